Source: an optimization exercise on an open RTL-to-GDS flow (aim: small area). Production flows keep margins and buffers that such runs may drop. Function was checked by simulation only, so behaviour that the tests miss may differ from the original. Runs are listed by start time; runs that overlapped did not see each other's results, and the first one shown may already differ from the original design. Some runs may be left out. An edit can pass the tests and still lose a function that they never use. The clock port is modelled as an ideal driver; clocking choices that lean on that would not hold on a real chip. No activity file was given, so power comes from the tool's default toggle rates.

==> flow/design.v <==
module DMA(
	clk_in_COM,
	write_in_COM,
	addr_in_COM,
	reset_in_COM,
	error_in_COM,
	data_in_RAM,
	data_in_FIFO,
	full_FIFO,
	block_size_REG,
	continue_block_gap_REG,
	stop_block_gap_REG,
	enable_transfer_mode_REG,
	transfer_complete_DAT,
	addr_out_RAM,
	data_out_RAM,
	data_out_FIFO,
	busy,
	newDAT_DAT
);
	input clk_in_COM;
	input write_in_COM;
	input [95:0] addr_in_COM;
	input reset_in_COM;
	input error_in_COM;
	input [7:0] data_in_RAM;
	input [7:0] data_in_FIFO;
	input full_FIFO;
	input [11:0] block_size_REG;
	input continue_block_gap_REG;
	input stop_block_gap_REG;
	input enable_transfer_mode_REG;
	input transfer_complete_DAT;
	output reg [63:0] addr_out_RAM;
	output reg [7:0] data_out_RAM;
	output reg [7:0] data_out_FIFO;
	output reg busy;
	output reg newDAT_DAT;
	reg        valid_r, end_r, act2_r;
	reg [63:0] addr_r;
	localparam [1:0] ST_STOP = 2'd0, ST_FDS = 2'd1, ST_CADR = 2'd2, ST_TFR = 2'd3;
	reg [1:0]  state;
	reg [11:0] cnt;    
	wire kill = reset_in_COM | error_in_COM;
	wire c2r  = ~write_in_COM & enable_transfer_mode_REG;
	wire run  = ~kill & ~c2r;
	wire lt   = cnt < block_size_REG;
	wire ld   = run & (state == ST_TFR) & lt;
	wire clr  = kill | c2r | (state == ST_STOP);
	always @(posedge clk_in_COM) begin
		valid_r    <= addr_in_COM[0];
		end_r      <= addr_in_COM[1];
		act2_r     <= addr_in_COM[5];
		addr_r     <= addr_in_COM[95:32];
		newDAT_DAT <= |data_in_RAM;
		if (clr)
			addr_out_RAM <= 64'd0;
		else if (ld)
			addr_out_RAM <= addr_r + {52'd0, cnt};
		if (clr)
			data_out_FIFO <= 8'd0;
		else if (ld)
			data_out_FIFO <= data_in_RAM;
		if (kill)
			data_out_RAM <= 8'd0;
		else if (c2r)
			data_out_RAM <= data_in_FIFO;
		else if (state == ST_STOP)
			data_out_RAM <= 8'd0;
		if (kill) begin
			busy  <= 1'b0;
			state <= ST_STOP;
		end else if (!c2r) begin
			case (state)
				ST_STOP: begin
					busy <= 1'b0;
					if ((write_in_COM | continue_block_gap_REG) & ~full_FIFO)
						state <= ST_FDS;
				end
				ST_FDS: begin
					busy <= valid_r;
					if (valid_r)
						state <= ST_CADR;
				end
				ST_CADR: begin
					if (act2_r)
						state <= ST_TFR;
					else if (end_r)
						state <= ST_STOP;
					else
						state <= ST_FDS;
				end
				default: begin
					if (!lt)
						state <= (end_r | stop_block_gap_REG) ? ST_STOP : ST_FDS;
				end
			endcase
		end
		if (run & (state == ST_CADR) & act2_r)
			cnt <= 12'd0;
		else if (ld)
			cnt <= cnt + 12'd1;
	end
endmodule
==> flow/run.sh <==
#!/bin/bash
# synth_recipe.tcl (not shown) runs the flow's synth.tcl, then flattens the netlist and writes it again
# the make line also repeats each setting of config.mk as NAME=value (left out here)
make -C /OpenROAD-flow-scripts/flow DESIGN_CONFIG=/design/flow/config.mk WORK_HOME=/design/flow/orfs CLKGATE_MAP_FILE= SYNTH_SCRIPT=/design/flow/synth_recipe.tcl finish
==> flow/config.mk <==
export PLATFORM = sky130hd
export DESIGN_NAME = DMA
export DESIGN_NICKNAME = DMA
export VERILOG_FILES = /design/flow/design.v
export SDC_FILE = /design/flow/constraint.sdc
export NUM_CORES = 4
export LEC_CHECK = 0
export CAP_MARGIN = 20
export CORE_MARGIN = 2
export CORE_UTILIZATION = 40
export SLEW_MARGIN = 20
==> flow/constraint.sdc <==
create_clock -name core_clock -period 4.0 [get_ports {clk_in_COM}]
set_input_delay 0.8000 -clock core_clock [delete_from_list [all_inputs] [get_ports {clk_in_COM}]]
set_output_delay 0.8000 -clock core_clock [all_outputs]
set_load 0.01 [all_outputs]
==> flow_summary_export.csv, run 1 <==
group,metric,value,unit
outcome,outcome,"finished clean",
sta,hold_viol,0,
global_routing,grtUsageTotal,0.203,
power,clockPowerShare,0.469,
power,cell_internal_pwr,2.81,mW
sta,final_period_minus_worst_setup_slack,3080,ps
synth,synth_xor_xnor_area_share,0.0893,
synth,yosys-top-cells-count,"163 x dfxtp_1, 78 x nand2_1, 72 x a21oi_1, 51 x xnor2_1, 46 x o21ai_0",
synth,synth_fp_nets,911,
place,placement.io_buffers,184,
synth,synth-async-reset-ratio,0,
min_path,hold_path_depth,2,
final_layout,layout-area-overhead-vs-synth,37.8,%
clock_tree,clockBufferDepth,2,
die,dieHeight,136,µm
worst_setup_path,setup.worst_path.class,"in2reg",
global_routing,antenna_found_initial,0,
clock_tree,postCtsResizedCells,0,
power,power.ir.vdd_worst,0.000293,V
synth,synth.mux.area_fraction,0.00144,
synth,synth-compound-area-share,0.154,
power,seq_power_share,0.475,
job,max_cap_violations,0,
power,p_total,3.58,mW
sta,final_min_period_over_clock_period,0.771,
route,initialDrtViolationCount,307,
worst_setup_path,reg2regPathDepth,9,
final_layout,drive_gt1_frac,0.0749,
synth,synth_area,6970,µm²
global_routing,first_pass_grt_wire_length,29.4,mm
clock_tree,cts-buffers-inserted,17,
worst_setup_path,timing.critical_path.from_type,"input port",
route,postRouteAntennaNets,0,
power,power.switching_fraction,0.215,
clock_tree,hold_buffers,0,
die,design.core.area,17200,µm²
sta,fmax,324,MHz
synth,synth_top_area_cell,"dfxtp_1",
die,ioPinCount,215,
synth,synth-edff-count,0,
clock_tree,cts.htree.levels,4,
global_routing,overflow,0,
global_routing,number_of_global_route_vias_before_repair,5895,
sta,setup_total_negative_slack,0,ps
synth,synth_top_cells_by_area,"dfxtp_1 47%, xnor2_1 6.4%, ha_1 5.2%, a21oi_1 5.2%, nand2_1 4.2%",
die,floorplan.die_area,18500,µm²
synth,syn-instance-count,748,
route,finalWirelength,18.5,mm
route,viasPerCell,5.09,
sta,rsz_0062_raised_after_global_routing,"no",
power,leakagePower,3.54,nW
clock_tree,clkLatencyLatePin,430,ps
clock_tree,ctsRootBufferMaster,"clkbuf_16",
route,drtPass1Iterations,4,
clock_tree,tritoncts,"yes",
synth,synth_ff_type,"dfxtp_1",
die,die_w,136,µm
synth,flops_latches_synth,163,
synth,synth_most_common_cell,"dfxtp_1",
synth,syn_area_per_cell,9.31,µm²
clock_tree,clk_pin_slew,60,ps
sta,slew_violations,0,
place,gp_congestion,0.911,
die,placement_rows,48,
synth,synth_top_family_by_area,"simple AND/OR/NAND/NOR gates",
sta,timing.clock.skew,11.0,ps
min_path,worst_hold_path_type,"reg2reg",
worst_setup_path,worstPathMaxFanout,44,
route,post_drt_wl_per_cell,15.9,µm
synth,synthAdderAreaFrac,0.0550,
clock_tree,post_cts_buffers,0,
synth,yosysWarnings,1,
power,switching_power,771,µW
worst_setup_path,worst_ep_arrival_time,3430,ps
final_layout,antennaDiodeCount,0,
die,floorplan.initialDensity,0.406,
route,post-route-drc-count,0,
global_routing,largest_net_degree_at_the_start_of_global_routing,46,
route,num_vias,5901,
synth,count_of_cell_types_in_the_netlist,62,
clock_tree,clock_sinks,163,
synth,synth_seq_area_share,0.468,
worst_setup_path,critPathRequiredTime,4350,ps
synth,synth_simple_gate_area_frac,0.196,
final_layout,nets,1086,
place,hpwl,13.9,mm
power,combPwrFrac,0.056,
worst_setup_path,worstSetupEndpointType,"flop",
sta,slew_headroom,0.396,
synth,post-synth-top-area-fraction,0.468,
sta,setup_viol,0,
power,power_per_cell_area,373,nW/µm²
sta,least_margin_pin_slew,899,ps
state kept, by name, summed over array words and instances, names as in the netlist:
name / count
busy: 1
state: 2
end_r: 1
act2_r: 1
valid_r: 1
addr_out_RAM: 64
newDAT_DAT: 1
data_out_FIFO: 8
data_out_RAM: 8
cnt: 12
addr_r: 64
power by group through the flow:
stage	clock network, mW	logic (mW)	registers (mW)
after floorplan	0	0.0807	1.73
after global placement	0	0.199	1.73
after detailed placement	0	0.202	1.74
after CTS	1.71	0.204	1.70
after global routing	1.78	0.219	1.70
final	1.68	0.202	1.70
critical path, cell delays in order:
cell and delay, ps:
clkdlybuf4s50_1 460, inv_1 40, ha_1 290, a211oi_1 190
o21ai_0 120, a21oi_1 170, o21ai_0 100, buf_4 200
nor2_4 130, buf_4 390, nand2_1 310, o2bb2ai_1 220
layout make-up:
cell class	count	area, µm²
Clock buffer	20	457
Sequential cell	163	3260
Multi-Input combinational cell	526	3460
Timing Repair Buffer	189	1880
Inverter	26	97.6
Fill cell	1522	7580
Tap cell	225	282
Clock inverter	11	153
cell families after synthesis:
kind of cell,Yosys count
AO/OA/AOI/OAI,173
XOR/XNOR,71
adder cells (fa/ha/maj),30
buffers and inverters,59
flip-flops,163
multiplexers,1
AND/OR/NAND/NOR,251
layout by cell type (no fill, tap or decap), types with 6 or more instances in the layout:
| cell | synthesis | routed |
|---|---|---|
| o21ai_0 | 46 | 46 |
| dfxtp_1 | 163 | 163 |
| nand2_1 | 78 | 78 |
| clkbuf_16 | 0 | 17 |
| and3_1 | 11 | 11 |
| xnor2_1 | 51 | 51 |
| nor4_1 | 6 | 6 |
| nand4_1 | 13 | 13 |
| nor2_1 | 45 | 43 |
| xor2_1 | 20 | 20 |
| clkdlybuf4s50_1 | 0 | 184 |
| a211oi_1 | 12 | 12 |
| a22o_1 | 8 | 8 |
| a21oi_1 | 72 | 72 |
| inv_1 | 26 | 26 |
| o2bb2ai_1 | 7 | 7 |
| nor3_1 | 19 | 19 |
| nand3_1 | 31 | 31 |
| ha_1 | 29 | 29 |
metal layers:
layer  global-route usage  vias up  wire, µm  part of all wire
met2                0.348      162      8880              0.48
met4               0.0735        0       344             0.019
met5                    0        -         0                 0
met3               0.0488       26       970             0.052
li1                     -     2980         -                 -
met1                0.248     2733      8310              0.45
stage by stage:
step / utilization / setup slack [ps] / area (µm²) / std cells / hold WS, ps
after floorplan: - / 1370 / 6970 / 748 / 476
after global placement: 0.523 / 482 / 8990 / 1129 / 443
after detailed placement: 0.523 / 422 / 8990 / 1129 / 447
after CTS: 0.559 / 862 / 9600 / 1160 / 455
after global routing: 0.559 / 674 / 9600 / 1160 / 477
final: 0.559 / 916 / 9600 / 1160 / 454
worst paths after layout:
check                                         to         startpoint  slack (ps)
worst max register to register  addr_out_RAM[40]             cnt[0]        1040
worst min register to register   addr_out_RAM[1]    addr_out_RAM[1]         450
worst max-delay path            addr_out_RAM[48]  block_size_REG[2]         920
worst min-delay path             addr_out_RAM[1]    addr_out_RAM[1]         450
==> run 2, diff against run 1 <==
--- a/flow/design.v
+++ b/flow/design.v
@@ -45,28 +45,25 @@
 	wire c2r  = ~write_in_COM & enable_transfer_mode_REG;
 	wire run  = ~kill & ~c2r;
 	wire lt   = cnt < block_size_REG;
-	wire ld   = run & (state == ST_TFR) & lt;
-	wire clr  = kill | c2r | (state == ST_STOP);
+	wire ld   = run & (state == ST_TFR) & lt;           
+	wire hold = run & (state != ST_STOP) & ~ld;          
+	wire zc   = run & (state == ST_CADR) & act2_r;       
+	wire ldr  = ~kill & c2r;                             
+	wire hldr = run & (state != ST_STOP);                
+	wire [12:0] lo = {1'b0, addr_r[11:0]} + {1'b0, cnt};
+	wire [51:0] hi = addr_r[63:12] + {51'd0, lo[12]};
+	wire [63:0] sum = {hi, lo[11:0]};
+	wire [11:0] inc = cnt + 12'd1;
 	always @(posedge clk_in_COM) begin
 		valid_r    <= addr_in_COM[0];
 		end_r      <= addr_in_COM[1];
 		act2_r     <= addr_in_COM[5];
 		addr_r     <= addr_in_COM[95:32];
 		newDAT_DAT <= |data_in_RAM;
-		if (clr)
-			addr_out_RAM <= 64'd0;
-		else if (ld)
-			addr_out_RAM <= addr_r + {52'd0, cnt};
-		if (clr)
-			data_out_FIFO <= 8'd0;
-		else if (ld)
-			data_out_FIFO <= data_in_RAM;
-		if (kill)
-			data_out_RAM <= 8'd0;
-		else if (c2r)
-			data_out_RAM <= data_in_FIFO;
-		else if (state == ST_STOP)
-			data_out_RAM <= 8'd0;
+		addr_out_RAM  <= ({64{ld}} & sum) | ({64{hold}} & addr_out_RAM);
+		data_out_FIFO <= ({8{ld}} & data_in_RAM) | ({8{hold}} & data_out_FIFO);
+		data_out_RAM  <= ({8{ldr}} & data_in_FIFO) | ({8{hldr}} & data_out_RAM);
+		cnt           <= ({12{ld}} & inc) | ({12{~zc & ~ld}} & cnt);
 		if (kill) begin
 			busy  <= 1'b0;
 			state <= ST_STOP;
@@ -96,9 +93,5 @@
 				end
 			endcase
 		end
-		if (run & (state == ST_CADR) & act2_r)
-			cnt <= 12'd0;
-		else if (ld)
-			cnt <= cnt + 12'd1;
 	end
 endmodule
==> flow/flow/run.sh (new file) <==
#!/bin/bash
# The standard layout, with two changes:
#  - after the standard synthesis, the combinational logic between the registers is mapped
#    again by ABC with an area-oriented script (registers, their names and cells are kept);
#  - the port buffers are made from the smallest buffer cell.
set -euo pipefail
WORK=$(pwd)
export BUFFER_PORTS_ARGS="-buffer_cell sky130_fd_sc_hd__buf_1"
RES=$WORK/orfs/results/$FLOW_PLATFORM/DMA/base
LOGS=$WORK/orfs/logs/$FLOW_PLATFORM/DMA/base
LIB=$FLOW_HOME/platforms/$FLOW_PLATFORM/lib/sky130_fd_sc_hd__tt_025C_1v80.lib
YOSYS=$FLOW_HOME/../tools/install/yosys/bin/yosys
[[ -x $YOSYS ]] || YOSYS=yosys

bash standard.sh synth > flow_synth.log 2>&1

# re-map the combinational logic
cp $RES/1_2_yosys.v $WORK/1_2_yosys_standard.v
ABCARGS=$(grep -o -- "-liberty [^ ]*tt_025C_1v80.lib.* -constr" $LOGS/1_2_yosys.log | head -1 | sed 's/ -constr$//')
cat > $WORK/remap.ys <<EOT
read_liberty -ignore_miss_func -overwrite $LIB
read_verilog $WORK/1_2_yosys_standard.v
hierarchy -top $FLOW_TOP
setattr -mod -set keep_hierarchy 1 sky130_fd_sc_hd__df*
flatten
opt_clean -purge
abc -script $WORK/flow/remap.abc $ABCARGS -constr $WORK/orfs/objects/$FLOW_PLATFORM/DMA/base/abc.constr
opt_clean -purge
rename -hide w:*.*
select -module $FLOW_TOP
stat -liberty $LIB
write_verilog -noattr -nohex -nodec -selected $WORK/1_2_yosys_remap.v
EOT
$YOSYS -l remap.log -q remap.ys > /dev/null 2>&1
cp $WORK/1_2_yosys_remap.v $RES/1_2_yosys.v
rm -f $RES/1_synth.odb $RES/1_synth.sdc

bash standard.sh > flow_layout.log 2>&1
==> flow/flow/remap.abc (new file) <==
strash
dc2
dch -f
map -a
topo
strash
dch -f
map -a
topo
==> flow/standard.sh (new file) <==
#!/bin/bash
# synth_recipe.tcl (not shown) runs the flow's synth.tcl, then flattens the netlist and writes it again
# the make line also repeats each setting of config.mk as NAME=value (left out here)
make -C /OpenROAD-flow-scripts/flow DESIGN_CONFIG=/design/flow/config.mk WORK_HOME=/design/flow/orfs CLKGATE_MAP_FILE= SYNTH_SCRIPT=/design/flow/synth_recipe.tcl "${@:-finish}"
--- a/flow/config.mk
+++ b/flow/config.mk
@@ -8,4 +8,5 @@
 export CAP_MARGIN = 20
 export CORE_MARGIN = 2
 export CORE_UTILIZATION = 40
+export CTS_BUF_LIST = sky130_fd_sc_hd__clkbuf_8
 export SLEW_MARGIN = 20
removed: flow/run.sh
==> run 2 against run 1 <==
Against the previous run:
- now fails the layout checks on setup timing
- clock power down 29%
- utilization up 12 points
- first-iteration DRC count decreased by 14%
- worst hold slack worse by 21 ps
- sequential power about the same
- total power down 11%
- final area is 2.9% lower
- critical path depth grew 76
- clock skew up 2.3 ps
- non-clock buffer count increased by 216
- final cell count is 11% higher
- largest power group unchanged
==> flow_summary_export.csv, run 2 <==
group,metric,value,unit
route,num_vias,6183,
global_routing,largest_net_degree_at_the_start_of_global_routing,49,
die,floorplan.die_area,15100,µm²
sta,hold_viol,0,
final_layout,area_of_all_placed_cells_without_fillers,9320,µm²
worst_setup_path,setup.worst_path.class,"reg2reg",
route,post-route-drc-count,0,
global_routing,antenna_found_initial,0,
die,floorplan.initialDensity,0.409,
clock_tree,cts.htree.levels,4,
worst_setup_path,worstPathMaxFanout,3,
clock_tree,clock_sinks,163,
final_layout,antennaDiodeCount,0,
final_layout,layoutNonFillerInstCount,1284,
place,hpwl,10.4,mm
place,gp_congestion,0.823,
route,post_drt_wl_per_cell,14.1,µm
route,viasPerCell,4.82,
sta,setup_slack,-3070,ps
worst_setup_path,critPathRequiredTime,4350,ps
outcome,so_faults,"setup timing",
clock_tree,tritoncts,"yes",
global_routing,number_of_global_route_vias_before_repair,6360,
sta,setup_total_negative_slack,-79060,ps
sta,rsz_0062_raised_after_global_routing,"yes",
final_layout,multi_input_area,2430,µm²
outcome,outcome,"failed layout checks",
die,die_w,123,µm
place,place_inst,1111,
final_layout,nets,1224,
sta,slew_headroom,0.518,
final_layout,num-fill-cells,1095,
die,design.core.area,13800,µm²
synth,synth_area,5650,µm²
sta,least_margin_pin_slew,724,ps
sta,setup_viol,41,
route,finalWirelength,18.1,mm
power,power.ir.vdd_worst,0.000287,V
worst_setup_path,timing.critical_path.from_type,"flop",
place,placed_area,7370,µm²
synth,syn_area_per_cell,8.47,µm²
final_layout,sequential_cell_area,3270,µm²
die,ioPinCount,215,
die,dieHeight,123,µm
sta,fmax,141,MHz
worst_setup_path,worst_ep_arrival_time,7420,ps
clock_tree,clockBufferDepth,2,
route,initialDrtViolationCount,264,
worst_setup_path,critical_path.most_common_cell,"nand2_4",
global_routing,grtUsageTotal,0.245,
route,drtPass1Iterations,5,
power,leakagePower,4.01,nW
sta,final_min_period_over_clock_period,1.77,
power,power_per_cell_area,341,nW/µm²
global_routing,overflow,0,
final_layout,mostFrequentLayoutCell,"buf_1",
route,postRouteAntennaNets,0,
final_layout,top_regs,"addr_out_RAM x64, addr_r x64, cnt x12",
synth,yosysWarnings,1,
synth,synth_fp_nets,800,
die,placement_rows,43,
sta,slew_violations,0,
place,placement.io_buffers,184,
worst_setup_path,worstSetupEndpointType,"flop",
clock_tree,hold_buffers,0,
clock_tree,cts-buffers-inserted,17,
job,max_cap_violations,0,
worst_setup_path,slowest_stage,"dfxtp_2",
clock_tree,clk_pin_slew,90,ps
final_layout,layout.cells.most_common_list,"184 x buf_1, 170 x buf_4, 157 x dfxtp_1",
synth,syn-instance-count,667,
worst_setup_path,crit_path_max_incr_delay,370,ps
final_layout,layout-area-overhead-vs-synth,64.9,%
min_path,worst_hold_path_type,"in2reg",
global_routing,first_pass_grt_wire_length,28.8,mm
sta,final_period_minus_worst_setup_slack,7070,ps
clock_tree,ctsRootBufferMaster,"clkbuf_8",
clock_tree,clkLatencyLatePin,450,ps
final_layout,drive_gt1_frac,0.341,
sta,timing.clock.skew,13.4,ps
## run 2: routing by layer
metal	part of all wire	wire length (µm)	global-route usage
met1	0.39	7120	0.268
met2	0.51	9300	0.436
met3	0.058	1060	0.0683
met4	0.034	613	0.114
met5	0	0	0
## run 2: layout make-up
| cell class | instances | share of cell area |
|---|---|---|
| Clock buffer | 17 | 0.0251 |
| Multi-Input combinational cell | 410 | 0.261 |
| Sequential cell | 163 | 0.351 |
| Inverter | 94 | 0.0469 |
| Tap cell | 180 | 0.0242 |
| Timing Repair Buffer | 405 | 0.275 |
| Clock inverter | 15 | 0.0167 |
## run 2: timing repair
item	in CTS	in global routing
buffers inserted	198	28
gates resized for setup	65	79
endpoints found under the setup margin	38	50
pin swaps	26	29
## run 2: power breakdown
part / leakage [nW] / internal [mW] / switching, mW
clock: 0.193 / 0.559 / 0.628
sequential: 1.34 / 1.67 / 0.0386
combinational: 2.47 / 0.150 / 0.130
## run 2: path summary, 6_finish.rpt
kind | from | slack, ps | end | cells after the start
setup reg to reg | cnt[1] | -3070 | addr_out_RAM[63] | 88
setup / recovery | cnt[1] | -3070 | addr_out_RAM[63] | 88
hold / removal | addr_in_COM[90] | 430 | addr_r[58] | 1
hold reg to reg | addr_out_RAM[5] | 460 | addr_out_RAM[5] | 2
## run 2: through the flow
stage          total power, mW  hold slack [ps]  utilization  setup WS [ps]
3_5_place_dp              1.93              444        0.533          -2840
5_1_grt                   3.31              396        0.674          -3680
3_3_place_gp              1.92              436        0.533          -2680
6_report                  3.17              433        0.674          -3070
2_1_floorplan             1.83              476            -          -2650
4_1_cts                   3.17              407        0.671          -2690
## run 2: critical path: cells and delay by family (launching register included)
family | cells | cell delay (ps)
buf+inv | 26 | 1570
simple gates | 55 | 4120
flops | 1 | 370
compound gates | 7 | 920
==> run 3, diff against run 2 <==
==> flow/flow/run.sh (replaced) <==
#!/bin/bash
set -euo pipefail
export BUFFER_PORTS_ARGS="-buffer_cell sky130_fd_sc_hd__buf_1"
bash standard.sh > standard_flow.log 2>&1
removed: flow/flow/remap.abc
==> run 3 against run 2 <==
Against the previous run:
- now clean on timing, DRC and antenna
- worst setup slack better by 3300 ps
- clock-buffer cell count up 2
- utilization down 17 points
- synthesized cell count down 8.7%
- clock skew down 2.3 ps
- sequential share of layout area up 6.0 points
- total power down 2.7%
- first-iteration DRC count down 33%
- via count down 16%
- critical path type unchanged
- critical endpoint is now addr_out_RAM[58]
==> flow_summary_export.csv, run 3 <==
group,metric,value,unit
outcome,outcome,"finished clean",
power,clockPowerShare,0.405,
global_routing,number_of_global_route_vias_before_repair,4929,
final_layout,layoutNonFillerInstCount,1031,
final_layout,nets,963,
min_path,worst_hold_path_type,"in2reg",
worst_setup_path,critical_path.top_delay_family,"simple AND/OR/NAND/NOR gates",
final_layout,multi_input_area,3080,µm²
sta,hold_viol,0,
die,ioPinCount,215,
clock_tree,clk_pin_slew,90,ps
route,highest-signal-layer,"met5",
sta,slew_headroom,0.415,
global_routing,largest_net_degree_at_the_start_of_global_routing,39,
worst_setup_path,slowest_stage,"fa_1",
synth,post-synth-top-area-fraction,0.505,
final_layout,final_core_util,0.502,
place,place_inst,997,
sta,setup_total_negative_slack,0,ps
sta,finalHoldWorstSlack,432,ps
place,placed_area,7430,µm²
synth,flops_latches_synth,163,
synth,synth-async-reset-ratio,0,
synth,synth_top_area_cell,"dfxtp_1",
route,drtPass1Iterations,4,
place,placement.io_buffers,184,
route,route.met3.wl,1.09,mm
worst_setup_path,crit_path_max_incr_delay,370,ps
synth,synth_seq_area_share,0.505,
synth,synth_most_common_cell,"dfxtp_1",
power,power.ir.vdd_worst,0.000244,V
final_layout,num-fill-cells,1488,
clock_tree,clkLatencyLatePin,450,ps
clock_tree,tritoncts,"yes",
clock_tree,cts.htree.levels,4,
route,post_drt_wl_per_cell,14.9,µm
global_routing,antenna_found_initial,1,
sta,final_period_minus_worst_setup_slack,3740,ps
die,dieHeight,131,µm
power,power_per_cell_area,389,nW/µm²
worst_setup_path,critPathRequiredTime,4340,ps
die,placement_rows,46,
synth,synth_area,6460,µm²
final_layout,layout-area-overhead-vs-synth,22.9,%
power,switching_power,709,µW
synth,syn_area_per_cell,10.6,µm²
global_routing,first_pass_grt_wire_length,23.7,mm
synth,synth-edff-count,0,
final_layout,area_of_all_placed_cells_without_fillers,7940,µm²
global_routing,overflow,0,
job,max_cap_violations,0,
die,floorplan.die_area,17200,µm²
clock_tree,ctsRootBufferMaster,"clkbuf_8",
power,cell_internal_pwr,2.38,mW
sta,fmax,267,MHz
worst_setup_path,critical_path_cell_by_cell,"ha_1, inv_1, fa_1, nand2b_1, a21oi_2, o21ai_1, o21ai_1, a21o_1, a21o_1, ha_1, nand4_4, nor4_4, buf_4, nand4_4, nor4_2, xor2_1, a22o_1",
die,design.core.area,15800,µm²
worst_setup_path,worstPathMaxFanout,8,
sta,final_min_period_over_clock_period,0.935,
clock_tree,clock_sinks,163,
route,num_vias,5178,
die,die_w,131,µm
worst_setup_path,timing.critical_path.from_type,"flop",
global_routing,grtUsageTotal,0.176,
synth,count_of_cell_types_in_the_netlist,55,
sta,least_margin_pin_slew,877,ps
final_layout,layout.cells.most_common_list,"184 x buf_1, 163 x dfxtp_1, 71 x a22o_1",
sta,setup_viol,0,
clock_tree,clockBufferDepth,2,
sta,timing.clock.skew,11.0,ps
worst_setup_path,worst-path-buf-inv,2,
clock_tree,cts-buffers-inserted,17,
synth,syn-instance-count,609,
final_layout,top_regs,"addr_out_RAM x64, addr_r x64, cnt x12",
synth,synth_top_cells_by_area,"dfxtp_1 51%, a22o_1 9.6%, ha_1 5.0%, xor2_1 4.2%, xnor2_1 4.1%",
final_layout,drive_gt1_frac,0.0847,
route,route.layer.met1.wl,6.70,mm
power,combPwrFrac,0.045,
route,viasPerCell,5.02,
synth,yosysWarnings,1,
sta,slew_violations,0,
route,post-route-drc-count,0,
place,gp_congestion,0.809,
worst_setup_path,worst_ep_arrival_time,4080,ps
die,floorplan.initialDensity,0.408,
power,seq_power_share,0.550,
power,leakagePower,3.13,nW
power,power.switching_fraction,0.230,
synth,synth_fp_nets,769,
route,postRouteAntennaNets,0,
route,finalWirelength,15.3,mm
worst_setup_path,worstSetupEndpointType,"flop",
final_layout,sequential_cell_area,3260,µm²
place,hpwl,11.3,mm
worst_setup_path,setup.worst_path.class,"reg2reg",
final_layout,mostFrequentLayoutCell,"buf_1",
synth,yosys-top-cells-count,"163 x dfxtp_1, 71 x a22o_1, 31 x xor2_1, 30 x nand2_1, 30 x xnor2_1",
route,dr_wl_met2,7.31,mm
synth,synth_ff_type,"dfxtp_1",
route,initialDrtViolationCount,178,
final_layout,antennaDiodeCount,0,
==> run 3: worst paths after layout <==
kind | slack, ps | depth (start not counted) | to | startpoint
setup / recovery | 260 | 17 | addr_out_RAM[58] | cnt[0]
hold / removal | 430 | 1 | addr_r[61] | addr_in_COM[93]
setup reg to reg | 260 | 17 | addr_out_RAM[58] | cnt[0]
hold reg to reg | 470 | 1 | addr_out_RAM[47] | addr_out_RAM[47]
==> run 3: per-stage QoR <==
stage          total power [mW]  worst slack [ps]
4_1_cts                    3.13              11.2
6_report                   3.09               259
2_1_floorplan              1.81               395
3_3_place_gp               1.87              72.2
5_1_grt                    3.22             -19.9
3_5_place_dp               1.87              -102
==> run 3: cell families after synthesis <==
logic type / count (synthesis) / synth area share
and+or+nand+nor: 163 / 0.151
DFF: 163 / 0.505
xor gates and xnor gates: 61 / 0.0827
buffers and inverters: 49 / 0.0304
muxes: 1 / 0.00155
adders and majority gates: 27 / 0.0535
AOI/OAI and AO/OA: 145 / 0.176
==> run 3: power by group through the flow <==
stage / clock network (mW) / registers [mW] / logic [mW]
3_5_place_dp: 0 / 1.73 / 0.136
2_1_floorplan: 0 / 1.73 / 0.0821
6_report: 1.25 / 1.70 / 0.139
5_1_grt: 1.36 / 1.70 / 0.157
3_3_place_gp: 0 / 1.73 / 0.132
4_1_cts: 1.29 / 1.70 / 0.138
==> run 3: area by class of cell <==
cell class                      count  share of cell area
Sequential cell                   163               0.411
Clock buffer                       19              0.0329
Tap cell                          216              0.0340
Inverter                           28              0.0132
Multi-Input combinational cell    397               0.388
Clock inverter                     12              0.0195
Timing Repair Buffer              196               0.101
==> run 3: timing repair <==
action | 4_1_cts | 5_1_grt
hold buffers | 0 | 0
buffers inserted | 2 | 1
pin swaps | 1 | 2
resized for setup | 4 | 10
endpoints found under the setup margin | 8 | 27
==> run 3: per-layer routing <==
metal  vias up  track usage
li1       2608            -
met5         -            0
met2       144        0.284
met4         2       0.0613
met3        19       0.0641
met1      2405        0.217
==> run 4, diff against run 3 <==
==> flow/flow/run.sh (replaced) <==
#!/bin/bash
# The standard layout, with two changes:
#  - after the standard synthesis, the combinational logic between the registers is mapped
#    again by ABC with the speed script, on the flattened netlist (half and full adder cells included) (registers, their names and cells are kept);
#  - the port buffers are made from the smallest buffer cell.
set -euo pipefail
WORK=$(pwd)
export BUFFER_PORTS_ARGS="-buffer_cell sky130_fd_sc_hd__buf_1"
RES=$WORK/orfs/results/$FLOW_PLATFORM/DMA/base
LOGS=$WORK/orfs/logs/$FLOW_PLATFORM/DMA/base
LIB=$FLOW_HOME/platforms/$FLOW_PLATFORM/lib/sky130_fd_sc_hd__tt_025C_1v80.lib
YOSYS=$FLOW_HOME/../tools/install/yosys/bin/yosys
[[ -x $YOSYS ]] || YOSYS=yosys

bash standard.sh synth > flow_synth.log 2>&1

# re-map the combinational logic
cp $RES/1_2_yosys.v $WORK/1_2_yosys_standard.v
ABCARGS=$(grep -o -- "-liberty [^ ]*tt_025C_1v80.lib.* -constr" $LOGS/1_2_yosys.log | head -1 | sed 's/ -constr$//')
cat > $WORK/remap.ys <<EOT
read_liberty -ignore_miss_func -overwrite $LIB
read_verilog $WORK/1_2_yosys_standard.v
hierarchy -top $FLOW_TOP
setattr -mod -set keep_hierarchy 1 sky130_fd_sc_hd__df*
flatten
opt_clean -purge
abc -script $WORK/flow/remap.abc $ABCARGS -constr $WORK/orfs/objects/$FLOW_PLATFORM/DMA/base/abc.constr
opt_clean -purge
rename -hide w:*.*
select -module $FLOW_TOP
stat -liberty $LIB
write_verilog -noattr -nohex -nodec -selected $WORK/1_2_yosys_remap.v
EOT
$YOSYS -l remap.log -q remap.ys > /dev/null 2>&1
cp $WORK/1_2_yosys_remap.v $RES/1_2_yosys.v
rm -f $RES/1_synth.odb $RES/1_synth.sdc

bash standard.sh > flow_layout.log 2>&1
==> flow/flow/remap.abc (new file) <==
&get -n
&st
&dch
&nf
&st
&syn2
&if -g -K 6
&synch2
&nf
&st
&syn2
&if -g -K 6
&synch2
&nf
&st
&syn2
&if -g -K 6
&synch2
&nf
&st
&syn2
&if -g -K 6
&synch2
&nf
&st
&syn2
&if -g -K 6
&synch2
&nf
&put
buffer -c
topo
stime -c
upsize -c
dnsize -c
--- a/flow/config.mk
+++ b/flow/config.mk
@@ -7,6 +7,6 @@
 export LEC_CHECK = 0
 export CAP_MARGIN = 20
 export CORE_MARGIN = 2
-export CORE_UTILIZATION = 40
+export CORE_UTILIZATION = 65
 export CTS_BUF_LIST = sky130_fd_sc_hd__clkbuf_8
 export SLEW_MARGIN = 20
==> run 4 against run 3 <==
Against the previous run:
- sequential cell count unchanged
- non-clock buffer count is the same
- global-route usage is 11 points higher
- final area increased by 0.39%
- largest power group unchanged
- critical path type unchanged
- die area is 34% lower
- utilization rose by 27 points
- maximum frequency is 14% higher
- clock power is 14% lower
- routed wire length grew 5.1%
==> flow_summary_export.csv, run 4 <==
group,metric,value,unit
outcome,outcome,"finished clean",
synth,synth_area,6830,µm²
clock_tree,tritoncts,"yes",
route,post-route-drc-count,0,
die,die_w,107,µm
die,floorplan.die_area,11300,µm²
clock_tree,clk_pin_slew,80,ps
clock_tree,postCtsResizedCells,0,
global_routing,grtUsageTotal,0.289,
worst_setup_path,timing.critical_path.from_type,"flop",
min_path,holdCritStartpoint,"addr_in_COM[81]",
global_routing,overflow,0,
power,power.ir.vdd_worst,0.000279,V
clock_tree,cts.htree.levels,4,
power,clockPowerShare,0.367,
final_layout,top_regs,"addr_out_RAM x64, addr_r x64, cnt x12",
route,post_drt_wl_per_cell,15.1,µm
clock_tree,clockBufferDepth,2,
die,floorplan.initialDensity,0.665,
sta,fmax,305,MHz
place,hpwl,11.3,mm
worst_setup_path,reg2regPathDepth,8,
power,power_per_cell_area,369,nW/µm²
route,postRouteAntennaNets,0,
worst_setup_path,timing.critical_path.to,"addr_out_RAM[59]",
worst_setup_path,timing.rr.end,"addr_out_RAM[59]",
power,switching_power,701,µW
sta,slew_headroom,0.409,
worst_setup_path,worstPathMaxFanout,10,
die,dieHeight,107,µm
route,num_vias,6248,
route,initialDrtViolationCount,347,
final_layout,mostFrequentLayoutCell,"buf_1",
synth,syn-instance-count,750,
route,finalWirelength,16.1,mm
sta,hold_viol,0,
sta,timing.clock.skew,8.80,ps
place,placement.io_buffers,184,
worst_setup_path,worst_ep_arrival_time,3600,ps
final_layout,drive_gt1_frac,0.0721,
final_layout,num-fill-cells,771,
sta,rsz_0062_raised_after_global_routing,"no",
route,viasPerCell,5.87,
die,design.core.area,10300,µm²
die,placement_rows,37,
clock_tree,ctsRootBufferMaster,"clkbuf_8",
worst_setup_path,regToRegSetupSlack,720,ps
clock_tree,cts-buffers-inserted,17,
clock_tree,clkLatencyLatePin,450,ps
power,power.switching_fraction,0.238,
clock_tree,post_cts_buffers,0,
clock_tree,clock_sinks,163,
die,ioPinCount,215,
sta,final_min_period_over_clock_period,0.820,
final_layout,antennaDiodeCount,0,
power,cell_internal_pwr,2.24,mW
power,leakagePower,2.91,nW
sta,setup_total_negative_slack,0,ps
power,seq_power_share,0.581,
route,drtPass1Iterations,5,
power,p_total,2.94,mW
sta,slew_violations,0,
worst_setup_path,startpoint_of_the_most_critical_setup_path,"addr_r[27]",
sta,least_margin_pin_slew,880,ps
job,max_cap_violations,0,
worst_setup_path,rr_startpoint,"addr_r[27]",
final_layout,layout.cells.most_common_list,"184 x buf_1, 163 x dfxtp_1, 100 x nand2_1",
global_routing,largest_net_degree_at_the_start_of_global_routing,73,
global_routing,antenna_found_initial,0,
sta,final_period_minus_worst_setup_slack,3280,ps
power,combPwrFrac,0.052,
worst_setup_path,worstSetupEndpointType,"flop",
global_routing,first_pass_grt_wire_length,26.4,mm
min_path,worst_hold_path_type,"in2reg",
final_layout,nets,1051,
synth,synth_fp_nets,883,
final_layout,layout-area-overhead-vs-synth,16.7,%
synth,syn_area_per_cell,9.11,µm²
clock_tree,hold_buffers,0,
synth,yosysWarnings,1,
global_routing,number_of_global_route_vias_before_repair,5956,
worst_setup_path,setup.worst_path.class,"reg2reg",
worst_setup_path,critPathRequiredTime,4330,ps
sta,setup_viol,0,
place,gp_congestion,0.843,
-- run 4: stage by stage --
step	instances	area (µm²)	hold slack [ps]	setup slack [ps]	utilization
2_1_floorplan	750	6830	480	853	-
3_3_place_gp	1035	7620	433	562	0.741
3_5_place_dp	1035	7620	440	513	0.741
4_1_cts	1065	7970	420	708	0.776
5_1_grt	1065	7970	411	489	0.776
6_report	1065	7970	437	721	0.776
-- run 4: metal layers --
layer / GRT usage / wire length (µm) / vias up
met4: 0.105 / 257 / 0
li1: - / - / 3102
met5: 0 / 0 / -
met3: 0.0822 / 988 / 28
met2: 0.507 / 8130 / 189
met1: 0.337 / 6750 / 2929
-- run 4: critical path: stages (launching register included) --
cell and delay [ps]:
dfxtp_1 450, nand4_4 160, nor4_2 530, nand3_4 180, nor4_4 300, a31oi_1 230
a2111oi_4 850, mux2i_1 340, nand2_1 100
-- run 4: worst min path at each step --
stage	end	slack, ps	cells past startpoint
after floorplan	addr_out_RAM[14]	480	2
after global placement	addr_out_RAM[41]	430	2
after detailed placement	addr_out_RAM[39]	440	2
after CTS	addr_r[26]	420	1
after global routing	addr_r[49]	410	1
final	addr_r[49]	440	1
-- run 4: area by class of cell --
class / instances / area [µm²] / share of cell area
inverter: 30 / 113 / 0.0141
sequential: 163 / 3260 / 0.409
multi-input combinational: 510 / 3260 / 0.408
tap: 136 / 170 / 0.0213
timing repair buffer: 196 / 818 / 0.103
clock inverter: 11 / 90.1 / 0.0113
clock buffer: 19 / 262 / 0.0328
-- run 4: power groups by stage --
stage                     registers, mW  clock network [mW]  logic (mW)
final                              1.71                1.08       0.154
after global placement             1.74                   0       0.144
after detailed placement           1.75                   0       0.152
after CTS                          1.71                1.09       0.154
after global routing               1.72                1.16       0.173
after floorplan                    1.73                   0      0.0962
==> run 5, diff against run 4 <==
==> flow/flow/run.sh (replaced) <==
#!/bin/bash
set -euo pipefail
export BUFFER_PORTS_ARGS="-buffer_cell sky130_fd_sc_hd__buf_1"
bash standard.sh > standard_flow.log 2>&1
--- a/flow/config.mk
+++ b/flow/config.mk
@@ -8,5 +8,5 @@
 export CAP_MARGIN = 20
 export CORE_MARGIN = 2
 export CORE_UTILIZATION = 65
-export CTS_BUF_LIST = sky130_fd_sc_hd__clkbuf_8
+export CTS_BUF_LIST = sky130_fd_sc_hd__clkbuf_4 sky130_fd_sc_hd__clkbuf_8
 export SLEW_MARGIN = 20
removed: flow/flow/remap.abc
==> run 5 against run 4 <==
Against the previous run:
- die area fell by 5.2%
- utilization rose by 2.8 points
- total power rose by 3.5%
- first-iteration DRC count fell by 36%
==> flow_summary_export.csv, run 5 <==
group,metric,value,unit
outcome,outcome,"finished clean",
final_layout,top_regs,"addr_out_RAM x64, addr_r x64, cnt x12",
clock_tree,ctsRootBufferMaster,"clkbuf_8",
global_routing,first_pass_grt_wire_length,23.8,mm
worst_setup_path,crit_path_max_incr_delay,380,ps
sta,slew_headroom,0.481,
worst_setup_path,critical_path_cell_by_cell,"ha_1, inv_1, fa_1, nand2b_4, a21oi_2, o21ai_1, o21ai_2, a21o_1, a21o_1, ha_2, nand4_1, buf_4, nor4_4, buf_4, nand4_4, nor4_4, xor2_1, a22o_1",
min_path,worst_hold_path_type,"in2reg",
route,postRouteAntennaNets,0,
worst_setup_path,worstPathMaxFanout,7,
worst_setup_path,worstSetupEndpointType,"flop",
job,max_cap_violations,0,
synth,yosys-top-cells-count,"163 x dfxtp_1, 71 x a22o_1, 31 x xor2_1, 30 x nand2_1, 30 x xnor2_1",
final_layout,mostFrequentLayoutCell,"buf_1",
clock_tree,tritoncts,"yes",
clock_tree,hold_buffers,0,
place,gp_congestion,0.839,
worst_setup_path,worst-path-buf-inv,3,
clock_tree,clk_pin_slew,90,ps
final_layout,layout.cells.most_common_list,"184 x buf_1, 163 x dfxtp_1, 71 x a22o_1",
worst_setup_path,worst_ep_arrival_time,4120,ps
synth,count_of_cell_types_in_the_netlist,55,
sta,timing.clock.skew,11.0,ps
final_layout,layout-area-overhead-vs-synth,21.0,%
worst_setup_path,setup.worst_path.class,"reg2reg",
sta,final_min_period_over_clock_period,0.941,
route,post-route-drc-count,0,
sta,fmax,266,MHz
route,post_drt_wl_per_cell,15.5,µm
sta,final_period_minus_worst_setup_slack,3760,ps
synth,syn-instance-count,609,
place,hpwl,10.4,mm
synth,synth_most_common_cell,"dfxtp_1",
final_layout,antennaDiodeCount,0,
die,floorplan.die_area,10700,µm²
synth,synth_top_area_cell,"dfxtp_1",
synth,yosysWarnings,1,
final_layout,final_core_util,0.803,
synth,synth_fp_nets,769,
synth,synth_ff_type,"dfxtp_1",
global_routing,grtUsageTotal,0.276,
clock_tree,cts-buffers-inserted,17,
worst_setup_path,timing.critical_path.from_type,"flop",
power,power.ir.vdd_worst,0.000355,V
synth,syn_area_per_cell,10.6,µm²
global_routing,largest_net_degree_at_the_start_of_global_routing,41,
worst_setup_path,critical_path.top_delay_family,"simple AND/OR/NAND/NOR gates",
synth,synth-async-reset-ratio,0,
die,dieHeight,104,µm
die,die_w,104,µm
route,drtPass1Iterations,4,
clock_tree,clock_sinks,163,
global_routing,number_of_global_route_vias_before_repair,5215,
synth,post-synth-top-area-fraction,0.505,
synth,synth_area,6460,µm²
synth,synth-edff-count,0,
route,finalWirelength,14.8,mm
die,placement_rows,36,
die,ioPinCount,215,
clock_tree,clockBufferDepth,2,
synth,synth_top_cells_by_area,"dfxtp_1 51%, a22o_1 9.6%, ha_1 5.0%, xor2_1 4.2%, xnor2_1 4.1%",
sta,setup_total_negative_slack,0,ps
power,power_per_cell_area,390,nW/µm²
worst_setup_path,critPathRequiredTime,4360,ps
die,design.core.area,9730,µm²
global_routing,antenna_found_initial,0,
final_layout,sequential_cell_area,3260,µm²
route,num_vias,5313,
clock_tree,clkLatencyLatePin,470,ps
synth,flops_latches_synth,163,
route,initialDrtViolationCount,222,
final_layout,drive_gt1_frac,0.0857,
final_layout,num-fill-cells,644,
sta,setup_viol,0,
synth,synth_seq_area_share,0.505,
final_layout,nets,964,
sta,slew_violations,0,
place,placement.io_buffers,184,
die,floorplan.initialDensity,0.664,
sta,hold_viol,0,
final_layout,multi_input_area,3070,µm²
worst_setup_path,slowest_stage,"fa_1",
route,viasPerCell,5.59,
global_routing,overflow,0,
sta,least_margin_pin_slew,779,ps
clock_tree,cts.htree.levels,4,
power,leakagePower,3.16,nW
run 5: where the power goes:
group	switching [mW]	internal [mW]	total, mW	leakage, nW
combinational	0.0732	0.0677	0.141	1.61
sequential	0.0356	1.66	1.70	1.34
clock	0.596	0.615	1.21	0.212
run 5: layout make-up:
| cell class | instances | share of cell area |
|---|---|---|
| multi-input combinational | 397 | 0.392 |
| clock buffer | 21 | 0.0362 |
| inverter | 28 | 0.0134 |
| clock inverter | 11 | 0.0160 |
| timing repair buffer | 197 | 0.103 |
| sequential | 163 | 0.417 |
| tap | 133 | 0.0213 |
run 5: repair_timing:
action,CTS,global route
setup buffers,2,1
gates resized for setup,3,10
pin swaps,1,3
endpoints found under the setup margin,8,16
run 5: metal layers:
metal | up-vias | global-route usage | wire length [µm]
met5 | - | 0 | 0
met2 | 160 | 0.468 | 7390
met3 | 34 | 0.0963 | 907
li1 | 2610 | - | -
met1 | 2509 | 0.314 | 6090
met4 | 0 | 0.125 | 377
run 5: path summary, 6_finish.rpt:
kind	startpoint	endpoint	slack [ps]	depth (start not counted)
min reg2reg	addr_out_RAM[22]	addr_out_RAM[22]	470	1
max	cnt[0]	addr_out_RAM[59]	240	18
min	addr_in_COM[45]	addr_r[13]	410	1
max reg2reg	cnt[0]	addr_out_RAM[59]	240	18
run 5: worst reg2reg max path, delay by kind of cell (launching register included):
| family | cells | cell delay, ps |
|---|---|---|
| AOI/OAI and AO/OA | 6 | 980 |
| xor gates and xnor gates | 1 | 100 |
| adders and majority gates | 3 | 760 |
| buffers and inverters | 3 | 430 |
| DFF | 1 | 340 |
| and+or+nand+nor | 5 | 1060 |
run 5: stage by stage:
| stage | hold WS, ps | setup WS [ps] | total power, mW | std cells | instance area, µm² |
|---|---|---|---|---|---|
| 5_1_grt | 392 | -16.2 | 3.16 | 950 | 7820 |
| 2_1_floorplan | 483 | 395 | 1.81 | 609 | 6460 |
| 6_report | 414 | 237 | 3.05 | 950 | 7820 |
| 3_3_place_gp | 443 | 89.5 | 1.86 | 914 | 7300 |
| 3_5_place_dp | 449 | -88.3 | 1.87 | 914 | 7300 |
| 4_1_cts | 393 | 43.2 | 3.06 | 948 | 7740 |
run 5: cells by family (layout without fill, tap and decap cells):
family,count (synthesis),count (layout),synth area share
and+or+nand+nor,163,163,0.151
buffers and inverters,49,257,0.0304
xor gates and xnor gates,61,61,0.0827
AOI/OAI and AO/OA,145,145,0.176
DFF,163,163,0.505
muxes,1,1,0.00155
adders and majority gates,27,27,0.0535
==> run 6, diff against run 5 <==
--- a/flow/design.v
+++ b/flow/design.v
@@ -40,18 +40,19 @@
 	reg [63:0] addr_r;
 	localparam [1:0] ST_STOP = 2'd0, ST_FDS = 2'd1, ST_CADR = 2'd2, ST_TFR = 2'd3;
 	reg [1:0]  state;
-	reg [11:0] cnt;    
+	reg [11:0] cnt;
 	wire kill = reset_in_COM | error_in_COM;
 	wire c2r  = ~write_in_COM & enable_transfer_mode_REG;
 	wire run  = ~kill & ~c2r;
+	wire tfr  = (state == ST_TFR);
 	wire lt   = cnt < block_size_REG;
-	wire ld   = run & (state == ST_TFR) & lt;           
+	wire ld   = run & tfr & lt;                          
 	wire hold = run & (state != ST_STOP) & ~ld;          
-	wire zc   = run & (state == ST_CADR) & act2_r;       
 	wire ldr  = ~kill & c2r;                             
 	wire hldr = run & (state != ST_STOP);                
-	wire [12:0] lo = {1'b0, addr_r[11:0]} + {1'b0, cnt};
-	wire [51:0] hi = addr_r[63:12] + {51'd0, lo[12]};
+	wire hcnt = tfr & ~ld;                               
+	wire [12:0] lo  = {1'b0, addr_r[11:0]} + {1'b0, cnt};
+	wire [51:0] hi  = addr_r[63:12] + {51'd0, lo[12]};
 	wire [63:0] sum = {hi, lo[11:0]};
 	wire [11:0] inc = cnt + 12'd1;
 	always @(posedge clk_in_COM) begin
@@ -63,7 +64,7 @@
 		addr_out_RAM  <= ({64{ld}} & sum) | ({64{hold}} & addr_out_RAM);
 		data_out_FIFO <= ({8{ld}} & data_in_RAM) | ({8{hold}} & data_out_FIFO);
 		data_out_RAM  <= ({8{ldr}} & data_in_FIFO) | ({8{hldr}} & data_out_RAM);
-		cnt           <= ({12{ld}} & inc) | ({12{~zc & ~ld}} & cnt);
+		cnt           <= ({12{ld}} & inc) | ({12{hcnt}} & cnt);
 		if (kill) begin
 			busy  <= 1'b0;
 			state <= ST_STOP;
==> flow/flow/run.sh (replaced) <==
#!/bin/bash
# The standard layout, with two changes:
#  - after the standard synthesis, its flip-flops are kept (same instances and cells) and the logic
#    between them is replaced by the one flow/handmap.py writes: the wide datapath as explicit
#    cells, the control as expressions that Yosys/ABC map with ORFS's own speed script;
#  - the port buffers are made from the smallest buffer cell.
set -euo pipefail
WORK=$(pwd)
export BUFFER_PORTS_ARGS="-buffer_cell sky130_fd_sc_hd__buf_1"
RES=$WORK/orfs/results/$FLOW_PLATFORM/DMA/base
LOGS=$WORK/orfs/logs/$FLOW_PLATFORM/DMA/base
LIB=$FLOW_HOME/platforms/$FLOW_PLATFORM/lib/sky130_fd_sc_hd__tt_025C_1v80.lib
YOSYS=$FLOW_HOME/../tools/install/yosys/bin/yosys
[[ -x $YOSYS ]] || YOSYS=yosys

bash standard.sh synth > flow_synth.log 2>&1

cp $RES/1_2_yosys.v $WORK/1_2_yosys_standard.v
python3 $WORK/flow/handmap.py $WORK/1_2_yosys_standard.v $WORK/handmap.v 6 > handmap.log 2>&1
ABCARGS=$(grep -o -- "-liberty [^ ]*tt_025C_1v80.lib.* -constr" $LOGS/1_2_yosys.log | head -1 | sed 's/ -constr$//')
cat > $WORK/map.ys <<EOT
read_liberty -lib $LIB
read_verilog $WORK/handmap.v
hierarchy -top $FLOW_TOP
proc
opt_expr
opt_clean
techmap
opt -fast
abc -script $FLOW_HOME/scripts/abc_speed.script $ABCARGS -constr $WORK/orfs/objects/$FLOW_PLATFORM/DMA/base/abc.constr
opt_clean -purge
stat -liberty $LIB
write_verilog -noattr -nohex -nodec $WORK/1_2_yosys_handmap.v
EOT
$YOSYS -l map.log -q map.ys > /dev/null 2>&1
cp $WORK/1_2_yosys_handmap.v $RES/1_2_yosys.v
rm -f $RES/1_synth.odb $RES/1_synth.sdc

bash standard.sh > flow_layout.log 2>&1
==> flow/flow/handmap.py (new file) <==
#!/usr/bin/env python3
"""Write the DMA netlist with a hand-built datapath.

usage: handmap.py STANDARD_NETLIST OUT.v [GROUP]

STANDARD_NETLIST is the standard synthesis of rtl/ (1_2_yosys.v); its flip-flops are kept as they
are (same instance names and cell type). The datapath between them is written here as cells:
 - addr_out_RAM[63:12]: A[63:12] + carry, as ripple chains of half adders in groups of GROUP bits,
   each group's carry-in being the low carry ANDed with all the address bits below the group;
 - every register with a hold: one a22o (load & new | hold & old);
 - the byte counter's +1: a half-adder chain.
The control (state machine, compare, the low 12-bit add, group carries) is left as expressions
for ABC to map; the result still has to go through Yosys (see run.sh).
"""
import re
import sys

std, out = sys.argv[1], sys.argv[2]
G = int(sys.argv[3]) if len(sys.argv) > 3 else 6

txt = open(std).read()
flops = {}
for typ, name in re.findall(r'^\s*(sky130_fd_sc_hd__\w+)\s+(\\\S+|\S+)\s*\(', txt, re.M):
    if not typ.startswith('sky130_fd_sc_hd__df'):
        continue
    assert typ == 'sky130_fd_sc_hd__dfxtp_1', typ
    reg = name.lstrip('\\').split('$')[0]
    flops[reg] = name
assert len(flops) == 163, len(flops)

L = []
w = L.append


def q(reg):
    return 'q_' + re.sub(r'\W', '_', reg).strip('_')


def d(reg):
    return 'd_' + re.sub(r'\W', '_', reg).strip('_')


def bits(base, n):
    return [f'{base}[{i}]' for i in range(n)]


regs = (['valid_r', 'end_r', 'act2_r', 'newDAT_DAT', 'busy'] + bits('state', 2) + bits('cnt', 12)
        + bits('addr_r', 64) + bits('addr_out_RAM', 64) + bits('data_out_FIFO', 8)
        + bits('data_out_RAM', 8))
assert sorted(regs) == sorted(flops), set(regs) ^ set(flops)

ncell = [0]


def cell(typ, **pins):
    ncell[0] += 1
    conn = ', '.join(f'.{p}({n})' for p, n in pins.items())
    w(f'  sky130_fd_sc_hd__{typ} hm_{ncell[0]} ({conn});')


w('module DMA(clk_in_COM, write_in_COM, addr_in_COM, reset_in_COM, error_in_COM, data_in_RAM,')
w('  data_in_FIFO, full_FIFO, block_size_REG, continue_block_gap_REG, stop_block_gap_REG,')
w('  enable_transfer_mode_REG, transfer_complete_DAT, addr_out_RAM, data_out_RAM, data_out_FIFO,')
w('  busy, newDAT_DAT);')
w('  input clk_in_COM; input write_in_COM; input [95:0] addr_in_COM; input reset_in_COM;')
w('  input error_in_COM; input [7:0] data_in_RAM; input [7:0] data_in_FIFO; input full_FIFO;')
w('  input [11:0] block_size_REG; input continue_block_gap_REG; input stop_block_gap_REG;')
w('  input enable_transfer_mode_REG; input transfer_complete_DAT;')
w('  output [63:0] addr_out_RAM; output [7:0] data_out_RAM; output [7:0] data_out_FIFO;')
w('  output busy; output newDAT_DAT;')
for r in regs:
    w(f'  wire {q(r)}, {d(r)};')
for r in regs:
    w(f'  sky130_fd_sc_hd__dfxtp_1 {flops[r]} (.CLK(clk_in_COM), .D({d(r)}), .Q({q(r)}));')

# register inputs that are plain wires
w(f'  assign {d("valid_r")} = addr_in_COM[0];')
w(f'  assign {d("end_r")} = addr_in_COM[1];')
w(f'  assign {d("act2_r")} = addr_in_COM[5];')
for i in range(64):
    w(f'  assign {d(f"addr_r[{i}]")} = addr_in_COM[{32 + i}];')
# outputs
for i in range(64):
    w(f'  assign addr_out_RAM[{i}] = {q(f"addr_out_RAM[{i}]")};')
for i in range(8):
    w(f'  assign data_out_FIFO[{i}] = {q(f"data_out_FIFO[{i}]")};')
    w(f'  assign data_out_RAM[{i}] = {q(f"data_out_RAM[{i}]")};')
w(f'  assign busy = {q("busy")};')
w(f'  assign newDAT_DAT = {q("newDAT_DAT")};')

A = [q(f'addr_r[{i}]') for i in range(64)]
N = [q(f'cnt[{i}]') for i in range(12)]
s1, s0 = q('state[1]'), q('state[0]')

# ---- control, left to ABC
w('  wire kill = reset_in_COM | error_in_COM;')
w('  wire c2r = ~write_in_COM & enable_transfer_mode_REG;')
w('  wire run = ~kill & ~c2r;')
w(f'  wire tfr = {s1} & {s0};')
w(f'  wire stop = ~{s1} & ~{s0};')
w(f'  wire [11:0] cntv = {{{", ".join(reversed(N))}}};')
w('  wire lt = cntv < block_size_REG;')
w('  wire ld = run & tfr & lt;')
w('  wire hold = run & ~stop & ~ld;')
w('  wire ldr = ~kill & c2r;')
w('  wire hldr = run & ~stop;')
w('  wire hcnt = tfr & ~ld;')
w(f'  assign {d("newDAT_DAT")} = |data_in_RAM;')
# state machine: STOP 00, FDS 01, CADR 10, TFR 11
w('  wire go = (write_in_COM | continue_block_gap_REG) & ~full_FIFO;')
w(f'  wire n1 = {s1} ? ({s0} ? lt : {q("act2_r")}) : ({s0} ? {q("valid_r")} : 1\'b0);')
w(f'  wire n0 = {s1} ? ({s0} ? (lt | ~({q("end_r")} | stop_block_gap_REG)) : '
  f'({q("act2_r")} | ~{q("end_r")})) : ({s0} ? ~{q("valid_r")} : go);')
w(f'  assign {d("state[1]")} = ~kill & (c2r ? {s1} : n1);')
w(f'  assign {d("state[0]")} = ~kill & (c2r ? {s0} : n0);')
w(f'  wire nb = {s1} ? {q("busy")} : ({s0} ? {q("valid_r")} : 1\'b0);')
w(f'  assign {d("busy")} = ~kill & (c2r ? {q("busy")} : nb);')
# low 12-bit add and the carries into the upper groups
w(f'  wire [11:0] alo = {{{", ".join(reversed(A[:12]))}}};')
w('  wire [12:0] lo = {1\'b0, alo} + {1\'b0, cntv};')
starts = list(range(12, 64, G))
for s in starts:
    if s == 12:
        w(f'  wire cg_{s} = lo[12];')
    else:
        w(f'  wire cg_{s} = lo[12] & {" & ".join(A[12:s])};')


def a22o(out, a1, a2, b1, b2):
    cell('a22o_1', A1=a1, A2=a2, B1=b1, B2=b2, X=out)


# ---- upper 52 bits: half-adder ripple inside each group
for s in starts:
    e = min(s + G, 64)
    c = f'cg_{s}'
    for i in range(s, e):
        sm = f'su_{i}'
        w(f'  wire {sm};')
        if i == e - 1:
            cell('xor2_1', A=A[i], B=c, X=sm)
        else:
            nc = f'cu_{i + 1}'
            w(f'  wire {nc};')
            cell('ha_1', A=A[i], B=c, SUM=sm, COUT=nc)
            c = nc
        a22o(d(f'addr_out_RAM[{i}]'), 'ld', sm, 'hold', q(f'addr_out_RAM[{i}]'))
for i in range(12):
    a22o(d(f'addr_out_RAM[{i}]'), 'ld', f'lo[{i}]', 'hold', q(f'addr_out_RAM[{i}]'))
for i in range(8):
    a22o(d(f'data_out_FIFO[{i}]'), 'ld', f'data_in_RAM[{i}]', 'hold', q(f'data_out_FIFO[{i}]'))
    a22o(d(f'data_out_RAM[{i}]'), 'ldr', f'data_in_FIFO[{i}]', 'hldr', q(f'data_out_RAM[{i}]'))

# ---- byte counter +1: half-adder chain
w('  wire inc_0, pc_1;')
cell('inv_1', A=N[0], Y='inc_0')
w(f'  assign pc_1 = {N[0]};')
for i in range(1, 12):
    w(f'  wire inc_{i};')
    if i == 11:
        cell('xor2_1', A=N[i], B=f'pc_{i}', X=f'inc_{i}')
    else:
        w(f'  wire pc_{i + 1};')
        cell('ha_1', A=N[i], B=f'pc_{i}', SUM=f'inc_{i}', COUT=f'pc_{i + 1}')
for i in range(12):
    a22o(d(f'cnt[{i}]'), 'ld', f'inc_{i}', 'hcnt', N[i])

w('endmodule')
open(out, 'w').write('\n'.join(L) + '\n')
==> run 6 against run 5 <==
Against the previous run:
- largest power group unchanged
- still clean on timing, DRC and antenna
- largest cell class unchanged
- routed wire length down 12%
- final area down 6.7%
- clock skew up 1.3 ps
- critical path type unchanged
- combinational power down 27%
==> flow_summary_export.csv, run 6 <==
group,metric,value,unit
outcome,outcome,"finished clean",
place,gp_congestion,0.823,
sta,slew_headroom,0.588,
power,power.ir.vdd_worst,0.000331,V
synth,yosysWarnings,1,
clock_tree,cts.htree.levels,4,
route,dr_wl_met2,6.07,mm
clock_tree,tritoncts,"yes",
worst_setup_path,critical_path.top_delay_family,"adder cells",
global_routing,largest_net_degree_at_the_start_of_global_routing,85,
clock_tree,hold_buffers,0,
sta,final_min_period_over_clock_period,0.820,
clock_tree,clk_pin_slew,90,ps
clock_tree,clkLatencyLatePin,440,ps
min_path,worst_hold_path_type,"in2reg",
route,finalWirelength,13.0,mm
power,leakagePower,3.01,nW
route,route.layer.met1.wl,5.79,mm
clock_tree,clockBufferDepth,2,
global_routing,first_pass_grt_wire_length,20.8,mm
route,viasPerCell,5.68,
sta,fmax,305,MHz
route,route.met3.wl,924,µm
sta,rsz_0062_raised_after_global_routing,"no",
worst_setup_path,reg2regPathDepth,13,
worst_setup_path,critical_path_cell_by_cell,"a31oi_1, nor2_1, maj3_1, maj3_1, a41oi_1, nor4b_1, ha_1, ha_1, ha_1, ha_1, ha_1, xor2_1, a22o_1",
sta,timing.clock.skew,12.3,ps
worst_setup_path,critPathRequiredTime,4320,ps
route,initialDrtViolationCount,126,
clock_tree,cts-buffers-inserted,17,
worst_setup_path,timing.rr.end,"addr_out_RAM[41]",
min_path,hold_path_depth,1,
route,drtPass1Iterations,4,
route,num_vias,4684,
final_layout,final_core_util,0.801,
worst_setup_path,critical_path.most_common_cell,"ha_1",
route,highest-signal-layer,"met4",
clock_tree,clock_sinks,163,
clock_tree,post_cts_buffers,0,
route,post-route-drc-count,0,
clock_tree,postCtsResizedCells,0,
global_routing,antenna_found_initial,0,
sta,setup_viol,0,
final_layout,drive_gt1_frac,0.0602,
job,max_cap_violations,0,
die,floorplan.initialDensity,0.662,
worst_setup_path,rr_startpoint,"cnt[8]",
synth,synth_area,6030,µm²
sta,final_period_minus_worst_setup_slack,3280,ps
route,postRouteAntennaNets,0,
final_layout,top_regs,"addr_out_RAM x64, addr_r x64, cnt x12",
sta,hold_viol,0,
power,clockPowerShare,0.405,
die,design.core.area,9110,µm²
power,power.switching_fraction,0.237,
synth,syn_area_per_cell,12.0,µm²
worst_setup_path,worstSetupEndpointType,"flop",
worst_setup_path,crit_path_max_incr_delay,400,ps
min_path,min_to,"addr_r[26]",
sta,least_margin_pin_slew,618,ps
worst_setup_path,timing.critical_path.from_type,"flop",
sta,setup_total_negative_slack,0,ps
final_layout,num-fill-cells,581,
final_layout,mostFrequentLayoutCell,"buf_1",
global_routing,overflow,0,
die,ioPinCount,215,
worst_setup_path,worstPathMaxFanout,8,
worst_setup_path,worst-path-buf-inv,0,
worst_setup_path,startpoint_of_the_most_critical_setup_path,"cnt[8]",
synth,syn-instance-count,501,
global_routing,grtUsageTotal,0.262,
route,post_drt_wl_per_cell,15.8,µm
min_path,holdCritStartpoint,"addr_in_COM[58]",
power,switching_power,713,µW
synth,synth_fp_nets,687,
place,placement.io_buffers,184,
worst_setup_path,slowest_stage,"dfxtp_1",
power,seq_power_share,0.561,
final_layout,nets,887,
place,hpwl,8.93,mm
sta,slew_violations,0,
final_layout,antennaDiodeCount,0,
final_layout,layout-area-overhead-vs-synth,21.1,%
power,power_per_cell_area,412,nW/µm²
die,placement_rows,35,
final_layout,layout.cells.most_common_list,"184 x buf_1, 163 x dfxtp_1, 92 x a22o_1",
die,floorplan.die_area,10100,µm²
power,cell_internal_pwr,2.29,mW
worst_setup_path,regToRegSetupSlack,720,ps
worst_setup_path,setup.worst_path.class,"reg2reg",
worst_setup_path,worst_ep_arrival_time,3600,ps
global_routing,number_of_global_route_vias_before_repair,4522,
die,die_w,100,µm
power,combPwrFrac,0.034,
clock_tree,ctsRootBufferMaster,"clkbuf_8",
die,dieHeight,100,µm
==> run 6: worst register-to-register path: cells and delay by family (launching register included) <==
| family | cells | cell delay [ps] |
|---|---|---|
| fa+ha+maj | 7 | 1710 |
| flops | 1 | 400 |
| simple gates | 2 | 220 |
| xor+xnor | 1 | 140 |
| compound gates | 3 | 710 |
==> run 6: power by group through the flow <==
| stage | Sequential [mW] | Clock (mW) | Combinational, mW |
|---|---|---|---|
| after floorplan | 1.72 | 0 | 0.0517 |
| after global placement | 1.72 | 0 | 0.0971 |
| after detailed placement | 1.72 | 0 | 0.102 |
| after CTS | 1.69 | 1.24 | 0.103 |
| after global routing | 1.69 | 1.31 | 0.116 |
| final | 1.69 | 1.22 | 0.103 |
==> run 6: stage by stage <==
step                      hold slack, ps  total power, mW  instances  instance area [µm²]  worst slack, ps
after floorplan                      465             1.77        501                 6030              127
after global placement               453             1.82        793                 6890              684
after detailed placement             454             1.83        793                 6890              644
after CTS                            425             3.03        825                 7300              712
after global routing                 419             3.12        825                 7300              490
final                                447             3.01        825                 7300              721
==> run 6: worst max-delay path by stage <==
stage,slack (ps),cells after the start,endpoint
6_report,720,13,addr_out_RAM[41]
5_1_grt,490,14,addr_out_RAM[59]
4_1_cts,710,13,addr_out_RAM[41]
3_5_place_dp,640,9,addr_out_RAM[60]
3_3_place_gp,680,9,addr_out_RAM[28]
2_1_floorplan,130,7,addr_out_RAM[0]
==> run 6: metal layers <==
layer,track usage,vias to the layer above
li1,-,2319
met1,0.324,2175
met2,0.424,169
met3,0.0836,21
met4,0.106,0
met5,0,-
==> run 6: area by class of cell <==
class / instances / area, µm² / area share
Clock buffer: 18 / 241 / 0.0331
Sequential cell: 163 / 3260 / 0.447
Inverter: 12 / 45.0 / 0.00617
Tap cell: 111 / 139 / 0.0190
Timing Repair Buffer: 187 / 738 / 0.101
Multi-Input combinational cell: 320 / 2710 / 0.371
Clock inverter: 14 / 164 / 0.0225
==> run 7, diff against run 6 <==
--- a/flow/flow/run.sh
+++ b/flow/flow/run.sh
@@ -2,7 +2,7 @@
 # The standard layout, with two changes:
 #  - after the standard synthesis, its flip-flops are kept (same instances and cells) and the logic
 #    between them is replaced by the one flow/handmap.py writes: the wide datapath as explicit
-#    cells, the control as expressions that Yosys/ABC map with ORFS's own speed script;
+#    cells, the control as expressions that Yosys/ABC map with ORFS's speed script less its final buffering and sizing (flow/ctrl.abc);
 #  - the port buffers are made from the smallest buffer cell.
 set -euo pipefail
 WORK=$(pwd)
@@ -27,7 +27,7 @@
 opt_clean
 techmap
 opt -fast
-abc -script $FLOW_HOME/scripts/abc_speed.script $ABCARGS -constr $WORK/orfs/objects/$FLOW_PLATFORM/DMA/base/abc.constr
+abc -script $WORK/flow/ctrl.abc $ABCARGS -constr $WORK/orfs/objects/$FLOW_PLATFORM/DMA/base/abc.constr
 opt_clean -purge
 stat -liberty $LIB
 write_verilog -noattr -nohex -nodec $WORK/1_2_yosys_handmap.v
==> flow/flow/ctrl.abc (new file) <==
&get -n
&st
&dch
&nf
&st
&syn2
&if -g -K 6
&synch2
&nf
&st
&syn2
&if -g -K 6
&synch2
&nf
&st
&syn2
&if -g -K 6
&synch2
&nf
&st
&syn2
&if -g -K 6
&synch2
&nf
&st
&syn2
&if -g -K 6
&synch2
&nf
&put
topo
==> run 7 against run 6 <==
Against the previous run:
- still clean
- combinational power barely moved
- critical path depth fell by 1
- die area fell by 0.87%
- via count rose by 1.4%
- sequential share of layout area rose by 0.23 points
- utilization rose by 2.3 points
- register-to-register slack got worse by 120 ps
- sequential cell count did not move
- area after synthesis fell by 0.89%
- sequential power barely moved
- clock-buffer cell count did not move
- final area fell by 0.51%
- critical path type unchanged
==> flow_summary_export.csv, run 7 <==
group,metric,value,unit
outcome,outcome,"finished clean",
final_layout,layout-area-overhead-vs-synth,21.6,%
worst_setup_path,timing.critical_path.from_type,"flop",
clock_tree,cts.htree.levels,4,
place,dpl_worst_slack,442,ps
worst_setup_path,worstSetupEndpointType,"flop",
final_layout,multi_input_area,2680,µm²
global_routing,largest_net_degree_at_the_start_of_global_routing,73,
clock_tree,post_cts_buffers,0,
sta,final_period_minus_worst_setup_slack,3400,ps
die,dieHeight,99.9,µm
die,floorplan.die_area,9970,µm²
route,initialDrtViolationCount,118,
global_routing,routing_usage_on_met2,0.454,
worst_setup_path,worst-path-buf-inv,0,
route,viasPerCell,5.78,
final_layout,sequential_cell_area,3260,µm²
clock_tree,hold_buffers,0,
worst_setup_path,worst_ep_arrival_time,3730,ps
place,hpwl,9.33,mm
clock_tree,clk_pin_slew,100,ps
worst_setup_path,critical_path.top_delay_family,"adder cells",
die,ioPinCount,215,
route,postRouteAntennaNets,0,
sta,setup_slack,602,ps
worst_setup_path,critical_path.most_common_cell,"ha_1",
worst_setup_path,regToRegSetupSlack,600,ps
place,placement.io_buffers,184,
synth,yosysWarnings,1,
sta,slew_headroom,0.461,
route,num_vias,4751,
worst_setup_path,slowest_stage,"dfxtp_1",
sta,slew_violations,0,
worst_setup_path,crit_path_max_incr_delay,510,ps
die,design.core.area,8810,µm²
worst_setup_path,rr_startpoint,"cnt[0]",
clock_tree,clockBufferDepth,2,
synth,synth_area,5970,µm²
power,power_per_cell_area,413,nW/µm²
sta,final_min_period_over_clock_period,0.849,
final_layout,antennaDiodeCount,0,
clock_tree,postCtsResizedCells,0,
global_routing,number_of_global_route_vias_before_repair,4699,
min_path,hold_path_depth,1,
worst_setup_path,timing.rr.end,"addr_out_RAM[40]",
clock_tree,tritoncts,"yes",
min_path,holdCritStartpoint,"addr_in_COM[52]",
final_layout,num-fill-cells,537,
final_layout,nets,887,
clock_tree,clkLatencyLatePin,450,ps
route,post-route-drc-count,0,
global_routing,first_pass_grt_wire_length,21.7,mm
synth,syn-instance-count,495,
clock_tree,cts-buffers-inserted,17,
clock_tree,ctsRootBufferMaster,"clkbuf_8",
global_routing,overflow,0,
sta,hold_viol,0,
die,placement_rows,34,
route,finalWirelength,13.5,mm
global_routing,use_met3,0.0850,
synth,syn_area_per_cell,12.1,µm²
final_layout,final_core_util,0.824,
sta,timing.clock.skew,15.9,ps
global_routing,grt-busiest-layer,"met2",
sta,finalHoldWorstSlack,433,ps
sta,setup_viol,0,
place,gp_congestion,0.832,
sta,rsz_0062_raised_after_global_routing,"no",
die,die_w,99.9,µm
worst_setup_path,reg2regPathDepth,12,
worst_setup_path,critPathRequiredTime,4330,ps
sta,least_margin_pin_slew,788,ps
min_path,min_to,"addr_r[20]",
worst_setup_path,setup.worst_path.class,"reg2reg",
min_path,worst_hold_path_type,"in2reg",
sta,fmax,294,MHz
global_routing,grtUsageTotal,0.274,
final_layout,mostFrequentLayoutCell,"buf_1",
die,floorplan.initialDensity,0.678,
route,drtPass1Iterations,4,
final_layout,layout.cells.most_common_list,"184 x buf_1, 163 x dfxtp_1, 92 x a22o_1",
worst_setup_path,critical_path_cell_by_cell,"a22oi_1, o21ai_0, maj3_1, a21o_1, a41oi_1, nor4b_1, ha_1, ha_1, ha_1, ha_1, ha_1, a22o_1",
clock_tree,clock_sinks,163,
sta,setup_total_negative_slack,0,ps
final_layout,top_regs,"addr_out_RAM x64, addr_r x64, cnt x12",
power,leakagePower,2.96,nW
global_routing,antenna_found_initial,0,
synth,synth_fp_nets,681,
power,power.ir.vdd_worst,0.000262,V
worst_setup_path,worstPathMaxFanout,9,
route,post_drt_wl_per_cell,16.5,µm
global_routing,gr-usage-met1,0.333,
job,max_cap_violations,0,
final_layout,drive_gt1_frac,0.0518,
-- run 7: cell types whose count changed in the layout (fill, tap and decap cells not counted), sizes merged --
cell / delta
bufinv: -1
clkinv: +11
inv: -10
-- run 7: worst max path at each step --
stage / startpoint / end / slack (ps) / depth (start not counted)
after floorplan: block_size_REG[9] / addr_out_RAM[0] / 60 / 7
after global placement: block_size_REG[9] / addr_out_RAM[49] / 570 / 9
after detailed placement: block_size_REG[9] / addr_out_RAM[33] / 440 / 9
after CTS: cnt[0] / addr_out_RAM[40] / 550 / 12
after global routing: cnt[0] / addr_out_RAM[40] / 280 / 12
final: cnt[0] / addr_out_RAM[40] / 600 / 12
-- run 7: per-layer routing --
layer	part of all wire	routed length, µm
met5	0	0
met4	0.022	301
met3	0.067	912
met2	0.48	6490
met1	0.43	5840
-- run 7: final cells by class --
class                   instances  share of cell area
inverters                      12             0.00620
clock buffers                  18              0.0341
well taps                     108              0.0186
repair buffers                187               0.102
multi-input cells             320               0.369
flip-flops and latches        163               0.450
clock inverters                14              0.0212
-- run 7: metrics by stage --
| stage | area [µm²] | instances | power, mW |
|---|---|---|---|
| after floorplan | 5980 | 495 | 1.77 |
| after global routing | 7260 | 822 | 3.09 |
| after CTS | 7260 | 822 | 3.01 |
| after global placement | 6860 | 790 | 1.82 |
| after detailed placement | 6860 | 790 | 1.82 |
| final | 7260 | 822 | 2.99 |
-- run 7: where the power goes --
group	switching (mW)	internal, mW	leakage (nW)
combinational	0.0509	0.0514	1.43
clock	0.665	0.541	0.201
sequential	0.0269	1.66	1.34
==> run 8, diff against run 7 <==
--- a/flow/flow/run.sh
+++ b/flow/flow/run.sh
@@ -2,7 +2,8 @@
 # The standard layout, with two changes:
 #  - after the standard synthesis, its flip-flops are kept (same instances and cells) and the logic
 #    between them is replaced by the one flow/handmap.py writes: the wide datapath as explicit
-#    cells, the control as expressions that Yosys/ABC map with ORFS's speed script less its final buffering and sizing (flow/ctrl.abc);
+#    cells; the low add, compare and group carries (module hm_fast) mapped by ABC with ORFS's
+#    speed script, the rest of the control with an area script (flow/ctrl_area.abc);
 #  - the port buffers are made from the smallest buffer cell.
 set -euo pipefail
 WORK=$(pwd)
@@ -27,8 +28,12 @@
 opt_clean
 techmap
 opt -fast
-abc -script $WORK/flow/ctrl.abc $ABCARGS -constr $WORK/orfs/objects/$FLOW_PLATFORM/DMA/base/abc.constr
+abc -script $FLOW_HOME/scripts/abc_speed.script $ABCARGS -constr $WORK/orfs/objects/$FLOW_PLATFORM/DMA/base/abc.constr hm_fast
+abc -script $WORK/flow/ctrl_area.abc $ABCARGS -constr $WORK/orfs/objects/$FLOW_PLATFORM/DMA/base/abc.constr $FLOW_TOP
+flatten
+hierarchy -top $FLOW_TOP
 opt_clean -purge
+rename -hide w:*.*
 stat -liberty $LIB
 write_verilog -noattr -nohex -nodec $WORK/1_2_yosys_handmap.v
 EOT
==> flow/flow/ctrl_area.abc (new file) <==
strash
dc2
dch -f
map -a
topo
--- a/flow/flow/handmap.py
+++ b/flow/flow/handmap.py
@@ -9,8 +9,9 @@
    each group's carry-in being the low carry ANDed with all the address bits below the group;
  - every register with a hold: one a22o (load & new | hold & old);
  - the byte counter's +1: a half-adder chain.
-The control (state machine, compare, the low 12-bit add, group carries) is left as expressions
-for ABC to map; the result still has to go through Yosys (see run.sh).
+The rest is left as expressions for ABC to map (see run.sh): the low 12-bit add, the compare and
+the group carries in module hm_fast, mapped for speed; the state machine and the load / hold
+enables in DMA itself, mapped for area.
 """
 import re
 import sys
@@ -99,7 +100,7 @@
 w(f'  wire tfr = {s1} & {s0};')
 w(f'  wire stop = ~{s1} & ~{s0};')
 w(f'  wire [11:0] cntv = {{{", ".join(reversed(N))}}};')
-w('  wire lt = cntv < block_size_REG;')
+w('  wire lt;')
 w('  wire ld = run & tfr & lt;')
 w('  wire hold = run & ~stop & ~ld;')
 w('  wire ldr = ~kill & c2r;')
@@ -115,15 +116,24 @@
 w(f'  assign {d("state[0]")} = ~kill & (c2r ? {s0} : n0);')
 w(f'  wire nb = {s1} ? {q("busy")} : ({s0} ? {q("valid_r")} : 1\'b0);')
 w(f'  assign {d("busy")} = ~kill & (c2r ? {q("busy")} : nb);')
-# low 12-bit add and the carries into the upper groups
+# low 12-bit add, compare and the carries into the upper groups: module hm_fast, mapped for speed
+starts = list(range(12, 64, G))
 w(f'  wire [11:0] alo = {{{", ".join(reversed(A[:12]))}}};')
-w('  wire [12:0] lo = {1\'b0, alo} + {1\'b0, cntv};')
-starts = list(range(12, 64, G))
-for s in starts:
-    if s == 12:
-        w(f'  wire cg_{s} = lo[12];')
-    else:
-        w(f'  wire cg_{s} = lo[12] & {" & ".join(A[12:s])};')
+w(f'  wire [51:0] ahi = {{{", ".join(reversed(A[12:]))}}};')
+w('  wire [12:0] lo;')
+w(f'  wire [{len(starts) - 1}:0] cg;')
+w('  hm_fast fast (.alo(alo), .ahi(ahi), .cnt(cntv), .bs(block_size_REG), .lo(lo), .lt(lt), .cg(cg));')
+for k, s in enumerate(starts):
+    w(f'  wire cg_{s} = cg[{k}];')
+F = []
+F.append('module hm_fast(alo, ahi, cnt, bs, lo, lt, cg);')
+F.append('  input [11:0] alo; input [51:0] ahi; input [11:0] cnt; input [11:0] bs;')
+F.append(f'  output [12:0] lo; output lt; output [{len(starts) - 1}:0] cg;')
+F.append("  assign lo = {1'b0, alo} + {1'b0, cnt};")
+F.append('  assign lt = cnt < bs;')
+for k, s in enumerate(starts):
+    F.append(f'  assign cg[{k}] = lo[12]' + (f' & (&ahi[{s - 13}:0]);' if s > 12 else ';'))
+F.append('endmodule')
 
 
 def a22o(out, a1, a2, b1, b2):
@@ -166,4 +176,5 @@
     a22o(d(f'cnt[{i}]'), 'ld', f'inc_{i}', 'hcnt', N[i])
 
 w('endmodule')
+L += F
 open(out, 'w').write('\n'.join(L) + '\n')
removed: flow/flow/ctrl.abc
==> run 8 against run 7 <==
Against the previous run:
- critical endpoint is now addr_out_RAM[47]
- routed wire length decreased by 5.5%
- critical path depth rose by 2
- synthesized cell count fell by 2.8%
- sequential share of layout area increased by 0.62 points
- largest cell class unchanged
- clock power fell by 5%
- total power decreased by 1.9%
- worst setup slack gained 77 ps
- still clean on timing, DRC and antenna
- critical path type unchanged
==> flow_summary_export.csv, run 8 <==
group,metric,value,unit
outcome,outcome,"finished clean",
worst_setup_path,slowest_stage,"dfxtp_1",
final_layout,drive_gt1_frac,0.0713,
worst_setup_path,reg2regPathDepth,14,
global_routing,grtUsageTotal,0.268,
sta,hold_viol,0,
synth,synth_fp_nets,667,
place,gp_congestion,0.910,
sta,timing.clock.skew,17.6,ps
final_layout,area_of_all_placed_cells_without_fillers,7160,µm²
power,power.switching_fraction,0.239,
synth,syn-instance-count,481,
job,max_cap_violations,0,
power,combPwrFrac,0.034,
worst_setup_path,setup.worst_path.class,"reg2reg",
sta,slew_headroom,0.389,
worst_setup_path,timing.rr.end,"addr_out_RAM[47]",
worst_setup_path,startpoint_of_the_most_critical_setup_path,"cnt[9]",
die,floorplan.die_area,9780,µm²
global_routing,first_pass_grt_wire_length,20.8,mm
power,seq_power_share,0.573,
sta,rsz_0062_raised_after_global_routing,"no",
route,postRouteAntennaNets,0,
clock_tree,hold_buffers,0,
min_path,min_to,"addr_r[40]",
worst_setup_path,timing.critical_path.from_type,"flop",
route,num_vias,4495,
route,post_drt_wl_per_cell,15.8,µm
power,p_total,2.94,mW
worst_setup_path,regToRegSetupSlack,680,ps
global_routing,overflow,0,
worst_setup_path,critical_path.most_common_cell,"ha_1",
final_layout,top_regs,"addr_out_RAM x64, addr_r x64, cnt x12",
clock_tree,clkLatencyLatePin,440,ps
worst_setup_path,crit_path_max_incr_delay,390,ps
worst_setup_path,critical_path.top_delay_family,"adder cells",
sta,setup_total_negative_slack,0,ps
sta,final_period_minus_worst_setup_slack,3320,ps
worst_setup_path,critical_path_cell_by_cell,"nor2_1, o31ai_1, maj3_1, maj3_1, o2111a_2, nand3_4, nor2b_1, ha_1, ha_1, ha_1, ha_1, ha_1, xor2_1, a22o_1",
die,dieHeight,98.9,µm
synth,syn_area_per_cell,12.2,µm²
route,finalWirelength,12.8,mm
global_routing,antenna_found_initial,0,
clock_tree,tritoncts,"yes",
worst_setup_path,worst-path-buf-inv,0,
power,cell_internal_pwr,2.24,mW
global_routing,number_of_global_route_vias_before_repair,4439,
sta,setup_viol,0,
route,post-route-drc-count,0,
min_path,hold_path_depth,1,
die,die_w,98.9,µm
power,power_per_cell_area,410,nW/µm²
worst_setup_path,worstSetupEndpointType,"flop",
sta,slew_violations,0,
power,leakagePower,3.00,nW
worst_setup_path,critPathRequiredTime,4330,ps
sta,final_min_period_over_clock_period,0.830,
worst_setup_path,rr_startpoint,"cnt[9]",
min_path,worst_hold_path_type,"in2reg",
synth,yosysWarnings,1,
synth,synth_area,5850,µm²
clock_tree,post_cts_buffers,0,
clock_tree,ctsRootBufferMaster,"clkbuf_8",
clock_tree,cts.htree.levels,4,
place,placement.io_buffers,184,
clock_tree,clockBufferDepth,2,
power,power.ir.vdd_worst,0.000284,V
sta,least_margin_pin_slew,910,ps
power,switching_power,701,µW
die,ioPinCount,215,
clock_tree,clock_sinks,163,
worst_setup_path,worst_ep_arrival_time,3660,ps
min_path,holdCritStartpoint,"addr_in_COM[72]",
final_layout,mostFrequentLayoutCell,"buf_1",
power,clockPowerShare,0.392,
clock_tree,clk_pin_slew,100,ps
route,drtPass1Iterations,5,
clock_tree,cts-buffers-inserted,17,
route,viasPerCell,5.56,
worst_setup_path,worstPathMaxFanout,7,
die,floorplan.initialDensity,0.671,
place,placed_area,6760,µm²
final_layout,final_core_util,0.821,
final_layout,layout-area-overhead-vs-synth,22.3,%
clock_tree,postCtsResizedCells,0,
route,initialDrtViolationCount,163,
global_routing,largest_net_degree_at_the_start_of_global_routing,58,
die,placement_rows,34,
place,hpwl,8.93,mm
sta,fmax,301,MHz
final_layout,antennaDiodeCount,0,
final_layout,layout.cells.most_common_list,"184 x buf_1, 163 x dfxtp_1, 92 x a22o_1",
final_layout,nets,874,
die,design.core.area,8720,µm²
==> run 8: metal layers <==
layer / global-route usage / wire [µm] / vias to the layer above
li1: - / - / 2213
met1: 0.322 / 5310 / 2120
met2: 0.453 / 6360 / 146
met3: 0.0887 / 933 / 16
met4: 0.0917 / 189 / 0
met5: 0 / 0 / -
==> run 8: layout make-up <==
type / instances / area (µm²)
timing repair buffer: 188 / 753
clock inverter: 14 / 140
tap: 108 / 135
multi-input combinational: 301 / 2560
fill: 579 / 1560
sequential: 163 / 3260
inverter: 17 / 63.8
clock buffer: 18 / 248
==> run 8: worst max-delay path by stage <==
stage | endpoint | cells after the start
floorplan | cnt[6] | 13
global placement | addr_out_RAM[5] | 13
detailed placement | addr_out_RAM[35] | 13
CTS | addr_out_RAM[47] | 14
global route | addr_out_RAM[40] | 13
finish | addr_out_RAM[47] | 14
==> run 8: through the flow <==
step                      hold WS, ps  cells  setup WS, ps
after global routing              404    809           501
after global placement            454    776           324
after detailed placement          452    776           292
final                             441    809           679
after floorplan                   494    481          11.2
after CTS                         416    808           688
==> run 8: power groups by stage <==
stage | registers (mW) | clock network (mW) | logic (mW)
finish | 1.68 | 1.15 | 0.100
global placement | 1.72 | 0 | 0.0928
global route | 1.69 | 1.24 | 0.113
floorplan | 1.72 | 0 | 0.0464
CTS | 1.68 | 1.17 | 0.0998
detailed placement | 1.72 | 0 | 0.0978
==> run 9, diff against run 8 <==
--- a/flow/flow/handmap.py
+++ b/flow/flow/handmap.py
@@ -7,7 +7,8 @@
 are (same instance names and cell type). The datapath between them is written here as cells:
  - addr_out_RAM[63:12]: A[63:12] + carry, as ripple chains of half adders in groups of GROUP bits,
    each group's carry-in being the low carry ANDed with all the address bits below the group;
- - every register with a hold: one a22o (load & new | hold & old);
+ - every register with a hold: one a22o (load & new | hold & old), the load and hold enables
+   made by one small gate per 12 of them;
  - the byte counter's +1: a half-adder chain.
 The rest is left as expressions for ABC to map (see run.sh): the low 12-bit add, the compare and
 the group carries in module hm_fast, mapped for speed; the state machine and the load / hold
@@ -101,11 +102,11 @@
 w(f'  wire stop = ~{s1} & ~{s0};')
 w(f'  wire [11:0] cntv = {{{", ".join(reversed(N))}}};')
 w('  wire lt;')
-w('  wire ld = run & tfr & lt;')
-w('  wire hold = run & ~stop & ~ld;')
+w('  wire ldx = run & tfr;')
+w('  wire yn = ~(run & ~stop);')
 w('  wire ldr = ~kill & c2r;')
 w('  wire hldr = run & ~stop;')
-w('  wire hcnt = tfr & ~ld;')
+w('  wire hcnt = tfr & ~(run & lt);')
 w(f'  assign {d("newDAT_DAT")} = |data_in_RAM;')
 # state machine: STOP 00, FDS 01, CADR 10, TFR 11
 w('  wire go = (write_in_COM | continue_block_gap_REG) & ~full_FIFO;')
@@ -136,7 +137,30 @@
 F.append('endmodule')
 
 
+# ld = run & tfr & lt and hold = run & ~stop & ~ld drive about 80 cells each: one small gate
+# per FAN of them instead of one net to be buffered
+FAN = 12
+used = {'ld': 0, 'hold': 0}
+
+
+def copy(kind):
+    k = used[kind] // FAN
+    used[kind] += 1
+    net = f'{kind}_{k}'
+    if used[kind] % FAN == 1:
+        w(f'  wire {net};')
+        if kind == 'ld':
+            cell('and2_1', A='ldx', B='lt', X=net)
+        else:
+            cell('a21oi_1', A1='ldx', A2='lt', B1='yn', Y=net)
+    return net
+
+
 def a22o(out, a1, a2, b1, b2):
+    if a1 in used:
+        a1 = copy(a1)
+    if b1 in used:
+        b1 = copy(b1)
     cell('a22o_1', A1=a1, A2=a2, B1=b1, B2=b2, X=out)
 
 
==> run 9 against run 8 <==
Against the previous run:
- clock skew decreased by 2.1 ps
- routed wire length increased by 3.8%
- largest cell class unchanged
- combinational power about the same
- clock power about the same
- first-iteration DRC count decreased by 0.61%
- maximum frequency decreased by 1.2%
- worst hold slack improved by 5.2 ps
==> flow_summary_export.csv, run 9 <==
group,metric,value,unit
worst_setup_path,worstPathMaxFanout,7,
sta,slew_headroom,0.343,
die,placement_rows,34,
final_layout,top_regs,"addr_out_RAM x64, addr_r x64, cnt x12",
power,power.ir.vdd_worst,0.000325,V
clock_tree,cts.htree.levels,4,
clock_tree,post_cts_buffers,0,
worst_setup_path,setup.worst_path.class,"reg2reg",
clock_tree,clockBufferDepth,2,
sta,rsz_0062_raised_after_global_routing,"no",
min_path,worst_hold_path_type,"in2reg",
sta,final_period_minus_worst_setup_slack,3360,ps
final_layout,multi_input_area,2590,µm²
worst_setup_path,worst_ep_arrival_time,3690,ps
clock_tree,postCtsResizedCells,0,
clock_tree,clkLatencyLatePin,430,ps
sta,finalHoldWorstSlack,447,ps
place,placement.io_buffers,184,
synth,syn_area_per_cell,12.0,µm²
clock_tree,hold_buffers,0,
final_layout,antennaDiodeCount,0,
route,postRouteAntennaNets,0,
synth,syn-instance-count,492,
final_layout,layout.cells.most_common_list,"184 x buf_1, 163 x dfxtp_1, 92 x a22o_1",
final_layout,sequential_cell_area,3260,µm²
power,power_per_cell_area,412,nW/µm²
clock_tree,cts-buffers-inserted,17,
global_routing,largest_net_degree_at_the_start_of_global_routing,18,
final_layout,drive_gt1_frac,0.0634,
route,post-route-drc-count,0,
sta,fmax,298,MHz
global_routing,number_of_global_route_vias_before_repair,4553,
route,post_drt_wl_per_cell,16.2,µm
die,floorplan.die_area,9900,µm²
job,max_cap_violations,0,
power,leakagePower,3.02,nW
clock_tree,ctsRootBufferMaster,"clkbuf_8",
global_routing,grtUsageTotal,0.270,
clock_tree,clock_sinks,163,
sta,slew_violations,0,
clock_tree,tritoncts,"yes",
synth,synth_area,5930,µm²
global_routing,antenna_found_initial,0,
route,initialDrtViolationCount,162,
route,drtPass1Iterations,5,
route,viasPerCell,5.53,
global_routing,first_pass_grt_wire_length,21.1,mm
die,die_w,99.5,µm
final_layout,mostFrequentLayoutCell,"buf_1",
sta,setup_total_negative_slack,0,ps
sta,final_min_period_over_clock_period,0.840,
clock_tree,clk_pin_slew,100,ps
sta,setup_viol,0,
worst_setup_path,critPathRequiredTime,4330,ps
final_layout,num-fill-cells,544,
sta,least_margin_pin_slew,985,ps
route,finalWirelength,13.3,mm
place,dpl_worst_slack,685,ps
die,dieHeight,99.5,µm
worst_setup_path,timing.critical_path.from_type,"flop",
worst_setup_path,worstSetupEndpointType,"flop",
synth,yosysWarnings,1,
worst_setup_path,regToRegSetupSlack,640,ps
die,design.core.area,8760,µm²
place,hpwl,9.60,mm
sta,hold_viol,0,
synth,synth_fp_nets,678,
die,ioPinCount,215,
sta,timing.clock.skew,15.6,ps
die,floorplan.initialDensity,0.676,
route,num_vias,4525,
place,gp_congestion,0.893,
final_layout,nets,884,
global_routing,overflow,0,
sta,setup_slack,639,ps
outcome,outcome,"finished clean",
final_layout,layout-area-overhead-vs-synth,21.0,%
run 9: cell count changes in the layout (fill, tap and decap cells not counted), moves of 2 or more:
cell,delta
clkinv_4,-3
o31ai_1,+2
clkinv_2,-2
nor3_4,-2
a21oi_1,+9
buf_12,-2
inv_8,+2
and2_1,+7
nor2_1,-3
nand3_1,-3
clkinv_1,+3
o21ai_0,-2
buf_4,+2
run 9: through the flow:
stage          total power [mW]  utilization  cell area, µm²  instances
3_5_place_dp               1.82        0.774            6780        787
3_3_place_gp               1.81        0.774            6780        787
4_1_cts                    2.98        0.819            7170        818
5_1_grt                    3.06        0.819            7170        818
2_1_floorplan              1.76            -            5930        492
6_report                   2.96        0.819            7170        818
run 9: critical path, stage by stage (launching register included):
cell and delay, ps:
dfxtp_1 390, nor2_1 180, o31ai_1 100, maj3_1 370, maj3_1 380, o2111a_2 300
nand3_4 120, nor2_1 70, ha_1 190, ha_1 180, ha_1 180, ha_1 200
ha_1 210, xor2_1 150, a22o_1 230
run 9: cell type report:
type                    count  share of cell area
multi-input cells         309               0.362
clock inverters            14              0.0222
flip-flops and latches    163               0.455
inverters                  20              0.0105
clock buffers              17              0.0326
repair buffers            187              0.0994
well taps                 108              0.0188
run 9: metal layers:
layer	wire (µm)	up-vias	global-route usage
li1	-	2251	-
met1	5370	2113	0.313
met2	6880	146	0.478
met3	843	15	0.0780
met4	187	0	0.0948
met5	0	-	0
run 9: power breakdown:
part	switching [mW]	internal, mW
clock	0.652	0.522
sequential	0.0253	1.66
combinational	0.0493	0.0481
total	0.727	2.23
run 9: worst paths after layout:
path                                 startpoint                to  depth (start not counted)
worst max-delay path                     cnt[9]  addr_out_RAM[41]                         14
worst min register to register  addr_out_RAM[6]   addr_out_RAM[6]                          1
worst min-delay path            addr_in_COM[76]        addr_r[44]                          1
worst max register to register           cnt[9]  addr_out_RAM[41]                         14
==> run 10, diff against run 9 <==
--- a/flow/flow/handmap.py
+++ b/flow/flow/handmap.py
@@ -7,8 +7,7 @@
 are (same instance names and cell type). The datapath between them is written here as cells:
  - addr_out_RAM[63:12]: A[63:12] + carry, as ripple chains of half adders in groups of GROUP bits,
    each group's carry-in being the low carry ANDed with all the address bits below the group;
- - every register with a hold: one a22o (load & new | hold & old), the load and hold enables
-   made by one small gate per 12 of them;
+ - every register with a hold: one a22o (load & new | hold & old);
  - the byte counter's +1: a half-adder chain.
 The rest is left as expressions for ABC to map (see run.sh): the low 12-bit add, the compare and
 the group carries in module hm_fast, mapped for speed; the state machine and the load / hold
@@ -102,11 +101,11 @@
 w(f'  wire stop = ~{s1} & ~{s0};')
 w(f'  wire [11:0] cntv = {{{", ".join(reversed(N))}}};')
 w('  wire lt;')
-w('  wire ldx = run & tfr;')
-w('  wire yn = ~(run & ~stop);')
+w('  wire ld = run & tfr & lt;')
+w('  wire hold = run & ~stop & ~ld;')
 w('  wire ldr = ~kill & c2r;')
 w('  wire hldr = run & ~stop;')
-w('  wire hcnt = tfr & ~(run & lt);')
+w('  wire hcnt = tfr & ~ld;')
 w(f'  assign {d("newDAT_DAT")} = |data_in_RAM;')
 # state machine: STOP 00, FDS 01, CADR 10, TFR 11
 w('  wire go = (write_in_COM | continue_block_gap_REG) & ~full_FIFO;')
@@ -137,30 +136,7 @@
 F.append('endmodule')
 
 
-# ld = run & tfr & lt and hold = run & ~stop & ~ld drive about 80 cells each: one small gate
-# per FAN of them instead of one net to be buffered
-FAN = 12
-used = {'ld': 0, 'hold': 0}
-
-
-def copy(kind):
-    k = used[kind] // FAN
-    used[kind] += 1
-    net = f'{kind}_{k}'
-    if used[kind] % FAN == 1:
-        w(f'  wire {net};')
-        if kind == 'ld':
-            cell('and2_1', A='ldx', B='lt', X=net)
-        else:
-            cell('a21oi_1', A1='ldx', A2='lt', B1='yn', Y=net)
-    return net
-
-
 def a22o(out, a1, a2, b1, b2):
-    if a1 in used:
-        a1 = copy(a1)
-    if b1 in used:
-        b1 = copy(b1)
     cell('a22o_1', A1=a1, A2=a2, B1=b1, B2=b2, X=out)
 
 
--- a/flow/config.mk
+++ b/flow/config.mk
@@ -5,8 +5,8 @@
 export SDC_FILE = /design/flow/constraint.sdc
 export NUM_CORES = 4
 export LEC_CHECK = 0
-export CAP_MARGIN = 20
+export CAP_MARGIN = 0
 export CORE_MARGIN = 2
 export CORE_UTILIZATION = 65
 export CTS_BUF_LIST = sky130_fd_sc_hd__clkbuf_4 sky130_fd_sc_hd__clkbuf_8
-export SLEW_MARGIN = 20
+export SLEW_MARGIN = 0
==> run 10 against run 9 <==
Against the previous run:
- still clean on timing, DRC and antenna
- combinational power is 2.3% higher
- worst setup slack better by 33 ps
- global-route usage is 0.24 points lower
- total power is 0.89% lower
- sequential cell count stayed put
- sequential power hardly changed
- clock skew is 1.3 ps higher
- via count is 1.2% lower
- clock power hardly changed
- critical path depth is 2 lower
- maximum frequency is 0.99% higher
- area after synthesis is 1.2% lower
- critical endpoint is now addr_out_RAM[53]
==> flow_summary_export.csv, run 10 <==
group,metric,value,unit
outcome,outcome,"finished clean",
sta,timing.clock.skew,16.9,ps
route,postRouteAntennaNets,0,
power,power_per_cell_area,410,nW/µm²
sta,hold_viol,0,
clock_tree,cts.htree.levels,4,
clock_tree,postCtsResizedCells,0,
final_layout,top_regs,"addr_out_RAM x64, addr_r x64, cnt x12",
sta,fmax,300,MHz
final_layout,num-fill-cells,581,
die,placement_rows,34,
final_layout,antennaDiodeCount,0,
sta,final_min_period_over_clock_period,0.832,
clock_tree,clkLatencyLatePin,430,ps
global_routing,first_pass_grt_wire_length,20.8,mm
final_layout,nets,873,
worst_setup_path,critPathRequiredTime,4360,ps
worst_setup_path,worstSetupEndpointType,"flop",
global_routing,number_of_global_route_vias_before_repair,4439,
route,post-route-drc-count,0,
global_routing,largest_net_degree_at_the_start_of_global_routing,58,
synth,synth_fp_nets,667,
synth,syn_area_per_cell,12.2,µm²
sta,final_period_minus_worst_setup_slack,3330,ps
route,post_drt_wl_per_cell,15.8,µm
final_layout,layout-area-overhead-vs-synth,22.1,%
clock_tree,clk_pin_slew,100,ps
power,power.ir.vdd_worst,0.000284,V
clock_tree,tritoncts,"yes",
die,die_w,98.9,µm
final_layout,layout.cells.most_common_list,"184 x buf_1, 163 x dfxtp_1, 92 x a22o_1",
global_routing,gr-usage-met1,0.322,
min_path,worst_hold_path_type,"in2reg",
clock_tree,ctsRootBufferMaster,"clkbuf_8",
power,p_total,2.93,mW
global_routing,use_met3,0.0887,
sta,setup_total_negative_slack,0,ps
global_routing,overflow,0,
route,viasPerCell,5.53,
die,floorplan.die_area,9780,µm²
job,max_cap_violations,0,
clock_tree,post_cts_buffers,0,
route,finalWirelength,12.7,mm
worst_setup_path,timing.critical_path.from_type,"flop",
worst_setup_path,worstPathMaxFanout,44,
worst_setup_path,worst_ep_arrival_time,3690,ps
sta,setup_viol,0,
power,leakagePower,2.99,nW
final_layout,drive_gt1_frac,0.0700,
die,design.core.area,8720,µm²
clock_tree,hold_buffers,0,
synth,syn-instance-count,481,
route,initialDrtViolationCount,164,
worst_setup_path,setup.worst_path.class,"reg2reg",
clock_tree,clock_sinks,163,
clock_tree,clockBufferDepth,2,
synth,synth_area,5850,µm²
global_routing,antenna_found_initial,0,
sta,least_margin_pin_slew,1120,ps
place,gp_congestion,0.910,
global_routing,grtUsageTotal,0.268,
synth,yosysWarnings,1,
die,ioPinCount,215,
global_routing,routing_usage_on_met2,0.453,
final_layout,mostFrequentLayoutCell,"buf_1",
sta,slew_violations,0,
place,hpwl,8.93,mm
die,dieHeight,98.9,µm
sta,slew_headroom,0.250,
route,drtPass1Iterations,4,
sta,rsz_0062_raised_after_global_routing,"no",
place,placement.io_buffers,184,
die,floorplan.initialDensity,0.671,
global_routing,grt-busiest-layer,"met2",
route,num_vias,4470,
clock_tree,cts-buffers-inserted,17,
[run 10: cell types whose count changed in the layout (fill, tap and decap cells not counted), moves of 3 or more]
cell      before  now
a21oi_1       15    6
and2_1         8    1
clkinv_1       9    6
clkinv_4       0    3
nand3_1        1    4
nor2_1        18   21
[run 10: per-stage QoR]
stage | setup WS (ps) | hold slack [ps] | util | cell area, µm² | instances
floorplan | 11.2 | 494 | - | 5880 | 481
global placement | 324 | 454 | 0.775 | 6760 | 776
detailed placement | 292 | 452 | 0.775 | 6760 | 776
CTS | 688 | 416 | 0.819 | 7150 | 808
global route | 456 | 404 | 0.819 | 7150 | 808
finish | 672 | 448 | 0.819 | 7150 | 808
[run 10: path summary, 6_finish.rpt]
kind / startpoint / end / slack, ps / depth (start not counted)
worst max register to register: cnt[0] / addr_out_RAM[53] / 670 / 12
worst min-delay path: addr_in_COM[72] / addr_r[40] / 450 / 1
worst min register to register: addr_out_RAM[36] / addr_out_RAM[36] / 480 / 1
worst max-delay path: cnt[0] / addr_out_RAM[53] / 670 / 12
[run 10: critical path, stage by stage (launching register included)]
cell and delay (ps):
dfxtp_1 480, nor2b_1 80, maj3_1 350, o21ai_0 240
o2111ai_1 160, nand2_1 100, maj3_2 190, a21oi_1 70
nand2_1 90, nor2_1 90, nor3_4 900, buf_12 320
a22o_1 170
[run 10: metal layers]
layer / vias up / share of wire
li1: 2210 / -
met1: 2094 / 0.41
met2: 148 / 0.50
met3: 18 / 0.074
met4: 0 / 0.016
met5: - / 0
[run 10: layout make-up]
type                       count  area, µm²  area share
sequential                   163       3260       0.457
multi-input combinational    301       2560       0.358
timing repair buffer         187        738       0.103
clock buffer                  18        248      0.0347
clock inverter                14        140      0.0196
tap                          108        135      0.0189
inverter                      17       63.8     0.00893
[run 10: where the power goes]
group | internal (mW) | switching [mW]
sequential | 1.66 | 0.0245
clock | 0.528 | 0.619
combinational | 0.0484 | 0.0512
==> run 11, diff against run 10 <==
--- a/flow/flow/run.sh
+++ b/flow/flow/run.sh
@@ -4,10 +4,12 @@
 #    between them is replaced by the one flow/handmap.py writes: the wide datapath as explicit
 #    cells; the low add, compare and group carries (module hm_fast) mapped by ABC with ORFS's
 #    speed script, the rest of the control with an area script (flow/ctrl_area.abc);
-#  - the port buffers are made from the smallest buffer cell.
+#  - the port buffers are made from the smallest buffer cell;
+#  - clock tree synthesis adds no dummy loads.
 set -euo pipefail
 WORK=$(pwd)
 export BUFFER_PORTS_ARGS="-buffer_cell sky130_fd_sc_hd__buf_1"
+export CTS_ARGS="-sink_clustering_enable -repair_clock_nets -buf_list {sky130_fd_sc_hd__clkbuf_4 sky130_fd_sc_hd__clkbuf_8} -dont_use_dummy_load"
 RES=$WORK/orfs/results/$FLOW_PLATFORM/DMA/base
 LOGS=$WORK/orfs/logs/$FLOW_PLATFORM/DMA/base
 LIB=$FLOW_HOME/platforms/$FLOW_PLATFORM/lib/sky130_fd_sc_hd__tt_025C_1v80.lib
--- a/flow/config.mk
+++ b/flow/config.mk
@@ -5,8 +5,8 @@
 export SDC_FILE = /design/flow/constraint.sdc
 export NUM_CORES = 4
 export LEC_CHECK = 0
-export CAP_MARGIN = 0
+export CAP_MARGIN = 20
 export CORE_MARGIN = 2
 export CORE_UTILIZATION = 65
 export CTS_BUF_LIST = sky130_fd_sc_hd__clkbuf_4 sky130_fd_sc_hd__clkbuf_8
-export SLEW_MARGIN = 0
+export SLEW_MARGIN = 20
==> run 11 against run 10 <==
Against the previous run:
- critical path depth up 2
- die area unchanged
- via count down 1.1%
- synthesized cell count unchanged
- sequential cell count unchanged
- maximum frequency grew 0.59%
- area after synthesis stayed put
- routed wire length fell by 3.2%
- sequential share of layout area grew 0.91 points
- global-route usage is 1.2 points lower
- final area shrank 1.9%
- largest cell class unchanged
- sequential power is essentially flat
==> flow_summary_export.csv, run 11 <==
group,metric,value,unit
outcome,outcome,"finished clean",
route,initialDrtViolationCount,126,
die,floorplan.initialDensity,0.671,
die,floorplan.die_area,9780,µm²
power,leakagePower,2.92,nW
power,power_per_cell_area,376,nW/µm²
route,viasPerCell,5.57,
place,hpwl,8.93,mm
job,max_cap_violations,0,
global_routing,number_of_global_route_vias_before_repair,4368,
synth,synth_area,5850,µm²
worst_setup_path,worstSetupEndpointType,"flop",
worst_setup_path,reg2regPathDepth,14,
min_path,holdCritStartpoint,"addr_in_COM[56]",
clock_tree,clk_pin_slew,90,ps
synth,synth_fp_nets,667,
final_layout,mostFrequentLayoutCell,"buf_1",
route,drtPass1Iterations,5,
route,post-route-drc-count,0,
clock_tree,cts.htree.levels,4,
worst_setup_path,critical_path.top_delay_family,"adder cells",
worst_setup_path,timing.rr.end,"addr_out_RAM[53]",
worst_setup_path,timing.critical_path.from_type,"flop",
die,ioPinCount,215,
worst_setup_path,critical_path_cell_by_cell,"nor2_1, o31ai_1, maj3_1, maj3_1, o2111a_2, nand3_4, nor2_1, ha_1, ha_1, ha_1, ha_1, ha_1, xor2_1, a22o_1",
sta,least_margin_pin_slew,892,ps
die,placement_rows,34,
clock_tree,clkLatencyLatePin,430,ps
min_path,hold_path_depth,1,
clock_tree,clockBufferDepth,2,
clock_tree,post_cts_buffers,0,
final_layout,antennaDiodeCount,0,
power,power.ir.vdd_worst,0.000258,V
global_routing,antenna_found_initial,0,
worst_setup_path,worst-path-buf-inv,0,
place,placement.io_buffers,184,
min_path,worst_hold_path_type,"in2reg",
final_layout,layout-area-overhead-vs-synth,19.7,%
sta,timing.clock.skew,33.5,ps
sta,setup_total_negative_slack,0,ps
route,post_drt_wl_per_cell,15.5,µm
die,die_w,98.9,µm
final_layout,nets,874,
worst_setup_path,worstPathMaxFanout,7,
die,dieHeight,98.9,µm
clock_tree,clock_sinks,163,
route,postRouteAntennaNets,0,
route,finalWirelength,12.3,mm
worst_setup_path,critPathRequiredTime,4290,ps
sta,hold_viol,0,
synth,syn_area_per_cell,12.2,µm²
sta,fmax,302,MHz
clock_tree,ctsRootBufferMaster,"clkbuf_8",
sta,slew_violations,0,
final_layout,final_core_util,0.803,
clock_tree,cts-buffers-inserted,17,
synth,yosysWarnings,1,
sta,slew_headroom,0.401,
final_layout,drive_gt1_frac,0.0510,
power,p_total,2.63,mW
global_routing,grtUsageTotal,0.257,
final_layout,top_regs,"addr_out_RAM x64, addr_r x64, cnt x12",
global_routing,largest_net_degree_at_the_start_of_global_routing,58,
worst_setup_path,critical_path.most_common_cell,"ha_1",
sta,final_period_minus_worst_setup_slack,3310,ps
sta,setup_viol,0,
clock_tree,hold_buffers,0,
worst_setup_path,rr_startpoint,"cnt[9]",
final_layout,layout.cells.most_common_list,"184 x buf_1, 163 x dfxtp_1, 92 x a22o_1",
synth,syn-instance-count,481,
sta,rsz_0062_raised_after_global_routing,"no",
route,num_vias,4422,
worst_setup_path,worst_ep_arrival_time,3600,ps
min_path,min_to,"addr_r[24]",
worst_setup_path,crit_path_max_incr_delay,390,ps
global_routing,first_pass_grt_wire_length,20.1,mm
worst_setup_path,setup.worst_path.class,"reg2reg",
die,design.core.area,8720,µm²
clock_tree,postCtsResizedCells,0,
global_routing,overflow,0,
sta,final_min_period_over_clock_period,0.827,
worst_setup_path,slowest_stage,"maj3_1",
worst_setup_path,regToRegSetupSlack,690,ps
place,gp_congestion,0.910,
clock_tree,tritoncts,"yes",
## run 11: where the power goes
group / switching [mW] / leakage (nW) / internal, mW
combinational: 0.0506 / 1.46 / 0.0486
sequential: 0.0245 / 1.34 / 1.66
clock: 0.472 / 0.122 / 0.376
## run 11: through the flow
stage               setup WS, ps  hold slack, ps  instances  cell area, µm²
floorplan                   11.2             494        481            5880
global placement             324             454        776            6760
detailed placement           292             452        776            6760
CTS                          704             428        793            6990
global route                 506             423        794            7010
finish                       692             453        794            7010
## run 11: layout make-up
class / count / area [µm²]
Clock buffer: 17 / 234
Fill cell: 590 / 1710
Inverter: 17 / 63.8
Multi-Input combinational cell: 301 / 2560
Sequential cell: 163 / 3260
Tap cell: 108 / 135
Timing Repair Buffer: 188 / 753
## run 11: how the worst max path moves through the flow
stage / from / to / slack [ps] / cells after the start
floorplan: block_size_REG[3] / cnt[6] / 10 / 13
global placement: block_size_REG[0] / addr_out_RAM[5] / 320 / 13
detailed placement: block_size_REG[0] / addr_out_RAM[35] / 290 / 13
CTS: cnt[0] / addr_out_RAM[12] / 700 / 12
finish: cnt[9] / addr_out_RAM[53] / 690 / 14
global route: cnt[3] / data_out_FIFO[5] / 510 / 13
## run 11: metal layers
layer	part of all wire	routed length, µm	global-route usage	vias to the layer above
met1	0.43	5320	0.319	2060
met3	0.069	855	0.0738	18
met4	0.017	213	0.0927	0
met2	0.48	5930	0.426	154
li1	-	-	-	2190
met5	0	0	0	-
==> run 12, diff against run 11 <==
--- a/flow/flow/run.sh
+++ b/flow/flow/run.sh
@@ -2,8 +2,8 @@
 # The standard layout, with two changes:
 #  - after the standard synthesis, its flip-flops are kept (same instances and cells) and the logic
 #    between them is replaced by the one flow/handmap.py writes: the wide datapath as explicit
-#    cells; the low add, compare and group carries (module hm_fast) mapped by ABC with ORFS's
-#    speed script, the rest of the control with an area script (flow/ctrl_area.abc);
+#    cells; the low add, compare and group carries (module hm_fast) mapped by ABC with flow/fast.abc (delay-oriented),
+#    the rest of the control with an area script (flow/ctrl_area.abc);
 #  - the port buffers are made from the smallest buffer cell;
 #  - clock tree synthesis adds no dummy loads.
 set -euo pipefail
@@ -30,7 +30,7 @@
 opt_clean
 techmap
 opt -fast
-abc -script $FLOW_HOME/scripts/abc_speed.script $ABCARGS -constr $WORK/orfs/objects/$FLOW_PLATFORM/DMA/base/abc.constr hm_fast
+abc -script $WORK/flow/fast.abc $ABCARGS -constr $WORK/orfs/objects/$FLOW_PLATFORM/DMA/base/abc.constr hm_fast
 abc -script $WORK/flow/ctrl_area.abc $ABCARGS -constr $WORK/orfs/objects/$FLOW_PLATFORM/DMA/base/abc.constr $FLOW_TOP
 flatten
 hierarchy -top $FLOW_TOP
==> flow/flow/fast.abc (new file) <==
strash
&get -n
&st
&dch
&nf
&put
topo
==> run 12 against run 11 <==
Against the previous run:
- final cell count is 0.13% lower
- final area fell by 1.4%
- critical path depth up 1
- register-to-register slack worse by 370 ps
- total power hardly changed
- worst hold slack improved by 0.60 ps
- combinational power is 2% lower
- clock-buffer cell count unchanged
- clock skew grew 3.7 ps
- critical path type unchanged
- largest power group unchanged
==> flow_summary_export.csv, run 12 <==
group,metric,value,unit
place,placed_area,6670,µm²
place,place_inst,776,
route,post-route-drc-count,0,
clock_tree,cts-buffers-inserted,17,
worst_setup_path,critical_path.top_delay_family,"compound AO/OA/AOI/OAI gates",
final_layout,nets,873,
route,post_drt_wl_per_cell,15.0,µm
synth,synth_area,5760,µm²
final_layout,final_core_util,0.796,
route,postRouteAntennaNets,0,
sta,setup_slack,320,ps
sta,setup_total_negative_slack,0,ps
die,ioPinCount,215,
clock_tree,hold_buffers,0,
power,p_total,2.63,mW
sta,setup_viol,0,
worst_setup_path,critPathRequiredTime,4310,ps
route,num_vias,4388,
final_layout,layout-area-overhead-vs-synth,19.9,%
place,hpwl,8.78,mm
place,dpl_worst_slack,216,ps
sta,timing.clock.skew,37.2,ps
die,die_w,98.2,µm
sta,final_min_period_over_clock_period,0.920,
sta,slew_headroom,0.392,
global_routing,largest_net_degree_at_the_start_of_global_routing,74,
synth,yosysWarnings,1,
global_routing,grtUsageTotal,0.247,
die,dieHeight,98.2,µm
worst_setup_path,slowest_stage,"dfxtp_1",
final_layout,top_regs,"addr_out_RAM x64, addr_r x64, cnt x12",
synth,syn_area_per_cell,12.0,µm²
route,finalWirelength,11.9,mm
min_path,worst_hold_path_type,"in2reg",
final_layout,mostFrequentLayoutCell,"buf_1",
synth,syn-instance-count,479,
clock_tree,clkLatencyLatePin,430,ps
min_path,hold_path_depth,1,
power,power_per_cell_area,381,nW/µm²
clock_tree,cts.htree.levels,4,
worst_setup_path,worst-path-buf-inv,1,
worst_setup_path,setup.worst_path.class,"reg2reg",
sta,slew_violations,0,
min_path,min_to,"addr_r[61]",
place,placement.io_buffers,184,
synth,synth_fp_nets,665,
sta,final_period_minus_worst_setup_slack,3680,ps
worst_setup_path,crit_path_max_incr_delay,440,ps
outcome,outcome,"finished clean",
worst_setup_path,timing.critical_path.from_type,"flop",
final_layout,layoutNonFillerInstCount,793,
sta,finalHoldWorstSlack,454,ps
worst_setup_path,worstSetupEndpointType,"flop",
place,gp_congestion,0.821,
final_layout,area_of_all_placed_cells_without_fillers,6910,µm²
die,floorplan.initialDensity,0.664,
sta,least_margin_pin_slew,904,ps
worst_setup_path,rr_startpoint,"cnt[3]",
worst_setup_path,timing.rr.end,"addr_out_RAM[41]",
route,viasPerCell,5.53,
clock_tree,ctsRootBufferMaster,"clkbuf_8",
route,drtPass1Iterations,4,
sta,rsz_0062_raised_after_global_routing,"no",
clock_tree,clk_pin_slew,90,ps
clock_tree,tritoncts,"yes",
job,max_cap_violations,0,
power,power.ir.vdd_worst,0.000252,V
sta,hold_viol,0,
global_routing,antenna_found_initial,0,
worst_setup_path,critical_path_cell_by_cell,"xor2_1, and3_1, a311oi_1, o21ai_1, a21oi_2, o221a_1, buf_4, nor3_1, ha_1, ha_1, ha_1, ha_1, ha_1, xor2_1, a22o_1",
clock_tree,clockBufferDepth,2,
final_layout,drive_gt1_frac,0.0380,
worst_setup_path,worst_ep_arrival_time,3990,ps
worst_setup_path,critical_path.most_common_cell,"ha_1",
worst_setup_path,worstPathMaxFanout,6,
clock_tree,clock_sinks,163,
sta,fmax,272,MHz
final_layout,antennaDiodeCount,0,
global_routing,overflow,0,
power,leakagePower,2.84,nW
worst_setup_path,regToRegSetupSlack,320,ps
worst_setup_path,reg2regPathDepth,15,
route,initialDrtViolationCount,175,
global_routing,first_pass_grt_wire_length,19.2,mm
die,floorplan.die_area,9640,µm²
die,design.core.area,8680,µm²
global_routing,number_of_global_route_vias_before_repair,4250,
die,placement_rows,34,
min_path,holdCritStartpoint,"addr_in_COM[93]",
final_layout,layout.cells.most_common_list,"184 x buf_1, 163 x dfxtp_1, 92 x a22o_1",
run 12: where the power goes:
group / total [mW] / internal (mW) / switching (mW)
clock: 0.849 / 0.376 / 0.473
sequential: 1.68 / 1.66 / 0.0229
combinational: 0.0974 / 0.0485 / 0.0489
run 12: worst max-delay path by stage:
stage	from	end	slack, ps	cells past startpoint
6_report	cnt[3]	addr_out_RAM[41]	320	15
5_1_grt	cnt[3]	addr_out_RAM[47]	20	15
4_1_cts	cnt[3]	addr_out_RAM[41]	200	15
3_5_place_dp	cnt[3]	addr_out_RAM[41]	220	15
3_3_place_gp	cnt[3]	addr_out_RAM[41]	260	15
2_1_floorplan	block_size_REG[0]	cnt[0]	60	13
run 12: metal layers:
layer  up-vias  track usage  share of wire
met5         -            0              0
met4         0       0.0832          0.017
met3        16       0.0637          0.048
met2       119        0.435           0.51
met1      2080        0.296           0.42
li1       2173            -              -
run 12: area by class of cell:
type                            count  area (µm²)
Timing Repair Buffer              189         753
Inverter                           14        52.6
Sequential cell                   163        3260
Fill cell                         604        1770
Multi-Input combinational cell    302        2470
Tap cell                          108         135
Clock buffer                       17         234
run 12: repair_timing:
action / in CTS / in global routing
hold endpoints to repair: 0 / 0
buffers inserted: 0 / 0
setup endpoints to repair: 0 / 12
gates resized for setup: 0 / 2
==> run 13, diff against run 12 <==
--- a/flow/flow/run.sh
+++ b/flow/flow/run.sh
@@ -2,7 +2,7 @@
 # The standard layout, with two changes:
 #  - after the standard synthesis, its flip-flops are kept (same instances and cells) and the logic
 #    between them is replaced by the one flow/handmap.py writes: the wide datapath as explicit
-#    cells; the low add, compare and group carries (module hm_fast) mapped by ABC with flow/fast.abc (delay-oriented),
+#    cells; the compare and group carries (module hm_fast) mapped by ABC with flow/fast.abc (delay-oriented),
 #    the rest of the control with an area script (flow/ctrl_area.abc);
 #  - the port buffers are made from the smallest buffer cell;
 #  - clock tree synthesis adds no dummy loads.
--- a/flow/flow/handmap.py
+++ b/flow/flow/handmap.py
@@ -8,9 +8,10 @@
  - addr_out_RAM[63:12]: A[63:12] + carry, as ripple chains of half adders in groups of GROUP bits,
    each group's carry-in being the low carry ANDed with all the address bits below the group;
  - every register with a hold: one a22o (load & new | hold & old);
- - the byte counter's +1: a half-adder chain.
-The rest is left as expressions for ABC to map (see run.sh): the low 12-bit add, the compare and
-the group carries in module hm_fast, mapped for speed; the state machine and the load / hold
+ - the byte counter's +1: a half-adder chain;
+ - the low 12-bit add A[11:0] + N: a ripple of one and-or-invert gate per bit.
+The rest is left as expressions for ABC to map (see run.sh): the compare and the group carries
+in module hm_fast, mapped for speed; the state machine and the load / hold
 enables in DMA itself, mapped for area.
 """
 import re
@@ -116,23 +117,42 @@
 w(f'  assign {d("state[0]")} = ~kill & (c2r ? {s0} : n0);')
 w(f'  wire nb = {s1} ? {q("busy")} : ({s0} ? {q("valid_r")} : 1\'b0);')
 w(f'  assign {d("busy")} = ~kill & (c2r ? {q("busy")} : nb);')
-# low 12-bit add, compare and the carries into the upper groups: module hm_fast, mapped for speed
+# low 12-bit add A[11:0] + N by hand: half adder at bit 0, then a carry ripple through one
+# and-or-invert gate per bit, alternating the carry's polarity (odd bits take the true carry and
+# give the inverted one, even bits the other way round)
 starts = list(range(12, 64, G))
-w(f'  wire [11:0] alo = {{{", ".join(reversed(A[:12]))}}};')
+w('  wire [12:0] lo;')
+w('  wire c_1;')
+cell('ha_1', A=A[0], B=N[0], SUM='lo[0]', COUT='c_1')
+for i in range(1, 12):
+    w(f'  wire p_{i}, g_{i};')
+    if i % 2 == 1:          # carry in true: c_i
+        cell('ha_1', A=A[i], B=N[i], SUM=f'p_{i}', COUT=f'g_{i}')
+        cell('xor2_1', A=f'p_{i}', B=f'c_{i}', X=f'lo[{i}]')
+        if i == 11:
+            cell('a21o_1', A1=f'p_{i}', A2=f'c_{i}', B1=f'g_{i}', X='lo[12]')
+        else:
+            w(f'  wire cn_{i + 1};')
+            cell('a21oi_1', A1=f'p_{i}', A2=f'c_{i}', B1=f'g_{i}', Y=f'cn_{i + 1}')
+    else:                   # carry in inverted: cn_i; p_ and g_ hold the inverted propagate / generate
+        cell('xnor2_1', A=A[i], B=N[i], Y=f'p_{i}')
+        cell('nand2_1', A=A[i], B=N[i], Y=f'g_{i}')
+        cell('xor2_1', A=f'p_{i}', B=f'cn_{i}', X=f'lo[{i}]')
+        w(f'  wire c_{i + 1};')
+        cell('o21ai_1', A1=f'p_{i}', A2=f'cn_{i}', B1=f'g_{i}', Y=f'c_{i + 1}')
+# compare and the carries into the upper groups: module hm_fast, mapped for speed
 w(f'  wire [51:0] ahi = {{{", ".join(reversed(A[12:]))}}};')
-w('  wire [12:0] lo;')
 w(f'  wire [{len(starts) - 1}:0] cg;')
-w('  hm_fast fast (.alo(alo), .ahi(ahi), .cnt(cntv), .bs(block_size_REG), .lo(lo), .lt(lt), .cg(cg));')
+w('  hm_fast fast (.c12(lo[12]), .ahi(ahi), .cnt(cntv), .bs(block_size_REG), .lt(lt), .cg(cg));')
 for k, s in enumerate(starts):
     w(f'  wire cg_{s} = cg[{k}];')
 F = []
-F.append('module hm_fast(alo, ahi, cnt, bs, lo, lt, cg);')
-F.append('  input [11:0] alo; input [51:0] ahi; input [11:0] cnt; input [11:0] bs;')
-F.append(f'  output [12:0] lo; output lt; output [{len(starts) - 1}:0] cg;')
-F.append("  assign lo = {1'b0, alo} + {1'b0, cnt};")
+F.append('module hm_fast(c12, ahi, cnt, bs, lt, cg);')
+F.append('  input c12; input [51:0] ahi; input [11:0] cnt; input [11:0] bs;')
+F.append(f'  output lt; output [{len(starts) - 1}:0] cg;')
 F.append('  assign lt = cnt < bs;')
 for k, s in enumerate(starts):
-    F.append(f'  assign cg[{k}] = lo[12]' + (f' & (&ahi[{s - 13}:0]);' if s > 12 else ';'))
+    F.append(f'  assign cg[{k}] = c12' + (f' & (&ahi[{s - 13}:0]);' if s > 12 else ';'))
 F.append('endmodule')
 
 
==> run 13 against run 12 <==
Against the previous run:
- largest power group unchanged
- combinational power grew 5%
- first-iteration DRC count shrank 29%
- via count grew 1.5%
- critical path depth grew 7
- highest routed layer unchanged
- register-to-register slack lost 110 ps
- still clean
- global-route usage grew 2.7 points
==> flow_summary_export.csv, run 13 <==
group,metric,value,unit
clock_tree,clk_pin_slew,90,ps
worst_setup_path,slowest_stage,"dfxtp_1",
worst_setup_path,critical_path_cell_by_cell,"ha_1, a21oi_4, o21ai_2, a21oi_2, o21ai_2, a21oi_2, o21ai_2, a21oi_2, o21ai_2, a21oi_2, o21ai_2, a21o_1, nand2_2, nor3_2, and3_1, ha_2, ha_1, ha_1, ha_1, ha_2, xor2_1, a22o_1",
sta,final_period_minus_worst_setup_slack,3790,ps
sta,slew_headroom,0.359,
worst_setup_path,critical_path.top_delay_family,"compound AO/OA/AOI/OAI gates",
worst_setup_path,timing.critical_path.from_type,"flop",
job,max_cap_violations,0,
global_routing,antenna_found_initial,0,
worst_setup_path,rr_startpoint,"addr_r[0]",
global_routing,number_of_global_route_vias_before_repair,4490,
final_layout,area_of_all_placed_cells_without_fillers,7090,µm²
route,num_vias,4454,
route,finalWirelength,12.8,mm
route,viasPerCell,5.55,
sta,timing.clock.skew,31.4,ps
die,floorplan.die_area,9520,µm²
global_routing,first_pass_grt_wire_length,20.8,mm
die,die_w,97.5,µm
worst_setup_path,worstPathMaxFanout,3,
worst_setup_path,critical_path.most_common_cell,"o21ai_2",
final_layout,layout-area-overhead-vs-synth,24.6,%
synth,synth_fp_nets,657,
worst_setup_path,setup.worst_path.class,"reg2reg",
route,post-route-drc-count,0,
power,power.ir.vdd_worst,0.000254,V
synth,syn_area_per_cell,12.3,µm²
worst_setup_path,worst_ep_arrival_time,4110,ps
sta,fmax,264,MHz
clock_tree,clock_sinks,163,
sta,finalHoldWorstSlack,448,ps
min_path,worst_hold_path_type,"in2reg",
route,postRouteAntennaNets,0,
power,power_per_cell_area,374,nW/µm²
final_layout,mostFrequentLayoutCell,"buf_1",
min_path,holdCritStartpoint,"addr_in_COM[47]",
final_layout,layout.cells.most_common_list,"184 x buf_1, 161 x dfxtp_1, 92 x a22o_1",
die,placement_rows,34,
global_routing,largest_net_degree_at_the_start_of_global_routing,56,
sta,least_margin_pin_slew,954,ps
clock_tree,cts.htree.levels,4,
global_routing,grtUsageTotal,0.274,
clock_tree,ctsRootBufferMaster,"clkbuf_8",
final_layout,antennaDiodeCount,0,
worst_setup_path,worst-path-buf-inv,0,
place,gp_congestion,0.889,
place,hpwl,9.00,mm
place,dpl_worst_slack,-193,ps
clock_tree,clockBufferDepth,2,
sta,setup_viol,0,
sta,slew_violations,0,
route,drtPass1Iterations,4,
place,placement.io_buffers,184,
outcome,outcome,"finished clean",
route,initialDrtViolationCount,125,
worst_setup_path,critPathRequiredTime,4320,ps
synth,synth_area,5690,µm²
sta,hold_viol,0,
clock_tree,clkLatencyLatePin,440,ps
sta,final_min_period_over_clock_period,0.947,
worst_setup_path,startpoint_of_the_most_critical_setup_path,"addr_r[0]",
power,leakagePower,2.97,nW
power,p_total,2.65,mW
place,placed_area,6740,µm²
die,design.core.area,8590,µm²
clock_tree,cts-buffers-inserted,17,
synth,syn-instance-count,464,
sta,setup_total_negative_slack,0,ps
worst_setup_path,worstSetupEndpointType,"flop",
final_layout,nets,889,
final_layout,drive_gt1_frac,0.105,
sta,rsz_0062_raised_after_global_routing,"yes",
clock_tree,tritoncts,"yes",
synth,yosysWarnings,1,
sta,setup_slack,213,ps
global_routing,overflow,0,
die,ioPinCount,215,
final_layout,top_regs,"addr_out_RAM x64, addr_r x64, cnt x12",
clock_tree,hold_buffers,0,
worst_setup_path,crit_path_max_incr_delay,310,ps
die,dieHeight,97.5,µm
route,post_drt_wl_per_cell,16.0,µm
die,floorplan.initialDensity,0.662,
run 13: what timing repair did:
action / in CTS / in global routing
pin swaps: 6 / 12
buffers inserted: 2 / 1
gates resized for setup: 8 / 18
endpoints found under the setup margin: 14 / 23
run 13: worst register-to-register path, stage by stage (launching register included):
cell and delay, ps:
dfxtp_1 310, ha_1 240, a21oi_4 180, o21ai_2 80, a21oi_2 180, o21ai_2 100, a21oi_2 170, o21ai_2 100
a21oi_2 160, o21ai_2 90, a21oi_2 200, o21ai_2 80, a21o_1 220, nand2_2 100, nor3_2 50, and3_1 180
ha_2 170, ha_1 170, ha_1 180, ha_1 180, ha_2 170, xor2_1 130, a22o_1 220
run 13: layout make-up:
cell class / count / area (µm²)
Multi-Input combinational cell: 288 / 2490
Tap cell: 108 / 135
Inverter: 13 / 48.8
Clock buffer: 17 / 234
Fill cell: 529 / 1510
Timing Repair Buffer: 213 / 916
Sequential cell: 163 / 3270
run 13: routing by layer:
metal	vias to the layer above	GRT usage	wire length, µm
li1	2175	-	-
met1	2102	0.331	5370
met2	156	0.459	6290
met3	21	0.0871	914
met4	0	0.101	249
met5	-	0	0
run 13: path summary, 6_finish.rpt:
path | slack [ps] | to | depth (start not counted)
worst max-delay path | 210 | addr_out_RAM[41] | 22
worst min-delay path | 450 | addr_r[15] | 1
worst max register to register | 210 | addr_out_RAM[41] | 22
worst min register to register | 470 | addr_out_RAM[48] | 1
run 13: stage by stage:
step / std cells / util
2_1_floorplan: 464 / -
3_3_place_gp: 780 / 0.781
3_5_place_dp: 782 / 0.784
4_1_cts: 801 / 0.816
5_1_grt: 802 / 0.825
6_report: 802 / 0.825
run 13: report_power, final:
group,internal (mW),switching [mW]
combinational,0.0495,0.0521
sequential,1.66,0.0231
clock,0.376,0.489
total,2.09,0.564
==> run 14, diff against run 13 <==
--- a/flow/flow/run.sh
+++ b/flow/flow/run.sh
@@ -2,8 +2,8 @@
 # The standard layout, with two changes:
 #  - after the standard synthesis, its flip-flops are kept (same instances and cells) and the logic
 #    between them is replaced by the one flow/handmap.py writes: the wide datapath as explicit
-#    cells; the compare and group carries (module hm_fast) mapped by ABC with flow/fast.abc (delay-oriented),
-#    the rest of the control with an area script (flow/ctrl_area.abc);
+#    cells; the compare and group carries (module hm_fast) mapped by ABC with ORFS's
+#    speed script, the rest of the control with an area script (flow/ctrl_area.abc);
 #  - the port buffers are made from the smallest buffer cell;
 #  - clock tree synthesis adds no dummy loads.
 set -euo pipefail
@@ -30,7 +30,7 @@
 opt_clean
 techmap
 opt -fast
-abc -script $WORK/flow/fast.abc $ABCARGS -constr $WORK/orfs/objects/$FLOW_PLATFORM/DMA/base/abc.constr hm_fast
+abc -script $FLOW_HOME/scripts/abc_speed.script $ABCARGS -constr $WORK/orfs/objects/$FLOW_PLATFORM/DMA/base/abc.constr hm_fast
 abc -script $WORK/flow/ctrl_area.abc $ABCARGS -constr $WORK/orfs/objects/$FLOW_PLATFORM/DMA/base/abc.constr $FLOW_TOP
 flatten
 hierarchy -top $FLOW_TOP
removed: flow/flow/fast.abc
==> run 14 against run 13 <==
Against the previous run:
- now fails the layout checks on setup timing
- clock skew up 3.2 ps
- register-to-register slack worse by 300 ps
- total power up 0.44%
- maximum frequency down 7.3%
- area after synthesis up 0.53%
- worst setup slack worse by 300 ps
- sequential share of layout area down 2.7 points
- worst hold slack better by 7.5 ps
- via count up 2.5%
- critical path type unchanged
- largest cell class unchanged
==> flow_summary_export.csv, run 14 <==
group,metric,value,unit
clock_tree,clkLatencyLatePin,430,ps
die,floorplan.initialDensity,0.662,
sta,rsz_0062_raised_after_global_routing,"yes",
worst_setup_path,startpoint_of_the_most_critical_setup_path,"cnt[1]",
sta,hold_viol,0,
worst_setup_path,critPathRequiredTime,4310,ps
global_routing,grtUsageTotal,0.288,
power,power_per_cell_area,354,nW/µm²
final_layout,mostFrequentLayoutCell,"buf_1",
min_path,worst_hold_path_type,"in2reg",
power,seq_power_share,0.635,
final_layout,layout-area-overhead-vs-synth,31.7,%
synth,syn_area_per_cell,12.5,µm²
outcome,outcome,"failed layout checks",
synth,synth_area,5720,µm²
final_layout,num-fill-cells,449,
job,max_cap_violations,0,
worst_setup_path,worst_ep_arrival_time,4390,ps
sta,slew_headroom,0.418,
power,power.ir.vdd_worst,0.000286,V
die,die_w,97.8,µm
sta,final_min_period_over_clock_period,1.02,
clock_tree,cts-buffers-inserted,17,
global_routing,number_of_global_route_vias_before_repair,4577,
route,initialDrtViolationCount,187,
power,switching_power,572,µW
route,num_vias,4565,
place,placement.io_buffers,184,
synth,yosysWarnings,1,
worst_setup_path,worstPathMaxFanout,2,
global_routing,largest_net_degree_at_the_start_of_global_routing,85,
place,gp_congestion,0.810,
worst_setup_path,worstSetupEndpointType,"flop",
global_routing,first_pass_grt_wire_length,22.0,mm
power,leakagePower,3.13,nW
sta,setup_viol,6,
die,design.core.area,8640,µm²
place,place_inst,771,
die,dieHeight,97.8,µm
global_routing,antenna_found_initial,0,
worst_setup_path,setup.worst_path.class,"reg2reg",
route,post_drt_wl_per_cell,17.1,µm
synth,synth_fp_nets,650,
die,ioPinCount,215,
final_layout,layout.cells.most_common_list,"184 x buf_1, 161 x dfxtp_1, 92 x a22o_1",
die,floorplan.die_area,9560,µm²
clock_tree,clk_pin_slew,90,ps
route,finalWirelength,13.9,mm
clock_tree,ctsRootBufferMaster,"clkbuf_8",
sta,setup_total_negative_slack,-376,ps
sta,timing.clock.skew,34.7,ps
clock_tree,cts.htree.levels,4,
power,clockPowerShare,0.324,
sta,fmax,245,MHz
sta,setup_slack,-83.2,ps
synth,syn-instance-count,457,
global_routing,routing_usage_on_met2,0.483,
route,viasPerCell,5.63,
outcome,so_faults,"setup timing",
die,placement_rows,34,
global_routing,gr-usage-met1,0.354,
sta,final_period_minus_worst_setup_slack,4080,ps
worst_setup_path,timing.critical_path.from_type,"flop",
final_layout,layoutNonFillerInstCount,811,
worst_setup_path,rr_startpoint,"cnt[1]",
sta,least_margin_pin_slew,866,ps
clock_tree,tritoncts,"yes",
clock_tree,clock_sinks,163,
global_routing,use_met3,0.0816,
route,postRouteAntennaNets,0,
global_routing,grt-busiest-layer,"met2",
final_layout,top_regs,"addr_out_RAM x64, addr_r x64, cnt x12",
place,placed_area,6880,µm²
place,hpwl,9.04,mm
final_layout,drive_gt1_frac,0.158,
power,cell_internal_pwr,2.09,mW
final_layout,antennaDiodeCount,0,
power,combPwrFrac,0.040,
global_routing,overflow,0,
final_layout,area_of_all_placed_cells_without_fillers,7530,µm²
power,power.switching_fraction,0.215,
route,drtPass1Iterations,5,
route,post-route-drc-count,0,
min_path,holdCritStartpoint,"addr_in_COM[57]",
clock_tree,clockBufferDepth,2,
final_layout,nets,898,
sta,slew_violations,0,
-- run 14: worst max-delay path, cell delays in order, from the launching register on --
cell and delay (ps):
dfxtp_2 340, ha_4 280, a21oi_4 50, o21ai_2 140
a21oi_2 80, o21ai_2 160, a21oi_2 90, o21ai_2 150
a21oi_2 90, o21ai_2 180, a21oi_2 100, o21ai_2 160
a21o_1 190, nand4_4 110, nor4_4 190, nand4_2 190
buf_4 190, buf_6 110, nor3_4 110, ha_2 220
ha_4 140, ha_4 130, ha_4 130, ha_4 120
xor2_1 70, a22o_1 240
-- run 14: cell type report --
class | count | area (µm²) | share of cell area
flip-flops and latches | 163 | 3270 | 0.434
multi-input cells | 278 | 2760 | 0.366
repair buffers | 229 | 1080 | 0.143
clock buffers | 17 | 234 | 0.0311
well taps | 108 | 135 | 0.0179
inverters | 16 | 60.1 | 0.00797
-- run 14: metrics by stage --
stage / utilization / worst slack [ps] / total power, mW / hold WS, ps
after floorplan: - / -73.9 / 1.76 / 494
after global placement: 0.796 / -299 / 1.81 / 454
after detailed placement: 0.796 / -327 / 1.82 / 453
after CTS: 0.863 / -151 / 2.67 / 426
after global routing: 0.872 / -359 / 2.75 / 425
final: 0.872 / -83.2 / 2.66 / 455
-- run 14: final timing paths --
kind                 endpoint  slack (ps)  cells after the start
max          addr_out_RAM[41]         -80                     25
min                addr_r[25]         460                      1
max reg2reg  addr_out_RAM[41]         -80                     25
min reg2reg  addr_out_RAM[30]         480                      1
-- run 14: power groups by stage --
stage | Clock [mW] | Combinational, mW | Sequential (mW)
finish | 0.863 | 0.107 | 1.69
global route | 0.938 | 0.120 | 1.70
CTS | 0.881 | 0.104 | 1.69
detailed placement | 0 | 0.0996 | 1.72
global placement | 0 | 0.0936 | 1.72
floorplan | 0 | 0.0453 | 1.72
-- run 14: per-layer routing --
metal	vias to the layer above	wire, µm
met5	-	0
met4	0	316
met3	27	880
met2	179	7030
met1	2174	5680
li1	2185	-
-- run 14: what timing repair did --
action / in CTS / in global routing
gates resized for setup: 34 / 12
hold buffers: 0 / 0
setup buffers: 22 / 4
pin swaps: 33 / 14
endpoints found under the setup margin: 26 / 27
==> run 15, diff against run 14 <==
--- a/flow/flow/run.sh
+++ b/flow/flow/run.sh
@@ -2,7 +2,7 @@
 # The standard layout, with two changes:
 #  - after the standard synthesis, its flip-flops are kept (same instances and cells) and the logic
 #    between them is replaced by the one flow/handmap.py writes: the wide datapath as explicit
-#    cells; the compare and group carries (module hm_fast) mapped by ABC with ORFS's
+#    cells; the low add and the compare (module hm_fast) mapped by ABC with ORFS's
 #    speed script, the rest of the control with an area script (flow/ctrl_area.abc);
 #  - the port buffers are made from the smallest buffer cell;
 #  - clock tree synthesis adds no dummy loads.
--- a/flow/flow/handmap.py
+++ b/flow/flow/handmap.py
@@ -6,11 +6,11 @@
 STANDARD_NETLIST is the standard synthesis of rtl/ (1_2_yosys.v); its flip-flops are kept as they
 are (same instance names and cell type). The datapath between them is written here as cells:
  - addr_out_RAM[63:12]: A[63:12] + carry, as ripple chains of half adders in groups of GROUP bits,
-   each group's carry-in being the low carry ANDed with all the address bits below the group;
+   each group's carry-in being one AND gate of the low carry with all the address bits below the
+   group (those all-ones prefixes by a chain of and2 across the groups);
  - every register with a hold: one a22o (load & new | hold & old);
- - the byte counter's +1: a half-adder chain;
- - the low 12-bit add A[11:0] + N: a ripple of one and-or-invert gate per bit.
-The rest is left as expressions for ABC to map (see run.sh): the compare and the group carries
+ - the byte counter's +1: a half-adder chain.
+The rest is left as expressions for ABC to map (see run.sh): the low 12-bit add and the compare
 in module hm_fast, mapped for speed; the state machine and the load / hold
 enables in DMA itself, mapped for area.
 """
@@ -117,42 +117,39 @@
 w(f'  assign {d("state[0]")} = ~kill & (c2r ? {s0} : n0);')
 w(f'  wire nb = {s1} ? {q("busy")} : ({s0} ? {q("valid_r")} : 1\'b0);')
 w(f'  assign {d("busy")} = ~kill & (c2r ? {q("busy")} : nb);')
-# low 12-bit add A[11:0] + N by hand: half adder at bit 0, then a carry ripple through one
-# and-or-invert gate per bit, alternating the carry's polarity (odd bits take the true carry and
-# give the inverted one, even bits the other way round)
+# low 12-bit add A[11:0] + N: module hm_fast, mapped for speed
 starts = list(range(12, 64, G))
 w('  wire [12:0] lo;')
-w('  wire c_1;')
-cell('ha_1', A=A[0], B=N[0], SUM='lo[0]', COUT='c_1')
-for i in range(1, 12):
-    w(f'  wire p_{i}, g_{i};')
-    if i % 2 == 1:          # carry in true: c_i
-        cell('ha_1', A=A[i], B=N[i], SUM=f'p_{i}', COUT=f'g_{i}')
-        cell('xor2_1', A=f'p_{i}', B=f'c_{i}', X=f'lo[{i}]')
-        if i == 11:
-            cell('a21o_1', A1=f'p_{i}', A2=f'c_{i}', B1=f'g_{i}', X='lo[12]')
-        else:
-            w(f'  wire cn_{i + 1};')
-            cell('a21oi_1', A1=f'p_{i}', A2=f'c_{i}', B1=f'g_{i}', Y=f'cn_{i + 1}')
-    else:                   # carry in inverted: cn_i; p_ and g_ hold the inverted propagate / generate
-        cell('xnor2_1', A=A[i], B=N[i], Y=f'p_{i}')
-        cell('nand2_1', A=A[i], B=N[i], Y=f'g_{i}')
-        cell('xor2_1', A=f'p_{i}', B=f'cn_{i}', X=f'lo[{i}]')
-        w(f'  wire c_{i + 1};')
-        cell('o21ai_1', A1=f'p_{i}', A2=f'cn_{i}', B1=f'g_{i}', Y=f'c_{i + 1}')
-# compare and the carries into the upper groups: module hm_fast, mapped for speed
-w(f'  wire [51:0] ahi = {{{", ".join(reversed(A[12:]))}}};')
-w(f'  wire [{len(starts) - 1}:0] cg;')
-w('  hm_fast fast (.c12(lo[12]), .ahi(ahi), .cnt(cntv), .bs(block_size_REG), .lt(lt), .cg(cg));')
+w(f'  wire [11:0] alo = {{{", ".join(reversed(A[:12]))}}};')
+# all-ones prefixes of the upper address bits, by hand: each group's bits ANDed by two nand3 and a
+# nor2, then a chain of and2 across the groups; each group's carry-in is one AND gate with the
+# low carry, which arrives last
+for k, s in enumerate(starts[:-1]):
+    w(f'  wire bn_{k}a, bn_{k}b, blk_{k};')
+    bb = A[s:s + G]
+    assert len(bb) == 6
+    cell('nand3_1', A=bb[0], B=bb[1], C=bb[2], Y=f'bn_{k}a')
+    cell('nand3_1', A=bb[3], B=bb[4], C=bb[5], Y=f'bn_{k}b')
+    cell('nor2_1', A=f'bn_{k}a', B=f'bn_{k}b', Y=f'blk_{k}')
+    w(f'  wire gp_{k + 1};')
+    if k == 0:
+        w(f'  assign gp_1 = blk_0;')
+    else:
+        cell('and2_1', A=f'gp_{k}', B=f'blk_{k}', X=f'gp_{k + 1}')
 for k, s in enumerate(starts):
-    w(f'  wire cg_{s} = cg[{k}];')
+    if k == 0:
+        w(f'  wire cg_{s} = lo[12];')
+    else:
+        w(f'  wire cg_{s};')
+        cell('and2_1', A='lo[12]', B=f'gp_{k}', X=f'cg_{s}')
+# the low add and the compare: module hm_fast, mapped for speed
+w('  hm_fast fast (.alo(alo), .cnt(cntv), .bs(block_size_REG), .lo(lo), .lt(lt));')
 F = []
-F.append('module hm_fast(c12, ahi, cnt, bs, lt, cg);')
-F.append('  input c12; input [51:0] ahi; input [11:0] cnt; input [11:0] bs;')
-F.append(f'  output lt; output [{len(starts) - 1}:0] cg;')
+F.append('module hm_fast(alo, cnt, bs, lo, lt);')
+F.append('  input [11:0] alo; input [11:0] cnt; input [11:0] bs;')
+F.append('  output [12:0] lo; output lt;')
+F.append("  assign lo = {1'b0, alo} + {1'b0, cnt};")
 F.append('  assign lt = cnt < bs;')
-for k, s in enumerate(starts):
-    F.append(f'  assign cg[{k}] = c12' + (f' & (&ahi[{s - 13}:0]);' if s > 12 else ';'))
 F.append('endmodule')
 
 
==> run 15 against run 14 <==
Against the previous run:
- the run now finishes clean
- maximum frequency rose by 12%
- via count fell by 1.8%
- area after synthesis rose by 2.6%
- worst setup slack improved by 430 ps
- utilization fell by 6.8 points
- critical path type unchanged
- largest cell class unchanged
- largest power group unchanged
- highest routed layer unchanged
==> flow_summary_export.csv, run 15 <==
group,metric,value,unit
clock_tree,ctsRootBufferMaster,"clkbuf_8",
die,floorplan.initialDensity,0.673,
power,p_total,2.63,mW
clock_tree,cts-buffers-inserted,17,
sta,final_period_minus_worst_setup_slack,3650,ps
final_layout,layout-area-overhead-vs-synth,19.4,%
min_path,worst_hold_path_type,"in2reg",
clock_tree,postCtsResizedCells,0,
sta,setup_viol,0,
worst_setup_path,setup.worst_path.class,"reg2reg",
sta,slew_violations,0,
route,post-route-drc-count,0,
global_routing,number_of_global_route_vias_before_repair,4275,
job,max_cap_violations,0,
power,power_per_cell_area,375,nW/µm²
sta,least_margin_pin_slew,916,ps
outcome,outcome,"finished clean",
die,floorplan.die_area,9800,µm²
die,dieHeight,99.0,µm
worst_setup_path,worstPathMaxFanout,11,
place,placed_area,6780,µm²
route,post_drt_wl_per_cell,15.3,µm
final_layout,drive_gt1_frac,0.0445,
global_routing,antenna_found_initial,0,
worst_setup_path,critical_path.most_common_cell,"ha_1",
worst_setup_path,crit_path_max_incr_delay,580,ps
final_layout,sequential_cell_area,3260,µm²
sta,finalHoldWorstSlack,445,ps
final_layout,mostFrequentLayoutCell,"buf_1",
synth,synth_area,5870,µm²
route,num_vias,4482,
clock_tree,clockBufferDepth,2,
clock_tree,tritoncts,"yes",
power,leakagePower,2.85,nW
clock_tree,clock_sinks,163,
worst_setup_path,startpoint_of_the_most_critical_setup_path,"cnt[5]",
clock_tree,cts.htree.levels,4,
final_layout,num-fill-cells,590,
synth,syn-instance-count,493,
final_layout,layout.cells.most_common_list,"184 x buf_1, 163 x dfxtp_1, 92 x a22o_1",
final_layout,multi_input_area,2540,µm²
worst_setup_path,rr_startpoint,"cnt[5]",
sta,slew_headroom,0.388,
clock_tree,clk_pin_slew,90,ps
global_routing,overflow,0,
place,gp_congestion,0.883,
final_layout,top_regs,"addr_out_RAM x64, addr_r x64, cnt x12",
worst_setup_path,slowest_stage,"dfxtp_1",
route,initialDrtViolationCount,164,
place,dpl_worst_slack,242,ps
final_layout,layoutNonFillerInstCount,805,
worst_setup_path,critical_path_cell_by_cell,"xnor2_1, or4_1, nand2b_1, o211ai_2, maj3_1, maj3_1, and2_1, ha_1, ha_1, ha_1, ha_1, ha_1, xor2_1, a22o_1",
clock_tree,hold_buffers,0,
synth,yosysWarnings,1,
die,design.core.area,8720,µm²
worst_setup_path,timing.critical_path.from_type,"flop",
route,postRouteAntennaNets,0,
sta,rsz_0062_raised_after_global_routing,"no",
final_layout,final_core_util,0.804,
final_layout,antennaDiodeCount,0,
sta,setup_slack,349,ps
sta,fmax,274,MHz
sta,setup_total_negative_slack,0,ps
die,placement_rows,34,
min_path,holdCritStartpoint,"addr_in_COM[85]",
clock_tree,clkLatencyLatePin,440,ps
final_layout,nets,885,
global_routing,first_pass_grt_wire_length,19.6,mm
clock_tree,post_cts_buffers,0,
sta,final_min_period_over_clock_period,0.913,
route,drtPass1Iterations,5,
sta,hold_viol,0,
die,die_w,99.0,µm
worst_setup_path,critPathRequiredTime,4320,ps
die,ioPinCount,215,
place,placement.io_buffers,184,
worst_setup_path,worst_ep_arrival_time,3970,ps
synth,syn_area_per_cell,11.9,µm²
route,viasPerCell,5.57,
worst_setup_path,worstSetupEndpointType,"flop",
place,place_inst,788,
global_routing,grtUsageTotal,0.252,
global_routing,largest_net_degree_at_the_start_of_global_routing,62,
sta,timing.clock.skew,36.6,ps
route,finalWirelength,12.3,mm
synth,synth_fp_nets,679,
power,power.ir.vdd_worst,0.000244,V
final_layout,area_of_all_placed_cells_without_fillers,7010,µm²
place,hpwl,8.91,mm
[run 15: worst paths after layout]
check                          end  slack [ps]  depth (start not counted)
setup / recovery  addr_out_RAM[35]         350                         14
hold / removal          addr_r[53]         450                          1
setup reg to reg  addr_out_RAM[35]         350                         14
hold reg to reg   addr_out_RAM[31]         470                          1
[run 15: worst max-delay path: cells and delay by family, from the launching register on]
kind            cells  cell delay [ps]
compound gates      2              320
simple gates        3              460
xor+xnor            2              340
fa+ha+maj           7             1830
flops               1              580
[run 15: metal layers]
metal	GRT usage	vias up	routed length, µm	part of all wire
met2	0.409	171	5940	0.48
met3	0.0830	24	875	0.071
li1	-	2212	-	-
met4	0.114	0	291	0.024
met1	0.306	2075	5190	0.42
met5	0	-	0	0
[run 15: report_power, final]
part | internal [mW] | leakage, nW | total, mW | switching, mW
clock | 0.375 | 0.122 | 0.848 | 0.473
combinational | 0.0494 | 1.39 | 0.0965 | 0.0471
sequential | 1.66 | 1.34 | 1.69 | 0.0254
[run 15: layout make-up]
type	instances	share of cell area
inverter	18	0.00964
timing repair buffer	191	0.110
sequential	163	0.466
multi-input combinational	308	0.363
tap	108	0.0193
clock buffer	17	0.0334
==> run 16, diff against run 15 <==
--- a/flow/flow/run.sh
+++ b/flow/flow/run.sh
@@ -2,7 +2,7 @@
 # The standard layout, with two changes:
 #  - after the standard synthesis, its flip-flops are kept (same instances and cells) and the logic
 #    between them is replaced by the one flow/handmap.py writes: the wide datapath as explicit
-#    cells; the low add and the compare (module hm_fast) mapped by ABC with ORFS's
+#    cells; the compare (module hm_fast) mapped by ABC with ORFS's
 #    speed script, the rest of the control with an area script (flow/ctrl_area.abc);
 #  - the port buffers are made from the smallest buffer cell;
 #  - clock tree synthesis adds no dummy loads.
--- a/flow/flow/handmap.py
+++ b/flow/flow/handmap.py
@@ -9,9 +9,10 @@
    each group's carry-in being one AND gate of the low carry with all the address bits below the
    group (those all-ones prefixes by a chain of and2 across the groups);
  - every register with a hold: one a22o (load & new | hold & old);
- - the byte counter's +1: a half-adder chain.
-The rest is left as expressions for ABC to map (see run.sh): the low 12-bit add and the compare
-in module hm_fast, mapped for speed; the state machine and the load / hold
+ - the byte counter's +1: a half-adder chain;
+ - the low 12-bit add A[11:0] + N: a ripple of one and-or-invert gate per bit.
+The rest is left as expressions for ABC to map (see run.sh): the compare in module hm_fast,
+mapped for speed; the state machine and the load / hold
 enables in DMA itself, mapped for area.
 """
 import re
@@ -117,10 +118,29 @@
 w(f'  assign {d("state[0]")} = ~kill & (c2r ? {s0} : n0);')
 w(f'  wire nb = {s1} ? {q("busy")} : ({s0} ? {q("valid_r")} : 1\'b0);')
 w(f'  assign {d("busy")} = ~kill & (c2r ? {q("busy")} : nb);')
-# low 12-bit add A[11:0] + N: module hm_fast, mapped for speed
+# low 12-bit add A[11:0] + N by hand: half adder at bit 0, then a carry ripple through one
+# and-or-invert gate per bit, alternating the carry's polarity (odd bits take the true carry and
+# give the inverted one, even bits the other way round)
 starts = list(range(12, 64, G))
 w('  wire [12:0] lo;')
-w(f'  wire [11:0] alo = {{{", ".join(reversed(A[:12]))}}};')
+w('  wire c_1;')
+cell('ha_1', A=A[0], B=N[0], SUM='lo[0]', COUT='c_1')
+for i in range(1, 12):
+    w(f'  wire p_{i}, g_{i};')
+    if i % 2 == 1:          # carry in true: c_i
+        cell('ha_1', A=A[i], B=N[i], SUM=f'p_{i}', COUT=f'g_{i}')
+        cell('xor2_1', A=f'p_{i}', B=f'c_{i}', X=f'lo[{i}]')
+        if i == 11:
+            cell('a21o_1', A1=f'p_{i}', A2=f'c_{i}', B1=f'g_{i}', X='lo[12]')
+        else:
+            w(f'  wire cn_{i + 1};')
+            cell('a21oi_1', A1=f'p_{i}', A2=f'c_{i}', B1=f'g_{i}', Y=f'cn_{i + 1}')
+    else:                   # carry in inverted: cn_i; p_ and g_ hold the inverted propagate / generate
+        cell('xnor2_1', A=A[i], B=N[i], Y=f'p_{i}')
+        cell('nand2_1', A=A[i], B=N[i], Y=f'g_{i}')
+        cell('xor2_1', A=f'p_{i}', B=f'cn_{i}', X=f'lo[{i}]')
+        w(f'  wire c_{i + 1};')
+        cell('o21ai_1', A1=f'p_{i}', A2=f'cn_{i}', B1=f'g_{i}', Y=f'c_{i + 1}')
 # all-ones prefixes of the upper address bits, by hand: each group's bits ANDed by two nand3 and a
 # nor2, then a chain of and2 across the groups; each group's carry-in is one AND gate with the
 # low carry, which arrives last
@@ -142,13 +162,12 @@
     else:
         w(f'  wire cg_{s};')
         cell('and2_1', A='lo[12]', B=f'gp_{k}', X=f'cg_{s}')
-# the low add and the compare: module hm_fast, mapped for speed
-w('  hm_fast fast (.alo(alo), .cnt(cntv), .bs(block_size_REG), .lo(lo), .lt(lt));')
+# the compare: module hm_fast, mapped for speed
+w('  hm_fast fast (.cnt(cntv), .bs(block_size_REG), .lt(lt));')
 F = []
-F.append('module hm_fast(alo, cnt, bs, lo, lt);')
-F.append('  input [11:0] alo; input [11:0] cnt; input [11:0] bs;')
-F.append('  output [12:0] lo; output lt;')
-F.append("  assign lo = {1'b0, alo} + {1'b0, cnt};")
+F.append('module hm_fast(cnt, bs, lt);')
+F.append('  input [11:0] cnt; input [11:0] bs;')
+F.append('  output lt;')
 F.append('  assign lt = cnt < bs;')
 F.append('endmodule')
 
==> run 16 against run 15 <==
Against the previous run:
- worst setup slack worse by 130 ps
- sequential cell count is the same
- first-iteration DRC count shrank 11%
- critical path depth up 6
==> flow_summary_export.csv, run 16 <==
group,metric,value,unit
outcome,outcome,"finished clean",
sta,final_period_minus_worst_setup_slack,3780,ps
sta,hold_viol,0,
worst_setup_path,setup.worst_path.class,"reg2reg",
min_path,worst_hold_path_type,"in2reg",
clock_tree,cts.htree.levels,4,
final_layout,antennaDiodeCount,0,
global_routing,antenna_found_initial,0,
die,floorplan.die_area,9550,µm²
final_layout,top_regs,"addr_out_RAM x64, addr_r x64, cnt x12",
route,drtPass1Iterations,7,
clock_tree,clk_pin_slew,90,ps
worst_setup_path,worstPathMaxFanout,5,
job,max_cap_violations,0,
place,placement.io_buffers,184,
worst_setup_path,timing.critical_path.from_type,"flop",
route,initialDrtViolationCount,146,
route,num_vias,4354,
route,viasPerCell,5.49,
global_routing,number_of_global_route_vias_before_repair,4398,
power,p_total,2.64,mW
route,postRouteAntennaNets,0,
power,leakagePower,2.95,nW
final_layout,layout-area-overhead-vs-synth,22.3,%
die,ioPinCount,215,
die,die_w,97.7,µm
route,finalWirelength,12.4,mm
clock_tree,clkLatencyLatePin,430,ps
global_routing,grtUsageTotal,0.262,
clock_tree,cts-buffers-inserted,17,
sta,rsz_0062_raised_after_global_routing,"no",
clock_tree,clockBufferDepth,2,
die,design.core.area,8640,µm²
clock_tree,ctsRootBufferMaster,"clkbuf_8",
final_layout,drive_gt1_frac,0.0788,
sta,slew_violations,0,
clock_tree,hold_buffers,0,
synth,yosysWarnings,1,
sta,least_margin_pin_slew,985,ps
worst_setup_path,worstSetupEndpointType,"flop",
global_routing,overflow,0,
final_layout,mostFrequentLayoutCell,"buf_1",
sta,final_min_period_over_clock_period,0.946,
worst_setup_path,crit_path_max_incr_delay,360,ps
synth,synth_fp_nets,659,
final_layout,nets,880,
worst_setup_path,slowest_stage,"dfxtp_1",
worst_setup_path,critPathRequiredTime,4310,ps
final_layout,layoutNonFillerInstCount,793,
route,post_drt_wl_per_cell,15.6,µm
worst_setup_path,worst_ep_arrival_time,4100,ps
die,floorplan.initialDensity,0.661,
sta,finalHoldWorstSlack,450,ps
sta,slew_headroom,0.338,
synth,syn_area_per_cell,12.3,µm²
global_routing,first_pass_grt_wire_length,20.1,mm
worst_setup_path,critical_path_cell_by_cell,"ha_4, a21oi_2, o21ai_2, a21oi_2, o21ai_1, a21oi_2, o21ai_2, a21oi_2, o21ai_2, a21oi_2, o21ai_2, a21o_2, and2_1, ha_1, ha_1, ha_1, ha_1, ha_1, xor2_1, a22o_1",
final_layout,final_core_util,0.809,
clock_tree,tritoncts,"yes",
final_layout,layout.cells.most_common_list,"184 x buf_1, 162 x dfxtp_1, 92 x a22o_1",
place,place_inst,774,
global_routing,largest_net_degree_at_the_start_of_global_routing,83,
die,placement_rows,34,
sta,setup_viol,0,
synth,synth_area,5710,µm²
synth,syn-instance-count,466,
power,power.ir.vdd_worst,0.000263,V
sta,fmax,264,MHz
sta,timing.clock.skew,29.9,ps
place,gp_congestion,0.870,
die,dieHeight,97.7,µm
place,hpwl,8.53,mm
route,post-route-drc-count,0,
power,power_per_cell_area,377,nW/µm²
clock_tree,clock_sinks,163,
run 16: worst paths after layout:
kind	startpoint	endpoint	slack (ps)	cells after the start
worst max-delay path	addr_r[1]	addr_out_RAM[47]	220	20
worst min-delay path	addr_in_COM[56]	addr_r[24]	450	1
worst max register to register	addr_r[1]	addr_out_RAM[47]	220	20
worst min register to register	addr_out_RAM[13]	addr_out_RAM[13]	470	1
run 16: routing by layer:
metal  track usage  wire [µm]  up-vias
met4        0.0823        254        0
li1              -          -     2150
met3        0.0791        547       22
met1         0.313       5190     2056
met2         0.456       6400      126
met5             0          0        -
run 16: timing repair:
item / CTS / global route
buffers inserted: 0 / 1
gates resized for setup: 3 / 9
gates cloned: 1 / 0
pin swaps: 4 / 6
endpoints found under the setup margin: 15 / 20
run 16: stage by stage:
step	worst slack [ps]	area, µm²	setup TNS, ps
finish	216	6980	0
global route	6.34	6980	0
CTS	5.81	6940	0
detailed placement	-92.3	6690	-493
global placement	12.2	6690	0
floorplan	118	5730	0
run 16: cell type report:
type,instances,area [µm²]
Sequential cell,163,3260
Timing Repair Buffer,201,831
Multi-Input combinational cell,288,2460
Clock buffer,17,234
Fill cell,575,1650
Tap cell,108,135
Inverter,16,60.1
run 16: power by group:
part | internal [mW] | total (mW) | switching, mW
registers | 1.66 | 1.68 | 0.0222
logic | 0.0477 | 0.0961 | 0.0484
clock network | 0.375 | 0.856 | 0.480
run 16: worst max-delay path: cells and delay by family (launching register included):
family | cells | cell delay, ps
flip-flops | 1 | 360
XOR/XNOR | 1 | 140
AND/OR/NAND/NOR | 1 | 160
AO/OA/AOI/OAI | 12 | 1870
adder cells (fa/ha/maj) | 6 | 1150
==> run 17, diff against run 16 <==
--- a/flow/flow/run.sh
+++ b/flow/flow/run.sh
@@ -2,8 +2,8 @@
 # The standard layout, with two changes:
 #  - after the standard synthesis, its flip-flops are kept (same instances and cells) and the logic
 #    between them is replaced by the one flow/handmap.py writes: the wide datapath as explicit
-#    cells; the compare (module hm_fast) mapped by ABC with ORFS's
-#    speed script, the rest of the control with an area script (flow/ctrl_area.abc);
+#    cells; the low add, compare and group carries (module hm_fast) mapped by ABC with flow/fast.abc (delay-oriented),
+#    the rest of the control with an area script (flow/ctrl_area.abc);
 #  - the port buffers are made from the smallest buffer cell;
 #  - clock tree synthesis adds no dummy loads.
 set -euo pipefail
@@ -30,7 +30,7 @@
 opt_clean
 techmap
 opt -fast
-abc -script $FLOW_HOME/scripts/abc_speed.script $ABCARGS -constr $WORK/orfs/objects/$FLOW_PLATFORM/DMA/base/abc.constr hm_fast
+abc -script $WORK/flow/fast.abc $ABCARGS -constr $WORK/orfs/objects/$FLOW_PLATFORM/DMA/base/abc.constr hm_fast
 abc -script $WORK/flow/ctrl_area.abc $ABCARGS -constr $WORK/orfs/objects/$FLOW_PLATFORM/DMA/base/abc.constr $FLOW_TOP
 flatten
 hierarchy -top $FLOW_TOP
==> flow/flow/fast.abc (new file) <==
strash
&get -n
&st
&dch
&nf
&put
topo
==> flow/flow/handmap.py: back to that of run 8 <==
--- a/flow/config.mk
+++ b/flow/config.mk
@@ -9,4 +9,5 @@
 export CORE_MARGIN = 2
 export CORE_UTILIZATION = 65
 export CTS_BUF_LIST = sky130_fd_sc_hd__clkbuf_4 sky130_fd_sc_hd__clkbuf_8
+export GPL_TIMING_DRIVEN = 0
 export SLEW_MARGIN = 20
==> run 17 against run 16 <==
Against the previous run:
- sequential power is essentially flat
- first-iteration DRC count is the same
- final cell count grew 0.13%
- sequential cell count is the same
- routed wire length grew 0.65%
- maximum frequency grew 1.7%
- critical path type unchanged
- largest power group unchanged
==> flow_summary_export.csv, run 17 <==
group,metric,value,unit
outcome,outcome,"finished clean",
die,ioPinCount,215,
final_layout,layout-area-overhead-vs-synth,21.3,%
global_routing,grtUsageTotal,0.263,
route,viasPerCell,5.56,
worst_setup_path,setup.worst_path.class,"reg2reg",
clock_tree,cts-buffers-inserted,17,
final_layout,layoutNonFillerInstCount,794,
clock_tree,clock_sinks,163,
worst_setup_path,worst_ep_arrival_time,4020,ps
die,dieHeight,98.2,µm
clock_tree,clk_pin_slew,90,ps
synth,yosysWarnings,1,
synth,synth_area,5760,µm²
place,placement.io_buffers,184,
sta,final_min_period_over_clock_period,0.930,
final_layout,sequential_cell_area,3260,µm²
global_routing,first_pass_grt_wire_length,20.4,mm
global_routing,number_of_global_route_vias_before_repair,4354,
power,power_per_cell_area,377,nW/µm²
die,design.core.area,8680,µm²
worst_setup_path,worstPathMaxFanout,9,
final_layout,top_regs,"addr_out_RAM x64, addr_r x64, cnt x12",
worst_setup_path,rr_startpoint,"cnt[3]",
worst_setup_path,timing.critical_path.to,"addr_out_RAM[29]",
clock_tree,tritoncts,"yes",
route,drtPass1Iterations,4,
route,post-route-drc-count,0,
die,die_w,98.2,µm
route,post_drt_wl_per_cell,15.7,µm
sta,setup_viol,0,
clock_tree,ctsRootBufferMaster,"clkbuf_8",
worst_setup_path,critPathRequiredTime,4300,ps
clock_tree,clockBufferDepth,2,
worst_setup_path,timing.critical_path.from_type,"flop",
sta,fmax,269,MHz
job,max_cap_violations,0,
place,gp_congestion,0.813,
sta,slew_headroom,0.382,
min_path,hold_path_depth,1,
die,floorplan.die_area,9640,µm²
global_routing,antenna_found_initial,0,
worst_setup_path,regToRegSetupSlack,280,ps
synth,synth_fp_nets,665,
worst_setup_path,reg2regPathDepth,14,
final_layout,drive_gt1_frac,0.0423,
final_layout,nets,874,
final_layout,antennaDiodeCount,0,
power,power.ir.vdd_worst,0.000257,V
global_routing,largest_net_degree_at_the_start_of_global_routing,29,
sta,least_margin_pin_slew,920,ps
worst_setup_path,startpoint_of_the_most_critical_setup_path,"cnt[3]",
place,place_inst,777,
die,floorplan.initialDensity,0.664,
sta,hold_viol,0,
final_layout,mostFrequentLayoutCell,"buf_1",
sta,slew_violations,0,
clock_tree,clkLatencyLatePin,430,ps
clock_tree,cts.htree.levels,4,
worst_setup_path,timing.rr.end,"addr_out_RAM[29]",
place,hpwl,9.19,mm
final_layout,multi_input_area,2490,µm²
synth,syn-instance-count,479,
clock_tree,post_cts_buffers,0,
sta,timing.clock.skew,33.5,ps
sta,final_period_minus_worst_setup_slack,3720,ps
route,num_vias,4413,
power,leakagePower,2.87,nW
route,finalWirelength,12.5,mm
route,postRouteAntennaNets,0,
final_layout,num-fill-cells,587,
route,initialDrtViolationCount,146,
die,placement_rows,34,
final_layout,layout.cells.most_common_list,"184 x buf_1, 163 x dfxtp_1, 92 x a22o_1",
power,p_total,2.63,mW
min_path,worst_hold_path_type,"in2reg",
worst_setup_path,worstSetupEndpointType,"flop",
synth,syn_area_per_cell,12.0,µm²
sta,rsz_0062_raised_after_global_routing,"no",
global_routing,overflow,0,
## run 17: worst max-delay path: stages (launching register included)
cell      delay, ps
dfxtp_1         440
xor2_1          170
and3_1          240
a311oi_2        350
o21ai_0         270
a21oi_1         330
o221a_4         320
and3b_1         210
ha_1            190
ha_1            200
ha_1            180
ha_1            180
ha_1            180
xor2_1          140
a22o_1          220
## run 17: final cells by class
type                            count  area share
Sequential cell                   163       0.467
Multi-Input combinational cell    302       0.356
Timing Repair Buffer              190       0.117
Clock buffer                       17      0.0335
Tap cell                          108      0.0193
Inverter                           14     0.00752
## run 17: metrics by stage
stage                     area (µm²)  TNS, ps  hold slack [ps]  setup WS (ps)  utilization
after global placement          6610   -57640              454          -1060        0.761
after detailed placement        6740    -2.05              455          -2.05        0.777
after CTS                       6970        0              438           92.3        0.804
final                           6990        0              454            278        0.805
after global routing            6990        0              426           4.86        0.805
after floorplan                 5780        0              494           57.1            -
## run 17: report_power, final
part,internal [mW],total [mW],switching (mW)
logic,0.0496,0.101,0.0518
registers,1.66,1.68,0.0229
clock network,0.376,0.849,0.473
## run 17: what timing repair did
item                                    CTS  global route
hold buffers                              0             0
endpoints found under the setup margin    2            12
gates resized for setup                   1             3
gates cloned                              0             0
## run 17: per-layer routing
metal / GRT usage / part of all wire / vias up
li1: - / - / 2177
met1: 0.316 / 0.42 / 2067
met2: 0.468 / 0.51 / 148
met3: 0.0630 / 0.048 / 21
met4: 0.0801 / 0.017 / 0
met5: 0 / 0 / -
## run 17: worst min path at each step
stage                             to        startpoint
floorplan                   state[1]          state[1]
global placement    addr_out_RAM[57]  addr_out_RAM[57]
detailed placement  addr_out_RAM[59]  addr_out_RAM[59]
CTS                       addr_r[20]   addr_in_COM[52]
global route              addr_r[15]   addr_in_COM[47]
finish                    addr_r[15]   addr_in_COM[47]
==> run 18, diff against run 17 <==
--- a/flow/flow/run.sh
+++ b/flow/flow/run.sh
@@ -2,8 +2,8 @@
 # The standard layout, with two changes:
 #  - after the standard synthesis, its flip-flops are kept (same instances and cells) and the logic
 #    between them is replaced by the one flow/handmap.py writes: the wide datapath as explicit
-#    cells; the low add, compare and group carries (module hm_fast) mapped by ABC with flow/fast.abc (delay-oriented),
-#    the rest of the control with an area script (flow/ctrl_area.abc);
+#    cells; the compare (module hm_fast) mapped by ABC with ORFS's
+#    speed script, the rest of the control with an area script (flow/ctrl_area.abc);
 #  - the port buffers are made from the smallest buffer cell;
 #  - clock tree synthesis adds no dummy loads.
 set -euo pipefail
@@ -30,7 +30,7 @@
 opt_clean
 techmap
 opt -fast
-abc -script $WORK/flow/fast.abc $ABCARGS -constr $WORK/orfs/objects/$FLOW_PLATFORM/DMA/base/abc.constr hm_fast
+abc -script $FLOW_HOME/scripts/abc_speed.script $ABCARGS -constr $WORK/orfs/objects/$FLOW_PLATFORM/DMA/base/abc.constr hm_fast
 abc -script $WORK/flow/ctrl_area.abc $ABCARGS -constr $WORK/orfs/objects/$FLOW_PLATFORM/DMA/base/abc.constr $FLOW_TOP
 flatten
 hierarchy -top $FLOW_TOP
==> flow/flow/handmap.py: back to that of run 16 <==
removed: flow/flow/fast.abc
==> run 18 against run 17 <==
Against the previous run:
- area after synthesis is 0.93% lower
- first-iteration DRC count is 34% lower
- via count is 1.0% lower
- synthesized cell count is 2.7% lower
- total power hardly changed
- die area is 0.89% lower
- combinational power hardly changed
- clock skew is 6.4 ps higher
- non-clock buffer count is 2 higher
- critical path depth is 6 higher
- sequential power hardly changed
==> flow_summary_export.csv, run 18 <==
group,metric,value,unit
outcome,outcome,"finished clean",
place,placement.io_buffers,184,
worst_setup_path,setup.worst_path.class,"reg2reg",
worst_setup_path,timing.critical_path.from_type,"flop",
final_layout,layout.cells.most_common_list,"184 x buf_1, 161 x dfxtp_1, 92 x a22o_1",
die,dieHeight,97.7,µm
sta,final_period_minus_worst_setup_slack,3910,ps
clock_tree,tritoncts,"yes",
power,cell_internal_pwr,2.08,mW
worst_setup_path,worstSetupEndpointType,"flop",
clock_tree,cts-buffers-inserted,17,
route,drtPass1Iterations,4,
clock_tree,clockBufferDepth,2,
route,finalWirelength,12.6,mm
synth,synth_area,5710,µm²
power,power.ir.vdd_worst,0.000245,V
final_layout,area_of_all_placed_cells_without_fillers,6980,µm²
worst_setup_path,crit_path_max_incr_delay,370,ps
clock_tree,ctsRootBufferMaster,"clkbuf_8",
sta,timing.clock.skew,39.9,ps
final_layout,num-fill-cells,584,
route,initialDrtViolationCount,97,
power,power.switching_fraction,0.209,
die,die_w,97.7,µm
sta,slew_headroom,0.361,
worst_setup_path,regToRegSetupSlack,90,ps
worst_setup_path,timing.rr.end,"addr_out_RAM[41]",
synth,syn_area_per_cell,12.3,µm²
final_layout,antennaDiodeCount,0,
place,gp_congestion,0.809,
global_routing,number_of_global_route_vias_before_repair,4296,
worst_setup_path,worst-path-buf-inv,0,
power,p_total,2.64,mW
synth,syn-instance-count,466,
worst_setup_path,rr_startpoint,"cnt[1]",
place,hpwl,9.10,mm
sta,slew_violations,0,
final_layout,nets,871,
global_routing,antenna_found_initial,0,
clock_tree,hold_buffers,0,
global_routing,grtUsageTotal,0.264,
global_routing,overflow,0,
sta,fmax,256,MHz
power,power_per_cell_area,378,nW/µm²
power,leakagePower,2.92,nW
die,floorplan.initialDensity,0.661,
global_routing,largest_net_degree_at_the_start_of_global_routing,34,
clock_tree,clock_sinks,163,
worst_setup_path,reg2regPathDepth,20,
clock_tree,cts.htree.levels,4,
power,combPwrFrac,0.038,
worst_setup_path,worst-path-stages,20,
sta,hold_viol,0,
worst_setup_path,critPathRequiredTime,4310,ps
worst_setup_path,worst_ep_arrival_time,4220,ps
power,seq_power_share,0.638,
place,placed_area,6650,µm²
synth,synth_fp_nets,659,
sta,setup_viol,0,
power,clockPowerShare,0.324,
final_layout,layout-area-overhead-vs-synth,22.2,%
clock_tree,clk_pin_slew,100,ps
final_layout,sequential_cell_area,3270,µm²
sta,least_margin_pin_slew,952,ps
final_layout,drive_gt1_frac,0.0725,
clock_tree,clkLatencyLatePin,440,ps
final_layout,top_regs,"addr_out_RAM x64, addr_r x64, cnt x12",
die,floorplan.die_area,9550,µm²
route,post-route-drc-count,0,
final_layout,mostFrequentLayoutCell,"buf_1",
die,placement_rows,34,
worst_setup_path,startpoint_of_the_most_critical_setup_path,"cnt[1]",
worst_setup_path,critical_path_cell_by_cell,"ha_4, a21oi_4, o21ai_2, a21oi_2, o21ai_2, a21oi_2, o21ai_2, a21oi_2, o21ai_2, a21oi_2, o21ai_2, a21o_2, and2_1, ha_1, ha_1, ha_1, ha_1, ha_1, xor2_1, a22o_1",
route,postRouteAntennaNets,0,
final_layout,multi_input_area,2480,µm²
route,post_drt_wl_per_cell,16.1,µm
synth,yosysWarnings,1,
worst_setup_path,slowest_stage,"dfxtp_4",
power,switching_power,551,µW
global_routing,first_pass_grt_wire_length,20.1,mm
die,ioPinCount,215,
sta,setup_total_negative_slack,0,ps
job,max_cap_violations,0,
worst_setup_path,timing.critical_path.to,"addr_out_RAM[41]",
route,num_vias,4369,
route,viasPerCell,5.57,
worst_setup_path,critical_path.top_delay_family,"compound AO/OA/AOI/OAI gates",
worst_setup_path,worstPathMaxFanout,5,
die,design.core.area,8640,µm²
sta,final_min_period_over_clock_period,0.977,
min_path,worst_hold_path_type,"in2reg",
==> run 18: worst min-delay path by stage <==
stage                     start               end  slack (ps)  cells past startpoint
2_1_floorplan          state[1]          state[1]         490                      2
3_3_place_gp   addr_out_RAM[28]  addr_out_RAM[28]         450                      1
3_5_place_dp   addr_out_RAM[28]  addr_out_RAM[28]         450                      1
4_1_cts         addr_in_COM[58]        addr_r[26]         420                      1
5_1_grt         addr_in_COM[60]        addr_r[28]         410                      1
6_report        addr_in_COM[60]        addr_r[28]         440                      1
==> run 18: cell type report <==
cell class | instances | share of cell area
Inverter | 16 | 0.00861
Timing Repair Buffer | 192 | 0.115
Tap cell | 108 | 0.0194
Multi-Input combinational cell | 288 | 0.355
Sequential cell | 163 | 0.468
Clock buffer | 17 | 0.0335
==> run 18: power by group through the flow <==
stage          registers (mW)  logic, mW  clock network, mW
6_report                 1.68     0.0998              0.853
2_1_floorplan            1.72     0.0424                  0
5_1_grt                  1.69      0.113              0.930
3_3_place_gp             1.72     0.0878                  0
4_1_cts                  1.68     0.0972              0.866
3_5_place_dp             1.72     0.0951                  0
==> run 18: worst reg2reg max path: stages (launching register included) <==
cell	delay [ps]
dfxtp_4	370
ha_4	240
a21oi_4	180
o21ai_2	100
a21oi_2	220
o21ai_2	90
a21oi_2	200
o21ai_2	90
a21oi_2	200
o21ai_2	90
a21oi_2	190
o21ai_2	120
a21o_2	270
and2_1	160
ha_1	170
ha_1	180
ha_1	190
ha_1	190
ha_1	190
xor2_1	140
a22o_1	220
==> run 18: per-layer routing <==
layer  vias to the layer above  track usage  wire length, µm  part of all wire
met1                      2096        0.322             5360              0.42
met3                        19       0.0626              571             0.045
li1                       2135            -                -                 -
met2                       119        0.460             6510              0.51
met5                         -            0                0                 0
met4                         0       0.0919              200             0.016
==> run 18: timing repair <==
item | 4_1_cts | 5_1_grt
setup endpoints to repair | 30 | 15
pin swaps | 3 | 7
resized for setup | 8 | 9
cloned | 1 | 0
setup buffers | 1 | 2
==> run 18: per-stage QoR <==
step / std cells / hold WS, ps / utilization / setup slack (ps)
floorplan: 466 / 494 / - / 118
global placement: 758 / 454 / 0.759 / -1030
detailed placement: 763 / 454 / 0.770 / -389
CTS: 782 / 417 / 0.802 / 8.99
global route: 784 / 407 / 0.808 / -106
finish: 784 / 441 / 0.808 / 93.3
==> run 19, diff against run 18 <==
--- a/flow/flow/run.sh
+++ b/flow/flow/run.sh
@@ -5,7 +5,8 @@
 #    cells; the compare (module hm_fast) mapped by ABC with ORFS's
 #    speed script, the rest of the control with an area script (flow/ctrl_area.abc);
 #  - the port buffers are made from the smallest buffer cell;
-#  - clock tree synthesis adds no dummy loads.
+#  - clock tree synthesis adds no dummy loads, and afterwards flow/cts_trim.tcl swaps clock
+#    buffers for smaller ones while the flip-flop clock slews stay well under the limit.
 set -euo pipefail
 WORK=$(pwd)
 export BUFFER_PORTS_ARGS="-buffer_cell sky130_fd_sc_hd__buf_1"
@@ -43,4 +44,6 @@
 cp $WORK/1_2_yosys_handmap.v $RES/1_2_yosys.v
 rm -f $RES/1_synth.odb $RES/1_synth.sdc
 
+bash standard.sh cts > flow_cts.log 2>&1
+LIB=$LIB RES=$RES openroad -no_init -exit $WORK/flow/cts_trim.tcl > cts_trim.log 2>&1
 bash standard.sh > flow_layout.log 2>&1
==> flow/flow/cts_trim.tcl (new file) <==
set limit 0.112
read_liberty $::env(LIB)
read_db $::env(RES)/4_cts.odb
read_sdc $::env(RES)/4_cts.sdc
source $::env(FLOW_HOME)/platforms/$::env(FLOW_PLATFORM)/setRC.tcl
estimate_parasitics -placement

proc maxslew {} {
  set w 0
  foreach p [get_pins -hierarchical */CLK] {
    set s [expr max([get_property $p slew_max_rise],[get_property $p slew_max_fall])]
    if {$s > $w} {set w $s}
  }
  return $w
}

set cands {}
foreach inst [get_cells -filter "ref_name==sky130_fd_sc_hd__clkbuf_8"] {
  set out [get_pins -of_objects $inst -filter "direction==output"]
  set n [llength [get_pins -of_objects [get_nets -of_objects $out] -filter "direction==input"]]
  lappend cands [list $n [get_full_name $inst]]
}
puts "clock slew before: [maxslew]"
foreach c [lsort -integer -index 0 $cands] {
  lassign $c n name
  set inst [get_cells $name]
  replace_cell $inst sky130_fd_sc_hd__clkbuf_4
  estimate_parasitics -placement
  set s [maxslew]
  if {$s > $limit} {
    replace_cell $inst sky130_fd_sc_hd__clkbuf_8
    estimate_parasitics -placement
    puts "keep $name (fanout $n): slew would be $s"
  } else {
    puts "clkbuf_4 for $name (fanout $n): slew $s"
  }
}
puts "clock slew after: [maxslew]"
write_db $::env(RES)/4_cts.odb
--- a/flow/config.mk
+++ b/flow/config.mk
@@ -9,5 +9,4 @@
 export CORE_MARGIN = 2
 export CORE_UTILIZATION = 65
 export CTS_BUF_LIST = sky130_fd_sc_hd__clkbuf_4 sky130_fd_sc_hd__clkbuf_8
-export GPL_TIMING_DRIVEN = 0
 export SLEW_MARGIN = 20
==> run 19 against run 18 <==
Against the previous run:
- final area shrank 1.0%
- first-iteration DRC count grew 31%
- non-clock buffer count grew 9
- synthesized cell count is the same
- register-to-register slack gained 130 ps
- sequential cell count is the same
- largest cell class unchanged
- critical path type unchanged
- worst setup slack gained 130 ps
- still clean on timing, DRC and antenna
- critical endpoint is now addr_out_RAM[59]
==> flow_summary_export.csv, run 19 <==
group,metric,value,unit
outcome,outcome,"finished clean",
route,num_vias,4380,
route,post-route-drc-count,0,
worst_setup_path,worst_ep_arrival_time,4170,ps
place,placement.io_buffers,184,
global_routing,overflow,0,
die,floorplan.die_area,9550,µm²
worst_setup_path,worstPathMaxFanout,5,
final_layout,num-fill-cells,591,
clock_tree,cts-buffers-inserted,17,
worst_setup_path,setup.worst_path.class,"reg2reg",
route,post_drt_wl_per_cell,15.6,µm
job,max_cap_violations,0,
clock_tree,tritoncts,"yes",
sta,fmax,265,MHz
synth,syn_area_per_cell,12.3,µm²
route,postRouteAntennaNets,0,
clock_tree,clock_sinks,163,
route,initialDrtViolationCount,127,
worst_setup_path,worstSetupEndpointType,"flop",
place,dpl_worst_slack,-92.3,ps
power,power.ir.vdd_worst,0.000232,V
sta,final_period_minus_worst_setup_slack,3780,ps
clock_tree,clkLatencyLatePin,530,ps
die,floorplan.initialDensity,0.661,
die,placement_rows,34,
sta,finalHoldWorstSlack,349,ps
die,dieHeight,97.7,µm
final_layout,antennaDiodeCount,0,
place,hpwl,8.53,mm
synth,syn-instance-count,466,
place,gp_congestion,0.870,
route,finalWirelength,12.4,mm
route,viasPerCell,5.52,
route,drtPass1Iterations,8,
final_layout,nets,880,
die,die_w,97.7,µm
sta,least_margin_pin_slew,981,ps
clock_tree,hold_buffers,0,
clock_tree,ctsRootBufferMaster,"clkbuf_8",
clock_tree,cts.htree.levels,4,
min_path,worst_hold_path_type,"in2reg",
sta,slew_violations,0,
global_routing,number_of_global_route_vias_before_repair,4411,
power,power_per_cell_area,360,nW/µm²
die,ioPinCount,215,
final_layout,final_core_util,0.800,
synth,synth_area,5710,µm²
final_layout,layout.cells.most_common_list,"184 x buf_1, 163 x dfxtp_1, 92 x a22o_1",
synth,yosysWarnings,1,
sta,setup_slack,222,ps
sta,slew_headroom,0.341,
global_routing,grtUsageTotal,0.262,
final_layout,drive_gt1_frac,0.0774,
synth,synth_fp_nets,659,
worst_setup_path,critPathRequiredTime,4390,ps
sta,timing.clock.skew,37.5,ps
final_layout,top_regs,"addr_out_RAM x64, addr_r x64, cnt x12",
clock_tree,clk_pin_slew,110,ps
power,leakagePower,2.92,nW
sta,final_min_period_over_clock_period,0.944,
die,design.core.area,8640,µm²
final_layout,layout-area-overhead-vs-synth,21.0,%
global_routing,first_pass_grt_wire_length,20.1,mm
clock_tree,clockBufferDepth,2,
global_routing,antenna_found_initial,0,
sta,setup_viol,0,
final_layout,mostFrequentLayoutCell,"buf_1",
worst_setup_path,timing.critical_path.from_type,"flop",
sta,hold_viol,0,
global_routing,largest_net_degree_at_the_start_of_global_routing,83,
-- run 19: final timing paths --
kind	from	endpoint	slack (ps)	cells past startpoint
worst max-delay path	cnt[1]	addr_out_RAM[59]	220	20
worst min-delay path	addr_in_COM[86]	addr_r[54]	350	1
worst max register to register	cnt[1]	addr_out_RAM[59]	220	20
worst min register to register	addr_out_RAM[28]	addr_out_RAM[28]	480	1
-- run 19: per-stage QoR --
step | instances | power, mW | cell area, µm² | setup TNS (ps)
2_1_floorplan | 466 | 1.76 | 5730 | 0
6_report | 793 | 2.48 | 6910 | 0
5_1_grt | 793 | 2.58 | 6910 | -4.29
3_5_place_dp | 774 | 1.81 | 6690 | -493
3_3_place_gp | 774 | 1.81 | 6690 | 0
4_1_cts | 792 | 2.65 | 6940 | 0
-- run 19: layout make-up --
class	count	area (µm²)	share of cell area
well taps	108	135	0.0196
multi-input cells	288	2460	0.356
inverters	16	60.1	0.00869
clock buffers	17	159	0.0230
flip-flops and latches	163	3260	0.472
repair buffers	201	831	0.120
-- run 19: where the power goes --
part           switching (mW)  internal [mW]
sequential             0.0222           1.66
combinational          0.0483         0.0477
clock                   0.459          0.247
-- run 19: layer usage --
layer	vias to the layer above	GRT usage	wire, µm
met1	2053	0.312	5170
met3	34	0.0777	586
li1	2152	-	-
met2	141	0.455	6300
met4	0	0.0876	337
met5	-	0	0
-- run 19: timing repair --
item / CTS / global route
cloned: 1 / 0
pin swaps: 4 / 6
setup endpoints to repair: 15 / 19
buffers inserted: 0 / 1
resized for setup: 3 / 8
-- run 19: worst max-delay path: stages, from the launching register on --
cell and delay, ps:
dfxtp_1 380, ha_4 220, a21oi_2 170, o21ai_2 90
a21oi_2 170, o21ai_1 100, a21oi_2 200, o21ai_2 80
a21oi_2 190, o21ai_2 80, a21oi_2 160, o21ai_2 100
a21o_2 290, and2_1 160, ha_1 170, ha_1 180
ha_1 180, ha_1 180, ha_1 190, xor2_1 140
a22o_1 230
==> run 20, diff against run 19 <==
--- a/flow/flow/run.sh
+++ b/flow/flow/run.sh
@@ -2,8 +2,8 @@
 # The standard layout, with two changes:
 #  - after the standard synthesis, its flip-flops are kept (same instances and cells) and the logic
 #    between them is replaced by the one flow/handmap.py writes: the wide datapath as explicit
-#    cells; the compare (module hm_fast) mapped by ABC with ORFS's
-#    speed script, the rest of the control with an area script (flow/ctrl_area.abc);
+#    cells; the low add, compare and group carries (module hm_fast) mapped by ABC with flow/fast.abc (delay-oriented),
+#    the rest of the control with an area script (flow/ctrl_area.abc);
 #  - the port buffers are made from the smallest buffer cell;
 #  - clock tree synthesis adds no dummy loads, and afterwards flow/cts_trim.tcl swaps clock
 #    buffers for smaller ones while the flip-flop clock slews stay well under the limit.
@@ -31,7 +31,7 @@
 opt_clean
 techmap
 opt -fast
-abc -script $FLOW_HOME/scripts/abc_speed.script $ABCARGS -constr $WORK/orfs/objects/$FLOW_PLATFORM/DMA/base/abc.constr hm_fast
+abc -script $WORK/flow/fast.abc $ABCARGS -constr $WORK/orfs/objects/$FLOW_PLATFORM/DMA/base/abc.constr hm_fast
 abc -script $WORK/flow/ctrl_area.abc $ABCARGS -constr $WORK/orfs/objects/$FLOW_PLATFORM/DMA/base/abc.constr $FLOW_TOP
 flatten
 hierarchy -top $FLOW_TOP
==> flow/flow/fast.abc (new file) <==
strash
&get -n
&st
&dch
&nf
&put
topo
==> flow/flow/handmap.py: back to that of run 8 <==
==> run 20 against run 19 <==
Against the previous run:
- still clean on timing, DRC and antenna
- synthesized cell count increased by 2.8%
- sequential share of layout area increased by 0.56 points
- worst setup slack improved by 120 ps
- sequential power about the same
- combinational power increased by 2%
- utilization decreased by 1.3 points
- largest cell class unchanged
- largest power group unchanged
- highest routed layer unchanged
==> flow_summary_export.csv, run 20 <==
group,metric,value,unit
final_layout,drive_gt1_frac,0.0380,
sta,setup_slack,341,ps
power,p_total,2.48,mW
synth,syn_area_per_cell,12.0,µm²
sta,slew_violations,0,
sta,fmax,273,MHz
clock_tree,hold_buffers,0,
global_routing,overflow,0,
clock_tree,clkLatencyLatePin,510,ps
clock_tree,clockBufferDepth,2,
final_layout,antennaDiodeCount,0,
job,max_cap_violations,0,
sta,slew_headroom,0.383,
global_routing,number_of_global_route_vias_before_repair,4261,
sta,timing.clock.skew,35.4,ps
clock_tree,cts-buffers-inserted,17,
place,hpwl,8.78,mm
worst_setup_path,timing.critical_path.from_type,"flop",
synth,synth_fp_nets,665,
sta,final_period_minus_worst_setup_slack,3660,ps
worst_setup_path,critical_path_cell_by_cell,"xor2_1, and3_1, a311oi_1, o21ai_1, a21oi_2, o221a_1, and3b_1, ha_1, ha_1, ha_1, ha_1, ha_1, xor2_1, a22o_1",
worst_setup_path,timing.rr.end,"addr_out_RAM[29]",
clock_tree,clk_pin_slew,110,ps
synth,syn-instance-count,479,
die,die_w,98.2,µm
clock_tree,cts.htree.levels,4,
worst_setup_path,worst_ep_arrival_time,4070,ps
worst_setup_path,worstSetupEndpointType,"flop",
die,floorplan.initialDensity,0.664,
min_path,worst_hold_path_type,"in2reg",
global_routing,first_pass_grt_wire_length,19.2,mm
clock_tree,ctsRootBufferMaster,"clkbuf_8",
final_layout,layout-area-overhead-vs-synth,18.5,%
outcome,outcome,"finished clean",
worst_setup_path,crit_path_max_incr_delay,450,ps
final_layout,nets,873,
sta,least_margin_pin_slew,919,ps
synth,yosysWarnings,1,
global_routing,largest_net_degree_at_the_start_of_global_routing,74,
final_layout,mostFrequentLayoutCell,"buf_1",
route,initialDrtViolationCount,140,
power,power.ir.vdd_worst,0.000237,V
clock_tree,post_cts_buffers,0,
worst_setup_path,setup.worst_path.class,"reg2reg",
global_routing,antenna_found_initial,0,
final_layout,area_of_all_placed_cells_without_fillers,6830,µm²
die,placement_rows,34,
route,viasPerCell,5.58,
route,num_vias,4428,
sta,hold_viol,0,
route,finalWirelength,12.0,mm
worst_setup_path,slowest_stage,"dfxtp_1",
route,post_drt_wl_per_cell,15.1,µm
clock_tree,tritoncts,"yes",
worst_setup_path,critPathRequiredTime,4420,ps
sta,rsz_0062_raised_after_global_routing,"no",
sta,final_min_period_over_clock_period,0.915,
route,drtPass1Iterations,5,
min_path,min_to,"addr_r[53]",
die,design.core.area,8680,µm²
min_path,hold_path_depth,1,
sta,setup_total_negative_slack,0,ps
final_layout,top_regs,"addr_out_RAM x64, addr_r x64, cnt x12",
place,gp_congestion,0.821,
route,postRouteAntennaNets,0,
worst_setup_path,reg2regPathDepth,14,
place,placed_area,6670,µm²
die,dieHeight,98.2,µm
route,post-route-drc-count,0,
clock_tree,clock_sinks,163,
final_layout,layout.cells.most_common_list,"184 x buf_1, 163 x dfxtp_1, 92 x a22o_1",
worst_setup_path,rr_startpoint,"cnt[3]",
min_path,holdCritStartpoint,"addr_in_COM[85]",
die,ioPinCount,215,
die,floorplan.die_area,9640,µm²
sta,finalHoldWorstSlack,371,ps
global_routing,grtUsageTotal,0.247,
power,leakagePower,2.81,nW
place,placement.io_buffers,184,
worst_setup_path,worstPathMaxFanout,6,
worst_setup_path,regToRegSetupSlack,340,ps
place,dpl_worst_slack,216,ps
sta,setup_viol,0,
synth,synth_area,5760,µm²
power,power_per_cell_area,363,nW/µm²
worst_setup_path,critical_path.most_common_cell,"ha_1",
==> run 20: per-stage QoR <==
step                instances   util
floorplan                 479      -
global placement          776  0.769
detailed placement        776  0.769
CTS                       793  0.796
global route              793  0.787
finish                    793  0.787
==> run 20: metal layers <==
layer / part of all wire / up-vias / GRT usage
met5: 0 / - / 0
met4: 0.019 / 0 / 0.0832
met3: 0.052 / 18 / 0.0637
met2: 0.50 / 137 / 0.434
met1: 0.43 / 2094 / 0.296
li1: - / 2179 / -
==> run 20: worst max-delay path: cells and delay by family, from the launching register on <==
| family | cells | cell delay (ps) |
|---|---|---|
| AOI/OAI and AO/OA | 5 | 1430 |
| xor gates and xnor gates | 2 | 300 |
| adders and majority gates | 5 | 950 |
| DFF | 1 | 450 |
| and+or+nand+nor | 2 | 450 |
==> run 20: worst max-delay path by stage <==
stage | startpoint | end
finish | cnt[3] | addr_out_RAM[29]
global route | cnt[3] | addr_out_RAM[47]
CTS | cnt[3] | addr_out_RAM[41]
detailed placement | cnt[3] | addr_out_RAM[41]
global placement | cnt[3] | addr_out_RAM[41]
floorplan | block_size_REG[0] | cnt[0]
==> run 20: area by class of cell <==
cell class | count | area (µm²)
Multi-Input combinational cell | 302 | 2470
Tap cell | 108 | 135
Inverter | 14 | 52.6
Clock buffer | 17 | 153
Sequential cell | 163 | 3260
Fill cell | 629 | 1850
Timing Repair Buffer | 189 | 753
==> run 20: what timing repair did <==
action                                  in CTS  in global routing
endpoints found under the setup margin       0                 12
gates resized for setup                      0                  2
endpoints found under the hold margin        0                  0
==> run 20: power by group <==
group / internal [mW] / switching [mW]
clock: 0.237 / 0.458
combinational: 0.0486 / 0.0491
sequential: 1.66 / 0.0229
total: 1.95 / 0.530

-- port drivers added, routing unchanged --
In the flow no input, the clock included, has a driving cell. The finished layouts below were timed again as built, in two steps. Step 1 (the two cells are an assumption about what drives the block):
set clk [get_ports {clk_in_COM}]
set_driving_cell -lib_cell sky130_fd_sc_hd__clkbuf_16 $clk
set_driving_cell -lib_cell sky130_fd_sc_hd__buf_2 [delete_from_list [all_inputs] $clk]
Step 2 times the ports against the registers' clock, not the clock port: input delays grow and output delays shrink by t, the midpoint of the rising clock arrivals with the driver on. a / b / c = ideal / step 1 / step 2; a / b = the first two.
run	shift t [ns]	setup WS [ns]	worst hold slack (ns)
run 1	0.465	0.916 / 0.933 / 0.468	0.454 / 0.454 / 0.454
run 2	0.474	-3.072 / -3.072 / -3.072	0.433 / 0.422 / 0.463
run 3	0.477	0.259 / 0.259 / 0.259	0.432 / 0.429 / 0.471
run 4	0.479	0.721 / 0.721 / 0.397	0.437 / 0.424 / 0.453
run 5	0.502	0.237 / 0.237 / 0.237	0.414 / 0.401 / 0.469
run 6	0.462	0.721 / 0.721 / 0.602	0.447 / 0.434 / 0.476
run 7	0.474	0.602 / 0.602 / 0.357	0.433 / 0.422 / 0.477
run 8	0.467	0.679 / 0.679 / 0.290	0.441 / 0.430 / 0.476
run 9	0.461	0.639 / 0.639 / 0.639	0.447 / 0.438 / 0.477
run 10	0.461	0.672 / 0.672 / 0.232	0.448 / 0.436 / 0.476
run 11	0.445	0.692 / 0.692 / 0.303	0.453 / 0.444 / 0.470
run 12	0.441	0.320 / 0.320 / 0.320	0.454 / 0.447 / 0.472
run 13	0.455	0.213 / 0.213 / 0.213	0.448 / 0.441 / 0.468
run 14	0.448	-0.083 / -0.083 / -0.083	0.455 / 0.446 / 0.475
run 15	0.452	0.349 / 0.349 / 0.157	0.445 / 0.435 / 0.473
run 16	0.454	0.216 / 0.216 / 0.216	0.450 / 0.442 / 0.471
run 17	0.446	0.278 / 0.278 / 0.278	0.454 / 0.445 / 0.470
run 18	0.457	0.093 / 0.093 / 0.093	0.441 / 0.434 / 0.473
run 19	0.546	0.222 / 0.222 / 0.222	0.349 / 0.343 / 0.476
run 20	0.522	0.341 / 0.341 / 0.341	0.371 / 0.370 / 0.475
The setup slack of run 1, which loses most, moves by +0.017 ns with the drivers and by -0.448 ns with both steps.
